What follows belongs to an exercise in optimizing a design on an open flow for small area and a short achievable clock period; a production flow would make more cautious choices.
At most, simulation tests tie the RTL to the original design; equivalence was not proved.
The runs stand in the order in which they began. Some may have run side by side, so a run need not build on the results above it, and the first need not be the original design.
The series may have gaps, and a smaller design here may also do less where the tests do not look.
Only the layout flow was run in run 3; the RTL was not checked for function there.
Power is estimated from default activity; no workload was simulated.

$ cat run.sh
#!/bin/bash
# synth_recipe.tcl (not shown) runs the flow's synth.tcl, then flattens the netlist and writes it again
# the make line also repeats each setting of config.mk as NAME=value (left out here)
make -C /OpenROAD-flow-scripts/flow DESIGN_CONFIG=/design/flow/config.mk WORK_HOME=/design/flow/orfs CLKGATE_MAP_FILE= SYNTH_SCRIPT=/design/flow/synth_recipe.tcl finish
$ cat config.mk
export PLATFORM = sky130hd
export DESIGN_NAME = Main_module
export DESIGN_NICKNAME = Main_module
export VERILOG_FILES = /design/flow/design.v
export SDC_FILE = /design/flow/constraint.sdc
export NUM_CORES = 4
export LEC_CHECK = 0
export CAP_MARGIN = 20
export CORE_MARGIN = 2
export CORE_UTILIZATION = 40
export SLEW_MARGIN = 20
$ cat constraint.sdc
create_clock -name core_clock -period 22.0 [get_ports {clk}]
set_input_delay 4.4000 -clock core_clock [delete_from_list [all_inputs] [get_ports {clk}]]
set_output_delay 4.4000 -clock core_clock [all_outputs]
set_load 0.01 [all_outputs]
$ cat design.v
`timescale 1ns / 1ps
module Fuzzy_logic_based_tuner(
 input [9:0] target_vel, 
 input [9:0] current_vel,
 output reg[3:0] Kp,Kd,
 input clk,rst,enable
 );
   reg[9:0] target_vel_r; 
   reg[9:0] current_vel_r;
   wire[3:0] Kp_final,Kd_final;
	reg signed[10:0] Error,D_Error,prev_error;
	reg signed[10:0] Negative_Error,Zero_Error,Positive_Error,Negative_D_Error,Zero_D_Error,Positive_D_Error;
	reg[3:0] Kp_Small, Kp_Medium, Kp_Large, Kd_Small, Kd_Medium, Kd_Large;
	reg[3:0] Kp_Small_q, Kp_Medium_q, Kp_Large_q, Kd_Small_q, Kd_Medium_q, Kd_Large_q;
	reg[9:0] Fuzzy_Matrix[0:2][0:2];
	wire[3:0] Kp_Small_Value,Kp_Medium_Value,Kp_Large_Value;
	wire[3:0] Kd_Small_Value,Kd_Medium_Value,Kd_Large_Value;
	wire[7:0] Kp_Small_prod,Kp_Medium_prod,Kp_Large_prod,Kp_num;
	wire[7:0] Kd_Small_prod,Kd_Medium_prod,Kd_Large_prod,Kd_num;
	wire[5:0] Kp_deno,Kd_deno;
	assign Kp_Small_Value=1;
	assign Kp_Medium_Value=4;
	assign Kp_Large_Value=7;
	assign Kd_Small_Value=2;
	assign Kd_Medium_Value=9;
	assign Kd_Large_Value=12;
	assign Kp_Small_prod=Kp_Small_q*Kp_Small_Value;
	assign Kp_Medium_prod=Kp_Medium_q*Kp_Medium_Value;
	assign Kp_Large_prod=Kp_Large_q*Kp_Large_Value;
	assign Kd_Small_prod=Kd_Small_q*Kd_Small_Value;
	assign Kd_Medium_prod=Kd_Medium_q*Kd_Medium_Value;
	assign Kd_Large_prod=Kd_Large_q*Kd_Large_Value;
	assign Kp_num=Kp_Small_prod+Kp_Medium_prod+Kp_Large_prod;
	assign Kd_num=Kd_Small_prod+Kd_Medium_prod+Kd_Large_prod;
   assign Kp_deno=Kp_Small_q+Kp_Medium_q+Kp_Large_q;	
	assign Kd_deno=Kd_Small_q+Kd_Medium_q+Kd_Large_q;
   assign Kp_final=(Kp_deno==0)?4'd0:Kp_num/Kp_deno;
   assign Kd_final=(Kd_deno==0)?4'd0:Kd_num/Kd_deno;	
   always@ (posedge clk)
	begin
		if(rst==1)begin
			Error=0;
			prev_error=0;
			Kp_Small_q<=0;
			Kp_Medium_q<=0;
			Kp_Large_q<=0;
			Kd_Small_q<=0;
			Kd_Medium_q<=0;
			Kd_Large_q<=0;
			Kp<=0;
			Kd<=0;
			end
		else if(enable==1)begin
			Kp<=Kp_final;
			Kd<=Kd_final;
         Error=target_vel-current_vel;
			D_Error=Error-prev_error;
			Negative_Error=0;
			Zero_Error=0;
			Positive_Error=0;
			Negative_D_Error=0;
			Zero_D_Error=0;
			Positive_D_Error=0;
			if(Error>10)begin
			   Positive_Error = 10;
		   end
		   else if(Error<-10)begin
			   Negative_Error = 10;
		   end
		   else begin
			  if(Error > 0) begin
				   Positive_Error = Error;
				   Zero_Error = 10 - Error;
			  end
			  else begin
					Negative_Error =  -Error;
					Zero_Error = 10 + Error;
			  end
		   end
			if(D_Error>10)begin
				Positive_D_Error = 10;
			end
			else if(D_Error<-10)begin
				Negative_D_Error = 10;
			end
			else begin
				if(D_Error > 0)begin
					Positive_D_Error = D_Error;
					Zero_D_Error = 10 - D_Error;
				end
				else begin
					Negative_D_Error =  - D_Error;
					Zero_D_Error = 10 + D_Error;
				end
			end
			Fuzzy_Matrix[0][0] = Negative_D_Error < Negative_Error ? Negative_D_Error : Negative_Error;
			Fuzzy_Matrix[0][1] = Zero_D_Error < Negative_Error ? Zero_D_Error : Negative_Error;
			Fuzzy_Matrix[0][2] = Positive_D_Error < Negative_Error ? Positive_D_Error : Negative_Error;
			Fuzzy_Matrix[1][0] = Negative_D_Error < Zero_Error ? Negative_D_Error : Zero_Error;
			Fuzzy_Matrix[1][1] = Zero_D_Error < Zero_Error ? Zero_D_Error : Zero_Error;
			Fuzzy_Matrix[1][2] = Positive_D_Error < Zero_Error ? Positive_D_Error : Zero_Error;
			Fuzzy_Matrix[2][0] = Negative_D_Error < Positive_Error ? Negative_D_Error : Positive_Error;
			Fuzzy_Matrix[2][1] = Zero_D_Error < Positive_Error ? Zero_D_Error : Positive_Error;
			Fuzzy_Matrix[2][2] = Positive_D_Error < Positive_Error ? Positive_D_Error : Positive_Error;
			Kp_Small = Fuzzy_Matrix[1][1];
			Kp_Medium = Fuzzy_Matrix[1][0] > Fuzzy_Matrix[0][1] ? Fuzzy_Matrix[1][0] : Fuzzy_Matrix[0][1];
			Kp_Medium = Kp_Medium > Fuzzy_Matrix[2][1] ? Kp_Medium : Fuzzy_Matrix[2][1];
			Kp_Medium = Kp_Medium > Fuzzy_Matrix[1][2] ? Kp_Medium : Fuzzy_Matrix[1][2];
			Kp_Medium = Kp_Medium > Fuzzy_Matrix[0][0] ? Kp_Medium : Fuzzy_Matrix[0][0];
			Kp_Medium = Kp_Medium > Fuzzy_Matrix[2][2] ? Kp_Medium : Fuzzy_Matrix[2][2];
			Kp_Large =  Fuzzy_Matrix[0][2] > Fuzzy_Matrix[2][0] ? Fuzzy_Matrix[0][2] : Fuzzy_Matrix[2][0];
			Kd_Small = Fuzzy_Matrix[0][2] > Fuzzy_Matrix[2][0] ? Fuzzy_Matrix[0][2] : Fuzzy_Matrix[2][0];
			Kd_Small = Kd_Small > Fuzzy_Matrix[1][1] ? Kd_Small : Fuzzy_Matrix[1][1];
			Kd_Medium = Fuzzy_Matrix[0][0] > Fuzzy_Matrix[0][1] ? Fuzzy_Matrix[0][0] : Fuzzy_Matrix[0][1];
			Kd_Medium = Kd_Medium > Fuzzy_Matrix[2][1] ? Kd_Medium : Fuzzy_Matrix[2][1];
			Kd_Medium = Kd_Medium > Fuzzy_Matrix[2][2] ? Kd_Medium : Fuzzy_Matrix[2][2];
			Kd_Large = Fuzzy_Matrix[1][0] > Fuzzy_Matrix[1][2] ? Fuzzy_Matrix[1][0] : Fuzzy_Matrix[1][2];
			Kp_Small_q<=Kp_Small;
			Kp_Medium_q<=Kp_Medium;
			Kp_Large_q<=Kp_Large;
			Kd_Small_q<=Kd_Small;
			Kd_Medium_q<=Kd_Medium;
			Kd_Large_q<=Kd_Large;
			prev_error=Error;
			end
		else begin
		end
	end
endmodule
`timescale 1ns / 1ps
module PID_Controller(
 input [9:0] target_vel, 
 input [9:0] current_vel,
 input [3:0] Kp,Kd,Ki,
 input clk,rst,en,
 output reg[9:0] vel_output
    );
	reg[9:0] target_vel_r; 
   reg[9:0] current_vel_r;
   reg[3:0] Kp_r,Kd_r,Ki_r;
	reg signed[10:0] error,error_diff,error_accum,prev_error;
	wire[9:0] vel_output_w;
   assign vel_output_w=Kp*error+Ki*error_accum+Kd*error_diff;	 
   always@ (posedge clk)
	begin
		if(rst==1)begin
			error<=0;
			error_diff<=0;
			error_accum<=0;
			prev_error<=0;
			vel_output<=0;
			end
		else if(en==1)begin
			vel_output<=vel_output_w;
		   target_vel_r=target_vel;
			current_vel_r=current_vel;
			Kp_r=Kp;
			Kd_r=Kd;
			Ki_r=Ki;
			error<=target_vel-current_vel;
			error_diff<=target_vel-current_vel-prev_error;
	      error_accum<=error_accum+target_vel-current_vel;
			prev_error<=target_vel-current_vel;
			end
		else begin
		   prev_error<=0;
			error_accum<=0;
			end
	end
endmodule
`timescale 1ns / 1ps
module Main_module(
 input clk,
 input rst,
 input enable,
 input [9:0] target_vel,
 input [9:0] current_vel,
 input [3:0] Ki,
 output [3:0] Kp,
 output [3:0] Kd,
 output [9:0] vel_output
 );
   Fuzzy_logic_based_tuner XLXI_2 (.target_vel(target_vel),
                                   .current_vel(current_vel),
                                   .Kp(Kp),
                                   .Kd(Kd),
                                   .clk(clk),
                                   .rst(rst),
                                   .enable(enable));
   PID_Controller XLXI_1 (.target_vel(target_vel),
                          .current_vel(current_vel),
                          .Kp(Kp),
                          .Kd(Kd),
                          .Ki(Ki),
                          .clk(clk),
                          .rst(rst),
                          .en(enable),
                          .vel_output(vel_output));
endmodule
==> flow_summary.ini, run 1 <==
[sta]
setup-violations-final = 0
max_freq_mhz = 48.6
fin_crit_sh = 0.935
finalHoldViolations = 0
fin_skew_ps = 9.96
tightest_slew_ps = 1010
tns_ps = 0
report.final.slew_viol_count = 0
slew_headroom = 0.317
min_period_ps = 20580
rsz0062_at_grt = false

[min_path]
min_path_cells = 2
min_to = XLXI_1.vel_output[7]$_SDFFE_PP0P_
min_from = XLXI_1.vel_output[7]$_SDFFE_PP0P_
hp-class = reg -> reg

[clocking]
numCtsBuffers = 9
cts_hold_buf = 0
insertion_delay_ps = 360
postCtsSetupBuffers = 0
cts_htree_levels = 3
clock_path_buffers = 2
clkTransAtPathRegs_ps = 70
cts_tree = built
cts_sinks = 83
ctsResizeCount = 0
cts_root_buf = clkbuf_16

[cells_and_area]
syn_to_final_growth_pct = 9.65
final_layout_size_suffix_gt1_frac = 0.0436
final_util = 0.445
final_cell_mix = ha_1 (345), inv_1 (250), nand2_1 (170)
diodes = 0
final_nets = 2755
layout_commonest_cell = ha_1

[grt]
grt_pass1_vias = 15600
antenna_found_initial = 0
overflow = 0
grt_max_degree = 42
grt_pass1_wl_um = 80800
grt_use_total = 0.222

[synth]
synthFlopType = dfxtp_1
synth_cell_types = 99
synth_edf_count = 0
synth.avg_cell_area_um2 = 8.05
syn_inst = 2183
yosys_register_bits = 83
async_flop_share = 0
yosys_warnings = 3
syn_area_um2 = 17600
ys_seq_area_frac = 0.0945

[route]
dr.pass1.iters = 5
drc = 0
vias = 15700
wl_per_cell_um = 17.1
drt-total-wl_um = 49200
via_per_inst = 5.47
ant_nets = 0
first_iter_violations = 945

[worst_setup_path]
worstPathRequired_ps = 22260
critPathMaxStageDelay_ps = 670
worst_setup_path_start_kind = input port
crit_type = in -> reg
cp_slowest_cell = a21oi_1
startpoint = target_vel[0]
r2r_end = XLXI_2.Kp_Medium_q[0]$_SDFFE_PP0P_
reg2regPathDepth = 65
r2r-start = XLXI_1.error[0]$_SDFFE_PP0P_
rrSetupSlack_ps = 6940
end_kind = flop
critPathArrivalTime_ps = 20840
cpMostUsedCell = o21ai_0
cp_max_fo = 14

[floorplanning]
die-area_um2 = 45600
fp.dieH_um = 214
die_width_um = 214
initial_core_util = 0.406
core_um2 = 43300
io_pins = 45
rows = 76

[place]
hpwl_um = 40600
placement.io_buffers = 44
gp_congestion = 0.982

[flow_run]
cap_violations = 0

[outcome]
outcome = complete, no violations
==> metal layers <==
layer / routed length [µm] / global-route usage / part of all wire
met1: 23300 / 0.297 / 0.47
met2: 23200 / 0.391 / 0.47
met3: 1840 / 0.0165 / 0.037
met4: 837 / 0.0474 / 0.017
met5: 0 / 0 / 0
==> worst max-delay path, delay by kind of cell <==
family	cells	cell delay, ps
compound gates	33	7270
xor+xnor	2	1150
fa+ha+maj	9	2790
buf+inv	6	1090
mux	2	720
simple gates	19	3340
==> synthesized netlist by cell type (14+ instances only) <==
cell | instances | share of area
mux2_2 | 25 | 0.016
nor3_1 | 54 | 0.015
clkbuf_1 | 39 | 0.0083
o21bai_1 | 14 | 0.0060
o21ai_0 | 94 | 0.027
o21a_1 | 59 | 0.025
nand2b_1 | 39 | 0.014
dfxtp_1 | 83 | 0.095
ha_1 | 345 | 0.25
nand3_1 | 38 | 0.011
nand2_1 | 170 | 0.036
inv_1 | 250 | 0.053
xor2_1 | 25 | 0.012
a211oi_1 | 17 | 0.0073
nand4_1 | 21 | 0.0075
fa_1 | 93 | 0.11
a21oi_1 | 144 | 0.041
xnor2_1 | 75 | 0.037
and2_1 | 57 | 0.020
o31ai_1 | 21 | 0.0090
a21o_1 | 88 | 0.038
nor2b_1 | 44 | 0.016
nor2_1 | 135 | 0.029
mux2i_1 | 50 | 0.028
==> metrics by stage <==
stage               hold slack, ps  worst slack, ps  cells  area [µm²]
global route                   518              155   2880       19300
detailed placement             484             1050   2864       19000
global placement               471             1610   2864       19000
finish                         487             1420   2880       19300
CTS                            494             1360   2880       19300
floorplan                      448             3890   2268       17900
==> sequential cells by signal, summed over array words and instances, names as in the netlist <==
signal and count:
XLXI_1.vel_output 10, XLXI_2.Kd_Large_q 4, XLXI_2.Kp_Small_q 4, XLXI_2.Kp 4
XLXI_2.Kd_Medium_q 4, XLXI_1.error 11, XLXI_2.Kp_Medium_q 4, XLXI_2.Kd_Small_q 4
XLXI_1.error_accum 10, XLXI_1.error_diff 10, XLXI_2.Kd 4, XLXI_2.Kp_Large_q 4
XLXI_1.prev_error 10
==> kinds of logic (layout without fill, tap and decap cells) <==
group,count (synthesis),count (layout),share of synthesized area
compound gates,552,552,0.213
xor+xnor,100,100,0.0498
mux,75,75,0.0445
buf+inv,301,328,0.0658
flops,83,83,0.0945
simple gates,632,632,0.180
fa+ha+maj,438,438,0.352
other cells,2,87,0.000427
==> worst max path at each step <==
stage                                                     to  slack (ps)  depth (start not counted)
after CTS                 XLXI_2.Kp_Medium_q[0]$_SDFFE_PP0P_        1360                         71
after detailed placement  XLXI_2.Kp_Medium_q[0]$_SDFFE_PP0P_        1050                         71
after floorplan           XLXI_2.Kp_Medium_q[3]$_SDFFE_PP0P_        3890                         79
final                     XLXI_2.Kp_Medium_q[0]$_SDFFE_PP0P_        1420                         71
after global routing      XLXI_2.Kp_Medium_q[0]$_SDFFE_PP0P_         150                         71
after global placement    XLXI_2.Kp_Medium_q[3]$_SDFFE_PP0P_        1610                         71
==> final cells by class <==
class / count / area (µm²)
clock buffers: 9 / 225
clock inverters: 7 / 58.8
fillers: 4324 / 24000
inverters: 252 / 946
multi-input cells: 1884 / 15100
flip-flops and latches: 83 / 1660
well taps: 585 / 732
repair buffers: 60 / 556
Power of run 1 is not shown: default switching activity piles up to over one toggle a cycle in this logic, so the estimate is an artifact.
==> run 2, diff against run 1 <==
==> design.v (replaced) <==
`timescale 1ns / 1ps
module Fuzzy_logic_based_tuner(
 input clk, rst, enable,
 input [10:0] err,
 input [3:0] dmag,
 input dneg,
 output reg [3:0] Kp, Kd
 );
   wire e_hi = ~err[10] & ((|err[9:4]) | (err[3:0] > 4'd10));
   wire e_lo =  err[10] & (~(&err[9:4]) | (err[3:0] < 4'd6));
   wire [3:0] e_abs = err[10] ? (4'd0 - err[3:0]) : err[3:0];
   wire [3:0] a = (e_hi | e_lo) ? 4'd10 : e_abs;
   wire same = ~(err[10] ^ dneg);
   reg [7:0] kpd;
   always @* begin
      case ({same, a, dmag})
        9'd0: kpd = 8'h12;
        9'd1: kpd = 8'h13;
        9'd2: kpd = 8'h14;
        9'd3: kpd = 8'h15;
        9'd4: kpd = 8'h26;
        9'd5: kpd = 8'h27;
        9'd6: kpd = 8'h28;
        9'd7: kpd = 8'h39;
        9'd8: kpd = 8'h3a;
        9'd9: kpd = 8'h3b;
        9'd10: kpd = 8'h4c;
        9'd16: kpd = 8'h12;
        9'd17: kpd = 8'h13;
        9'd18: kpd = 8'h24;
        9'd19: kpd = 8'h25;
        9'd20: kpd = 8'h26;
        9'd21: kpd = 8'h27;
        9'd22: kpd = 8'h38;
        9'd23: kpd = 8'h39;
        9'd24: kpd = 8'h39;
        9'd25: kpd = 8'h4a;
        9'd26: kpd = 8'h4b;
        9'd32: kpd = 8'h13;
        9'd33: kpd = 8'h24;
        9'd34: kpd = 8'h24;
        9'd35: kpd = 8'h25;
        9'd36: kpd = 8'h36;
        9'd37: kpd = 8'h37;
        9'd38: kpd = 8'h38;
        9'd39: kpd = 8'h39;
        9'd40: kpd = 8'h49;
        9'd41: kpd = 8'h49;
        9'd42: kpd = 8'h4a;
        9'd48: kpd = 8'h14;
        9'd49: kpd = 8'h24;
        9'd50: kpd = 8'h25;
        9'd51: kpd = 8'h35;
        9'd52: kpd = 8'h36;
        9'd53: kpd = 8'h37;
        9'd54: kpd = 8'h38;
        9'd55: kpd = 8'h49;
        9'd56: kpd = 8'h49;
        9'd57: kpd = 8'h49;
        9'd58: kpd = 8'h49;
        9'd64: kpd = 8'h24;
        9'd65: kpd = 8'h25;
        9'd66: kpd = 8'h36;
        9'd67: kpd = 8'h36;
        9'd68: kpd = 8'h36;
        9'd69: kpd = 8'h37;
        9'd70: kpd = 8'h48;
        9'd71: kpd = 8'h48;
        9'd72: kpd = 8'h48;
        9'd73: kpd = 8'h48;
        9'd74: kpd = 8'h58;
        9'd80: kpd = 8'h25;
        9'd81: kpd = 8'h26;
        9'd82: kpd = 8'h36;
        9'd83: kpd = 8'h37;
        9'd84: kpd = 8'h37;
        9'd85: kpd = 8'h47;
        9'd86: kpd = 8'h47;
        9'd87: kpd = 8'h47;
        9'd88: kpd = 8'h47;
        9'd89: kpd = 8'h57;
        9'd90: kpd = 8'h57;
        9'd96: kpd = 8'h26;
        9'd97: kpd = 8'h36;
        9'd98: kpd = 8'h37;
        9'd99: kpd = 8'h37;
        9'd100: kpd = 8'h47;
        9'd101: kpd = 8'h47;
        9'd102: kpd = 8'h46;
        9'd103: kpd = 8'h46;
        9'd104: kpd = 8'h56;
        9'd105: kpd = 8'h56;
        9'd106: kpd = 8'h56;
        9'd112: kpd = 8'h36;
        9'd113: kpd = 8'h37;
        9'd114: kpd = 8'h37;
        9'd115: kpd = 8'h48;
        9'd116: kpd = 8'h47;
        9'd117: kpd = 8'h47;
        9'd118: kpd = 8'h46;
        9'd119: kpd = 8'h45;
        9'd120: kpd = 8'h55;
        9'd121: kpd = 8'h55;
        9'd122: kpd = 8'h65;
        9'd128: kpd = 8'h37;
        9'd129: kpd = 8'h38;
        9'd130: kpd = 8'h48;
        9'd131: kpd = 8'h47;
        9'd132: kpd = 8'h47;
        9'd133: kpd = 8'h46;
        9'd134: kpd = 8'h56;
        9'd135: kpd = 8'h55;
        9'd136: kpd = 8'h54;
        9'd137: kpd = 8'h54;
        9'd138: kpd = 8'h64;
        9'd144: kpd = 8'h38;
        9'd145: kpd = 8'h48;
        9'd146: kpd = 8'h48;
        9'd147: kpd = 8'h47;
        9'd148: kpd = 8'h46;
        9'd149: kpd = 8'h56;
        9'd150: kpd = 8'h55;
        9'd151: kpd = 8'h54;
        9'd152: kpd = 8'h54;
        9'd153: kpd = 8'h63;
        9'd154: kpd = 8'h63;
        9'd160: kpd = 8'h49;
        9'd161: kpd = 8'h48;
        9'd162: kpd = 8'h47;
        9'd163: kpd = 8'h46;
        9'd164: kpd = 8'h56;
        9'd165: kpd = 8'h55;
        9'd166: kpd = 8'h54;
        9'd167: kpd = 8'h64;
        9'd168: kpd = 8'h63;
        9'd169: kpd = 8'h62;
        9'd170: kpd = 8'h72;
        9'd256: kpd = 8'h12;
        9'd257: kpd = 8'h13;
        9'd258: kpd = 8'h14;
        9'd259: kpd = 8'h15;
        9'd260: kpd = 8'h26;
        9'd261: kpd = 8'h27;
        9'd262: kpd = 8'h28;
        9'd263: kpd = 8'h39;
        9'd264: kpd = 8'h3a;
        9'd265: kpd = 8'h3b;
        9'd266: kpd = 8'h4c;
        9'd272: kpd = 8'h12;
        9'd273: kpd = 8'h13;
        9'd274: kpd = 8'h14;
        9'd275: kpd = 8'h15;
        9'd276: kpd = 8'h26;
        9'd277: kpd = 8'h27;
        9'd278: kpd = 8'h28;
        9'd279: kpd = 8'h39;
        9'd280: kpd = 8'h39;
        9'd281: kpd = 8'h3a;
        9'd282: kpd = 8'h4b;
        9'd288: kpd = 8'h13;
        9'd289: kpd = 8'h14;
        9'd290: kpd = 8'h14;
        9'd291: kpd = 8'h15;
        9'd292: kpd = 8'h26;
        9'd293: kpd = 8'h27;
        9'd294: kpd = 8'h28;
        9'd295: kpd = 8'h39;
        9'd296: kpd = 8'h39;
        9'd297: kpd = 8'h3a;
        9'd298: kpd = 8'h4b;
        9'd304: kpd = 8'h14;
        9'd305: kpd = 8'h14;
        9'd306: kpd = 8'h15;
        9'd307: kpd = 8'h15;
        9'd308: kpd = 8'h26;
        9'd309: kpd = 8'h27;
        9'd310: kpd = 8'h28;
        9'd311: kpd = 8'h39;
        9'd312: kpd = 8'h39;
        9'd313: kpd = 8'h3a;
        9'd314: kpd = 8'h4b;
        9'd320: kpd = 8'h24;
        9'd321: kpd = 8'h25;
        9'd322: kpd = 8'h26;
        9'd323: kpd = 8'h26;
        9'd324: kpd = 8'h26;
        9'd325: kpd = 8'h27;
        9'd326: kpd = 8'h28;
        9'd327: kpd = 8'h38;
        9'd328: kpd = 8'h39;
        9'd329: kpd = 8'h3a;
        9'd330: kpd = 8'h4a;
        9'd336: kpd = 8'h25;
        9'd337: kpd = 8'h26;
        9'd338: kpd = 8'h26;
        9'd339: kpd = 8'h27;
        9'd340: kpd = 8'h27;
        9'd341: kpd = 8'h27;
        9'd342: kpd = 8'h28;
        9'd343: kpd = 8'h28;
        9'd344: kpd = 8'h39;
        9'd345: kpd = 8'h39;
        9'd346: kpd = 8'h4a;
        9'd352: kpd = 8'h26;
        9'd353: kpd = 8'h26;
        9'd354: kpd = 8'h27;
        9'd355: kpd = 8'h27;
        9'd356: kpd = 8'h27;
        9'd357: kpd = 8'h27;
        9'd358: kpd = 8'h27;
        9'd359: kpd = 8'h38;
        9'd360: kpd = 8'h38;
        9'd361: kpd = 8'h39;
        9'd362: kpd = 8'h4a;
        9'd368: kpd = 8'h36;
        9'd369: kpd = 8'h37;
        9'd370: kpd = 8'h37;
        9'd371: kpd = 8'h38;
        9'd372: kpd = 8'h38;
        9'd373: kpd = 8'h27;
        9'd374: kpd = 8'h38;
        9'd375: kpd = 8'h38;
        9'd376: kpd = 8'h38;
        9'd377: kpd = 8'h39;
        9'd378: kpd = 8'h49;
        9'd384: kpd = 8'h37;
        9'd385: kpd = 8'h38;
        9'd386: kpd = 8'h38;
        9'd387: kpd = 8'h38;
        9'd388: kpd = 8'h38;
        9'd389: kpd = 8'h38;
        9'd390: kpd = 8'h38;
        9'd391: kpd = 8'h38;
        9'd392: kpd = 8'h38;
        9'd393: kpd = 8'h38;
        9'd394: kpd = 8'h49;
        9'd400: kpd = 8'h38;
        9'd401: kpd = 8'h38;
        9'd402: kpd = 8'h38;
        9'd403: kpd = 8'h38;
        9'd404: kpd = 8'h38;
        9'd405: kpd = 8'h38;
        9'd406: kpd = 8'h38;
        9'd407: kpd = 8'h38;
        9'd408: kpd = 8'h38;
        9'd409: kpd = 8'h38;
        9'd410: kpd = 8'h49;
        9'd416: kpd = 8'h49;
        9'd417: kpd = 8'h49;
        9'd418: kpd = 8'h49;
        9'd419: kpd = 8'h49;
        9'd420: kpd = 8'h49;
        9'd421: kpd = 8'h49;
        9'd422: kpd = 8'h49;
        9'd423: kpd = 8'h49;
        9'd424: kpd = 8'h49;
        9'd425: kpd = 8'h49;
        9'd426: kpd = 8'h49;
        default: kpd = 8'h00;
      endcase
   end
   always @(posedge clk) begin
      if (rst) begin
         Kp <= 0;
         Kd <= 0;
      end else if (enable) begin
         Kp <= kpd[7:4];
         Kd <= kpd[3:0];
      end
   end
endmodule
`timescale 1ns / 1ps
module PID_Controller(
 input clk, rst, en,
 input [9:0] target_vel,
 input [9:0] current_vel,
 input [3:0] Ki, Kp, Kd,
 output reg [10:0] err,
 output reg [3:0] dmag,
 output reg dneg,
 output reg [9:0] vel_output
 );
   reg [9:0] diff, acc;
   reg       pv;
   wire [10:0] E = {1'b0, target_vel} - {1'b0, current_vel};
   wire [10:0] D = E - err;
   wire d_hi = ~D[10] & ((|D[9:4]) | (D[3:0] > 4'd10));
   wire d_lo =  D[10] & (~(&D[9:4]) | (D[3:0] < 4'd6));
   wire [3:0] d_abs = D[10] ? (4'd0 - D[3:0]) : D[3:0];
   wire [3:0] d_mag = (d_hi | d_lo) ? 4'd10 : d_abs;
   wire [9:0] vel_w = Kp * err[9:0] + Ki * acc + Kd * diff;
   always @(posedge clk) begin
      if (rst) begin
         err <= 0;
         diff <= 0;
         acc <= 0;
         pv <= 0;
         dmag <= 4'd15;
         dneg <= 0;
         vel_output <= 0;
      end else if (en) begin
         vel_output <= vel_w;
         err <= E;
         diff <= pv ? D[9:0] : E[9:0];
         acc <= acc + E[9:0];
         pv <= 1'b1;
         dmag <= d_mag;
         dneg <= D[10];
      end else begin
         pv <= 1'b0;
         acc <= 0;
      end
   end
endmodule
`timescale 1ns / 1ps
module Main_module(
 input clk,
 input rst,
 input enable,
 input [9:0] target_vel,
 input [9:0] current_vel,
 input [3:0] Ki,
 output [3:0] Kp,
 output [3:0] Kd,
 output [9:0] vel_output
 );
   wire [10:0] err;
   wire [3:0]  dmag;
   wire        dneg;
   PID_Controller XLXI_1 (.clk(clk), .rst(rst), .en(enable),
                          .target_vel(target_vel), .current_vel(current_vel),
                          .Ki(Ki), .Kp(Kp), .Kd(Kd),
                          .err(err), .dmag(dmag), .dneg(dneg),
                          .vel_output(vel_output));
   Fuzzy_logic_based_tuner XLXI_2 (.clk(clk), .rst(rst), .enable(enable),
                                   .err(err), .dmag(dmag), .dneg(dneg),
                                   .Kp(Kp), .Kd(Kd));
endmodule
==> flow_summary.ini, run 2 <==
[outcome]
outcome = complete, no violations

[clocking]
cts_hold_buf = 0
cts_root_buf = clkbuf_16
cts_htree_levels = 2
numCtsBuffers = 5
ctsResizeCount = 0
cts_sinks = 54
cts_tree = built
clkTransAtPathRegs_ps = 70
insertion_delay_ps = 320
postCtsSetupBuffers = 0
clock_path_buffers = 2

[synth]
yosysMostFrequentCell = inv_1
syn_inst = 954
ys_seq_area_frac = 0.141
synth_area_leaders = fa_1 (16%), dfxtp_1 (14%), ha_1 (12%)
yosys_register_bits = 54
yosys_warnings = 2
synth_cell_types = 77
synth_top_area_share = 0.162
synthFlopType = dfxtp_1
synth_top_cell_by_area = fa_1
ys_top_cells_by_count = inv_1 (99), nand2_1 (91), nor2_1 (76)
async_flop_share = 0
syn_area_um2 = 7680
synth.avg_cell_area_um2 = 8.05
synth_edf_count = 0

[worst_setup_path]
r2r-start = XLXI_2.Kd[3]$_SDFFE_PP0P_
startpoint = Ki[0]
crit_type = in -> reg
worstPathRequired_ps = 22240
critPathTopFamily = adder cells
end_kind = flop
cp_max_fo = 10
critPathMaxStageDelay_ps = 590
cp_cell_sequence = clkdlybuf4s50_1, and2_1, fa_1, inv_1, fa_1, inv_1, fa_1, inv_1, fa_1, fa_1, inv_1, ha_1, a21o_1, a21oi_1, nor2b_1, o21a_1, o41ai_1, xnor2_1, a211oi_1
cp_slowest_cell = clkdlybuf4s50_1
cp.buffers_inverters = 5
cpMostUsedCell = fa_1
worst_setup_path_start_kind = input port
critPathArrivalTime_ps = 9660

[sta]
fin_skew_ps = 6.10
max_freq_mhz = 106
setup-violations-final = 0
tightest_slew_ps = 820
report.final.slew_viol_count = 0
slew_headroom = 0.449
fin_crit_sh = 0.428
min_period_ps = 9420
rsz0062_at_grt = false
finalHoldViolations = 0
timing.hold.ws_ps = 484
tns_ps = 0

[cells_and_area]
final_layout_size_suffix_gt1_frac = 0.0444
top_register = XLXI_1.err
final_nets = 1127
regArea_um2 = 1080
stdcell_count = 1202
fillers = 1917
diodes = 0
multi_input_comb_area_um2 = 6020
largest_register_ffs = 11
syn_to_final_growth_pct = 9.59
layout_commonest_cell = inv_1
final_util = 0.449
final_cell_mix = inv_1 (99), nand2_1 (91), nor2_1 (76)

[route]
first_iter_violations = 484
ant_nets = 0
dr.pass1.iters = 5
drc = 0
drt-total-wl_um = 21200
wl_per_cell_um = 17.6
vias = 6814
via_per_inst = 5.67

[floorplanning]
core_um2 = 18800
die_width_um = 143
die-area_um2 = 20300
rows = 50
initial_core_util = 0.409
io_pins = 45
fp.dieH_um = 143

[grt]
grt_use_met2 = 0.340
overflow = 0
antenna_found_initial = 0
met1_usage = 0.308
grt_max_degree = 58
busiest_layer = met2
grt_pass1_vias = 6627
grt_use_total = 0.216
met3_usage = 0.0326
grt_pass1_wl_um = 34900

[pwr]
power_density_nw_per_um2 = 67.2
vdd_ir_drop_max_v = 0.0000364
leakage_nw = 3.58
finalPower_mw = 0.566

[min_path]
min_from = XLXI_1.vel_output[4]$_SDFFE_PP0P_
hp-class = reg -> reg

[place]
placement.io_buffers = 43
gp_congestion = 0.907
hpwl_um = 16300
dp.cells = 1194

[flow_run]
cap_violations = 0
-- run 2: cell count changes in the layout (fill, tap and decap cells not counted), moves of 31 or more --
cell,previous run,this run
nor2b_1,44,9
xnor2_1,75,43
nor2_1,134,76
o21a_1,59,11
o21ai_0,94,45
a21o_1,88,11
nand2_1,170,91
fa_1,93,62
conb_1,87,1
nor3_1,54,13
a21oi_1,144,54
ha_1,345,71
inv_1,250,99
-- run 2: stage by stage --
| stage | instance area [µm²] | worst slack, ps |
|---|---|---|
| finish | 8420 | 12580 |
| global route | 8420 | 12190 |
| CTS | 8420 | 12500 |
| detailed placement | 8270 | 12170 |
| global placement | 8270 | 12340 |
| floorplan | 7680 | 12980 |
-- run 2: final timing paths --
| kind | endpoint | slack, ps | cells past startpoint |
|---|---|---|---|
| worst max register to register | XLXI_1.vel_output[9]$_SDFFE_PP0P_ | 16830 | 18 |
| worst min register to register | XLXI_1.vel_output[4]$_SDFFE_PP0P_ | 480 | 2 |
| worst max-delay path | XLXI_1.vel_output[9]$_SDFFE_PP0P_ | 12580 | 19 |
| worst min-delay path | XLXI_1.vel_output[4]$_SDFFE_PP0P_ | 480 | 2 |
-- run 2: logic make-up (layout without fill, tap and decap cells) --
logic type	Yosys count	after routing	synth area share
and+or+nand+nor	302	302	0.199
AOI/OAI and AO/OA	230	230	0.201
buffers and inverters	146	160	0.0752
adders and majority gates	133	133	0.277
xor gates and xnor gates	56	56	0.0638
DFF	54	54	0.141
muxes	32	32	0.0422
other	1	1	0.000488
-- run 2: metal layers --
layer	wire, µm	vias to the layer above
met5	0	-
met4	366	0
met3	1320	24
met2	9560	233
met1	9960	3232
li1	-	3325
-- run 2: cell type report --
class                   instances  share of cell area
clock inverters                 3             0.00342
clock buffers                   5              0.0149
inverters                     100              0.0446
well taps                     234              0.0348
flip-flops and latches         54               0.128
multi-input cells             754               0.715
repair buffers                 52              0.0586
-- run 2: worst min-delay path: stages (launching register included) --
cell and delay (ps):
dfxtp_1 310, nor2_1 80, a211oi_1 50
-- run 2: where the power goes --
group / leakage [nW] / internal [mW] / total, mW / switching (mW)
sequential: 0.445 / 0.113 / 0.137 / 0.0243
combinational: 3.06 / 0.146 / 0.341 / 0.195
clock: 0.0759 / 0.0436 / 0.0879 / 0.0443
==> run 3, diff against run 2 <==
--- a/design.v
+++ b/design.v
@@ -3,6 +3,6 @@
  input clk, rst, enable,
  input [10:0] err,
- input [3:0] dmag,
- input dneg,
+ input [10:0] D,
+ input valid,
  output reg [3:0] Kp, Kd
  );
@@ -11,8 +11,12 @@
    wire [3:0] e_abs = err[10] ? (4'd0 - err[3:0]) : err[3:0];
    wire [3:0] a = (e_hi | e_lo) ? 4'd10 : e_abs;
-   wire same = ~(err[10] ^ dneg);
+   wire d_hi = ~D[10] & ((|D[9:4]) | (D[3:0] > 4'd10));
+   wire d_lo =  D[10] & (~(&D[9:4]) | (D[3:0] < 4'd6));
+   wire [3:0] d_abs = D[10] ? (4'd0 - D[3:0]) : D[3:0];
+   wire [3:0] b = (d_hi | d_lo) ? 4'd10 : d_abs;
+   wire same = ~(err[10] ^ D[10]);
    reg [7:0] kpd;
    always @* begin
-      case ({same, a, dmag})
+      case ({same, a, b})
         9'd0: kpd = 8'h12;
         9'd1: kpd = 8'h13;
@@ -265,6 +269,6 @@
          Kd <= 0;
       end else if (enable) begin
-         Kp <= kpd[7:4];
-         Kd <= kpd[3:0];
+         Kp <= valid ? kpd[7:4] : 4'd0;
+         Kd <= valid ? kpd[3:0] : 4'd0;
       end
    end
@@ -277,37 +281,67 @@
  input [3:0] Ki, Kp, Kd,
  output reg [10:0] err,
- output reg [3:0] dmag,
- output reg dneg,
- output reg [9:0] vel_output
+ output [10:0] D,
+ output reg valid,
+ output [9:0] vel_output
  );
-   reg [9:0] diff, acc;
-   reg       pv;
+   reg [10:0] perr;
+   reg [9:0]  accb;
+   reg        pv, pvo;
    wire [10:0] E = {1'b0, target_vel} - {1'b0, current_vel};
-   wire [10:0] D = E - err;
-   wire d_hi = ~D[10] & ((|D[9:4]) | (D[3:0] > 4'd10));
-   wire d_lo =  D[10] & (~(&D[9:4]) | (D[3:0] < 4'd6));
-   wire [3:0] d_abs = D[10] ? (4'd0 - D[3:0]) : D[3:0];
-   wire [3:0] d_mag = (d_hi | d_lo) ? 4'd10 : d_abs;
-   wire [9:0] vel_w = Kp * err[9:0] + Ki * acc + Kd * diff;
+   assign D = err - perr;
+   wire [9:0] diff = pvo ? D[9:0] : err[9:0];
+   wire [9:0] acc_s = accb + err[9:0];
+   wire [9:0] acc = pv ? acc_s : 10'd0;
+   wire [9:0] p0 = Kp[0] ? err[9:0] : 10'd0;
+   wire [9:0] p1 = Kp[1] ? {err[8:0], 1'b0} : 10'd0;
+   wire [9:0] p2 = Kp[2] ? {err[7:0], 2'b0} : 10'd0;
+   wire [9:0] p3 = Kp[3] ? {err[6:0], 3'b0} : 10'd0;
+   wire [9:0] d0 = Kd[0] ? diff : 10'd0;
+   wire [9:0] d1 = Kd[1] ? {diff[8:0], 1'b0} : 10'd0;
+   wire [9:0] d2 = Kd[2] ? {diff[7:0], 2'b0} : 10'd0;
+   wire [9:0] d3 = Kd[3] ? {diff[6:0], 3'b0} : 10'd0;
+   function [19:0] csa(input [9:0] a, input [9:0] b, input [9:0] c);
+      csa = {(a & b | a & c | b & c) << 1, a ^ b ^ c};
+   endfunction
+   wire [9:0] s1, c1, s2, c2, s3, c3, s4, c4, s5, c5, rs, rc;
+   assign {c1, s1} = csa(p0, p1, p2);
+   assign {c2, s2} = csa(d0, d1, d2);
+   assign {c3, s3} = csa(s1, c1, p3);
+   assign {c4, s4} = csa(s2, c2, d3);
+   assign {c5, s5} = csa(s3, c3, s4);
+   assign {rc, rs} = csa(s5, c5, c4);
+   reg [9:0] vs, vc;
+   wire go = en & ~rst;
+   wire [9:0] hs = rst ? 10'd0 : (en ? rs : vs);
+   wire [9:0] hc = rst ? 10'd0 : (en ? rc : vc);
+   wire [3:0] kg = Ki & {4{go}};
+   wire [9:0] i0 = kg[0] ? acc : 10'd0;
+   wire [9:0] i1 = kg[1] ? {acc[8:0], 1'b0} : 10'd0;
+   wire [9:0] i2 = kg[2] ? {acc[7:0], 2'b0} : 10'd0;
+   wire [9:0] i3 = kg[3] ? {acc[6:0], 3'b0} : 10'd0;
+   wire [9:0] s6, c6, s7, c7, s8, c8, ns, nc;
+   assign {c6, s6} = csa(i0, i1, i2);
+   assign {c7, s7} = csa(i3, hs, hc);
+   assign {c8, s8} = csa(s6, c6, s7);
+   assign {nc, ns} = csa(s8, c8, c7);
+   assign vel_output = vs + vc;
    always @(posedge clk) begin
+      vs <= ns;
+      vc <= nc;
+      accb <= pv ? acc_s : 10'd0;
       if (rst) begin
          err <= 0;
-         diff <= 0;
-         acc <= 0;
+         perr <= 0;
          pv <= 0;
-         dmag <= 4'd15;
-         dneg <= 0;
-         vel_output <= 0;
+         pvo <= 0;
+         valid <= 0;
       end else if (en) begin
-         vel_output <= vel_w;
          err <= E;
-         diff <= pv ? D[9:0] : E[9:0];
-         acc <= acc + E[9:0];
+         perr <= err;
          pv <= 1'b1;
-         dmag <= d_mag;
-         dneg <= D[10];
+         pvo <= pv;
+         valid <= 1'b1;
       end else begin
          pv <= 1'b0;
-         acc <= 0;
       end
    end
@@ -325,14 +359,13 @@
  output [9:0] vel_output
  );
-   wire [10:0] err;
-   wire [3:0]  dmag;
-   wire        dneg;
+   wire [10:0] err, D;
+   wire        valid;
    PID_Controller XLXI_1 (.clk(clk), .rst(rst), .en(enable),
                           .target_vel(target_vel), .current_vel(current_vel),
                           .Ki(Ki), .Kp(Kp), .Kd(Kd),
-                          .err(err), .dmag(dmag), .dneg(dneg),
+                          .err(err), .D(D), .valid(valid),
                           .vel_output(vel_output));
    Fuzzy_logic_based_tuner XLXI_2 (.clk(clk), .rst(rst), .enable(enable),
-                                   .err(err), .dmag(dmag), .dneg(dneg),
+                                   .err(err), .D(D), .valid(valid),
                                    .Kp(Kp), .Kd(Kd));
 endmodule
==> flow_summary.ini, run 3 <==
[grt]
grt_use_total = 0.226
grt_pass1_wl_um = 39600
grt_max_degree = 49
overflow = 0
antenna_found_initial = 0
grt_pass1_vias = 7463

[route]
drc = 0
ant_nets = 0
via_per_inst = 5.76
drt-total-wl_um = 24000
first_iter_violations = 760
dr.pass1.iters = 6
wl_per_cell_um = 18.0
vias = 7707

[synth]
syn_area_um2 = 8340
synth_edf_count = 0
synthFlopType = dfxtp_1
synth_top_area_share = 0.149
yosysMostFrequentCell = nor2_1
ys_top_cells_by_count = nor2_1 (115), inv_1 (105), nand2_1 (105)
synth.avg_cell_area_um2 = 7.85
syn_inst = 1062
async_flop_share = 0
yosys_warnings = 2
ys_seq_area_frac = 0.144
yosys_register_bits = 60
synth_area_leaders = fa_1 (15%), dfxtp_1 (14%), ha_1 (11%)
synth_top_cell_by_area = fa_1
synth_cell_types = 83

[pwr]
power_density_nw_per_um2 = 55.5
vdd_ir_drop_max_v = 0.0000361
leakage_nw = 3.91
finalPower_mw = 0.511

[sta]
finalHoldViolations = 0
report.final.slew_viol_count = 0
setup-violations-final = 0
tightest_slew_ps = 853
rsz0062_at_grt = false
min_period_ps = 8290
max_freq_mhz = 121
fin_skew_ps = 11.6
slew_headroom = 0.431
tns_ps = 0
fin_crit_sh = 0.377

[clocking]
insertion_delay_ps = 340
numCtsBuffers = 9
cts_sinks = 60
postCtsSetupBuffers = 0
clock_path_buffers = 2
cts_root_buf = clkbuf_16
cts_tree = built
cts_hold_buf = 0
cts_htree_levels = 3
clkTransAtPathRegs_ps = 50
ctsResizeCount = 0

[worst_setup_path]
critPathArrivalTime_ps = 8510
worst_setup_path_start_kind = input port
end_kind = flop
critPathMaxStageDelay_ps = 500
crit_type = in -> reg
critPathTopFamily = XOR/XNOR gates
cp.buffers_inverters = 3
worstPathRequired_ps = 22230
cpMostUsedCell = xnor2_1
cp_cell_sequence = buf_2, buf_4, inv_1, nor2_1, nand2_1, nor2_1, fa_1, fa_1, xor2_1, xnor2_1, xnor2_1, xnor3_1, xnor2_1, xnor2_1
cp_slowest_cell = buf_4
cp_max_fo = 48

[cells_and_area]
final_cell_mix = nor2_1 (114), nand2_1 (105), inv_1 (105)
multi_input_comb_area_um2 = 6470
regArea_um2 = 1200
final_util = 0.452
final_layout_size_suffix_gt1_frac = 0.0515
fillers = 2013
layout_commonest_cell = nor2_1
stdcell_count = 1338
syn_to_final_growth_pct = 10.3
largest_registers = XLXI_1.err (11), XLXI_1.perr (11)
diodes = 0
final_nets = 1224

[place]
placement.io_buffers = 43
dp.cells = 1322
hpwl_um = 17900
gp_congestion = 0.997

[floorplanning]
rows = 52
io_pins = 45
die-area_um2 = 22000
fp.dieH_um = 148
initial_core_util = 0.409
die_width_um = 148
core_um2 = 20400

[min_path]
hp-class = reg -> reg

[flow_run]
cap_violations = 0

[outcome]
outcome = complete, no violations
-- run 3: cell type report --
| cell class | instances | share of cell area |
|---|---|---|
| inverters | 106 | 0.0433 |
| clock inverters | 5 | 0.00572 |
| clock buffers | 11 | 0.0253 |
| flip-flops and latches | 60 | 0.131 |
| well taps | 270 | 0.0367 |
| repair buffers | 54 | 0.0547 |
| multi-input cells | 832 | 0.704 |
-- run 3: logic make-up (layout without fill, tap and decap cells) --
family,count (synthesis),after routing,synth area share
flip-flops,60,60,0.144
AO/OA/AOI/OAI,237,237,0.203
adder cells (fa/ha/maj),134,134,0.257
XOR/XNOR,47,47,0.0527
buffers and inverters,170,176,0.0816
other,1,1,0.000450
multiplexers,34,34,0.0425
AND/OR/NAND/NOR,379,379,0.218
-- run 3: power breakdown --
group	internal (mW)	switching (mW)
logic	0.0892	0.150
clock network	0.0871	0.0535
registers	0.117	0.0144
total	0.293	0.218
-- run 3: worst paths after layout --
path / start / slack (ps) / depth (start not counted) / endpoint
max: enable / 13710 / 14 / XLXI_1.vs[9]$_DFF_P_
min: XLXI_1.valid$_SDFFE_PP0P_ / 470 / 2 / XLXI_1.valid$_SDFFE_PP0P_
max reg2reg: XLXI_1.err[0]$_SDFFE_PP0P_ / 14270 / 24 / XLXI_1.vs[9]$_DFF_P_
min reg2reg: XLXI_1.valid$_SDFFE_PP0P_ / 470 / 2 / XLXI_1.valid$_SDFFE_PP0P_
-- run 3: worst reg2reg max path: cells and delay by family, from the launching register on --
kind / cells / cell delay, ps
compound gates: 3 / 1070
xor+xnor: 6 / 1200
fa+ha+maj: 8 / 3580
buf+inv: 3 / 390
flops: 1 / 660
mux: 1 / 300
simple gates: 3 / 420
-- run 3: per-layer routing --
metal  global-route usage  up-vias  wire length (µm)
li1                     -     3684                 -
met1                0.321     3614             11000
met2                0.347      355             10500
met3               0.0390       54              1900
met4               0.0786        0               631
met5                    0        -                 0
-- run 3: stage by stage --
| step | hold slack [ps] | area [µm²] | worst slack (ps) |
|---|---|---|---|
| after floorplan | 435 | 8340 | 14500 |
| after global placement | 457 | 8910 | 13570 |
| after detailed placement | 466 | 8910 | 13390 |
| after CTS | 477 | 9200 | 13740 |
| after global routing | 524 | 9200 | 13420 |
| final | 474 | 9200 | 13710 |
==> run 4, diff against run 3 <==
==> design.v (replaced) <==
`timescale 1ns / 1ps
module Fuzzy_logic_based_tuner(
 input clk, rst, enable,
 input [10:0] err,
 input [10:0] D,
 input valid,
 output reg [3:0] Kp, Kd
 );
   wire e_hi = ~err[10] & ((|err[9:4]) | (err[3:0] > 4'd10));
   wire e_lo =  err[10] & (~(&err[9:4]) | (err[3:0] < 4'd6));
   wire [3:0] e_abs = err[10] ? (4'd0 - err[3:0]) : err[3:0];
   wire [3:0] a = (e_hi | e_lo) ? 4'd10 : e_abs;
   wire d_hi = ~D[10] & ((|D[9:4]) | (D[3:0] > 4'd10));
   wire d_lo =  D[10] & (~(&D[9:4]) | (D[3:0] < 4'd6));
   wire [3:0] d_abs = D[10] ? (4'd0 - D[3:0]) : D[3:0];
   wire [3:0] b = (d_hi | d_lo) ? 4'd10 : d_abs;
   wire same = ~(err[10] ^ D[10]);
   wire [6:0] kpd;
   fuzzy_gain_table table0 (.a(a), .b(b), .s(same), .o(kpd));
   always @(posedge clk) begin
      if (rst) begin
         Kp <= 0;
         Kd <= 0;
      end else if (enable) begin
         Kp <= valid ? {1'b0, kpd[6:4]} : 4'd0;
         Kd <= valid ? kpd[3:0] : 4'd0;
      end
   end
endmodule
module fuzzy_gain_table(
 input [3:0] a,
 input [3:0] b,
 input s,
 output [6:0] o
 );
  wire new_n17, new_n18, new_n19, new_n20, new_n21, new_n22, new_n23,
    new_n24, new_n25, new_n26, new_n27, new_n28, new_n29, new_n30, new_n31,
    new_n32, new_n33, new_n34, new_n35, new_n36, new_n37, new_n38, new_n39,
    new_n40, new_n41, new_n42, new_n43, new_n44, new_n45, new_n46, new_n47,
    new_n48, new_n49, new_n50, new_n51, new_n52, new_n53, new_n54, new_n55,
    new_n56, new_n57, new_n58, new_n59, new_n60, new_n61, new_n62, new_n63,
    new_n64, new_n65, new_n66, new_n67, new_n68, new_n69, new_n70, new_n71,
    new_n72, new_n73, new_n74, new_n75, new_n76, new_n77, new_n78, new_n79,
    new_n80, new_n81, new_n82, new_n83, new_n84, new_n85, new_n86, new_n87,
    new_n88, new_n89, new_n90, new_n91, new_n92, new_n93, new_n94, new_n95,
    new_n96, new_n97, new_n98, new_n99, new_n100, new_n101, new_n102,
    new_n103, new_n104, new_n105, new_n106, new_n107, new_n108, new_n109,
    new_n110, new_n111, new_n112, new_n113, new_n115, new_n116, new_n117,
    new_n118, new_n119, new_n120, new_n121, new_n122, new_n123, new_n124,
    new_n125, new_n126, new_n127, new_n128, new_n129, new_n130, new_n131,
    new_n132, new_n133, new_n134, new_n135, new_n136, new_n137, new_n138,
    new_n139, new_n140, new_n141, new_n142, new_n143, new_n145, new_n146,
    new_n147, new_n148, new_n149, new_n150, new_n152, new_n153, new_n155,
    new_n156, new_n157, new_n158, new_n159, new_n160, new_n161, new_n162,
    new_n163, new_n164, new_n165, new_n166, new_n167, new_n168, new_n169,
    new_n170, new_n171, new_n172, new_n173, new_n174, new_n175, new_n176,
    new_n177, new_n178, new_n179, new_n181, new_n183, new_n184, new_n185,
    new_n186, new_n187, new_n188;
  assign new_n17 = ~a[2] & ~a[3];
  assign new_n18 = ~b[1] & ~b[2];
  assign new_n19 = b[0] & new_n18;
  assign new_n20 = ~a[0] & ~a[1];
  assign new_n21 = b[3] & ~new_n20;
  assign new_n22 = ~new_n19 & new_n21;
  assign new_n23 = new_n17 & ~new_n22;
  assign new_n24 = b[0] & b[1];
  assign new_n25 = ~b[3] & ~new_n24;
  assign new_n26 = b[3] & ~new_n18;
  assign new_n27 = b[2] & ~new_n24;
  assign new_n28 = ~new_n26 & ~new_n27;
  assign new_n29 = ~b[0] & new_n28;
  assign new_n30 = ~b[1] & ~b[3];
  assign new_n31 = ~new_n29 & ~new_n30;
  assign new_n32 = a[0] & ~new_n31;
  assign new_n33 = b[2] & ~b[3];
  assign new_n34 = a[0] & b[0];
  assign new_n35 = new_n33 & new_n34;
  assign new_n36 = ~b[0] & ~b[1];
  assign new_n37 = ~new_n24 & ~new_n36;
  assign new_n38 = ~b[3] & ~new_n37;
  assign new_n39 = ~a[0] & ~new_n38;
  assign new_n40 = ~new_n35 & ~new_n39;
  assign new_n41 = ~new_n32 & new_n40;
  assign new_n42 = ~a[1] & ~a[2];
  assign new_n43 = ~new_n41 & new_n42;
  assign new_n44 = new_n19 & new_n43;
  assign new_n45 = ~b[1] & new_n33;
  assign new_n46 = b[0] & new_n45;
  assign new_n47 = a[3] & new_n29;
  assign new_n48 = ~new_n46 & ~new_n47;
  assign new_n49 = ~new_n44 & new_n48;
  assign new_n50 = a[0] & a[1];
  assign new_n51 = new_n26 & new_n50;
  assign new_n52 = a[2] & ~a[3];
  assign new_n53 = ~new_n51 & new_n52;
  assign new_n54 = ~a[0] & ~b[0];
  assign new_n55 = ~b[3] & new_n54;
  assign new_n56 = ~new_n19 & ~new_n55;
  assign new_n57 = new_n20 & ~new_n56;
  assign new_n58 = ~a[1] & ~b[1];
  assign new_n59 = ~new_n34 & new_n58;
  assign new_n60 = ~b[2] & new_n59;
  assign new_n61 = new_n56 & ~new_n60;
  assign new_n62 = ~b[2] & ~b[3];
  assign new_n63 = ~new_n61 & ~new_n62;
  assign new_n64 = ~new_n57 & new_n63;
  assign new_n65 = new_n53 & ~new_n64;
  assign new_n66 = new_n49 & new_n65;
  assign new_n67 = s & ~new_n29;
  assign new_n68 = ~a[3] & ~new_n67;
  assign new_n69 = a[3] & new_n36;
  assign new_n70 = ~b[3] & ~new_n69;
  assign new_n71 = ~new_n68 & ~new_n70;
  assign new_n72 = ~new_n43 & new_n71;
  assign new_n73 = new_n66 & new_n72;
  assign new_n74 = a[1] & b[1];
  assign new_n75 = new_n34 & new_n74;
  assign new_n76 = ~new_n33 & ~new_n75;
  assign new_n77 = ~new_n59 & ~new_n76;
  assign new_n78 = ~new_n60 & ~new_n77;
  assign new_n79 = new_n42 & ~new_n78;
  assign new_n80 = a[3] & ~new_n79;
  assign new_n81 = ~b[3] & ~new_n77;
  assign new_n82 = ~new_n80 & new_n81;
  assign new_n83 = ~new_n43 & new_n82;
  assign new_n84 = a[3] & b[1];
  assign new_n85 = ~new_n43 & new_n84;
  assign new_n86 = new_n62 & ~new_n85;
  assign new_n87 = ~s & ~new_n86;
  assign new_n88 = a[2] & b[3];
  assign new_n89 = ~a[3] & ~new_n88;
  assign new_n90 = ~new_n66 & new_n89;
  assign new_n91 = ~new_n87 & ~new_n90;
  assign new_n92 = new_n20 & new_n52;
  assign new_n93 = ~new_n91 & ~new_n92;
  assign new_n94 = ~new_n83 & ~new_n93;
  assign new_n95 = a[3] & b[2];
  assign new_n96 = ~new_n43 & new_n95;
  assign new_n97 = new_n52 & new_n62;
  assign new_n98 = ~new_n78 & new_n97;
  assign new_n99 = a[1] & ~new_n54;
  assign new_n100 = new_n18 & ~new_n99;
  assign new_n101 = ~a[2] & new_n100;
  assign new_n102 = ~new_n23 & new_n101;
  assign new_n103 = new_n23 & ~new_n100;
  assign new_n104 = ~a[3] & ~new_n50;
  assign new_n105 = ~new_n25 & ~new_n62;
  assign new_n106 = ~new_n104 & new_n105;
  assign new_n107 = ~new_n103 & ~new_n106;
  assign new_n108 = ~new_n102 & new_n107;
  assign new_n109 = ~new_n45 & ~new_n108;
  assign new_n110 = ~new_n98 & ~new_n109;
  assign new_n111 = ~new_n96 & new_n110;
  assign new_n112 = ~new_n72 & ~new_n111;
  assign new_n113 = ~new_n94 & ~new_n112;
  assign o[1] = new_n73 | new_n113;
  assign new_n115 = ~new_n25 & ~o[1];
  assign new_n116 = new_n23 & ~new_n115;
  assign new_n117 = ~s & ~new_n82;
  assign new_n118 = a[1] & new_n108;
  assign new_n119 = a[0] & ~new_n33;
  assign new_n120 = new_n74 & new_n119;
  assign new_n121 = new_n23 & ~new_n120;
  assign new_n122 = ~new_n118 & new_n121;
  assign new_n123 = ~new_n117 & ~new_n122;
  assign new_n124 = new_n49 & ~new_n123;
  assign new_n125 = new_n41 & new_n42;
  assign new_n126 = ~new_n20 & ~new_n118;
  assign new_n127 = ~new_n30 & ~new_n126;
  assign new_n128 = ~a[3] & ~new_n127;
  assign new_n129 = ~new_n125 & ~new_n128;
  assign new_n130 = new_n124 & ~new_n129;
  assign new_n131 = ~new_n116 & new_n130;
  assign new_n132 = ~new_n54 & new_n59;
  assign new_n133 = ~new_n34 & ~new_n74;
  assign new_n134 = ~new_n58 & ~new_n133;
  assign new_n135 = ~new_n132 & ~new_n134;
  assign new_n136 = new_n83 & ~new_n135;
  assign new_n137 = new_n66 & ~new_n136;
  assign new_n138 = a[3] & ~new_n42;
  assign new_n139 = ~new_n26 & ~new_n138;
  assign new_n140 = a[3] & new_n139;
  assign new_n141 = ~new_n83 & new_n140;
  assign new_n142 = ~new_n137 & ~new_n141;
  assign new_n143 = ~new_n124 & new_n142;
  assign o[0] = new_n131 | new_n143;
  assign new_n145 = b[3] & ~new_n52;
  assign new_n146 = ~new_n43 & new_n145;
  assign new_n147 = b[1] & new_n33;
  assign new_n148 = ~new_n100 & ~new_n147;
  assign new_n149 = new_n17 & ~new_n148;
  assign new_n150 = ~new_n146 & ~new_n149;
  assign o[2] = ~new_n94 & new_n150;
  assign new_n152 = new_n17 & ~new_n30;
  assign new_n153 = ~new_n62 & new_n152;
  assign o[3] = new_n94 | new_n153;
  assign new_n155 = new_n17 & ~new_n106;
  assign new_n156 = ~new_n78 & new_n155;
  assign new_n157 = ~new_n43 & new_n156;
  assign new_n158 = ~b[3] & new_n100;
  assign new_n159 = new_n53 & ~new_n158;
  assign new_n160 = new_n78 & new_n159;
  assign new_n161 = ~new_n28 & new_n138;
  assign new_n162 = new_n17 & new_n62;
  assign new_n163 = ~new_n20 & ~new_n36;
  assign new_n164 = ~new_n58 & new_n163;
  assign new_n165 = new_n162 & ~new_n164;
  assign new_n166 = ~new_n161 & ~new_n165;
  assign new_n167 = ~new_n160 & new_n166;
  assign new_n168 = ~new_n157 & new_n167;
  assign new_n169 = ~s & ~new_n168;
  assign new_n170 = new_n27 & new_n142;
  assign new_n171 = ~s & ~new_n79;
  assign new_n172 = ~a[0] & b[0];
  assign new_n173 = b[2] & new_n172;
  assign new_n174 = a[2] & ~b[3];
  assign new_n175 = ~new_n50 & new_n174;
  assign new_n176 = ~new_n173 & new_n175;
  assign new_n177 = new_n139 & ~new_n176;
  assign new_n178 = ~new_n171 & new_n177;
  assign new_n179 = ~new_n170 & new_n178;
  assign o[4] = new_n169 | new_n179;
  assign new_n181 = new_n117 & ~new_n156;
  assign o[6] = ~new_n139 | new_n181;
  assign new_n183 = ~new_n53 & new_n106;
  assign new_n184 = ~new_n79 & new_n183;
  assign new_n185 = ~o[3] & new_n184;
  assign new_n186 = o[6] & ~new_n185;
  assign new_n187 = ~new_n117 & new_n162;
  assign new_n188 = o[4] & new_n187;
  assign o[5] = ~new_n186 & ~new_n188;
endmodule
`timescale 1ns / 1ps
module PID_Controller(
 input clk, rst, en,
 input [9:0] target_vel,
 input [9:0] current_vel,
 input [3:0] Ki, Kp, Kd,
 output reg [10:0] err,
 output [10:0] D,
 output reg valid,
 output [9:0] vel_output
 );
   reg [10:0] perr;
   reg [9:0]  accb;
   reg        pv, pvo;
   wire [10:0] E = {1'b0, target_vel} - {1'b0, current_vel};
   assign D = err - perr;
   wire [9:0] diff = pvo ? D[9:0] : err[9:0];
   wire [9:0] acc_s = accb + err[9:0];
   wire [9:0] acc = pv ? acc_s : 10'd0;
   wire [9:0] p0 = Kp[0] ? err[9:0] : 10'd0;
   wire [9:0] p1 = Kp[1] ? {err[8:0], 1'b0} : 10'd0;
   wire [9:0] p2 = Kp[2] ? {err[7:0], 2'b0} : 10'd0;
   wire [9:0] p3 = Kp[3] ? {err[6:0], 3'b0} : 10'd0;
   wire [9:0] d0 = Kd[0] ? diff : 10'd0;
   wire [9:0] d1 = Kd[1] ? {diff[8:0], 1'b0} : 10'd0;
   wire [9:0] d2 = Kd[2] ? {diff[7:0], 2'b0} : 10'd0;
   wire [9:0] d3 = Kd[3] ? {diff[6:0], 3'b0} : 10'd0;
   function [19:0] csa(input [9:0] a, input [9:0] b, input [9:0] c);
      csa = {(a & b | a & c | b & c) << 1, a ^ b ^ c};
   endfunction
   wire [9:0] s1, c1, s2, c2, s3, c3, s4, c4, s5, c5, rs, rc;
   assign {c1, s1} = csa(p0, p1, p2);
   assign {c2, s2} = csa(d0, d1, d2);
   assign {c3, s3} = csa(s1, c1, p3);
   assign {c4, s4} = csa(s2, c2, d3);
   assign {c5, s5} = csa(s3, c3, s4);
   assign {rc, rs} = csa(s5, c5, c4);
   reg [9:0] vs, vc;
   wire go = en & ~rst;
   wire [9:0] hs = rst ? 10'd0 : (en ? rs : vs);
   wire [9:0] hc = rst ? 10'd0 : (en ? rc : vc);
   wire [3:0] kg = Ki & {4{go}};
   wire [9:0] i0 = kg[0] ? acc : 10'd0;
   wire [9:0] i1 = kg[1] ? {acc[8:0], 1'b0} : 10'd0;
   wire [9:0] i2 = kg[2] ? {acc[7:0], 2'b0} : 10'd0;
   wire [9:0] i3 = kg[3] ? {acc[6:0], 3'b0} : 10'd0;
   wire [9:0] s6, c6, s7, c7, s8, c8, ns, nc;
   assign {c6, s6} = csa(i0, i1, i2);
   assign {c7, s7} = csa(i3, hs, hc);
   assign {c8, s8} = csa(s6, c6, s7);
   assign {nc, ns} = csa(s8, c8, c7);
   assign vel_output = vs + vc;
   always @(posedge clk) begin
      vs <= ns;
      vc <= nc;
      accb <= pv ? acc_s : 10'd0;
      if (rst) begin
         err <= 0;
         perr <= 0;
         pv <= 0;
         pvo <= 0;
         valid <= 0;
      end else if (en) begin
         err <= E;
         perr <= err;
         pv <= 1'b1;
         pvo <= pv;
         valid <= 1'b1;
      end else begin
         pv <= 1'b0;
      end
   end
endmodule
`timescale 1ns / 1ps
module Main_module(
 input clk,
 input rst,
 input enable,
 input [9:0] target_vel,
 input [9:0] current_vel,
 input [3:0] Ki,
 output [3:0] Kp,
 output [3:0] Kd,
 output [9:0] vel_output
 );
   wire [10:0] err, D;
   wire        valid;
   PID_Controller XLXI_1 (.clk(clk), .rst(rst), .en(enable),
                          .target_vel(target_vel), .current_vel(current_vel),
                          .Ki(Ki), .Kp(Kp), .Kd(Kd),
                          .err(err), .D(D), .valid(valid),
                          .vel_output(vel_output));
   Fuzzy_logic_based_tuner XLXI_2 (.clk(clk), .rst(rst), .enable(enable),
                                   .err(err), .D(D), .valid(valid),
                                   .Kp(Kp), .Kd(Kd));
endmodule
==> flow/run.sh (new file) <==
#!/bin/bash
# Layout: the standard flow (standard.sh), with two changes made on
# make's command line after the standard synthesis:
#  - every port gets a plain buf_1 as its port buffer (instead of the
#    delay-cell buffer the flow picks by default);
#  - repair_timing aims for 15 ns of setup slack at the design's 22 ns
#    clock, so that it shortens the critical paths instead of stopping as soon
#    as the 22 ns period is met.
# The SDC, clock period and I/O constraints are the design's, unchanged.
set -euo pipefail
bash standard.sh synth > run_synth.log 2>&1
bash standard.sh \
  'BUFFER_PORTS_ARGS=-buffer_cell sky130_fd_sc_hd__buf_1' \
  SETUP_SLACK_MARGIN=15 \
  finish > run_layout.log 2>&1
==> standard.sh (new file) <==
#!/bin/bash
# synth_recipe.tcl (not shown) runs the flow's synth.tcl, then flattens the netlist and writes it again
# the make line also repeats each setting of config.mk as NAME=value (left out here)
make -C /OpenROAD-flow-scripts/flow DESIGN_CONFIG=/design/flow/config.mk WORK_HOME=/design/flow/orfs CLKGATE_MAP_FILE= SYNTH_SCRIPT=/design/flow/synth_recipe.tcl "${@:-finish}"
--- a/config.mk
+++ b/config.mk
@@ -8,4 +8,5 @@
 export CAP_MARGIN = 20
 export CORE_MARGIN = 2
-export CORE_UTILIZATION = 40
+export CORE_UTILIZATION = 70
+export CTS_BUF_LIST = sky130_fd_sc_hd__clkbuf_4
 export SLEW_MARGIN = 20
removed: run.sh
==> flow_summary.ini, run 4 <==
[sta]
min_period_ps = 6960
finalHoldViolations = 0
fin_skew_ps = 12.2
rsz0062_at_grt = true
report.final.slew_viol_count = 0
tightest_slew_ps = 999
slew_headroom = 0.327
timing.hold.ws_ps = 510
max_freq_mhz = 144
tns_ps = 0
fin_crit_sh = 0.317
setup-violations-final = 0

[synth]
async_flop_share = 0
yosysMostFrequentCell = inv_1
synth_cell_types = 73
yosys_register_bits = 60
synth_edf_count = 0
synth.avg_cell_area_um2 = 8.30
synthFlopType = dfxtp_1
ys_top_cells_by_count = inv_1 (108), nor2_1 (99), fa_1 (62)
yosys_warnings = 2
ys_seq_area_frac = 0.165
synth_area_leaders = fa_1 (17%), dfxtp_1 (16%), ha_1 (10%)
syn_area_um2 = 7290
synth_top_cell_by_area = fa_1
synth_top_area_share = 0.170
syn_inst = 878

[clocking]
insertion_delay_ps = 440
cts_htree_levels = 3
cts_tree = built
cts_sinks = 60
clkTransAtPathRegs_ps = 120
cts_root_buf = clkbuf_4
numCtsBuffers = 9
clock_path_buffers = 2

[route]
ant_nets = 0
dr_wl_met2_um = 9630
wl_per_cell_um = 19.6
vias = 6656
dr.pass1.iters = 5
via_per_inst = 6.37
drt-total-wl_um = 20500
met1_length_um = 8120
drc = 0
first_iter_violations = 640
wl_met3_um = 1910
top_layer_used = met4

[pwr]
p_clk_frac = 0.226
vdd_ir_drop_max_v = 0.0000370
pwr-share-seq = 0.280
finalPower_mw = 0.477
p_comb_frac = 0.494
leakage_nw = 3.59
p_int_mw = 0.259
p_switching_mw = 0.218
p_sw_frac = 0.458
power_density_nw_per_um2 = 60.4

[worst_setup_path]
critPathArrivalTime_ps = 7340
end_kind = flop
worst_setup_path_start_kind = input port
startpoint = enable
cp_max_fo = 17
r2r-start = XLXI_1.err[0]$_SDFFE_PP0P_
worstPathRequired_ps = 22370
crit_type = in -> reg

[grt]
grt_max_degree = 51
overflow = 0
grt_use_total = 0.373
grt_pass1_wl_um = 32900
grt_pass1_vias = 6607
antenna_found_initial = 0

[floorplanning]
die-area_um2 = 11200
rows = 37
initial_core_util = 0.712
io_pins = 45
core_um2 = 10200
fp.dieH_um = 106
die_width_um = 106

[place]
hpwl_um = 14800
gp_congestion = 0.949
placement.io_buffers = 43
place_area_um2 = 7510

[flow_run]
cap_violations = 0

[cells_and_area]
final_nets = 1053
final_area_um2 = 7910
diodes = 0
final_layout_size_suffix_gt1_frac = 0.0759
largest_registers = XLXI_1.err (11), XLXI_1.perr (11)
final_cell_mix = inv_1 (108), nor2_1 (96), fa_1 (60), ha_1 (60), dfxtp_1 (54)
syn_to_final_growth_pct = 8.46
layout_commonest_cell = inv_1

[outcome]
outcome = complete, no violations

[min_path]
hp-class = reg -> reg
min_from = XLXI_1.perr[9]$_SDFFE_PP0P_
run 4: layout make-up:
cell class	instances	area (µm²)
clock buffer	9	67.6
clock inverter	7	124
fill	681	2330
inverter	108	405
multi-input combinational	674	5640
sequential	60	1210
tap	136	170
timing repair buffer	51	283
run 4: path summary, 6_finish.rpt:
path              depth (start not counted)  slack, ps                          end
setup / recovery                         13      15040         XLXI_1.vs[9]$_DFF_P_
hold / removal                            2        510  XLXI_1.perr[9]$_SDFFE_PP0P_
setup reg to reg                         23      15220         XLXI_1.vs[9]$_DFF_P_
hold reg to reg                           2        510  XLXI_1.perr[9]$_SDFFE_PP0P_
run 4: worst max-delay path, stage by stage:
cell     delay [ps]
buf_2           180
buf_12          180
nor2b_4         320
nand2_4         140
nor2_1          140
fa_1            460
fa_2            420
xnor2_2         160
xnor2_2         140
xnor2_1         180
xnor3_1         250
xnor2_1         200
xor2_1          170
run 4: metal layers:
layer | GRT usage | up-vias
met2 | 0.614 | 366
met1 | 0.486 | 3185
met5 | 0 | -
met3 | 0.0730 | 74
li1 | - | 3031
met4 | 0.145 | 0
run 4: logic make-up (layout without fill, tap and decap cells):
group / Yosys count / in the layout / share of synthesized area
DFF: 60 / 60 / 0.165
muxes: 35 / 35 / 0.0486
xor gates and xnor gates: 52 / 52 / 0.0663
buffers and inverters: 144 / 175 / 0.0778
adders and majority gates: 122 / 122 / 0.273
and+or+nand+nor: 283 / 283 / 0.192
AOI/OAI and AO/OA: 181 / 181 / 0.177
other: 1 / 1 / 0.000515
run 4: power by group through the flow:
stage / Clock [mW] / Sequential (mW) / Combinational, mW
after floorplan: 0 / 0.126 / 0.171
after global routing: 0.111 / 0.134 / 0.259
after detailed placement: 0 / 0.135 / 0.219
after CTS: 0.106 / 0.133 / 0.224
after global placement: 0 / 0.135 / 0.214
final: 0.108 / 0.134 / 0.236
run 4: through the flow:
step,std cells,utilization,setup WS [ps]
after global routing,1045,0.773,14930
after global placement,1024,0.734,13990
after CTS,1044,0.762,15010
final,1045,0.773,15040
after detailed placement,1024,0.734,13850
after floorplan,878,-,15010
run 4: what timing repair did:
action | CTS | global route
pin swaps | 1 | 2
gates cloned | 1 | 1
setup endpoints to repair | 13 | 3
resized for setup | 15 | 21
hold buffers | 0 | 0
setup buffers | 3 | 0
hold endpoints to repair | 0 | 0
==> run 5, diff against run 4 <==
==> design.v (replaced) <==
`timescale 1ns / 1ps
module Fuzzy_logic_based_tuner(
 input clk, rst, enable,
 input [10:0] err,
 input [10:0] D,
 input valid,
 output reg [3:0] Kp, Kd
 );
   wire e_hi = ~err[10] & ((|err[9:4]) | (err[3:0] > 4'd10));
   wire e_lo =  err[10] & (~(&err[9:4]) | (err[3:0] < 4'd6));
   wire [3:0] e_abs = err[10] ? (4'd0 - err[3:0]) : err[3:0];
   wire [3:0] a = (e_hi | e_lo) ? 4'd10 : e_abs;
   wire d_hi = ~D[10] & ((|D[9:4]) | (D[3:0] > 4'd10));
   wire d_lo =  D[10] & (~(&D[9:4]) | (D[3:0] < 4'd6));
   wire [3:0] d_abs = D[10] ? (4'd0 - D[3:0]) : D[3:0];
   wire [3:0] b = (d_hi | d_lo) ? 4'd10 : d_abs;
   wire same = ~(err[10] ^ D[10]);
   wire [6:0] kpd;
   fuzzy_gain_table table0 (.a(a), .b(b), .s(same), .o(kpd));
   always @(posedge clk) begin
      if (rst) begin
         Kp <= 0;
         Kd <= 0;
      end else if (enable) begin
         Kp <= valid ? {1'b0, kpd[6:4]} : 4'd0;
         Kd <= valid ? kpd[3:0] : 4'd0;
      end
   end
endmodule
module fuzzy_gain_table(
 input [3:0] a,
 input [3:0] b,
 input s,
 output [6:0] o
 );
   wire new_n17, new_n18, new_n19, new_n20, new_n21, new_n22, new_n23, new_n24, new_n25, new_n26, new_n27, new_n28, new_n29, new_n30, new_n31, new_n32, new_n33, new_n34, new_n35, new_n36, new_n37, new_n38, new_n39, new_n40, new_n41, new_n42, new_n43, new_n44, new_n45, new_n46, new_n47, new_n48, new_n49, new_n50, new_n51, new_n52, new_n53, new_n54, new_n55, new_n56, new_n57, new_n58, new_n59, new_n60, new_n61, new_n62, new_n63, new_n64, new_n65, new_n66, new_n67, new_n68, new_n69, new_n70, new_n71, new_n72, new_n73, new_n74, new_n75, new_n76, new_n77, new_n78, new_n79, new_n80, new_n81, new_n82, new_n83, new_n84, new_n85, new_n86, new_n87, new_n88, new_n89, new_n90, new_n91, new_n92, new_n93, new_n94, new_n95, new_n96, new_n97, new_n98, new_n99, new_n100, new_n101, new_n102, new_n103, new_n104, new_n105, new_n107, new_n108, new_n109, new_n110, new_n111, new_n112, new_n113, new_n114, new_n115, new_n116, new_n118, new_n119, new_n122, new_n123, new_n124, new_n125, new_n126, new_n127, new_n128, new_n129, new_n130, new_n131, new_n132, new_n135, new_n136;
   tg_clkinv g000 (.A(b[0]), .Y(new_n17));
   tg_nor2 g001 (.A(b[1]), .B(b[2]), .Y(new_n18));
   tg_clkinv g002 (.A(new_n18), .Y(new_n19));
   tg_nor2 g003 (.A(new_n17), .B(new_n19), .Y(new_n20));
   tg_clkinv g004 (.A(new_n20), .Y(new_n21));
   tg_clkinv g005 (.A(b[3]), .Y(new_n22));
   tg_nor2 g006 (.A(new_n22), .B(new_n18), .Y(new_n23));
   tg_clkinv g007 (.A(new_n23), .Y(new_n24));
   tg_clkinv g008 (.A(b[1]), .Y(new_n25));
   tg_o21ai g009 (.A1(new_n17), .A2(new_n25), .B1(b[2]), .Y(new_n26));
   tg_nand2 g010 (.A(new_n24), .B(new_n26), .Y(new_n27));
   tg_nor2 g011 (.A(b[0]), .B(new_n27), .Y(new_n28));
   tg_nor2 g012 (.A(b[1]), .B(b[3]), .Y(new_n29));
   tg_o21ai g013 (.A1(new_n29), .A2(new_n28), .B1(a[0]), .Y(new_n30));
   tg_clkinv g014 (.A(a[0]), .Y(new_n31));
   tg_clkinv g015 (.A(b[2]), .Y(new_n32));
   tg_nor2 g016 (.A(b[3]), .B(new_n32), .Y(new_n33));
   tg_nor2 g017 (.A(new_n31), .B(new_n17), .Y(new_n34));
   tg_nor2 g018 (.A(new_n17), .B(new_n25), .Y(new_n35));
   tg_nor2 g019 (.A(b[0]), .B(b[1]), .Y(new_n36));
   tg_o21ai g020 (.A1(new_n36), .A2(new_n35), .B1(new_n22), .Y(new_n37));
   tg_a22oi g021 (.A1(new_n33), .A2(new_n34), .B1(new_n37), .B2(new_n31), .Y(new_n38));
   tg_nand2 g022 (.A(new_n30), .B(new_n38), .Y(new_n39));
   tg_nor2 g023 (.A(a[1]), .B(a[2]), .Y(new_n40));
   tg_nand2 g024 (.A(new_n39), .B(new_n40), .Y(new_n41));
   tg_nand2 g025 (.A(new_n33), .B(new_n25), .Y(new_n42));
   tg_nand2 g026 (.A(new_n28), .B(a[3]), .Y(new_n43));
   tg_o221ai g027 (.A1(new_n17), .A2(new_n42), .B1(new_n21), .B2(new_n41), .C1(new_n43), .Y(new_n44));
   tg_clkinv g028 (.A(s), .Y(new_n45));
   tg_clkinv g029 (.A(new_n40), .Y(new_n46));
   tg_nor2 g030 (.A(a[1]), .B(b[1]), .Y(new_n47));
   tg_clkinv g031 (.A(new_n47), .Y(new_n48));
   tg_nor2 g032 (.A(new_n34), .B(new_n48), .Y(new_n49));
   tg_nand2 g033 (.A(new_n49), .B(new_n32), .Y(new_n50));
   tg_clkinv g034 (.A(new_n49), .Y(new_n51));
   tg_clkinv g035 (.A(new_n33), .Y(new_n52));
   tg_clkinv g036 (.A(a[1]), .Y(new_n53));
   tg_nor2 g037 (.A(new_n53), .B(new_n25), .Y(new_n54));
   tg_nand2 g038 (.A(new_n34), .B(new_n54), .Y(new_n55));
   tg_nand2 g039 (.A(new_n55), .B(new_n52), .Y(new_n56));
   tg_nand2 g040 (.A(new_n51), .B(new_n56), .Y(new_n57));
   tg_nand2 g041 (.A(new_n57), .B(new_n50), .Y(new_n58));
   tg_clkinv g042 (.A(new_n58), .Y(new_n59));
   tg_nor2 g043 (.A(new_n46), .B(new_n59), .Y(new_n60));
   tg_clkinv g044 (.A(new_n60), .Y(new_n61));
   tg_nand2 g045 (.A(new_n57), .B(new_n22), .Y(new_n62));
   tg_a21oi g046 (.A1(new_n61), .A2(a[3]), .B1(new_n62), .Y(new_n63));
   tg_clkinv g047 (.A(new_n63), .Y(new_n64));
   tg_nand2 g048 (.A(new_n64), .B(new_n45), .Y(new_n65));
   tg_nor2 g049 (.A(a[2]), .B(a[3]), .Y(new_n66));
   tg_clkinv g050 (.A(new_n66), .Y(new_n67));
   tg_nor2 g051 (.A(a[0]), .B(a[1]), .Y(new_n68));
   tg_clkinv g052 (.A(new_n68), .Y(new_n69));
   tg_a31oi g053 (.A1(new_n21), .A2(new_n69), .A3(b[3]), .B1(new_n67), .Y(new_n70));
   tg_nor2 g054 (.A(a[0]), .B(b[0]), .Y(new_n71));
   tg_o21ai g055 (.A1(new_n53), .A2(new_n71), .B1(new_n18), .Y(new_n72));
   tg_clkinv g056 (.A(a[3]), .Y(new_n73));
   tg_nor2 g057 (.A(b[3]), .B(new_n35), .Y(new_n74));
   tg_nand2 g058 (.A(a[0]), .B(a[1]), .Y(new_n75));
   tg_nor2 g059 (.A(b[2]), .B(b[3]), .Y(new_n76));
   tg_a211oi g060 (.A1(new_n73), .A2(new_n75), .B1(new_n76), .C1(new_n74), .Y(new_n77));
   tg_a21oi g061 (.A1(new_n70), .A2(new_n72), .B1(new_n77), .Y(new_n78));
   tg_o31ai g062 (.A1(a[2]), .A2(new_n70), .A3(new_n72), .B1(new_n78), .Y(new_n79));
   tg_or2 g063 (.A(new_n53), .B(new_n79), .X(new_n80));
   tg_nand3 g064 (.A(new_n52), .B(a[0]), .C(new_n54), .Y(new_n81));
   tg_nand3 g065 (.A(new_n80), .B(new_n70), .C(new_n81), .Y(new_n82));
   tg_a21oi g066 (.A1(new_n65), .A2(new_n82), .B1(new_n44), .Y(new_n83));
   tg_clkinv g067 (.A(a[2]), .Y(new_n84));
   tg_nor2 g068 (.A(a[3]), .B(new_n84), .Y(new_n85));
   tg_o21ai g069 (.A1(new_n75), .A2(new_n24), .B1(new_n85), .Y(new_n86));
   tg_a21oi g070 (.A1(new_n22), .A2(new_n71), .B1(new_n20), .Y(new_n87));
   tg_a21oi g071 (.A1(new_n87), .A2(new_n50), .B1(new_n76), .Y(new_n88));
   tg_o21a g072 (.A1(new_n69), .A2(new_n87), .B1(new_n88), .X(new_n89));
   tg_or3 g073 (.A(new_n86), .B(new_n89), .C(new_n44), .X(new_n90));
   tg_o21ai g074 (.A1(new_n45), .A2(new_n28), .B1(new_n73), .Y(new_n91));
   tg_clkinv g075 (.A(new_n36), .Y(new_n92));
   tg_o21ai g076 (.A1(new_n73), .A2(new_n92), .B1(new_n22), .Y(new_n93));
   tg_nand3 g077 (.A(new_n41), .B(new_n91), .C(new_n93), .Y(new_n94));
   tg_clkinv g078 (.A(new_n41), .Y(new_n95));
   tg_nor2 g079 (.A(new_n95), .B(new_n64), .Y(new_n96));
   tg_clkinv g080 (.A(new_n76), .Y(new_n97));
   tg_nor3 g081 (.A(new_n73), .B(new_n25), .C(new_n95), .Y(new_n98));
   tg_o21ai g082 (.A1(new_n97), .A2(new_n98), .B1(new_n45), .Y(new_n99));
   tg_o211ai g083 (.A1(new_n84), .A2(new_n22), .B1(new_n73), .C1(new_n90), .Y(new_n100));
   tg_a22oi g084 (.A1(new_n68), .A2(new_n85), .B1(new_n100), .B2(new_n99), .Y(new_n101));
   tg_nor2 g085 (.A(new_n96), .B(new_n101), .Y(new_n102));
   tg_nand3 g086 (.A(new_n41), .B(a[3]), .C(b[2]), .Y(new_n103));
   tg_a32oi g087 (.A1(new_n85), .A2(new_n76), .A3(new_n58), .B1(new_n79), .B2(new_n42), .Y(new_n104));
   tg_a21boi g088 (.A1(new_n104), .A2(new_n103), .B1_N(new_n94), .Y(new_n105));
   tg_o22ai g089 (.A1(new_n90), .A2(new_n94), .B1(new_n105), .B2(new_n102), .Y(o[1]));
   tg_o21ai g090 (.A1(new_n74), .A2(o[1]), .B1(new_n70), .Y(new_n107));
   tg_a21oi g091 (.A1(new_n80), .A2(new_n69), .B1(new_n29), .Y(new_n108));
   tg_o22ai g092 (.A1(new_n39), .A2(new_n46), .B1(a[3]), .B2(new_n108), .Y(new_n109));
   tg_nand3 g093 (.A(new_n107), .B(new_n83), .C(new_n109), .Y(new_n110));
   tg_o21ai g094 (.A1(new_n34), .A2(new_n54), .B1(new_n48), .Y(new_n111));
   tg_o21ai g095 (.A1(new_n71), .A2(new_n51), .B1(new_n111), .Y(new_n112));
   tg_a21oi g096 (.A1(new_n96), .A2(new_n112), .B1(new_n90), .Y(new_n113));
   tg_a21oi g097 (.A1(new_n46), .A2(a[3]), .B1(new_n23), .Y(new_n114));
   tg_nand2 g098 (.A(new_n114), .B(a[3]), .Y(new_n115));
   tg_o21bai g099 (.A1(new_n96), .A2(new_n115), .B1_N(new_n113), .Y(new_n116));
   tg_o21ai g100 (.A1(new_n83), .A2(new_n116), .B1(new_n110), .Y(o[0]));
   tg_nor3 g101 (.A(new_n22), .B(new_n85), .C(new_n95), .Y(new_n118));
   tg_o21ai g102 (.A1(new_n25), .A2(new_n52), .B1(new_n72), .Y(new_n119));
   tg_a211oi g103 (.A1(new_n66), .A2(new_n119), .B1(new_n118), .C1(new_n102), .Y(o[2]));
   tg_o32ai g104 (.A1(new_n67), .A2(new_n29), .A3(new_n76), .B1(new_n96), .B2(new_n101), .Y(o[3]));
   tg_nor3 g105 (.A(new_n67), .B(new_n77), .C(new_n59), .Y(new_n122));
   tg_nor2 g106 (.A(b[3]), .B(new_n72), .Y(new_n123));
   tg_nor2 g107 (.A(new_n67), .B(new_n97), .Y(new_n124));
   tg_nand3 g108 (.A(new_n69), .B(new_n92), .C(new_n48), .Y(new_n125));
   tg_a32oi g109 (.A1(new_n27), .A2(a[3]), .A3(new_n46), .B1(new_n124), .B2(new_n125), .Y(new_n126));
   tg_o31ai g110 (.A1(new_n86), .A2(new_n123), .A3(new_n58), .B1(new_n126), .Y(new_n127));
   tg_a21oi g111 (.A1(new_n122), .A2(new_n41), .B1(new_n127), .Y(new_n128));
   tg_nand2 g112 (.A(new_n61), .B(new_n45), .Y(new_n129));
   tg_nand3 g113 (.A(new_n31), .B(b[0]), .C(b[2]), .Y(new_n130));
   tg_nand4 g114 (.A(new_n130), .B(a[2]), .C(new_n22), .D(new_n75), .Y(new_n131));
   tg_o2111ai g115 (.A1(new_n26), .A2(new_n116), .B1(new_n114), .C1(new_n129), .D1(new_n131), .Y(new_n132));
   tg_o21ai g116 (.A1(s), .A2(new_n128), .B1(new_n132), .Y(o[4]));
   tg_o21ai g117 (.A1(new_n122), .A2(new_n65), .B1(new_n114), .Y(o[6]));
   tg_nand3 g118 (.A(new_n61), .B(new_n86), .C(new_n77), .Y(new_n135));
   tg_o21a g119 (.A1(new_n135), .A2(o[3]), .B1(o[6]), .X(new_n136));
   tg_a31oi g120 (.A1(o[4]), .A2(new_n65), .A3(new_n124), .B1(new_n136), .Y(o[5]));
endmodule
module tg_a211oi(input A1, input A2, input B1, input C1, output Y);
  assign Y = (~A1&~B1&~C1) | (~A2&~B1&~C1);
endmodule
module tg_a21boi(input A1, input A2, input B1_N, output Y);
  assign Y = (~A1&B1_N) | (~A2&B1_N);
endmodule
module tg_a21oi(input A1, input A2, input B1, output Y);
  assign Y = (~A1&~B1) | (~A2&~B1);
endmodule
module tg_a22oi(input A1, input A2, input B1, input B2, output Y);
  assign Y = (~A1&~B1) | (~A1&~B2) | (~A2&~B1) | (~A2&~B2);
endmodule
module tg_a31oi(input A1, input A2, input A3, input B1, output Y);
  assign Y = (~A1&~B1) | (~A2&~B1) | (~A3&~B1);
endmodule
module tg_a32oi(input A1, input A2, input A3, input B1, input B2, output Y);
  assign Y = (~A1&~B1) | (~A1&~B2) | (~A2&~B1) | (~A3&~B1) | (~A2&~B2) | (~A3&~B2);
endmodule
module tg_clkinv(input A, output Y);
  assign Y = (~A);
endmodule
module tg_nand2(input A, input B, output Y);
  assign Y = (~A) | (~B);
endmodule
module tg_nand3(input A, input B, input C, output Y);
  assign Y = (~A) | (~B) | (~C);
endmodule
module tg_nand4(input A, input B, input C, input D, output Y);
  assign Y = (~A) | (~B) | (~C) | (~D);
endmodule
module tg_nor2(input A, input B, output Y);
  assign Y = (~A&~B);
endmodule
module tg_nor3(input A, input B, input C, output Y);
  assign Y = (~A&~B&~C);
endmodule
module tg_o2111ai(input A1, input A2, input B1, input C1, input D1, output Y);
  assign Y = (~A1&~A2) | (~B1) | (~C1) | (~D1);
endmodule
module tg_o211ai(input A1, input A2, input B1, input C1, output Y);
  assign Y = (~A1&~A2) | (~B1) | (~C1);
endmodule
module tg_o21a(input A1, input A2, input B1, output X);
  assign X = (A1&B1) | (A2&B1);
endmodule
module tg_o21ai(input A1, input A2, input B1, output Y);
  assign Y = (~A1&~A2) | (~B1);
endmodule
module tg_o21bai(input A1, input A2, input B1_N, output Y);
  assign Y = (~A1&~A2) | (B1_N);
endmodule
module tg_o221ai(input A1, input A2, input B1, input B2, input C1, output Y);
  assign Y = (~B1&~B2) | (~A1&~A2) | (~C1);
endmodule
module tg_o22ai(input A1, input A2, input B1, input B2, output Y);
  assign Y = (~B1&~B2) | (~A1&~A2);
endmodule
module tg_o31ai(input A1, input A2, input A3, input B1, output Y);
  assign Y = (~A1&~A2&~A3) | (~B1);
endmodule
module tg_o32ai(input A1, input A2, input A3, input B1, input B2, output Y);
  assign Y = (~A1&~A2&~A3) | (~B1&~B2);
endmodule
module tg_or2(input A, input B, output X);
  assign X = (A) | (B);
endmodule
module tg_or3(input A, input B, input C, output X);
  assign X = (A) | (B) | (C);
endmodule
`timescale 1ns / 1ps
module PID_Controller(
 input clk, rst, en,
 input [9:0] target_vel,
 input [9:0] current_vel,
 input [3:0] Ki, Kp, Kd,
 output reg [10:0] err,
 output [10:0] D,
 output reg valid,
 output [9:0] vel_output
 );
   reg [10:0] perr;
   reg [9:0]  accb;
   reg        pv, pvo;
   wire [10:0] E;
   pid_sub11 sub_e (.a({1'b0, target_vel}), .b({1'b0, current_vel}), .y(E));
   pid_sub11 sub_d (.a(err), .b(perr), .y(D));
   wire [9:0] diff = pvo ? D[9:0] : err[9:0];
   wire [9:0] acc_s;
   pid_add10_ripple add_acc (.a(accb), .b(err[9:0]), .y(acc_s));
   wire [9:0] acc = pv ? acc_s : 10'd0;
   wire [9:0] p0 = Kp[0] ? err[9:0] : 10'd0;
   wire [9:0] p1 = Kp[1] ? {err[8:0], 1'b0} : 10'd0;
   wire [9:0] p2 = Kp[2] ? {err[7:0], 2'b0} : 10'd0;
   wire [9:0] d0 = Kd[0] ? diff : 10'd0;
   wire [9:0] d1 = Kd[1] ? {diff[8:0], 1'b0} : 10'd0;
   wire [9:0] d2 = Kd[2] ? {diff[7:0], 2'b0} : 10'd0;
   wire [9:0] d3 = Kd[3] ? {diff[6:0], 3'b0} : 10'd0;
   function [19:0] csa(input [9:0] a, input [9:0] b, input [9:0] c);
      csa = {(a & b | a & c | b & c) << 1, a ^ b ^ c};
   endfunction
   wire [9:0] s1, c1, s2, c2, s3, c3, s4, c4, rs, rc;
   assign {c1, s1} = csa(p0, p1, p2);
   assign {c2, s2} = csa(d0, d1, d2);
   assign {c3, s3} = csa(d3, s1, c1);
   assign {c4, s4} = csa(s2, c2, s3);
   assign {rc, rs} = csa(s4, c4, c3);
   reg [9:0] vs, vc;
   reg       vx;
   wire [9:0] i0 = Ki[0] ? acc : 10'd0;
   wire [9:0] i1 = Ki[1] ? {acc[8:0], 1'b0} : 10'd0;
   wire [9:0] i2 = Ki[2] ? {acc[7:0], 2'b0} : 10'd0;
   wire [9:0] i3 = Ki[3] ? {acc[6:0], 3'b0} : 10'd0;
   wire [9:0] s6, c6, s7, c7, s8, c8, ns, nc;
   assign {c6, s6} = csa(i0, i1, i2);
   assign {c7, s7} = csa(i3, rs, rc);
   assign {c8, s8} = csa(s6, c6, s7);
   assign {nc, ns} = csa(s8, c8, c7);
   wire ns9;
   pid_xor8 x9 (.x({i0[9], i1[9], i2[9], i3[9], rs[9], rc[9], c6[9], c7[9]}), .y(ns9));
   wire [9:0] vsum;
   pid_add10 add_out (.a(vs), .b(vc), .y(vsum));
   assign vel_output = {vsum[9] ^ vx, vsum[8:0]};
   always @(posedge clk) begin
      accb <= pv ? acc_s : 10'd0;
      if (en)
         perr <= err;
      if (rst) begin
         vs <= 0;
         vc <= 0;
         vx <= 0;
         err <= 0;
         pv <= 0;
         pvo <= 0;
         valid <= 0;
      end else if (en) begin
         vs <= {ns9, ns[8:0]};
         vc <= nc;
         vx <= c8[9];
         err <= E;
         pv <= 1'b1;
         pvo <= pv;
         valid <= 1'b1;
      end else begin
         pv <= 1'b0;
      end
   end
endmodule
module pid_sub11(input [10:0] a, input [10:0] b, output [10:0] y);
   assign y = a - b;
endmodule
module pid_add10(input [9:0] a, input [9:0] b, output [9:0] y);
   assign y = a + b;
endmodule
module pid_xor8(input [7:0] x, output y);
   assign y = ^x;
endmodule
module pid_add10_ripple(input [9:0] a, input [9:0] b, output [9:0] y);
   wire [10:0] c;
   assign c[0] = 1'b0;
   genvar k;
   generate
      for (k = 0; k < 10; k = k + 1) begin : bitk
         assign y[k] = a[k] ^ b[k] ^ c[k];
         assign c[k+1] = (a[k] & b[k]) | (a[k] & c[k]) | (b[k] & c[k]);
      end
   endgenerate
endmodule
`timescale 1ns / 1ps
module Main_module(
 input clk,
 input rst,
 input enable,
 input [9:0] target_vel,
 input [9:0] current_vel,
 input [3:0] Ki,
 output [3:0] Kp,
 output [3:0] Kd,
 output [9:0] vel_output
 );
   wire [10:0] err, D;
   wire        valid;
   PID_Controller XLXI_1 (.clk(clk), .rst(rst), .en(enable),
                          .target_vel(target_vel), .current_vel(current_vel),
                          .Ki(Ki), .Kp(Kp), .Kd(Kd),
                          .err(err), .D(D), .valid(valid),
                          .vel_output(vel_output));
   Fuzzy_logic_based_tuner XLXI_2 (.clk(clk), .rst(rst), .enable(enable),
                                   .err(err), .D(D), .valid(valid),
                                   .Kp(Kp), .Kd(Kd));
endmodule
==> flow/run.sh (replaced) <==
#!/bin/bash
# Layout: the standard flow (standard.sh), with two changes made on
# make's command line after the standard synthesis:
#  - every port gets a plain buf_1 as its port buffer (instead of the
#    delay-cell buffer the flow picks by default);
#  - repair_timing aims for 15.5 ns of setup slack at the design's 22 ns
#    clock, so that it keeps shortening the critical paths instead of
#    stopping as soon as the 22 ns period is met.
# The SDC, clock period and I/O constraints are the design's, unchanged.
# Each step's full log is in orfs/logs/; make's own output is in
# run_synth.log and run_layout.log.
set -euo pipefail
bash standard.sh synth > run_synth.log 2>&1
bash standard.sh \
  'BUFFER_PORTS_ARGS=-buffer_cell sky130_fd_sc_hd__buf_1' \
  SETUP_SLACK_MARGIN=15.5 \
  finish > run_layout.log 2>&1
--- a/config.mk
+++ b/config.mk
@@ -8,5 +8,7 @@
 export CAP_MARGIN = 20
 export CORE_MARGIN = 2
-export CORE_UTILIZATION = 70
-export CTS_BUF_LIST = sky130_fd_sc_hd__clkbuf_4
+export CORE_UTILIZATION = 60
+export CTS_BUF_LIST = sky130_fd_sc_hd__clkbuf_8
 export SLEW_MARGIN = 20
+export SYNTH_HIERARCHICAL = 1
+export SYNTH_MINIMUM_KEEP_SIZE = 0
==> flow_summary.ini, run 5 <==
[worst_setup_path]
crit_type = reg -> out
r2r-start = XLXI_1.err[0]$_SDFFE_PP0P_
cp_max_fo = 5
worst_setup_path_start_kind = flop
end_kind = output port
rrSetupSlack_ps = 15900
worstPathRequired_ps = 17600
critPathArrivalTime_ps = 2110
startpoint = XLXI_1.vc[4]$_SDFFE_PP0P_

[floorplanning]
core_um2 = 11400
rows = 39
initial_core_util = 0.615
io_pins = 45
die-area_um2 = 12600
fp.dieH_um = 112
die_width_um = 112

[sta]
setup-violations-final = 0
tightest_slew_ps = 892
fin_ws_ps = 15490
finalHoldViolations = 0
tns_ps = 0
fin_skew_ps = 11.3
report.final.slew_viol_count = 0
min_period_ps = 6510
fin_crit_sh = 0.296
max_freq_mhz = 154
slew_headroom = 0.404
rsz0062_at_grt = true

[cells_and_area]
final_util = 0.665
layout_commonest_cell = inv_1
diodes = 0
final_cell_mix = inv_1 (126), nor2_1 (85), fa_1 (70)
largest_registers = XLXI_1.err (11), XLXI_1.perr (11)
syn_to_final_growth_pct = 8.18
final_layout_size_suffix_gt1_frac = 0.113
final_nets = 990

[flow_run]
cap_violations = 0

[synth]
synthFlopType = dfxtp_1
yosysMostFrequentCell = inv_1
yosys_register_bits = 61
syn_area_um2 = 7020
ys_top_cells_by_count = inv_1 (123), nor2_1 (85), fa_1 (70)
syn_inst = 803
synth_top_area_share = 0.200
synth_edf_count = 11
async_flop_share = 0
synth_cell_types = 64
yosys_warnings = 8
ys_seq_area_frac = 0.190
synth.avg_cell_area_um2 = 8.74
synth_top_cell_by_area = fa_1
synth_area_leaders = fa_1 (20%), dfxtp_1 (14%), ha_1 (8.4%)

[clocking]
cts_sinks = 61
insertion_delay_ps = 360
clkTransAtPathRegs_ps = 70
clock_path_buffers = 2
cts_hold_buf = 0
cts_htree_levels = 3
cts_tree = built
cts_root_buf = clkbuf_8
numCtsBuffers = 9

[grt]
grt_use_total = 0.260
grt_max_degree = 55
grt_pass1_wl_um = 26700
antenna_found_initial = 0
grt_pass1_vias = 5694
overflow = 0

[place]
gp_congestion = 0.904
preCtsSetupSlack_ps = 15100
placement.io_buffers = 43
hpwl_um = 12000

[pwr]
finalPower_mw = 0.410
p_int_mw = 0.239
p_clk_frac = 0.212
leakage_nw = 3.50
p_switching_mw = 0.172
vdd_ir_drop_max_v = 0.0000390
p_sw_frac = 0.418
power_density_nw_per_um2 = 54.0
p_comb_frac = 0.449
pwr-share-seq = 0.339

[route]
dr.pass1.iters = 5
drc = 0
first_iter_violations = 365
wl_per_cell_um = 15.4
ant_nets = 0
drt-total-wl_um = 15300
via_per_inst = 5.58
vias = 5544

[outcome]
outcome = complete, no violations

[min_path]
hp-class = reg -> reg
min_from = XLXI_1.valid$_SDFFE_PP0P_
-- run 5: cell count changes after synthesis, sizes merged, moves of 11 or more --
cell / previous run / this run
ha: 60 / 47
clkbuf: 24 / 12
edfxtp: 0 / 11
nand2b: 15 / 4
a211oi: 17 / 4
a21o: 17 / 3
nor2: 99 / 85
inv: 108 / 123
and3: 2 / 30
nand2: 53 / 67
-- run 5: cell families (layout without fill, tap and decap cells) --
group | Yosys count | in the layout | share of synthesized area
and+or+nand+nor | 281 | 281 | 0.199
AOI/OAI and AO/OA | 110 | 110 | 0.120
muxes | 39 | 39 | 0.0579
other | 2 | 6 | 0.00107
xor gates and xnor gates | 49 | 49 | 0.0672
buffers and inverters | 144 | 188 | 0.0815
DFF | 61 | 61 | 0.190
adders and majority gates | 117 | 117 | 0.283
-- run 5: repair_timing --
item,CTS,global route
gates resized for setup,12,13
setup buffers,2,3
pin swaps,8,7
setup endpoints to repair,1,11
-- run 5: metrics by stage --
| step | area, µm² | hold WS (ps) | std cells |
|---|---|---|---|
| after floorplan | 7030 | 432 | 807 |
| after global placement | 7270 | 446 | 973 |
| after detailed placement | 7270 | 455 | 973 |
| after CTS | 7510 | 472 | 991 |
| after global routing | 7590 | 508 | 994 |
| final | 7590 | 464 | 994 |
-- run 5: worst max-delay path, cell delays in order, from the launching register on --
cell and delay [ps]:
dfxtp_2 340, ha_4 260, nand2_2 80, o2111ai_4 140, a41o_1 300, a21oi_2 210, xnor2_2 140, xor2_1 140
buf_2 140
-- run 5: power by group through the flow --
stage	sequential, mW	combinational (mW)	clock, mW
after floorplan	0.133	0.144	0
after global placement	0.140	0.174	0
after detailed placement	0.141	0.177	0
after CTS	0.139	0.180	0.0895
after global routing	0.141	0.207	0.0939
final	0.139	0.184	0.0869
-- run 5: cell type report --
class,count,area (µm²)
repair buffers,49,213
clock buffers,9,124
multi-input cells,602,5240
flip-flops and latches,61,1340
clock inverters,7,33.8
inverters,123,462
well taps,143,179
fillers,966,3830
-- run 5: path summary, 6_finish.rpt --
check / to / cells past startpoint
setup / recovery: vel_output[9] / 8
hold / removal: XLXI_1.valid$_SDFFE_PP0P_ / 2
setup reg to reg: XLXI_1.vs[7]$_SDFFE_PP0P_ / 20
hold reg to reg: XLXI_1.valid$_SDFFE_PP0P_ / 2
-- run 5: routing by layer --
layer / vias to the layer above / global-route usage / wire, µm
li1: 2702 / - / -
met1: 2689 / 0.348 / 6940
met2: 131 / 0.439 / 7450
met4: 0 / 0.0691 / 227
met3: 22 / 0.0464 / 693
met5: - / 0 / 0
-- run 5: per-module statistics from Yosys, one instance, submodules excluded, a selection --
| module | area [µm²] | cells |
|---|---|---|
| pid_add10_ripple | 196 | 10 |
| tg_o211ai | 12.5 | 1 |
| tg_or3 | 6.26 | 1 |
| tg_clkinv | 3.75 | 1 |
| tg_o32ai | 16.3 | 1 |
| tg_a21oi | 8.76 | 1 |
| tg_a32oi | 8.76 | 1 |
| tg_a211oi | 12.5 | 1 |
| pid_xor8 | 61.3 | 7 |
| tg_a22oi | 12.5 | 1 |
==> run 6, diff against run 5 <==
--- a/design.v
+++ b/design.v
@@ -7,12 +7,7 @@
  output reg [3:0] Kp, Kd
  );
-   wire e_hi = ~err[10] & ((|err[9:4]) | (err[3:0] > 4'd10));
-   wire e_lo =  err[10] & (~(&err[9:4]) | (err[3:0] < 4'd6));
-   wire [3:0] e_abs = err[10] ? (4'd0 - err[3:0]) : err[3:0];
-   wire [3:0] a = (e_hi | e_lo) ? 4'd10 : e_abs;
-   wire d_hi = ~D[10] & ((|D[9:4]) | (D[3:0] > 4'd10));
-   wire d_lo =  D[10] & (~(&D[9:4]) | (D[3:0] < 4'd6));
-   wire [3:0] d_abs = D[10] ? (4'd0 - D[3:0]) : D[3:0];
-   wire [3:0] b = (d_hi | d_lo) ? 4'd10 : d_abs;
+   wire [3:0] a, b;
+   fuzzy_clamp10 clamp_e (.x(err), .a(a));
+   fuzzy_clamp10 clamp_d (.x(D), .a(b));
    wire same = ~(err[10] ^ D[10]);
    wire [6:0] kpd;
@@ -28,4 +23,36 @@
    end
 endmodule
+module fuzzy_clamp10(
+ input [10:0] x,
+ output [3:0] a
+ );
+   wire new_n16, new_n17, new_n18, new_n19, new_n20, new_n21, new_n22, new_n23, new_n24, new_n25, new_n26, new_n27, new_n28, new_n29, new_n30, new_n32, new_n33, new_n35, new_n36, new_n37, new_n39, new_n40;
+   tg_clkinv g00 (.A(x[0]), .Y(new_n16));
+   tg_clkinv g01 (.A(x[1]), .Y(new_n17));
+   tg_clkinv g02 (.A(x[2]), .Y(new_n18));
+   tg_nor2 g03 (.A(new_n17), .B(new_n18), .Y(new_n19));
+   tg_clkinv g04 (.A(x[10]), .Y(new_n20));
+   tg_nand2 g05 (.A(x[8]), .B(x[9]), .Y(new_n21));
+   tg_nand4 g06 (.A(x[4]), .B(x[5]), .C(x[6]), .D(x[7]), .Y(new_n22));
+   tg_nor3 g07 (.A(new_n20), .B(new_n21), .C(new_n22), .Y(new_n23));
+   tg_o21ai g08 (.A1(x[3]), .A2(new_n19), .B1(new_n23), .Y(new_n24));
+   tg_o21ai g09 (.A1(x[1]), .A2(x[2]), .B1(x[3]), .Y(new_n25));
+   tg_nor3 g10 (.A(x[8]), .B(x[9]), .C(x[10]), .Y(new_n26));
+   tg_nor4 g11 (.A(x[4]), .B(x[5]), .C(x[6]), .D(x[7]), .Y(new_n27));
+   tg_nand3 g12 (.A(new_n27), .B(new_n25), .C(new_n26), .Y(new_n28));
+   tg_nand2 g13 (.A(new_n24), .B(new_n28), .Y(new_n29));
+   tg_clkinv g14 (.A(new_n29), .Y(new_n30));
+   tg_nor2 g15 (.A(new_n16), .B(new_n30), .Y(a[0]));
+   tg_a21oi g16 (.A1(x[0]), .A2(x[10]), .B1(x[1]), .Y(new_n32));
+   tg_nor3 g17 (.A(new_n16), .B(new_n17), .C(new_n20), .Y(new_n33));
+   tg_o21ai g18 (.A1(new_n32), .A2(new_n33), .B1(new_n29), .Y(a[1]));
+   tg_o21ai g19 (.A1(x[0]), .A2(x[1]), .B1(x[10]), .Y(new_n35));
+   tg_nand2 g20 (.A(new_n35), .B(new_n18), .Y(new_n36));
+   tg_nor2 g21 (.A(new_n18), .B(new_n35), .Y(new_n37));
+   tg_nor3b g22 (.A(new_n37), .B(new_n30), .C_N(new_n36), .Y(a[2]));
+   tg_nand2 g23 (.A(new_n36), .B(x[10]), .Y(new_n39));
+   tg_xor2 g24 (.A(x[3]), .B(new_n39), .X(new_n40));
+   tg_nand2 g25 (.A(new_n40), .B(new_n29), .Y(a[3]));
+endmodule
 module fuzzy_gain_table(
  input [3:0] a,
@@ -226,4 +253,13 @@
   assign X = (A) | (B) | (C);
 endmodule
+module tg_nor3b(input A, input B, input C_N, output Y);
+  assign Y = (~A&~B&C_N);
+endmodule
+module tg_nor4(input A, input B, input C, input D, output Y);
+  assign Y = (~A&~B&~C&~D);
+endmodule
+module tg_xor2(input A, input B, output X);
+  assign X = (A&~B) | (~A&B);
+endmodule
 `timescale 1ns / 1ps
 module PID_Controller(
@@ -254,29 +290,97 @@
    wire [9:0] d2 = Kd[2] ? {diff[7:0], 2'b0} : 10'd0;
    wire [9:0] d3 = Kd[3] ? {diff[6:0], 3'b0} : 10'd0;
-   function [19:0] csa(input [9:0] a, input [9:0] b, input [9:0] c);
-      csa = {(a & b | a & c | b & c) << 1, a ^ b ^ c};
-   endfunction
-   wire [9:0] s1, c1, s2, c2, s3, c3, s4, c4, rs, rc;
-   assign {c1, s1} = csa(p0, p1, p2);
-   assign {c2, s2} = csa(d0, d1, d2);
-   assign {c3, s3} = csa(d3, s1, c1);
-   assign {c4, s4} = csa(s2, c2, s3);
-   assign {rc, rs} = csa(s4, c4, c3);
    reg [9:0] vs, vc;
-   reg       vx;
    wire [9:0] i0 = Ki[0] ? acc : 10'd0;
    wire [9:0] i1 = Ki[1] ? {acc[8:0], 1'b0} : 10'd0;
    wire [9:0] i2 = Ki[2] ? {acc[7:0], 2'b0} : 10'd0;
    wire [9:0] i3 = Ki[3] ? {acc[6:0], 3'b0} : 10'd0;
-   wire [9:0] s6, c6, s7, c7, s8, c8, ns, nc;
-   assign {c6, s6} = csa(i0, i1, i2);
-   assign {c7, s7} = csa(i3, rs, rc);
-   assign {c8, s8} = csa(s6, c6, s7);
-   assign {nc, ns} = csa(s8, c8, c7);
-   wire ns9;
-   pid_xor8 x9 (.x({i0[9], i1[9], i2[9], i3[9], rs[9], rc[9], c6[9], c7[9]}), .y(ns9));
-   wire [9:0] vsum;
-   pid_add10 add_out (.a(vs), .b(vc), .y(vsum));
-   assign vel_output = {vsum[9] ^ vx, vsum[8:0]};
+   wire [9:0] ns, nc;
+   wire nx;
+   wire t1, t2, t3, t4, t5, t6, t7, t8, t9, t10, t11, t12, t13, t14, t15, t16, t17, t18, t19, t20, t21, t22, t23, t24, t25, t26, t27, t28, t29, t30, t31, t32, t33, t34, t35, t36, t37, t38, t39, t40, t41, t42, t43, t44, t45, t46, t47, t48, t49, t50, t51, t52, t53, t54, t55, t56, t57, t58, t59, t60, t61, t62, t63, t64, t65, t66, t67, t68, t69, t70, t71, t72, t73, t74, t75, t76, t77, t78, t79, t80, t81, t82, t83, t84, t85, t86, t87, t88, t89, t90, t91, t92, t93, t94, t95, t96, t97, t98, t99, t100, t101, t102, t103, t104, t105, t106, t107, t108, t109, t110, t111, t112, t113, t114, t115, t116, t117, t118, t119, t120, t121, t122, t123, t124, t125, t126, t127, t128, t129, t130, t131, t132, t133, t134, t135, t136, t137, t138, t139, t140, t141, t142, t143, t144, t145, t146, t147, t148, t149, t150, t151, t152, t153;
+   pid_ha ha0 (.a(p0[1]), .b(p1[1]), .s(t1), .co(t2));
+   pid_fa fa0 (.a(p0[2]), .b(p1[2]), .ci(p2[2]), .s(t3), .co(t4));
+   pid_fa fa1 (.a(p0[3]), .b(p1[3]), .ci(p2[3]), .s(t5), .co(t6));
+   pid_fa fa2 (.a(p0[4]), .b(p1[4]), .ci(p2[4]), .s(t7), .co(t8));
+   pid_fa fa3 (.a(p0[5]), .b(p1[5]), .ci(p2[5]), .s(t9), .co(t10));
+   pid_fa fa4 (.a(p0[6]), .b(p1[6]), .ci(p2[6]), .s(t11), .co(t12));
+   pid_fa fa5 (.a(p0[7]), .b(p1[7]), .ci(p2[7]), .s(t13), .co(t14));
+   pid_fa fa6 (.a(p0[8]), .b(p1[8]), .ci(p2[8]), .s(t15), .co(t16));
+   pid_ha ha1 (.a(d0[1]), .b(d1[1]), .s(t17), .co(t18));
+   pid_fa fa7 (.a(d0[2]), .b(d1[2]), .ci(d2[2]), .s(t19), .co(t20));
+   pid_fa fa8 (.a(d0[3]), .b(d1[3]), .ci(d2[3]), .s(t21), .co(t22));
+   pid_fa fa9 (.a(d0[4]), .b(d1[4]), .ci(d2[4]), .s(t23), .co(t24));
+   pid_fa fa10 (.a(d0[5]), .b(d1[5]), .ci(d2[5]), .s(t25), .co(t26));
+   pid_fa fa11 (.a(d0[6]), .b(d1[6]), .ci(d2[6]), .s(t27), .co(t28));
+   pid_fa fa12 (.a(d0[7]), .b(d1[7]), .ci(d2[7]), .s(t29), .co(t30));
+   pid_fa fa13 (.a(d0[8]), .b(d1[8]), .ci(d2[8]), .s(t31), .co(t32));
+   pid_ha ha2 (.a(t2), .b(t3), .s(t33), .co(t34));
+   pid_fa fa14 (.a(t4), .b(t5), .ci(d3[3]), .s(t35), .co(t36));
+   pid_fa fa15 (.a(t6), .b(t7), .ci(d3[4]), .s(t37), .co(t38));
+   pid_fa fa16 (.a(t8), .b(t9), .ci(d3[5]), .s(t39), .co(t40));
+   pid_fa fa17 (.a(t10), .b(t11), .ci(d3[6]), .s(t41), .co(t42));
+   pid_fa fa18 (.a(t12), .b(t13), .ci(d3[7]), .s(t43), .co(t44));
+   pid_fa fa19 (.a(t14), .b(t15), .ci(d3[8]), .s(t45), .co(t46));
+   pid_ha ha3 (.a(p0[0]), .b(d0[0]), .s(t47), .co(t48));
+   pid_ha ha4 (.a(t1), .b(t17), .s(t49), .co(t50));
+   pid_fa fa20 (.a(t33), .b(t18), .ci(t19), .s(t51), .co(t52));
+   pid_fa fa21 (.a(t20), .b(t21), .ci(t35), .s(t53), .co(t54));
+   pid_fa fa22 (.a(t22), .b(t23), .ci(t37), .s(t55), .co(t56));
+   pid_fa fa23 (.a(t24), .b(t25), .ci(t39), .s(t57), .co(t58));
+   pid_fa fa24 (.a(t26), .b(t27), .ci(t41), .s(t59), .co(t60));
+   pid_fa fa25 (.a(t28), .b(t29), .ci(t43), .s(t61), .co(t62));
+   pid_fa fa26 (.a(t30), .b(t31), .ci(t45), .s(t63), .co(t64));
+   pid_ha ha5 (.a(t48), .b(t49), .s(t65), .co(t66));
+   pid_ha ha6 (.a(t50), .b(t51), .s(t67), .co(t68));
+   pid_fa fa27 (.a(t34), .b(t52), .ci(t53), .s(t69), .co(t70));
+   pid_fa fa28 (.a(t36), .b(t54), .ci(t55), .s(t71), .co(t72));
+   pid_fa fa29 (.a(t38), .b(t56), .ci(t57), .s(t73), .co(t74));
+   pid_fa fa30 (.a(t40), .b(t58), .ci(t59), .s(t75), .co(t76));
+   pid_fa fa31 (.a(t42), .b(t60), .ci(t61), .s(t77), .co(t78));
+   pid_fa fa32 (.a(t44), .b(t62), .ci(t63), .s(t79), .co(t80));
+   pid_ha ha7 (.a(i0[1]), .b(i1[1]), .s(t81), .co(t82));
+   pid_fa fa33 (.a(i0[2]), .b(i1[2]), .ci(i2[2]), .s(t83), .co(t84));
+   pid_fa fa34 (.a(i0[3]), .b(i1[3]), .ci(i2[3]), .s(t85), .co(t86));
+   pid_fa fa35 (.a(i0[4]), .b(i1[4]), .ci(i2[4]), .s(t87), .co(t88));
+   pid_fa fa36 (.a(i0[5]), .b(i1[5]), .ci(i2[5]), .s(t89), .co(t90));
+   pid_fa fa37 (.a(i0[6]), .b(i1[6]), .ci(i2[6]), .s(t91), .co(t92));
+   pid_fa fa38 (.a(i0[7]), .b(i1[7]), .ci(i2[7]), .s(t93), .co(t94));
+   pid_fa fa39 (.a(i0[8]), .b(i1[8]), .ci(i2[8]), .s(t95), .co(t96));
+   pid_ha ha8 (.a(t66), .b(t67), .s(t97), .co(t98));
+   pid_fa fa40 (.a(t68), .b(t69), .ci(i3[3]), .s(t99), .co(t100));
+   pid_fa fa41 (.a(t70), .b(t71), .ci(i3[4]), .s(t101), .co(t102));
+   pid_fa fa42 (.a(t72), .b(t73), .ci(i3[5]), .s(t103), .co(t104));
+   pid_fa fa43 (.a(t74), .b(t75), .ci(i3[6]), .s(t105), .co(t106));
+   pid_fa fa44 (.a(t76), .b(t77), .ci(i3[7]), .s(t107), .co(t108));
+   pid_fa fa45 (.a(t78), .b(t79), .ci(i3[8]), .s(t109), .co(t110));
+   pid_ha ha9 (.a(t47), .b(i0[0]), .s(t111), .co(t112));
+   pid_ha ha10 (.a(t65), .b(t81), .s(t113), .co(t114));
+   pid_fa fa46 (.a(t97), .b(t82), .ci(t83), .s(t115), .co(t116));
+   pid_fa fa47 (.a(t84), .b(t85), .ci(t99), .s(t117), .co(t118));
+   pid_fa fa48 (.a(t86), .b(t87), .ci(t101), .s(t119), .co(t120));
+   pid_fa fa49 (.a(t88), .b(t89), .ci(t103), .s(t121), .co(t122));
+   pid_fa fa50 (.a(t90), .b(t91), .ci(t105), .s(t123), .co(t124));
+   pid_fa fa51 (.a(t92), .b(t93), .ci(t107), .s(t125), .co(t126));
+   pid_fa fa52 (.a(t94), .b(t95), .ci(t109), .s(t127), .co(t128));
+   pid_ha ha11 (.a(t112), .b(t113), .s(t129), .co(t130));
+   pid_ha ha12 (.a(t114), .b(t115), .s(t131), .co(t132));
+   pid_fa fa53 (.a(t98), .b(t116), .ci(t117), .s(t133), .co(t134));
+   pid_fa fa54 (.a(t100), .b(t118), .ci(t119), .s(t135), .co(t136));
+   pid_fa fa55 (.a(t102), .b(t120), .ci(t121), .s(t137), .co(t138));
+   pid_fa fa56 (.a(t104), .b(t122), .ci(t123), .s(t139), .co(t140));
+   pid_fa fa57 (.a(t106), .b(t124), .ci(t125), .s(t141), .co(t142));
+   pid_fa fa58 (.a(t108), .b(t126), .ci(t127), .s(t143), .co(t144));
+   pid_xor3 xr0 (.a(p0[9]), .b(p1[9]), .c(p2[9]), .y(t145));
+   pid_xor3 xr1 (.a(t145), .b(t16), .c(d0[9]), .y(t146));
+   pid_xor3 xr2 (.a(d1[9]), .b(d2[9]), .c(d3[9]), .y(t147));
+   pid_xor3 xr3 (.a(t146), .b(t147), .c(t32), .y(t148));
+   pid_xor3 xr4 (.a(t46), .b(t148), .c(t64), .y(t149));
+   pid_xor3 xr5 (.a(t149), .b(t80), .c(i1[9]), .y(t150));
+   pid_xor3 xr6 (.a(i2[9]), .b(i3[9]), .c(i0[9]), .y(t151));
+   pid_xor3 xr7 (.a(t150), .b(t96), .c(t110), .y(t152));
+   pid_xor3 xr8 (.a(t151), .b(t152), .c(t128), .y(t153));
+   assign ns = {t153, t143, t141, t139, t137, t135, t133, t131, t129, t111};
+   assign nc = {t144, t142, t140, t138, t136, t134, t132, t130, 1'b0, 1'b0};
+   assign nx = 1'b0;
+   pid_add10 add_out (.a(vs), .b(vc), .y(vel_output));
    always @(posedge clk) begin
       accb <= pv ? acc_s : 10'd0;
@@ -286,5 +390,4 @@
          vs <= 0;
          vc <= 0;
-         vx <= 0;
          err <= 0;
          pv <= 0;
@@ -292,7 +395,6 @@
          valid <= 0;
       end else if (en) begin
-         vs <= {ns9, ns[8:0]};
+         vs <= ns;
          vc <= nc;
-         vx <= c8[9];
          err <= E;
          pv <= 1'b1;
@@ -310,6 +412,17 @@
    assign y = a + b;
 endmodule
-module pid_xor8(input [7:0] x, output y);
-   assign y = ^x;
+module pid_fa(input a, input b, input ci, output s, output co);
+   assign s = a ^ b ^ ci;
+   assign co = (a & b) | (ci & (a ^ b));
+endmodule
+module pid_ha(input a, input b, output s, output co);
+   assign s = a ^ b;
+   assign co = a & b;
+endmodule
+module pid_xor2(input a, input b, output y);
+   assign y = a ^ b;
+endmodule
+module pid_xor3(input a, input b, input c, output y);
+   assign y = a ^ b ^ c;
 endmodule
 module pid_add10_ripple(input [9:0] a, input [9:0] b, output [9:0] y);
==> flow/run.sh (replaced) <==
#!/bin/bash
# Layout: the standard flow (standard.sh) in three parts:
#  1. the standard synthesis, unchanged;
#  2. flow/downsize.tcl swaps each combinational cell of the synthesized
#     netlist for the smallest cell of its family (same function and pins);
#     registers are left as synthesis made them;
#  3. the rest of the standard flow, with two changes on make's command line:
#     every port gets a plain buf_1 as its port buffer, and repair_timing
#     aims for 15.6 ns of setup slack at the design's 22 ns clock, so that it
#     keeps shortening (and sizing up) the critical paths instead of stopping
#     as soon as the 22 ns period is met.
# The SDC, clock period and I/O constraints are the design's, unchanged.
# Each step's full log is in orfs/logs/; the steps' own output is in
# run_synth.log, run_downsize.log and run_layout.log.
set -euo pipefail
OPENROAD="${FLOW_HOME:-/OpenROAD-flow-scripts/flow}/../tools/install/OpenROAD/bin/openroad"
bash standard.sh synth > run_synth.log 2>&1
ODB_FILE="orfs/results/${FLOW_PLATFORM:-sky130hd}/Main_module/base/1_synth.odb" \
  "$OPENROAD" -no_init -exit flow/downsize.tcl > run_downsize.log 2>&1
bash standard.sh \
  'BUFFER_PORTS_ARGS=-buffer_cell sky130_fd_sc_hd__buf_1' \
  SETUP_SLACK_MARGIN=15.6 \
  finish > run_layout.log 2>&1
==> flow/downsize.tcl (new file) <==
# Swap each combinational standard cell of the synthesized netlist for the
# smallest cell of its family (same function and pins, another drive
# strength). Registers are left as synthesis made them. The timing repairs
# later in the flow size cells up again where the paths need it.
# usage: openroad -no_init -exit downsize.tcl  (ODB_FILE names the database)
read_db $::env(ODB_FILE)
set db [ord::get_db]
set dont_use {}
if {[info exists ::env(DONT_USE_CELLS)]} { set dont_use [split [string trim [regsub -all {\s+} $::env(DONT_USE_CELLS) " "]] " "] }
array set best {}
array set best_area {}
foreach lib [$db getLibs] {
  foreach m [$lib getMasters] {
    set n [$m getName]
    if {![regexp {^(sky130_fd_sc_hd__[a-z0-9]+)_([0-9]+)$} $n -> base size]} { continue }
    if {[lsearch -exact $dont_use $n] >= 0} { continue }
    set a [expr {[$m getWidth] * [$m getHeight]}]
    if {![info exists best($base)] || $a < $best_area($base)} {
      set best($base) $m
      set best_area($base) $a
    }
  }
}
set skip {^sky130_fd_sc_hd__(e?s?df|dl|tap|fill|decap|conb|diode)}
set swapped 0
set saved 0
foreach inst [[[$db getChip] getBlock] getInsts] {
  set m [$inst getMaster]
  set n [$m getName]
  if {[regexp $skip $n]} { continue }
  if {![regexp {^(sky130_fd_sc_hd__[a-z0-9]+)_([0-9]+)$} $n -> base size]} { continue }
  if {![info exists best($base)]} { continue }
  set nm $best($base)
  if {[$nm getName] eq $n} { continue }
  set a0 [expr {[$m getWidth] * [$m getHeight]}]
  if {[$inst swapMaster $nm]} {
    incr swapped
    set saved [expr {$saved + $a0 - $best_area($base)}]
  }
}
puts "downsize: swapped $swapped cells, [expr {$saved / 1e6}] um2 less"
write_db $::env(ODB_FILE)
==> flow_summary.ini, run 6 <==
[worst_setup_path]
critPathArrivalTime_ps = 1900
r2r_end = XLXI_2.Kd[0]$_SDFFE_PP0P_
critPathTopFamily = adder cells
worst_setup_path_start_kind = flop
end_kind = output port
cp.buffers_inverters = 1
reg2regPathDepth = 34
rrSetupSlack_ps = 16120
worstPathRequired_ps = 17600
cp_cell_sequence = ha_2, nand3_1, o211ai_1, o221ai_1, xnor2_1, buf_1
cp_slowest_cell = ha_2
crit_type = reg -> out
r2r-start = XLXI_1.err[0]$_SDFFE_PP0P_
cp_max_fo = 5
critPathMaxStageDelay_ps = 410

[clocking]
cts_tree = built
clock_path_buffers = 2
numCtsBuffers = 9
clkTransAtPathRegs_ps = 80
insertion_delay_ps = 370
cts_root_buf = clkbuf_8
cts_htree_levels = 3
cts_sinks = 60

[sta]
finalHoldViolations = 0
report.final.slew_viol_count = 0
timing.hold.ws_ps = 514
tns_ps = 0
tightest_slew_ps = 873
slew_headroom = 0.418
setup-violations-final = 0
fin_skew_ps = 11.7
rsz0062_at_grt = true
min_period_ps = 6300
max_freq_mhz = 159
fin_crit_sh = 0.287

[route]
drt-total-wl_um = 16500
dr.pass1.iters = 5
via_per_inst = 5.90
wl_per_cell_um = 18.0
ant_nets = 0
first_iter_violations = 447
vias = 5399
drc = 0

[min_path]
hp-class = reg -> reg
min_path_cells = 2
min_from = XLXI_1.vc[8]$_SDFFE_PP0P_
min_to = XLXI_1.vc[8]$_SDFFE_PP0P_

[flow_run]
cap_violations = 0

[pwr]
p_comb_frac = 0.420
power_density_nw_per_um2 = 56.3
leakage_nw = 3.41
p_clk_frac = 0.249
finalPower_mw = 0.406
p_sw_frac = 0.404
pwr-share-seq = 0.331
p_switching_mw = 0.164
vdd_ir_drop_max_v = 0.0000486
p_int_mw = 0.242

[floorplanning]
die-area_um2 = 11800
core_um2 = 10700
initial_core_util = 0.612
fp.dieH_um = 109
die_width_um = 109
io_pins = 45
rows = 38

[cells_and_area]
final_util = 0.671
syn_to_final_growth_pct = 9.65
final_cell_mix = fa_1 (70), nor2_1 (67), inv_1 (67)
final_area_um2 = 7210
diodes = 0
layout_commonest_cell = fa_1
final_nets = 910
final_layout_size_suffix_gt1_frac = 0.0555
largest_registers = XLXI_1.err (11), XLXI_1.perr (11)

[grt]
antenna_found_initial = 0
overflow = 0
grt_max_degree = 58
grt_pass1_wl_um = 26800
grt_pass1_vias = 5433
grt_use_total = 0.299

[place]
gp_congestion = 0.954
hpwl_um = 12700
place_area_um2 = 6890
placement.io_buffers = 43

[synth]
synth.avg_cell_area_um2 = 9.06
syn_inst = 725
syn_area_um2 = 6570
yosys_warnings = 8

[outcome]
outcome = complete, no violations
-- run 6: worst min-delay path, cell delays in order, from the launching register on --
cell and delay (ps):
dfxtp_1 340, mux2i_1 70, nor2_1 70
-- run 6: worst max-delay path by stage --
stage | cells after the start | startpoint | slack, ps | end
floorplan | 11 | target_vel[0] | 15600 | XLXI_1.err[10]$_SDFFE_PP0P_
global placement | 12 | target_vel[0] | 15230 | XLXI_1.err[10]$_SDFFE_PP0P_
detailed placement | 12 | target_vel[0] | 15140 | XLXI_1.err[10]$_SDFFE_PP0P_
CTS | 6 | XLXI_1.vs[5]$_SDFFE_PP0P_ | 15600 | vel_output[8]
global route | 35 | XLXI_1.err[0]$_SDFFE_PP0P_ | 15530 | XLXI_2.Kd[0]$_SDFFE_PP0P_
finish | 6 | XLXI_1.vc[3]$_SDFFE_PP0P_ | 15700 | vel_output[9]
-- run 6: final cells by class --
type / instances / area, µm²
well taps: 140 / 175
fillers: 905 / 3540
inverters: 66 / 248
flip-flops and latches: 60 / 1320
repair buffers: 50 / 219
clock buffers: 9 / 124
clock inverters: 7 / 68.8
multi-input cells: 583 / 5060
-- run 6: per-layer routing --
| layer | vias to the layer above | global-route usage | share of wire |
|---|---|---|---|
| li1 | 2548 | - | - |
| met1 | 2643 | 0.400 | 0.44 |
| met2 | 179 | 0.478 | 0.48 |
| met3 | 29 | 0.0771 | 0.061 |
| met4 | 0 | 0.0962 | 0.020 |
| met5 | - | 0 | 0 |
-- run 6: power by group through the flow --
stage	Clock [mW]	Combinational [mW]	Sequential [mW]
after floorplan	0	0.120	0.132
final	0.101	0.170	0.134
after global placement	0	0.159	0.136
after global routing	0.107	0.189	0.136
after detailed placement	0	0.162	0.136
after CTS	0.102	0.164	0.134
-- run 6: through the flow --
stage	instances	setup slack, ps
global route	915	15530
CTS	913	15600
finish	915	15700
floorplan	729	15600
detailed placement	897	15140
global placement	897	15230
-- run 6: repair_timing --
action / 4_1_cts / 5_1_grt
buffers inserted: 0 / 2
gates resized for setup: 6 / 20
pin swaps: 1 / 6
setup endpoints to repair: 6 / 15
gates cloned: 0 / 0
hold buffers: 0 / 0
hold endpoints to repair: 0 / 0
==> run 7, diff against run 6 <==
--- a/design.v
+++ b/design.v
@@ -296,90 +296,85 @@
    wire [9:0] i3 = Ki[3] ? {acc[6:0], 3'b0} : 10'd0;
    wire [9:0] ns, nc;
-   wire nx;
-   wire t1, t2, t3, t4, t5, t6, t7, t8, t9, t10, t11, t12, t13, t14, t15, t16, t17, t18, t19, t20, t21, t22, t23, t24, t25, t26, t27, t28, t29, t30, t31, t32, t33, t34, t35, t36, t37, t38, t39, t40, t41, t42, t43, t44, t45, t46, t47, t48, t49, t50, t51, t52, t53, t54, t55, t56, t57, t58, t59, t60, t61, t62, t63, t64, t65, t66, t67, t68, t69, t70, t71, t72, t73, t74, t75, t76, t77, t78, t79, t80, t81, t82, t83, t84, t85, t86, t87, t88, t89, t90, t91, t92, t93, t94, t95, t96, t97, t98, t99, t100, t101, t102, t103, t104, t105, t106, t107, t108, t109, t110, t111, t112, t113, t114, t115, t116, t117, t118, t119, t120, t121, t122, t123, t124, t125, t126, t127, t128, t129, t130, t131, t132, t133, t134, t135, t136, t137, t138, t139, t140, t141, t142, t143, t144, t145, t146, t147, t148, t149, t150, t151, t152, t153;
-   pid_ha ha0 (.a(p0[1]), .b(p1[1]), .s(t1), .co(t2));
-   pid_fa fa0 (.a(p0[2]), .b(p1[2]), .ci(p2[2]), .s(t3), .co(t4));
-   pid_fa fa1 (.a(p0[3]), .b(p1[3]), .ci(p2[3]), .s(t5), .co(t6));
-   pid_fa fa2 (.a(p0[4]), .b(p1[4]), .ci(p2[4]), .s(t7), .co(t8));
-   pid_fa fa3 (.a(p0[5]), .b(p1[5]), .ci(p2[5]), .s(t9), .co(t10));
-   pid_fa fa4 (.a(p0[6]), .b(p1[6]), .ci(p2[6]), .s(t11), .co(t12));
-   pid_fa fa5 (.a(p0[7]), .b(p1[7]), .ci(p2[7]), .s(t13), .co(t14));
-   pid_fa fa6 (.a(p0[8]), .b(p1[8]), .ci(p2[8]), .s(t15), .co(t16));
-   pid_ha ha1 (.a(d0[1]), .b(d1[1]), .s(t17), .co(t18));
-   pid_fa fa7 (.a(d0[2]), .b(d1[2]), .ci(d2[2]), .s(t19), .co(t20));
-   pid_fa fa8 (.a(d0[3]), .b(d1[3]), .ci(d2[3]), .s(t21), .co(t22));
-   pid_fa fa9 (.a(d0[4]), .b(d1[4]), .ci(d2[4]), .s(t23), .co(t24));
-   pid_fa fa10 (.a(d0[5]), .b(d1[5]), .ci(d2[5]), .s(t25), .co(t26));
-   pid_fa fa11 (.a(d0[6]), .b(d1[6]), .ci(d2[6]), .s(t27), .co(t28));
-   pid_fa fa12 (.a(d0[7]), .b(d1[7]), .ci(d2[7]), .s(t29), .co(t30));
-   pid_fa fa13 (.a(d0[8]), .b(d1[8]), .ci(d2[8]), .s(t31), .co(t32));
-   pid_ha ha2 (.a(t2), .b(t3), .s(t33), .co(t34));
-   pid_fa fa14 (.a(t4), .b(t5), .ci(d3[3]), .s(t35), .co(t36));
-   pid_fa fa15 (.a(t6), .b(t7), .ci(d3[4]), .s(t37), .co(t38));
-   pid_fa fa16 (.a(t8), .b(t9), .ci(d3[5]), .s(t39), .co(t40));
-   pid_fa fa17 (.a(t10), .b(t11), .ci(d3[6]), .s(t41), .co(t42));
-   pid_fa fa18 (.a(t12), .b(t13), .ci(d3[7]), .s(t43), .co(t44));
-   pid_fa fa19 (.a(t14), .b(t15), .ci(d3[8]), .s(t45), .co(t46));
-   pid_ha ha3 (.a(p0[0]), .b(d0[0]), .s(t47), .co(t48));
-   pid_ha ha4 (.a(t1), .b(t17), .s(t49), .co(t50));
-   pid_fa fa20 (.a(t33), .b(t18), .ci(t19), .s(t51), .co(t52));
-   pid_fa fa21 (.a(t20), .b(t21), .ci(t35), .s(t53), .co(t54));
-   pid_fa fa22 (.a(t22), .b(t23), .ci(t37), .s(t55), .co(t56));
-   pid_fa fa23 (.a(t24), .b(t25), .ci(t39), .s(t57), .co(t58));
-   pid_fa fa24 (.a(t26), .b(t27), .ci(t41), .s(t59), .co(t60));
-   pid_fa fa25 (.a(t28), .b(t29), .ci(t43), .s(t61), .co(t62));
-   pid_fa fa26 (.a(t30), .b(t31), .ci(t45), .s(t63), .co(t64));
-   pid_ha ha5 (.a(t48), .b(t49), .s(t65), .co(t66));
-   pid_ha ha6 (.a(t50), .b(t51), .s(t67), .co(t68));
-   pid_fa fa27 (.a(t34), .b(t52), .ci(t53), .s(t69), .co(t70));
-   pid_fa fa28 (.a(t36), .b(t54), .ci(t55), .s(t71), .co(t72));
-   pid_fa fa29 (.a(t38), .b(t56), .ci(t57), .s(t73), .co(t74));
-   pid_fa fa30 (.a(t40), .b(t58), .ci(t59), .s(t75), .co(t76));
-   pid_fa fa31 (.a(t42), .b(t60), .ci(t61), .s(t77), .co(t78));
-   pid_fa fa32 (.a(t44), .b(t62), .ci(t63), .s(t79), .co(t80));
-   pid_ha ha7 (.a(i0[1]), .b(i1[1]), .s(t81), .co(t82));
-   pid_fa fa33 (.a(i0[2]), .b(i1[2]), .ci(i2[2]), .s(t83), .co(t84));
-   pid_fa fa34 (.a(i0[3]), .b(i1[3]), .ci(i2[3]), .s(t85), .co(t86));
-   pid_fa fa35 (.a(i0[4]), .b(i1[4]), .ci(i2[4]), .s(t87), .co(t88));
-   pid_fa fa36 (.a(i0[5]), .b(i1[5]), .ci(i2[5]), .s(t89), .co(t90));
-   pid_fa fa37 (.a(i0[6]), .b(i1[6]), .ci(i2[6]), .s(t91), .co(t92));
-   pid_fa fa38 (.a(i0[7]), .b(i1[7]), .ci(i2[7]), .s(t93), .co(t94));
-   pid_fa fa39 (.a(i0[8]), .b(i1[8]), .ci(i2[8]), .s(t95), .co(t96));
-   pid_ha ha8 (.a(t66), .b(t67), .s(t97), .co(t98));
-   pid_fa fa40 (.a(t68), .b(t69), .ci(i3[3]), .s(t99), .co(t100));
-   pid_fa fa41 (.a(t70), .b(t71), .ci(i3[4]), .s(t101), .co(t102));
-   pid_fa fa42 (.a(t72), .b(t73), .ci(i3[5]), .s(t103), .co(t104));
-   pid_fa fa43 (.a(t74), .b(t75), .ci(i3[6]), .s(t105), .co(t106));
-   pid_fa fa44 (.a(t76), .b(t77), .ci(i3[7]), .s(t107), .co(t108));
-   pid_fa fa45 (.a(t78), .b(t79), .ci(i3[8]), .s(t109), .co(t110));
-   pid_ha ha9 (.a(t47), .b(i0[0]), .s(t111), .co(t112));
-   pid_ha ha10 (.a(t65), .b(t81), .s(t113), .co(t114));
-   pid_fa fa46 (.a(t97), .b(t82), .ci(t83), .s(t115), .co(t116));
-   pid_fa fa47 (.a(t84), .b(t85), .ci(t99), .s(t117), .co(t118));
-   pid_fa fa48 (.a(t86), .b(t87), .ci(t101), .s(t119), .co(t120));
-   pid_fa fa49 (.a(t88), .b(t89), .ci(t103), .s(t121), .co(t122));
-   pid_fa fa50 (.a(t90), .b(t91), .ci(t105), .s(t123), .co(t124));
-   pid_fa fa51 (.a(t92), .b(t93), .ci(t107), .s(t125), .co(t126));
-   pid_fa fa52 (.a(t94), .b(t95), .ci(t109), .s(t127), .co(t128));
-   pid_ha ha11 (.a(t112), .b(t113), .s(t129), .co(t130));
-   pid_ha ha12 (.a(t114), .b(t115), .s(t131), .co(t132));
-   pid_fa fa53 (.a(t98), .b(t116), .ci(t117), .s(t133), .co(t134));
-   pid_fa fa54 (.a(t100), .b(t118), .ci(t119), .s(t135), .co(t136));
-   pid_fa fa55 (.a(t102), .b(t120), .ci(t121), .s(t137), .co(t138));
-   pid_fa fa56 (.a(t104), .b(t122), .ci(t123), .s(t139), .co(t140));
-   pid_fa fa57 (.a(t106), .b(t124), .ci(t125), .s(t141), .co(t142));
-   pid_fa fa58 (.a(t108), .b(t126), .ci(t127), .s(t143), .co(t144));
-   pid_xor3 xr0 (.a(p0[9]), .b(p1[9]), .c(p2[9]), .y(t145));
-   pid_xor3 xr1 (.a(t145), .b(t16), .c(d0[9]), .y(t146));
-   pid_xor3 xr2 (.a(d1[9]), .b(d2[9]), .c(d3[9]), .y(t147));
-   pid_xor3 xr3 (.a(t146), .b(t147), .c(t32), .y(t148));
-   pid_xor3 xr4 (.a(t46), .b(t148), .c(t64), .y(t149));
-   pid_xor3 xr5 (.a(t149), .b(t80), .c(i1[9]), .y(t150));
-   pid_xor3 xr6 (.a(i2[9]), .b(i3[9]), .c(i0[9]), .y(t151));
-   pid_xor3 xr7 (.a(t150), .b(t96), .c(t110), .y(t152));
-   pid_xor3 xr8 (.a(t151), .b(t152), .c(t128), .y(t153));
-   assign ns = {t153, t143, t141, t139, t137, t135, t133, t131, t129, t111};
-   assign nc = {t144, t142, t140, t138, t136, t134, t132, t130, 1'b0, 1'b0};
-   assign nx = 1'b0;
+   wire t1, t2, t3, t4, t5, t6, t7, t8, t9, t10, t11, t12, t13, t14, t15, t16, t17, t18, t19, t20, t21, t22, t23, t24, t25, t26, t27, t28, t29, t30, t31, t32, t33, t34, t35, t36, t37, t38, t39, t40, t41, t42, t43, t44, t45, t46, t47, t48, t49, t50, t51, t52, t53, t54, t55, t56, t57, t58, t59, t60, t61, t62, t63, t64, t65, t66, t67, t68, t69, t70, t71, t72, t73, t74, t75, t76, t77, t78, t79, t80, t81, t82, t83, t84, t85, t86, t87, t88, t89, t90, t91, t92, t93, t94, t95, t96, t97, t98, t99, t100, t101, t102, t103, t104, t105, t106, t107, t108, t109, t110, t111, t112, t113, t114, t115, t116, t117, t118, t119, t120, t121, t122, t123, t124, t125, t126, t127, t128, t129, t130, t131, t132, t133, t134, t135, t136, t137, t138;
+   pid_fa fa0 (.a(p0[0]), .b(d0[0]), .ci(i0[0]), .s(t1), .co(t2));
+   pid_fa fa1 (.a(p0[1]), .b(p1[1]), .ci(d0[1]), .s(t3), .co(t4));
+   pid_fa fa2 (.a(d1[1]), .b(t3), .ci(i0[1]), .s(t5), .co(t6));
+   pid_fa fa3 (.a(i1[1]), .b(t2), .ci(t5), .s(t7), .co(t8));
+   pid_fa fa4 (.a(p0[2]), .b(p1[2]), .ci(p2[2]), .s(t9), .co(t10));
+   pid_fa fa5 (.a(t9), .b(d0[2]), .ci(d1[2]), .s(t11), .co(t12));
+   pid_fa fa6 (.a(d2[2]), .b(t4), .ci(t11), .s(t13), .co(t14));
+   pid_fa fa7 (.a(t13), .b(i0[2]), .ci(i1[2]), .s(t15), .co(t16));
+   pid_fa fa8 (.a(i2[2]), .b(t6), .ci(t15), .s(t17), .co(t18));
+   pid_fa fa9 (.a(p0[3]), .b(p1[3]), .ci(p2[3]), .s(t19), .co(t20));
+   pid_fa fa10 (.a(t10), .b(t19), .ci(d0[3]), .s(t21), .co(t22));
+   pid_fa fa11 (.a(d1[3]), .b(d2[3]), .ci(d3[3]), .s(t23), .co(t24));
+   pid_fa fa12 (.a(t12), .b(t21), .ci(t23), .s(t25), .co(t26));
+   pid_fa fa13 (.a(t14), .b(t25), .ci(i0[3]), .s(t27), .co(t28));
+   pid_fa fa14 (.a(i1[3]), .b(i2[3]), .ci(i3[3]), .s(t29), .co(t30));
+   pid_fa fa15 (.a(t16), .b(t27), .ci(t29), .s(t31), .co(t32));
+   pid_fa fa16 (.a(p0[4]), .b(p1[4]), .ci(p2[4]), .s(t33), .co(t34));
+   pid_fa fa17 (.a(t20), .b(t33), .ci(d0[4]), .s(t35), .co(t36));
+   pid_fa fa18 (.a(d1[4]), .b(d2[4]), .ci(d3[4]), .s(t37), .co(t38));
+   pid_fa fa19 (.a(t22), .b(t24), .ci(t35), .s(t39), .co(t40));
+   pid_fa fa20 (.a(t37), .b(t26), .ci(t39), .s(t41), .co(t42));
+   pid_fa fa21 (.a(t41), .b(i0[4]), .ci(i1[4]), .s(t43), .co(t44));
+   pid_fa fa22 (.a(i2[4]), .b(i3[4]), .ci(t28), .s(t45), .co(t46));
+   pid_fa fa23 (.a(t30), .b(t43), .ci(t32), .s(t47), .co(t48));
+   pid_fa fa24 (.a(p0[5]), .b(p1[5]), .ci(p2[5]), .s(t49), .co(t50));
+   pid_fa fa25 (.a(t34), .b(t49), .ci(d0[5]), .s(t51), .co(t52));
+   pid_fa fa26 (.a(d1[5]), .b(d2[5]), .ci(d3[5]), .s(t53), .co(t54));
+   pid_fa fa27 (.a(t36), .b(t38), .ci(t51), .s(t55), .co(t56));
+   pid_fa fa28 (.a(t53), .b(t40), .ci(t55), .s(t57), .co(t58));
+   pid_fa fa29 (.a(t42), .b(t57), .ci(i0[5]), .s(t59), .co(t60));
+   pid_fa fa30 (.a(i1[5]), .b(i2[5]), .ci(i3[5]), .s(t61), .co(t62));
+   pid_fa fa31 (.a(t44), .b(t59), .ci(t61), .s(t63), .co(t64));
+   pid_ha ha0 (.a(t46), .b(t63), .s(t65), .co(t66));
+   pid_fa fa32 (.a(p0[6]), .b(p1[6]), .ci(p2[6]), .s(t67), .co(t68));
+   pid_fa fa33 (.a(t50), .b(t67), .ci(d0[6]), .s(t69), .co(t70));
+   pid_fa fa34 (.a(d1[6]), .b(d2[6]), .ci(d3[6]), .s(t71), .co(t72));
+   pid_fa fa35 (.a(t52), .b(t54), .ci(t69), .s(t73), .co(t74));
+   pid_fa fa36 (.a(t71), .b(t56), .ci(t73), .s(t75), .co(t76));
+   pid_fa fa37 (.a(t58), .b(t75), .ci(i0[6]), .s(t77), .co(t78));
+   pid_fa fa38 (.a(i1[6]), .b(i2[6]), .ci(i3[6]), .s(t79), .co(t80));
+   pid_fa fa39 (.a(t60), .b(t62), .ci(t77), .s(t81), .co(t82));
+   pid_fa fa40 (.a(t79), .b(t64), .ci(t81), .s(t83), .co(t84));
+   pid_fa fa41 (.a(p0[7]), .b(p1[7]), .ci(p2[7]), .s(t85), .co(t86));
+   pid_fa fa42 (.a(t68), .b(t85), .ci(d0[7]), .s(t87), .co(t88));
+   pid_fa fa43 (.a(d1[7]), .b(d2[7]), .ci(d3[7]), .s(t89), .co(t90));
+   pid_fa fa44 (.a(t70), .b(t72), .ci(t87), .s(t91), .co(t92));
+   pid_fa fa45 (.a(t89), .b(t74), .ci(t91), .s(t93), .co(t94));
+   pid_fa fa46 (.a(t76), .b(t93), .ci(i0[7]), .s(t95), .co(t96));
+   pid_fa fa47 (.a(i1[7]), .b(i2[7]), .ci(i3[7]), .s(t97), .co(t98));
+   pid_fa fa48 (.a(t78), .b(t80), .ci(t95), .s(t99), .co(t100));
+   pid_fa fa49 (.a(t97), .b(t82), .ci(t99), .s(t101), .co(t102));
+   pid_fa fa50 (.a(p0[8]), .b(p1[8]), .ci(p2[8]), .s(t103), .co(t104));
+   pid_fa fa51 (.a(t86), .b(t103), .ci(d0[8]), .s(t105), .co(t106));
+   pid_fa fa52 (.a(d1[8]), .b(d2[8]), .ci(d3[8]), .s(t107), .co(t108));
+   pid_fa fa53 (.a(t88), .b(t90), .ci(t105), .s(t109), .co(t110));
+   pid_fa fa54 (.a(t107), .b(t92), .ci(t109), .s(t111), .co(t112));
+   pid_fa fa55 (.a(t94), .b(t111), .ci(i0[8]), .s(t113), .co(t114));
+   pid_fa fa56 (.a(i1[8]), .b(i2[8]), .ci(i3[8]), .s(t115), .co(t116));
+   pid_fa fa57 (.a(t96), .b(t98), .ci(t113), .s(t117), .co(t118));
+   pid_fa fa58 (.a(t115), .b(t100), .ci(t117), .s(t119), .co(t120));
+   pid_xor2 xr0 (.a(p0[9]), .b(p1[9]), .y(t121));
+   pid_xor2 xr1 (.a(p2[9]), .b(t121), .y(t122));
+   pid_xor2 xr2 (.a(t104), .b(t122), .y(t123));
+   pid_xor2 xr3 (.a(t123), .b(d0[9]), .y(t124));
+   pid_xor2 xr4 (.a(d1[9]), .b(d2[9]), .y(t125));
+   pid_xor2 xr5 (.a(d3[9]), .b(t124), .y(t126));
+   pid_xor2 xr6 (.a(t125), .b(t106), .y(t127));
+   pid_xor2 xr7 (.a(t108), .b(t126), .y(t128));
+   pid_xor2 xr8 (.a(t127), .b(t128), .y(t129));
+   pid_xor2 xr9 (.a(t129), .b(t110), .y(t130));
+   pid_xor2 xr10 (.a(t130), .b(t112), .y(t131));
+   pid_xor2 xr11 (.a(t131), .b(i1[9]), .y(t132));
+   pid_xor2 xr12 (.a(i2[9]), .b(i3[9]), .y(t133));
+   pid_xor2 xr13 (.a(i0[9]), .b(t132), .y(t134));
+   pid_xor2 xr14 (.a(t133), .b(t114), .y(t135));
+   pid_xor2 xr15 (.a(t116), .b(t134), .y(t136));
+   pid_xor2 xr16 (.a(t135), .b(t136), .y(t137));
+   pid_xor2 xr17 (.a(t137), .b(t118), .y(t138));
+   assign ns = {t138, t102, t84, t66, t65, t45, t18, t8, t7, t1};
+   assign nc = {t120, t119, t101, t83, t48, t47, t31, t17, 1'b0, 1'b0};
    pid_add10 add_out (.a(vs), .b(vc), .y(vel_output));
    always @(posedge clk) begin
@@ -423,7 +418,4 @@
    assign y = a ^ b;
 endmodule
-module pid_xor3(input a, input b, input c, output y);
-   assign y = a ^ b ^ c;
-endmodule
 module pid_add10_ripple(input [9:0] a, input [9:0] b, output [9:0] y);
    wire [10:0] c;
==> flow_summary.ini, run 7 <==
[outcome]
outcome = complete, no violations

[grt]
antenna_found_initial = 0
busiest_layer = met2
met1_usage = 0.361
grt_pass1_wl_um = 25500
grt_use_total = 0.287
met3_usage = 0.0657
grt_pass1_vias = 5295
overflow = 0
grt_max_degree = 58
grt_use_met2 = 0.495

[clocking]
clkTransAtPathRegs_ps = 70
cts_tree = built
cts_htree_levels = 3
numCtsBuffers = 9
cts_sinks = 60
insertion_delay_ps = 370
clock_path_buffers = 2
cts_root_buf = clkbuf_8

[route]
dr.pass1.iters = 5
ant_nets = 0
drt-total-wl_um = 15600
via_per_inst = 5.86
drc = 0
vias = 5296
first_iter_violations = 339
wl_per_cell_um = 17.3

[worst_setup_path]
critPathArrivalTime_ps = 6560
cp_cell_sequence = buf_1, and3_1, fa_1, fa_1, fa_1, mux2i_1, nor2_1
cp_slowest_cell = fa_1
worstPathRequired_ps = 22250
end_kind = flop
cpMostUsedCell = fa_1
crit_type = in -> reg
rrSetupSlack_ps = 16070
critPathMaxStageDelay_ps = 560
cp_max_fo = 9
worst_setup_path_start_kind = input port

[floorplanning]
io_pins = 45
initial_core_util = 0.617
rows = 37
core_um2 = 10300
fp.dieH_um = 107
die_width_um = 107
die-area_um2 = 11400

[sta]
fin_skew_ps = 8.16
min_period_ps = 6310
timing.hold.ws_ps = 515
rsz0062_at_grt = true
setup-violations-final = 0
fin_crit_sh = 0.287
slew_headroom = 0.460
fin_ws_ps = 15690
tns_ps = 0
tightest_slew_ps = 810
finalHoldViolations = 0
max_freq_mhz = 158
report.final.slew_viol_count = 0

[pwr]
vdd_ir_drop_max_v = 0.0000428
power_density_nw_per_um2 = 55.4
p_clk_frac = 0.224
p_comb_frac = 0.423
p_int_mw = 0.226
leakage_nw = 3.30
p_sw_frac = 0.410
pwr-share-seq = 0.354
p_switching_mw = 0.157

[flow_run]
cap_violations = 0

[synth]
syn_area_um2 = 6360
syn_inst = 722
yosys_warnings = 8
synth.avg_cell_area_um2 = 8.82

[min_path]
hp-class = reg -> reg

[place]
placement.io_buffers = 43
hpwl_um = 12100
dp.cells = 889
preCtsSetupSlack_ps = 15190
gp_congestion = 0.933

[cells_and_area]
final_nets = 893
diodes = 0
layout_commonest_cell = fa_1
final_layout_size_suffix_gt1_frac = 0.0430
stdcell_count = 903
syn_to_final_growth_pct = 8.73
final_cell_mix = fa_1 (70), inv_1 (69), nor2_1 (68)
largest_registers = XLXI_1.err (11), XLXI_1.perr (11)
## run 7: changes by cell type in the layout (fill, tap and decap cells not counted), moves of 2 or more
cell / previous run / this run
buf_4: 7 / 5
clkinv_2: 2 / 0
clkinv_4: 2 / 0
ha_1: 39 / 27
inv_1: 67 / 69
xor2_1: 12 / 30
xor3_1: 10 / 1
## run 7: final timing paths
check,startpoint,endpoint,cells after the start
max,Ki[1],XLXI_1.vc[8]$_SDFFE_PP0P_,7
min,XLXI_1.vc[8]$_SDFFE_PP0P_,XLXI_1.vc[8]$_SDFFE_PP0P_,2
max reg2reg,XLXI_1.err[0]$_SDFFE_PP0P_,XLXI_2.Kd[0]$_SDFFE_PP0P_,33
min reg2reg,XLXI_1.vc[8]$_SDFFE_PP0P_,XLXI_1.vc[8]$_SDFFE_PP0P_,2
## run 7: through the flow
step | instance area [µm²] | utilization | total power, mW
3_5_place_dp | 6670 | 0.646 | 0.292
4_1_cts | 6850 | 0.663 | 0.379
5_1_grt | 6920 | 0.670 | 0.408
2_1_floorplan | 6380 | - | 0.247
6_report | 6920 | 0.670 | 0.383
3_3_place_gp | 6670 | 0.646 | 0.289
## run 7: power by group through the flow
stage,Sequential [mW],Clock (mW),Combinational [mW]
2_1_floorplan,0.132,0,0.116
3_3_place_gp,0.137,0,0.152
3_5_place_dp,0.138,0,0.154
4_1_cts,0.135,0.0875,0.156
5_1_grt,0.137,0.0927,0.178
6_report,0.136,0.0857,0.162
## run 7: cell type report
class                      instances  area (µm²)
clock inverter                     3        11.3
timing repair buffer              48         203
inverter                          66         248
fill                             831        3400
tap                              136         170
multi-input combinational        580        4840
clock buffer                      10         138
sequential                        60        1320
## run 7: routing by layer
layer / wire [µm] / share of wire / up-vias
met5: 0 / 0 / -
met4: 264 / 0.017 / 0
met3: 1040 / 0.067 / 24
met2: 7830 / 0.50 / 206
met1: 6460 / 0.41 / 2564
li1: - / - / 2502
## run 7: critical path: cells and delay by family
| kind | cells | cell delay, ps |
|---|---|---|
| multiplexers | 1 | 150 |
| adder cells (fa/ha/maj) | 3 | 1460 |
| AND/OR/NAND/NOR | 2 | 330 |
| buffers and inverters | 1 | 210 |
## run 7: what timing repair did
item | CTS | global route
pin swaps | 0 | 7
buffers inserted | 0 | 1
endpoints found under the setup margin | 4 | 10
hold buffers | 0 | 0
cloned | 0 | 0
resized for setup | 6 | 16

[static timing again, ports no longer ideal]
No port has a modelled driver above. Below, the same layouts with a new extraction and two added sets of constraints. Step 1 sets driving cells, clkbuf_16 on the clock port and buf_2 on the other inputs (assumed; they add their load-dependent delay and slew). Step 2 moves the port delays by t, midway between the first and last clock arrival at a register: inputs arrive t later, outputs are due t later. That takes back most of the time a late clock gives input paths. a / b / c = ideal / step 1 / step 2; a / b = the first two.
run | shift t [ns] | setup slack, ns | worst hold slack (ns) | worst slew at a driven data input, ns
run 1 | 0.396 | 1.425 / 1.443 / 1.047 | 0.487 / 0.487 / 0.487 | 0.04
run 2 | 0.363 | 12.576 / 12.598 / 12.234 | 0.484 / 0.484 / 0.484 | 0.03
run 3 | 0.379 | 13.713 / 13.738 / 13.359 | 0.474 / 0.474 / 0.474 | 0.03
run 4 | 0.463 | 15.037 / 15.041 / 14.578 | 0.510 / 0.510 / 0.510 | 0.03
run 5 | 0.394 | 15.487 / 15.451 / 15.194 | 0.464 / 0.464 / 0.464 | 0.03
run 6 | 0.407 | 15.695 / 15.655 / 15.341 | 0.514 / 0.514 / 0.514 | 0.04
run 7 | 0.402 | 15.687 / 15.670 / 15.300 | 0.515 / 0.515 / 0.515 | 0.03
After both steps setup and hold are still met in every run listed. The setup slack of run 4, which loses most, moves by +0.004 ns with the drivers and by -0.459 ns with both steps.
